Source: an optimization exercise on an open RTL-to-GDS flow (aim: small area, a short achievable clock period and few clock cycles per item). Production flows keep margins and buffers that such runs may drop. RTL that was checked went through simulation tests only; none was proved equivalent to the original. Runs are listed by start time; runs that overlapped did not see each other's results, and the first one shown may already differ from the original design. Not every run is shown, and edits may drop behaviour that the tests do not exercise. The RTL of run 1 was laid out without a check of its function.

==> flow/design.v <==
`timescale 1ns / 1ps
module sbox(
    input  [7:0] data_i,
    output [7:0] data_o
    );
	wire[0:7] s, x;
	wire [21:1] y;
	wire [67:0] t;
	wire [17:0] z;
	assign x = data_i;
	assign y[14] = x[3]  ^ x[5];
	assign y[13] = x[0]  ^ x[6];
	assign y[9]  = x[0]  ^ x[3];
	assign y[8]  = x[0]  ^ x[5];
	assign t[0]  = x[1]  ^ x[2];
	assign y[1]  = t[0]  ^ x[7];
	assign y[4]  = y[1]  ^ x[3];
	assign y[12] = y[13] ^ y[14];
	assign y[2]  = y[1]  ^ x[0];
	assign y[5]  = y[1]  ^ x[6];
	assign y[3]  = y[5]  ^ y[8];
	assign t[1]  = x[4]  ^ y[12];
	assign y[15] = t[1]  ^ x[5];
	assign y[20] = t[1]  ^ x[1];
	assign y[6]  = y[15] ^ x[7];
	assign y[10] = y[15] ^ t[0];
	assign y[11] = y[20] ^ y[9];
	assign y[7]  = x[7]  ^ y[11];
	assign y[17] = y[10] ^ y[11];
	assign y[19] = y[10] ^ y[8];
	assign y[16] = t[0]  ^ y[11];
	assign y[21] = y[13] ^ y[16];
	assign y[18] = x[0]  ^ y[16];
	assign t[2]  = y[12] & y[15];
	assign t[3]  = y[3]  & y[6];
	assign t[4]  = t[3]  ^ t[2];
	assign t[5]  = y[4]  & x[7];
	assign t[6]  = t[5]  ^ t[2]; 
	assign t[7]  = y[13] & y[16];
	assign t[8]  = y[5]  & y[1];
	assign t[9]  = t[8]  ^ t[7];
	assign t[10] = y[2]  & y[7];
	assign t[11] = t[10] ^ t[7];
	assign t[12] = y[9]  & y[11];
	assign t[13] = y[14] & y[17];
	assign t[14] = t[13] ^ t[12];
	assign t[15] = y[8]  & y[10];
	assign t[16] = t[15] ^ t[12];
	assign t[17] = t[4]  ^ t[14];
	assign t[18] = t[6]  ^ t[16];
	assign t[19] = t[9]  ^ t[14];
	assign t[20] = t[11] ^ t[16];
	assign t[21] = t[17] ^ y[20];
	assign t[22] = t[18] ^ y[19];
	assign t[23] = t[19] ^ y[21];
	assign t[24] = t[20] ^ y[18];
	assign t[25] = t[21] ^ t[22];
	assign t[26] = t[21] & t[23];
	assign t[27] = t[24] ^ t[26];
	assign t[28] = t[25] & t[27]; 
	assign t[29] = t[28] ^ t[22];
	assign t[30] = t[23] ^ t[24];
	assign t[31] = t[22] ^ t[26];
	assign t[32] = t[31] & t[30];
	assign t[33] = t[32] ^ t[24];
	assign t[34] = t[23] ^ t[33];
	assign t[35] = t[27] ^ t[33];
	assign t[36] = t[24] & t[35]; 
	assign t[37] = t[36] ^ t[34];
	assign t[38] = t[27] ^ t[36];
	assign t[39] = t[29] & t[38];
	assign t[40] = t[25] ^ t[39];
	assign t[41] = t[40] ^ t[37];
	assign t[42] = t[29] ^ t[33];
	assign t[43] = t[29] ^ t[40];
	assign t[44] = t[33] ^ t[37];
	assign t[45] = t[42] ^ t[41];
	assign z[0]  = t[44] & y[15];
	assign z[1]  = t[37] & y[6];
	assign z[2]  = t[33] & x[7];
	assign z[3]  = t[43] & y[16];
	assign z[4]  = t[40] & y[1];
	assign z[5]  = t[29] & y[7];
	assign z[6]  = t[42] & y[11];
	assign z[7]  = t[45] & y[17];
	assign z[8]  = t[41] & y[10];
	assign z[9]  = t[44] & y[12];
	assign z[10] = t[37] & y[3];
	assign z[11] = t[33] & y[4];
	assign z[12] = t[43] & y[13];
	assign z[13] = t[40] & y[5];
	assign z[14] = t[29] & y[2];
	assign z[15] = t[42] & y[9];
	assign z[16] = t[45] & y[14];
	assign z[17] = t[41] & y[8];
	assign t[46] = z[15] ^ z[16];
	assign t[47] = z[10] ^ z[11];
	assign t[48] = z[5]  ^ z[13];
	assign t[49] = z[9]  ^ z[10];
	assign t[50] = z[2]  ^ z[12];
	assign t[51] = z[2]  ^ z[5];
	assign t[52] = z[7]  ^ z[8];
	assign t[53] = z[0]  ^ z[3];
	assign t[54] = z[6]  ^ z[7];
	assign t[55] = z[16] ^ z[17];
	assign t[56] = z[12] ^ t[48];
	assign t[57] = t[50] ^ t[53];
	assign t[58] = z[4]  ^ t[46];
	assign t[59] = z[3]  ^ t[54];
	assign t[60] = t[46] ^ t[57];
	assign t[61] = z[14] ^ t[57];
	assign t[62] = t[52] ^ t[58];
	assign t[63] = t[49] ^ t[58];
	assign t[64] = z[4]  ^ t[59];
	assign t[65] = t[61] ^ t[62];
	assign t[66] = z[1]  ^ t[63];
	assign s[0]  = t[59] ^ t[63];
	assign s[6]  = ~t[56] ^ t[62]; 
	assign s[7]  = ~t[48] ^ t[60]; 
	assign t[67] = t[64]  ^ t[65];
	assign s[3]  = t[53]  ^ t[66];
	assign s[4]  = t[51]  ^ t[66];
	assign s[5]  = t[47]  ^ t[65];
	assign s[1]  = ~t[64] ^ s[3]; 
	assign s[2]  = ~t[55] ^ t[67]; 
	assign data_o = s;
endmodule
module isbox(
    input  [7:0] data_i,
    output [7:0] data_o
    );
	wire[0:7] u, w;
	wire [63:0] m;
	wire [27:0] t;
	wire [19:0] r;
	wire [5:5]  y;
	wire [29:0] p;
	assign u = data_i;
	assign t[23] =   u[0]  ^ u[3];
	assign t[22] = ~(u[1]  ^ u[3]);
	assign t[2]  = ~(u[0]  ^ u[1]);
	assign t[1]  =   u[3]  ^ u[4];
	assign t[24] = ~(u[4]  ^ u[7]);
	assign r[5]  =   u[6]  ^ u[7];
	assign t[8]  = ~(u[1]  ^ t[23]);
	assign t[19] =   t[22] ^ r[5];
	assign t[9]  = ~(u[7]  ^ t[1]);
	assign t[10] =   t[2]  ^ t[24];
	assign t[13] =   t[2]  ^ r[5];
	assign t[3]  =   t[1]  ^ r[5];
	assign t[25] = ~(u[2]  ^ t[1]);
	assign r[13] =   u[1]  ^ u[6];
	assign t[17] = ~(u[2]  ^ t[19]);
	assign t[20] =   t[24] ^ r[13];
	assign t[4]  =   u[4]  ^ t[8];
	assign r[17] = ~(u[2]  ^ u[5]);
	assign r[18] = ~(u[5]  ^ u[6]);
	assign r[19] = ~(u[2]  ^ u[4]);
	assign y[5]  =  u[0]  ^ r[17];
	assign t[6]  =  t[22] ^ r[17];
	assign t[16] =  r[13] ^ r[19];
	assign t[27] =  t[1]  ^ r[18];
	assign t[15] =  t[10] ^ t[27];
	assign t[14] =  t[10] ^ r[18];
	assign t[26] =  t[3]  ^ t[16];
	assign m[1]  =  t[13] & t[6];
	assign m[2]  =  t[23] & t[8];
	assign m[3]  =  t[14] ^ m[1];
	assign m[4]  =  t[19] & y[5];
	assign m[5]  =  m[4]  ^ m[1];
	assign m[6]  =  t[3]  & t[16];
	assign m[7]  =  t[22] & t[9];
	assign m[8]  =  t[26] ^ m[6];
	assign m[9]  =  t[20] & t[17];
	assign m[10] =  m[9]  ^ m[6];
	assign m[11] =  t[1]  & t[15];
	assign m[12] =  t[4]  & t[27];
	assign m[13] =  m[12] ^ m[11];
	assign m[14] =  t[2]  & t[10];
	assign m[15] =  m[14] ^ m[11];
	assign m[16] =  m[3]  ^ m[2];
	assign m[17] =  m[5]  ^ t[24];
	assign m[18] =  m[8]  ^ m[7];
	assign m[19] =  m[10] ^ m[15];
	assign m[20] =  m[16] ^ m[13];
	assign m[21] =  m[17] ^ m[15];
	assign m[22] =  m[18] ^ m[13];
	assign m[23] =  m[19] ^ t[25];
	assign m[24] =  m[22] ^ m[23];
	assign m[25] =  m[22] & m[20];
	assign m[26] =  m[21] ^ m[25];
	assign m[27] =  m[20] ^ m[21];
	assign m[28] =  m[23] ^ m[25];
	assign m[29] =  m[28] & m[27];
	assign m[30] =  m[26] & m[24];
	assign m[31] =  m[20] & m[23];
	assign m[32] =  m[27] & m[31];
	assign m[33] =  m[27] ^ m[25];
	assign m[34] =  m[21] & m[22];
	assign m[35] =  m[24] & m[34];
	assign m[36] =  m[24] ^ m[25];
	assign m[37] =  m[21] ^ m[29];
	assign m[38] =  m[32] ^ m[33];
	assign m[39] =  m[23] ^ m[30];
	assign m[40] =  m[35] ^ m[36];
	assign m[41] =  m[38] ^ m[40];
	assign m[42] =  m[37] ^ m[39];
	assign m[43] =  m[37] ^ m[38];
	assign m[44] =  m[39] ^ m[40];
	assign m[45] =  m[42] ^ m[41];
	assign m[46] =  m[44] & t[6];
	assign m[47] =  m[40] & t[8];
	assign m[48] =  m[39] & y[5];
	assign m[49] =  m[43] & t[16];
	assign m[50] =  m[38] & t[9];
	assign m[51] =  m[37] & t[17];
	assign m[52] =  m[42] & t[15];
	assign m[53] =  m[45] & t[27];
	assign m[54] =  m[41] & t[10];
	assign m[55] =  m[44] & t[13];
	assign m[56] =  m[40] & t[23];
	assign m[57] =  m[39] & t[19];
	assign m[58] =  m[43] & t[3];
	assign m[59] =  m[38] & t[22];
	assign m[60] =  m[37] & t[20];
	assign m[61] =  m[42] & t[1];
	assign m[62] =  m[45] & t[4];
	assign m[63] =  m[41] & t[2];
	assign p[0]  =  m[52] ^ m[61];
	assign p[1]  =  m[58] ^ m[59];
	assign p[2]  =  m[54] ^ m[62];
	assign p[3]  =  m[47] ^ m[50];
	assign p[4]  =  m[48] ^ m[56];
	assign p[5]  =  m[46] ^ m[51];
	assign p[6]  =  m[49] ^ m[60];
	assign p[7]  =  p[0]  ^ p[1];
	assign p[8]  =  m[50] ^ m[53];
	assign p[9]  =  m[55] ^ m[63];
	assign p[10] =  m[57] ^ p[4];
	assign p[11] =  p[0]  ^ p[3];
	assign p[12] =  m[46] ^ m[48];
	assign p[13] =  m[49] ^ m[51];
	assign p[14] =  m[49] ^ m[62];
	assign p[15] =  m[54] ^ m[59];
	assign p[16] =  m[57] ^ m[61];
	assign p[17] =  m[58] ^ p[2];
	assign p[18] =  m[63] ^ p[5];
	assign p[19] =  p[2]  ^ p[3];
	assign p[20] =  p[4]  ^ p[6];
	assign p[22] =  p[2]  ^ p[7];
	assign p[23] =  p[7]  ^ p[8];
	assign p[24] =  p[5]  ^ p[7];
	assign p[25] =  p[6]  ^ p[10];
	assign p[26] =  p[9]  ^ p[11];
	assign p[27] =  p[10] ^ p[18];
	assign p[28] =  p[11] ^ p[25];
	assign p[29] =  p[15] ^ p[20];
	assign w[0]  =  p[13] ^ p[22];
	assign w[1]  =  p[26] ^ p[29];
	assign w[2]  =  p[17] ^ p[28];
	assign w[3]  =  p[12] ^ p[22];
	assign w[4]  =  p[23] ^ p[27];
	assign w[5]  =  p[19] ^ p[24];
	assign w[6]  =  p[14] ^ p[23];
	assign w[7]  =  p[9]  ^ p[16];
	assign data_o = w;
endmodule
`timescale 1ns / 1ps
module aes_gm2(
	input  [7:0] op_i,
	output [7:0] gm2_o
	);
 assign gm2_o = {op_i[6 : 0], 1'b0} ^ (8'h1b & {8{op_i[7]}});
endmodule  
 module aes_gm3(
	input  [7:0] op_i,
	output [7:0] gm3_o
	);
	wire [7:0] gm2;
	aes_gm2 m_gm2(.op_i(op_i), .gm2_o(gm2));
   assign gm3_o = gm2 ^ op_i;
 endmodule  
 module mixw(
	input  [31:0] w_i,
	output [31:0] mixw_o
	);
	wire [7:0] b0;
	wire [7:0] b1;
	wire [7:0] b2;
	wire [7:0] b3;
	wire [7:0] mb0;
	wire [7:0] mb1;
	wire [7:0] mb2;
	wire [7:0] mb3;
	wire [7:0] gm2_b0;
	wire [7:0] gm3_b1;
	wire [7:0] gm2_b1;
	wire [7:0] gm3_b2;
	wire [7:0] gm2_b2;
	wire [7:0] gm3_b3;
	wire [7:0] gm2_b3;
	wire [7:0] gm3_b0;
	assign b3 = w_i[31 : 24];
	assign b2 = w_i[23 : 16];
	assign b1 = w_i[15 : 8];
	assign b0 = w_i[07 : 0];
	aes_gm2 m0_gm2(.op_i(b0), .gm2_o(gm2_b0));
	aes_gm3 m0_gm3(.op_i(b1), .gm3_o(gm3_b1));
	aes_gm2 m1_gm2(.op_i(b1), .gm2_o(gm2_b1));
	aes_gm3 m1_gm3(.op_i(b2), .gm3_o(gm3_b2));
	aes_gm2 m2_gm2(.op_i(b2), .gm2_o(gm2_b2));
	aes_gm3 m2_gm3(.op_i(b3), .gm3_o(gm3_b3));
	aes_gm3 m3_gm3(.op_i(b0), .gm3_o(gm3_b0));
	aes_gm2 m3_gm2(.op_i(b3), .gm2_o(gm2_b3));
	assign mb0 = gm2_b0  ^ gm3_b1  ^ b2      ^ b3;
	assign mb1 = b0      ^ gm2_b1  ^ gm3_b2  ^ b3;
	assign mb2 = b0      ^ b1      ^ gm2_b2  ^ gm3_b3;
	assign mb3 = gm3_b0  ^ b1      ^ b2      ^ gm2_b3;
	assign mixw_o = {mb3, mb2, mb1, mb0};
 endmodule  
`timescale 1ns / 1ps
module gm2(
	input  [7:0] op_i,
	output [7:0] gm2_o
	);
	assign gm2_o = {op_i[6 : 0], 1'b0} ^ (8'h1b & {8{op_i[7]}});
endmodule
module gm4(
	input  [7:0] op_i,
	output [7:0] gm4_o
	);
	wire [7:0] gm2_p0;
	wire [7:0] gm2_p1;
	gm2 m_gm2_p0(.op_i(op_i),   .gm2_o(gm2_p0));
	gm2 m_gm2_p1(.op_i(gm2_p0), .gm2_o(gm2_p1));
	assign gm4_o = gm2_p1;
endmodule
module gm8(
	input  [7:0] op_i,
	output [7:0] gm8_o
	);
	wire [7:0] gm2;
	wire [7:0] gm4;
	gm4 m_gm4(.op_i(op_i), .gm4_o(gm4));
	gm2 m_gm2(.op_i(gm4),  .gm2_o(gm2));
	assign gm8_o = gm2;
endmodule
module gm09(
	input  [7:0] op_i,
	output [7:0] gm09_o
	);
	wire [7:0] gm8;
	gm8 m_gm8(.op_i(op_i), .gm8_o(gm8));
	assign gm09_o = gm8 ^ op_i;
endmodule 
module gm11(
	input  [7:0] op_i,
	output [7:0] gm11_o
	);
	wire [7:0] gm2;
	wire [7:0] gm8;
	gm8 m_gm8(.op_i(op_i), .gm8_o(gm8));
	gm2 m_gm2(.op_i(op_i), .gm2_o(gm2));
	assign gm11_o = gm8 ^ gm2 ^ op_i;
endmodule
module gm13(
	input  [7:0] op_i,
	output [7:0] gm13_o
	);
	wire [7:0] gm4;
	wire [7:0] gm8;
	gm8 m_gm8(.op_i(op_i), .gm8_o(gm8));
	gm4 m_gm4(.op_i(op_i), .gm4_o(gm4));
	assign gm13_o = gm8 ^ gm4 ^ op_i;
endmodule
module gm14(
	input  [7:0] op_i,
	output [7:0] gm14_o
	);
	wire [7:0] gm2;
	wire [7:0] gm4;
	wire [7:0] gm8;
	gm8 m_gm8(.op_i(op_i), .gm8_o(gm8));
	gm4 m_gm4(.op_i(op_i), .gm4_o(gm4));
	gm2 m_gm2(.op_i(op_i), .gm2_o(gm2));
	assign gm14_o = gm8 ^ gm4 ^ gm2;
endmodule  
module imixw(
	input  [31:0] w_i,
	output [31:0] mixw_o
	);
	wire [7:0] b0;
	wire [7:0] b1;
	wire [7:0] b2;
	wire [7:0] b3;
	wire [7:0] mb0;
	wire [7:0] mb1;
	wire [7:0] mb2;
	wire [7:0] mb3;
	wire [7:0] gm09_b0;
	wire [7:0] gm09_b1;
	wire [7:0] gm09_b2;
	wire [7:0] gm09_b3;
	wire [7:0] gm11_b0;
	wire [7:0] gm11_b1;
	wire [7:0] gm11_b2;
	wire [7:0] gm11_b3;
	wire [7:0] gm13_b0;
	wire [7:0] gm13_b1;
	wire [7:0] gm13_b2;
	wire [7:0] gm13_b3;
	wire [7:0] gm14_b0;
	wire [7:0] gm14_b1;
	wire [7:0] gm14_b2;
	wire [7:0] gm14_b3;
	gm09 m_gm09_b0(.op_i(b0), .gm09_o(gm09_b0));
	gm09 m_gm09_b1(.op_i(b1), .gm09_o(gm09_b1));
	gm09 m_gm09_b2(.op_i(b2), .gm09_o(gm09_b2));
	gm09 m_gm09_b3(.op_i(b3), .gm09_o(gm09_b3));
	gm11 m_gm11_b0(.op_i(b0), .gm11_o(gm11_b0));
	gm11 m_gm11_b1(.op_i(b1), .gm11_o(gm11_b1));
	gm11 m_gm11_b2(.op_i(b2), .gm11_o(gm11_b2));
	gm11 m_gm11_b3(.op_i(b3), .gm11_o(gm11_b3));
	gm13 m_gm13_b0(.op_i(b0), .gm13_o(gm13_b0));
	gm13 m_gm13_b1(.op_i(b1), .gm13_o(gm13_b1));
	gm13 m_gm13_b2(.op_i(b2), .gm13_o(gm13_b2));
	gm13 m_gm13_b3(.op_i(b3), .gm13_o(gm13_b3));
	gm14 m_gm14_b0(.op_i(b0), .gm14_o(gm14_b0));
	gm14 m_gm14_b1(.op_i(b1), .gm14_o(gm14_b1));
	gm14 m_gm14_b2(.op_i(b2), .gm14_o(gm14_b2));
	gm14 m_gm14_b3(.op_i(b3), .gm14_o(gm14_b3));
	assign b3 = w_i[31 : 24];
	assign b2 = w_i[23 : 16];
	assign b1 = w_i[15 : 08];
	assign b0 = w_i[07 : 00];
	assign mb0 = gm14_b0 ^ gm11_b1 ^ gm13_b2 ^ gm09_b3;
	assign mb1 = gm09_b0 ^ gm14_b1 ^ gm11_b2 ^ gm13_b3;
	assign mb2 = gm13_b0 ^ gm09_b1 ^ gm14_b2 ^ gm11_b3;
	assign mb3 = gm11_b0 ^ gm13_b1 ^ gm09_b2 ^ gm14_b3;
	assign mixw_o = {mb3, mb2, mb1, mb0};
endmodule
`timescale 1ns / 1ps
module aes_key_first_col(
	input  wire [31:0] key_w3_i,
	input  wire [7:0]  key_rcon_i,
	output wire [31:0] key_w3_next_o,
	output wire [7:0]  key_rcon_o
	);
	wire [31:0] key_rot;
	wire [31:0] key_sbox;
	wire [31:0] key_xor;
	wire [7:0]  rcon_next;
	wire [7:0]  debug_rcon_next;
	wire        rcon_overflow;
	assign key_rot[31:24] = key_w3_i[7:0];
	assign key_rot[23:16] = key_w3_i[31:24];
	assign key_rot[15:8]  = key_w3_i[23:16];
	assign key_rot[7:0]   = key_w3_i[15:8];
	genvar i;
	generate
		for(i=0; i<4; i=i+1) begin : loop_gen_key_sbox
			sbox m_key_sbox(
				.data_i(key_rot[(i*8)+7:(i*8)]),
				.data_o(key_sbox[(i*8)+7:(i*8)])
			);
		end
	endgenerate
	assign key_xor         = { key_sbox[31:8], key_sbox[7:0] ^ key_rcon_i };
	assign rcon_overflow   = key_rcon_i[7];
	assign rcon_next[7:0]  = { key_rcon_i[6:0], 1'b0} ;
	assign debug_rcon_next = ( {8{ rcon_overflow}} & 8'h1b ) 
			       			| ( {8{~rcon_overflow}} & rcon_next);
	assign key_w3_next_o   = key_xor;
	assign key_rcon_o[7:0] = debug_rcon_next[7:0];
endmodule  
module ks(
	input  wire [127:0] key_i,
	input  wire [7:0]   key_rcon_i,
	output wire [127:0] key_next_o,
	output wire [7:0]   key_rcon_o
	);
	wire [31:0] key_col[3:0];
	wire [31:0] key_col_w3;
	wire [31:0] key_col_next[3:0];
	wire [7:0]  key_rcon_next;
	genvar i;  
	generate
		for(i=0; i<4; i=i+1) begin : loop_gen_key_col
			assign key_col[i] = key_i[(i*32)+31:(i*32)];
			assign key_next_o[(i*32)+31:(i*32)] = key_col_next[i];
		end
	endgenerate
	aes_key_first_col aes_key_w3(
		.key_w3_i(key_col[3]),
		.key_rcon_i(key_rcon_i),
		.key_w3_next_o(key_col_w3),
		.key_rcon_o(key_rcon_next)
	);
	assign key_col_next[0] = key_col[0] ^ key_col_w3;
	assign key_col_next[1] = key_col_next[0] ^ key_col[1];
	assign key_col_next[2] = key_col_next[1] ^ key_col[2];
	assign key_col_next[3] = key_col_next[2] ^ key_col[3];
	assign key_rcon_o = key_rcon_next;
endmodule  
`timescale 1ns / 1ps
module aes_inv_key_first_col(
	input  wire [31:0] key_w3_i,
	input  wire [7:0]  key_rcon_i,
	output wire [31:0] key_w3_next_o,
	output wire [7:0]  key_rcon_o
	);
	wire [31:0] key_rot;
	wire [31:0] key_sbox;
	wire [31:0] key_xor;
	wire [7:0]  rcon_next;
	wire [7:0]  rcon_next_pq;
	wire        rcon_is27;
	assign key_rot[31:24] = key_w3_i[7:0];
	assign key_rot[23:16] = key_w3_i[31:24];
	assign key_rot[15:8]  = key_w3_i[23:16];
	assign key_rot[7:0]   = key_w3_i[15:8];
	genvar i;
	generate
		for(i=0; i<4; i=i+1) begin : loop_gen_key_sbox
			sbox m_key_sbox(
				.data_i(key_rot[(i*8)+7:(i*8)]),
				.data_o(key_sbox[(i*8)+7:(i*8)])
			);
		end
	endgenerate
	assign key_xor           = { key_sbox[31:8] ,  key_rcon_i ^ key_sbox[7:0] };
	assign rcon_is27         =  key_rcon_i[1] & key_rcon_i[0];  
	assign rcon_next_pq[7:0] = {  1'b0 , key_rcon_i[7:1]};  
	assign rcon_next         = ( {8{ rcon_is27}} & 8'h80 )  
				 | ( {8{~rcon_is27}} & rcon_next_pq);
	assign key_w3_next_o   = key_xor;
	assign key_rcon_o[7:0] = rcon_next[7:0];
endmodule  
module iks(
	input  wire [127:0] key_i,
	input  wire [7:0]   key_rcon_i,
	output wire [127:0] key_next_o,
	output wire [7:0]   key_rcon_o
	);
	wire [31:0] key_col[3:0];
	wire [31:0] key_col_xor[3:0];
	wire [31:0] key_col_w3;
	wire [31:0] key_col_next[3:0];
	wire [7:0]  key_rcon_next;
	genvar i;  
	generate
		for(i=0; i<4; i=i+1) begin : loop_gen_key_col
			assign key_col[i] = key_i[(i*32)+31:(i*32)];
			assign key_next_o[(i*32)+31:(i*32)] = key_col_xor[i];
		end
	endgenerate
	assign key_col_xor[3] = key_col[2] ^ key_col[3];
	assign key_col_xor[2] = key_col[1] ^ key_col[2];
	assign key_col_xor[1] = key_col[0] ^ key_col[1];
	aes_inv_key_first_col aes_inv_key_w3(
		.key_w3_i(      key_col_xor[3]),
		.key_rcon_i(    key_rcon_i),
		.key_w3_next_o( key_col_w3),
		.key_rcon_o(    key_rcon_next)
	);
	assign key_col_xor[0] = key_col[0] ^ key_col_w3; 
	assign key_rcon_o = key_rcon_next;
endmodule  
`timescale 1ns / 1ps
module aes(
	input clk,
	input nreset,
	input          data_v_i,  
	input [127:0]  data_i,    
	input [127:0]  key_i,     
	output         res_v_o,   
	output [127:0] res_o      
	);
	reg  [127:0] data_q;
	wire [127:0] data_next;
	reg  [3:0] fsm_q;
	wire [3:0] fsm_next;
	wire       fsm_en;
	wire       finished_v;
	wire       last_iter_v;
	wire       unused_fsm_sum_msb;
	wire [127:0] sub_bytes;
	wire [31:0]  sub_bytes_row[3:0];
	wire [127:0] shift_row;
	wire [31:0]  shift_row_row[3:0];
	wire [127:0] mix_columns;
	wire [127:0] round_key_next;
	wire [127:0] round_key;
	reg  [127:0] key_q;
	wire [127:0] key_next;
	wire [127:0] key_current;
	reg  [7:0]   key_rcon_q;
	wire [7:0]   key_rcon_next;
	wire [7:0]   key_rcon_current;
	assign fsm_en = |(fsm_q) | data_v_i;
	assign finished_v = fsm_q[3] & fsm_q[1] & fsm_q[0];
	assign {unused_fsm_sum_msb,fsm_next} = finished_v ? 5'b00000 : fsm_q + 4'b0001 ;
	assign last_iter_v = fsm_q[3] & fsm_q[1]; 
	always@(posedge clk) 
	begin : fsm_dff
		if (!nreset) 
			fsm_q <= 4'b0000;
		else
		if ( fsm_en ) 
			fsm_q <= fsm_next;
	end 
	always @(posedge clk)
		begin : data_dff
		 data_q <= data_next;
	end 
	genvar sb_i;
	generate 
		for (sb_i=0; sb_i<16; sb_i=sb_i+1) begin : loop_gen_sb_i				
			sbox m_sbox(
				.data_i( data_q[(sb_i*8)+7:(sb_i*8)]),
				.data_o( sub_bytes[(sb_i*8)+7:(sb_i*8)])
		        	);
		end
	endgenerate
	genvar sr_r;
	generate 
		for (sr_r=0; sr_r<4; sr_r=sr_r+1) begin : loop_gen_sr_r
			assign sub_bytes_row[sr_r] = { sub_bytes[3*32+8*sr_r+7:3*32+8*sr_r],
						       sub_bytes[2*32+8*sr_r+7:2*32+8*sr_r],
						       sub_bytes[32+8*sr_r+7:32+8*sr_r],
						       sub_bytes[8*sr_r+7:8*sr_r] };
			assign { shift_row[3*32+8*sr_r+7:3*32+8*sr_r],
						shift_row[2*32+8*sr_r+7:2*32+8*sr_r],
						shift_row[1*32+8*sr_r+7:1*32+8*sr_r],
						shift_row[0*32+8*sr_r+7:0*32+8*sr_r] } = shift_row_row[sr_r];
		end
	endgenerate
	assign shift_row_row[0]  =  sub_bytes_row[0];  
	assign shift_row_row[3]  =  { sub_bytes_row[3][23:16], sub_bytes_row[3][15:8],  sub_bytes_row[3][7:0] ,  sub_bytes_row[3][31:24] };  
	assign shift_row_row[2]  =  { sub_bytes_row[2][15:8],  sub_bytes_row[2][7:0],   sub_bytes_row[2][31:24], sub_bytes_row[2][23:16] };  
	assign shift_row_row[1]  =  { sub_bytes_row[1][7:0] ,  sub_bytes_row[1][31:24], sub_bytes_row[1][23:16], sub_bytes_row[1][15:8] };   
	genvar mc_c;  
	generate 
		for (mc_c=0; mc_c<4; mc_c=mc_c+1) begin : loop_gen_mc_c
			mixw m_mixw ( 
				.w_i(    shift_row[  mc_c*32+31:mc_c*32] ), 
				.mixw_o( mix_columns[mc_c*32+31:mc_c*32])
			);
		end
	endgenerate
	assign round_key_next = data_v_i ? data_i :( last_iter_v ?  shift_row : mix_columns );
	assign round_key = round_key_next ^ key_current;
	assign data_next = round_key;
	assign key_current      = data_v_i ? key_i        : key_q;
	assign key_rcon_current = data_v_i ? 8'b0000_0001 : key_rcon_q;
	ks m_ks(
		 .key_i     (key_current),
		 .key_rcon_i(key_rcon_current),
		 .key_next_o(key_next),
		 .key_rcon_o(key_rcon_next)
                 );
	 always @(posedge clk) begin
		 if ( fsm_en ) begin : key_dff
			key_q      <= key_next;
			key_rcon_q <= key_rcon_next;
		 end
	 end
	assign res_v_o = finished_v;  
	assign res_o   = data_q;
endmodule
module iaes(
	input clk,
	input nreset,
	input          data_v_i,  
	input  [127:0] data_i,	  
	input  [127:0] key_i,     
	output         res_v_o,   
	output [127:0] res_o      
	);
	reg  [127:0] data_q;
	wire [127:0] data_next;
	reg  [3:0] fsm_q;
	wire [3:0] fsm_next;
	wire       fsm_en;
	wire       finished_v;
	wire       last_iter_v;
	wire       unused_fsm_sum_msb;
	wire [127:0] inv_sbox_bytes;
	wire [31:0]  debug_inv_sbox[3:0];
	wire [31:0]  data_q_row[3:0];
	wire [127:0] inv_shift_row;
	wire [31:0]  inv_shift_row_row[3:0];
	wire [127:0] inv_mix_columns;
	wire [31:0]  debug_inv_mix_columns[3:0];
	wire [127:0] round_key_next;
	wire [127:0] round_key;
	reg  [127:0] key_q;
	wire [127:0] key_next;
	wire [127:0] key_current;
	reg  [7:0]   key_rcon_q;
	wire [7:0]   key_rcon_next;
	wire [7:0]   key_rcon_current;
	assign fsm_en = |(fsm_q) | data_v_i;
	assign finished_v = fsm_q[3] & fsm_q[1] & fsm_q[0];
	assign {unused_fsm_sum_msb,fsm_next} = finished_v ? 5'b00000 : fsm_q + 4'b0001 ;
	assign last_iter_v = fsm_q[3] & fsm_q[1]; 
	always@(posedge clk) 
	begin : fsm_dff
		if (!nreset) 
			fsm_q <= 4'b0000;
		else
		if ( fsm_en ) 
			fsm_q <= fsm_next;
	end 
	always @(posedge clk)
		begin : data_dff
		 data_q <= data_next;
	end 
	genvar sr_r;
	generate 
		for (sr_r=0; sr_r<4; sr_r=sr_r+1) begin : loop_gen_sr_r
			assign data_q_row[sr_r] = { data_q[3*32+8*sr_r+7:3*32+8*sr_r], 
						    data_q[2*32+8*sr_r+7:2*32+8*sr_r], 
						    data_q[32+8*sr_r+7:32+8*sr_r],     
						    data_q[8*sr_r+7:8*sr_r] };         
			assign debug_inv_sbox[sr_r] = { inv_sbox_bytes[3*32+8*sr_r+7:3*32+8*sr_r], 
							inv_sbox_bytes[2*32+8*sr_r+7:2*32+8*sr_r], 
							inv_sbox_bytes[32+8*sr_r+7:32+8*sr_r],     
							inv_sbox_bytes[8*sr_r+7:8*sr_r] };         
			assign debug_inv_mix_columns[sr_r] = { inv_mix_columns[3*32+8*sr_r+7:3*32+8*sr_r], 
							       inv_mix_columns[2*32+8*sr_r+7:2*32+8*sr_r], 
							       inv_mix_columns[32+8*sr_r+7:32+8*sr_r],     
							       inv_mix_columns[8*sr_r+7:8*sr_r] };         
			assign { inv_shift_row[3*32+8*sr_r+7:3*32+8*sr_r],
				 inv_shift_row[2*32+8*sr_r+7:2*32+8*sr_r],
				 inv_shift_row[1*32+8*sr_r+7:1*32+8*sr_r],
				 inv_shift_row[0*32+8*sr_r+7:0*32+8*sr_r] } = inv_shift_row_row[sr_r];
		end
	endgenerate
	assign inv_shift_row_row[0]  =  data_q_row[0];  
	assign inv_shift_row_row[1]  = { data_q_row[1][24:16],   data_q_row[1][15:8], data_q_row[1][7:0], data_q_row[1][31:24]  };  
	assign inv_shift_row_row[2]  =  { data_q_row[2][15:8],  data_q_row[2][7:0],   data_q_row[2][31:24], data_q_row[2][23:16] };  
	assign inv_shift_row_row[3]  =  { data_q_row[3][7:0], data_q_row[3][31:24],  data_q_row[3][23:16],   data_q_row[3][15:8] };  
	genvar sb_i;
	generate 
		for (sb_i=0; sb_i<16; sb_i=sb_i+1) begin : loop_gen_sb_i				
			isbox m_isbox(
				.data_i( inv_shift_row[(sb_i*8)+7:(sb_i*8)]),
				.data_o( inv_sbox_bytes[(sb_i*8)+7:(sb_i*8)])
			);
		end
	endgenerate
	genvar mc_c;  
	generate 
		for (mc_c=0; mc_c<4; mc_c=mc_c+1) begin : loop_gen_mc_c
			imixw m_imixw ( 
				.w_i(    round_key[      mc_c*32+31:mc_c*32] ), 
				.mixw_o( inv_mix_columns[mc_c*32+31:mc_c*32])
			);
	end
	endgenerate
	assign round_key_next = data_v_i ? data_i : inv_sbox_bytes ;
	assign round_key = round_key_next ^ key_current;
	assign data_next = ( last_iter_v | data_v_i ) ? round_key : inv_mix_columns;
	assign key_current      = data_v_i ? key_i        : key_q;
	assign key_rcon_current = data_v_i ? 8'b0011_0110 : key_rcon_q;  
	iks m_iks(
		 .key_i     (key_current),
		 .key_rcon_i(key_rcon_current),
		 .key_next_o(key_next),
		 .key_rcon_o(key_rcon_next)
    );
	 always @(posedge clk) begin
		 if ( fsm_en ) begin : key_dff
			key_q      <= key_next;
			key_rcon_q <= key_rcon_next;
		 end
	 end
	assign res_v_o = finished_v;  
	assign res_o   = data_q;
endmodule
`timescale 1ns / 1ps
module aes128_core(
	input          clk,
	input          rst_n,      
	input          start,      
	input          decrypt,    
	input  [127:0] key,        
	input  [127:0] data_in,    
	output         ready,      
	output         done,       
	output [127:0] data_out
	);
	reg  busy_q;
	reg  dec_q;
	wire accept;
	wire enc_v, dec_v;
	wire [127:0] enc_res, dec_res;
	assign ready  = ~busy_q;
	assign accept = start & ready;
	always @(posedge clk) begin
		if (!rst_n) begin
			busy_q <= 1'b0;
			dec_q  <= 1'b0;
		end else if (accept) begin
			busy_q <= 1'b1;
			dec_q  <= decrypt;
		end else if (done) begin
			busy_q <= 1'b0;
		end
	end
	aes m_enc(
		.clk     (clk),
		.nreset  (rst_n),
		.data_v_i(accept & ~decrypt),
		.data_i  (data_in),
		.key_i   (key),
		.res_v_o (enc_v),
		.res_o   (enc_res)
	);
	iaes m_dec(
		.clk     (clk),
		.nreset  (rst_n),
		.data_v_i(accept & decrypt),
		.data_i  (data_in),
		.key_i   (key),
		.res_v_o (dec_v),
		.res_o   (dec_res)
	);
	assign done     = enc_v | dec_v;
	assign data_out = dec_q ? dec_res : enc_res;
endmodule
==> flow/run.sh <==
#!/bin/bash
# synth_recipe.tcl (not shown) runs the flow's synth.tcl, then flattens the netlist and writes it again
# the make line also repeats each setting of config.mk as NAME=value (left out here)
make -C /OpenROAD-flow-scripts/flow DESIGN_CONFIG=/design/flow/config.mk WORK_HOME=/design/flow/orfs CLKGATE_MAP_FILE= SYNTH_SCRIPT=/design/flow/synth_recipe.tcl finish
==> flow/config.mk <==
export PLATFORM = sky130hd
export DESIGN_NAME = aes128_core
export DESIGN_NICKNAME = aes128_core
export VERILOG_FILES = /design/flow/design.v
export SDC_FILE = /design/flow/constraint.sdc
export NUM_CORES = 4
export LEC_CHECK = 0
export CAP_MARGIN = 20
export CORE_MARGIN = 2
export CORE_UTILIZATION = 40
export SLEW_MARGIN = 20
==> flow/constraint.sdc <==
create_clock -name core_clock -period 12.0 [get_ports {clk}]
set_input_delay 2.4000 -clock core_clock [delete_from_list [all_inputs] [get_ports {clk}]]
set_output_delay 2.4000 -clock core_clock [all_outputs]
set_load 0.01 [all_outputs]
==> results by group, run 1 <==
STA
  – Setup total negative slack: 0 ns
  – Max frequency: 95.8 MHz
  – Count of endpoints failing setup in the final report: 0
  – Tcrit/Tclk final: 87.0%
  – Final number of hold-violating endpoints: 0
  – Time the final worst path needs with I/O delays and setup: 10.44 ns
  – Max_slew headroom: 3.22%
  – Worst Max-Slew Pin Slew: 1.45 ns
  – Max Slew Vio Count: 0
  – Worst-case clock skew: 0.0591 ns
  – Setup repair after global routing missed its margin: false

Synthesis
  – Instance count of the mapped netlist: 15075
  – Count of flip-flops with a built-in enable after synthesis: 272
  – Fraction of the yosys area taken by sequential cells: 11.4%
  – Post-synthesis area per instance: 7.84 um2
  – Flop and latch count out of synthesis: 538
  – Library cells used by synthesis: 137
  – Async SR Flop Fraction: 0%
  – Most used DFF post-synth: sky130_fd_sc_hd__edfxtp_1
  – Yosys synthesis warning count: 5
  – Area of the mapped netlist: 118000 um2
  – Syn nets: 15467

Route
  – Residual antenna-violating net count after detailed routing: 0
  – Detailed router's first-iteration violation count: 18124
  – Per-cell routed wire length: 30.9 um
  – Total DRC errors in the routed layout: 0
  – Total via count after detailed routing: 121273
  – Number of detailed-routing iterations run before antenna repair: 8
  – Ratio of routed vias to standard cells: 6.36
  – Wire length reported by the detailed router: 588000 um

Critical path
  – Critical path data required time: 12.50 ns
  – Start-to-end type of the worst setup path: input pin to flip-flop
  – Reg2Reg Capture Point: m_enc.data_q[23]$_DFF_P_
  – Peak fanout along the critical path: 24
  – Data arrival, critical path: 10.93 ns
  – Endpoint type of the worst setup path: flip-flop
  – Delay of the slowest cell on the worst path: 0.65 ns
  – Master of the slowest instance on the critical path: sky130_fd_sc_hd__a2111oi_4
  – Cell repeated most along the worst path: sky130_fd_sc_hd__xnor2_1
  – Critical path launch point type: input pin
  – Reg-to-reg critical path startpoint: m_enc.data_q[87]$_DFF_P_
  – Worst reg2reg path depth: 24
  – Worst-case register-to-register setup slack: 2.04 ns
  – Cell-by-cell trace of the critical path: clkdlybuf4s50_1, or3b_4, buf_4, mux2i_1, xnor3_2, xnor2_1, xnor2_1, ha_1, xnor2_1, inv_1, ha_1, xor2_1, xnor2_1, xnor3_1, nand2_1, o22ai_1, a2111oi_4, xor2_2, xor2_2, xor2_2, xnor2_1, xnor2_2, xor2_1, xnor2_1

Place
  – Post-Place Cells: 18877
  – GPL Wtd Cong: 1.08
  – Buffers added on ports: 389
  – HPWL after detailed placement: 476000 um

Worst hold path
  – Start point of the worst min-delay path: m_enc.fsm_q[2]$_SDFFE_PN0P_
  – Worst min path class: flip-flop to flip-flop
  – Worst hold stages: 2
  – Hold Path Sink: m_enc.fsm_q[3]$_SDFFE_PN0P_

Final layout
  – Net count of the finished layout: 15429
  – Area used by multi-input combinational logic: 100000 um2
  – Commonest cells after routing, fill and taps aside: 2719 x sky130_fd_sc_hd__xnor2_1, 1239 x sky130_fd_sc_hd__xor2_1, 1190 x sky130_fd_sc_hd__nand2_1
  – Fraction of layout instances using a drive strength above 1: 7.48%
  – Cell Count, Final, Fillers Out: 19054
  – Synthesis-to-layout area growth: 9.63%
  – FILL cells: 29602
  – Most frequent standard cell in the layout excluding fill and tap cells: sky130_fd_sc_hd__xnor2_1
  – FF/Latch Area: 13500 um2

Job
  – Maxcap violations: 0

Clocking
  – Clock tree from TritonCTS: done
  – Htree depth: 3
  – Latest clock arrival within the worst-skew pair: 0.75 ns
  – # clock sinks: 538
  – Clock Path Buffers: 3
  – Number of buffers inserted by hold repair at cts: 0
  – Total clock buffers created by CTS: 76
  – Clock slew seen by the registers of the worst setup and hold paths: 0.07 ns
  – Gates resized, CTS repair: 0
  – Number of setup buffers added after CTS: 0
  – Clock root buffer: sky130_fd_sc_hd__clkbuf_16

GRT
  – Initial antenna violation count: 55
  – Number of global-route vias before repair: 107256
  – Wire length of the first global-routing pass: 818000 um
  – Pin count of the biggest net entering global routing: 130
  – Total grt overflow: 0
  – GR Util All Layers: 37.3%

Die
  – Number of rows in the core area: 199
  – Top Ports: 390
  – Die height: 548 um
  – Width of the die: 548 um
  – Effective utilization at floorplan: 40.2%
  – Die Footprint: 300000 um2
  – Std-Cell Core Area: 294000 um2

Status
  – Status: timing/DRC/antenna clean
-- logic make-up after synthesis --
kind of cell               count (synthesis)  synth area share [%]
xor gates and xnor gates                4548                  39.7
and+or+nand+nor                         4011                  15.9
muxes                                    539                  4.83
buffers and inverters                   1225                  4.19
DFF                                      538                  11.4
adders and majority gates                140                  1.47
AOI/OAI and AO/OA                       4074                  22.5
-- how the worst max path moves through the flow --
stage               startpoint                          end  slack (ns)  cells past startpoint
global route             start   m_enc.key_q[100]$_DFFE_PP_        1.27                     25
global placement         start   m_enc.key_q[124]$_DFFE_PP_        1.00                     24
finish                   start   m_enc.key_q[100]$_DFFE_PP_        1.56                     24
CTS                      start   m_enc.key_q[100]$_DFFE_PP_        1.75                     24
detailed placement       start   m_enc.key_q[100]$_DFFE_PP_        1.00                     24
floorplan                start  m_dec.fsm_q[2]$_SDFFE_PN0P_        1.22                     14
-- synth_stat cells (all sizes together) (261+ instances only) --
| cell type | number | area (um2) |
|---|---|---|
| buf | 343 | 1640 |
| xnor2 | 2812 | 25200 |
| clkbuf | 613 | 2300 |
| dfxtp | 266 | 5330 |
| nand3 | 373 | 1880 |
| a21oi | 981 | 4950 |
| nor2 | 1176 | 4440 |
| o21ai | 1118 | 5650 |
| xnor3 | 350 | 7890 |
| nor3 | 373 | 1920 |
| mux2i | 391 | 3990 |
| xor2 | 1291 | 11600 |
| nand2 | 1194 | 4490 |
| edfxtp | 272 | 8170 |
| inv | 261 | 980 |
-- final cells by class --
class / count / area share [%]
repair buffers: 840 / 5.65
inverters: 269 / 0.779
flip-flops and latches: 538 / 10.4
multi-input cells: 13312 / 77.3
diodes: 36 / 0.0695
clock buffers: 94 / 1.60
clock inverters: 46 / 0.381
well taps: 3919 / 3.78
-- flip-flops by register name, summed over array words and instances, names as in the netlist --
signal            cells
m_dec.data_q        128
m_dec.key_q         128
m_enc.fsm_q           4
busy_q                1
m_dec.fsm_q           4
m_enc.key_rcon_q      8
m_dec.key_rcon_q      8
dec_q                 1
m_enc.key_q         128
m_enc.data_q        128
-- per-stage QoR --
step	hold slack [ns]	area, um2	setup WS, ns	util [%]
2_1_floorplan	0.486	118000	1.22	-
3_3_place_gp	0.528	127000	1.00	43.1
3_5_place_dp	0.519	127000	1.00	43.1
4_1_cts	0.527	129000	1.75	44.0
5_1_grt	0.537	130000	1.27	44.0
6_report	0.528	130000	1.56	44.1
-- worst max-delay path: cells and delay by family --
kind | cells | cell delay, ns
xor+xnor | 14 | 4.35
fa+ha+maj | 2 | 0.81
buf+inv | 3 | 1.25
mux | 1 | 0.31
simple gates | 2 | 0.89
compound gates | 2 | 0.87
-- routing by layer --
layer | GRT usage [%] | wire, um | vias to the layer above
met5 | 0 | 152 | -
met4 | 26.5 | 49200 | 24
met3 | 7.79 | 65900 | 1208
met2 | 53.2 | 238000 | 7621
met1 | 49.8 | 234000 | 58331
li1 | - | - | 54089
Power of run 1 is not shown: default switching activity piles up to over one toggle a cycle in this logic, so the estimate is an artifact.
==> run 2: changes to the inputs <==
==> flow/design.v (replaced) <==
`timescale 1ns / 1ps
module sbox(
	input  [7:0] data_i,
	output [7:0] data_o
	);
	wire L0, L1, L2, L3, L4, L5, L6, L7, L8, L9, L10, L11, L12, L13, L14, L15, L16, L17, L18, L19, L20, L21, L22, L23, L24, L25, L26, L27, L28, L29, M1, M2, M3, M4, M5, M6, M7, M8, M9, M10, M11, M12, M13, M14, M15, M16, M17, M18, M19, M20, M21, M22, M23, M24, M25, M26, M27, M28, M29, M30, M31, M32, M33, M34, M35, M36, M37, M38, M39, M40, M41, M42, M43, M44, M45, M46, M47, M48, M49, M50, M51, M52, M53, M54, M55, M56, M57, M58, M59, M60, M61, M62, M63, T1, T2, T3, T4, T5, T6, T7, T8, T9, T10, T11, T12, T13, T14, T15, T16, T17, T18, T19, T20, T21, T22, T23, T24, T25, T26, T27;
	wire U0, U1, U2, U3, U4, U5, U6, U7;
	wire S0, S1, S2, S3, S4, S5, S6, S7;
	assign U0 = data_i[7];
	assign U1 = data_i[6];
	assign U2 = data_i[5];
	assign U3 = data_i[4];
	assign U4 = data_i[3];
	assign U5 = data_i[2];
	assign U6 = data_i[1];
	assign U7 = data_i[0];
	assign T1 = U0 ^ U3;
	assign T2 = U0 ^ U5;
	assign T3 = U0 ^ U6;
	assign T4 = U3 ^ U5;
	assign T5 = U4 ^ U6;
	assign T6 = T1 ^ T5;
	assign T7 = U1 ^ U2;
	assign T8 = U7 ^ T6;
	assign T9 = U7 ^ T7;
	assign T10 = T6 ^ T7;
	assign T11 = U1 ^ U5;
	assign T12 = U2 ^ U5;
	assign T13 = T3 ^ T4;
	assign T14 = T6 ^ T11;
	assign T15 = T5 ^ T11;
	assign T16 = T5 ^ T12;
	assign T17 = T9 ^ T16;
	assign T18 = U3 ^ U7;
	assign T19 = T7 ^ T18;
	assign T20 = T1 ^ T19;
	assign T21 = U6 ^ U7;
	assign T22 = T7 ^ T21;
	assign T23 = T2 ^ T22;
	assign T24 = T2 ^ T10;
	assign T25 = T20 ^ T17;
	assign T26 = T3 ^ T16;
	assign T27 = T1 ^ T12;
	assign M1 = T13 & T6;
	assign M2 = T23 & T8;
	assign M3 = T14 ^ M1;
	assign M4 = T19 & U7;
	assign M5 = M4 ^ M1;
	assign M6 = T3 & T16;
	assign M7 = T22 & T9;
	assign M8 = T26 ^ M6;
	assign M9 = T20 & T17;
	assign M10 = M9 ^ M6;
	assign M11 = T1 & T15;
	assign M12 = T4 & T27;
	assign M13 = M12 ^ M11;
	assign M14 = T2 & T10;
	assign M15 = M14 ^ M11;
	assign M16 = M3 ^ M2;
	assign M17 = M5 ^ T24;
	assign M18 = M8 ^ M7;
	assign M19 = M10 ^ M15;
	assign M20 = M16 ^ M13;
	assign M21 = M17 ^ M15;
	assign M22 = M18 ^ M13;
	assign M23 = M19 ^ T25;
	assign M24 = M22 ^ M23;
	assign M25 = M22 & M20;
	assign M26 = M21 ^ M25;
	assign M27 = M20 ^ M21;
	assign M28 = M23 ^ M25;
	assign M29 = M28 & M27;
	assign M30 = M26 & M24;
	assign M31 = M20 & M23;
	assign M32 = M27 & M31;
	assign M33 = M27 ^ M25;
	assign M34 = M21 & M22;
	assign M35 = M24 & M34;
	assign M36 = M24 ^ M25;
	assign M37 = M21 ^ M29;
	assign M38 = M32 ^ M33;
	assign M39 = M23 ^ M30;
	assign M40 = M35 ^ M36;
	assign M41 = M38 ^ M40;
	assign M42 = M37 ^ M39;
	assign M43 = M37 ^ M38;
	assign M44 = M39 ^ M40;
	assign M45 = M42 ^ M41;
	assign M46 = M44 & T6;
	assign M47 = M40 & T8;
	assign M48 = M39 & U7;
	assign M49 = M43 & T16;
	assign M50 = M38 & T9;
	assign M51 = M37 & T17;
	assign M52 = M42 & T15;
	assign M53 = M45 & T27;
	assign M54 = M41 & T10;
	assign M55 = M44 & T13;
	assign M56 = M40 & T23;
	assign M57 = M39 & T19;
	assign M58 = M43 & T3;
	assign M59 = M38 & T22;
	assign M60 = M37 & T20;
	assign M61 = M42 & T1;
	assign M62 = M45 & T4;
	assign M63 = M41 & T2;
	assign L0 = M61 ^ M62;
	assign L1 = M50 ^ M56;
	assign L2 = M46 ^ M48;
	assign L3 = M47 ^ M55;
	assign L4 = M54 ^ M58;
	assign L5 = M49 ^ M61;
	assign L6 = M62 ^ L5;
	assign L7 = M46 ^ L3;
	assign L8 = M51 ^ M59;
	assign L9 = M52 ^ M53;
	assign L10 = M53 ^ L4;
	assign L11 = M60 ^ L2;
	assign L12 = M48 ^ M51;
	assign L13 = M50 ^ L0;
	assign L14 = M52 ^ M61;
	assign L15 = M55 ^ L1;
	assign L16 = M56 ^ L0;
	assign L17 = M57 ^ L1;
	assign L18 = M58 ^ L8;
	assign L19 = M63 ^ L4;
	assign L20 = L0 ^ L1;
	assign L21 = L1 ^ L7;
	assign L22 = L3 ^ L12;
	assign L23 = L18 ^ L2;
	assign L24 = L15 ^ L9;
	assign L25 = L6 ^ L10;
	assign L26 = L7 ^ L9;
	assign L27 = L8 ^ L10;
	assign L28 = L11 ^ L14;
	assign L29 = L11 ^ L17;
	assign S0 = L6 ^ L24;
	assign S1 = ~(L16 ^ L26);
	assign S2 = ~(L19 ^ L28);
	assign S3 = L6 ^ L21;
	assign S4 = L20 ^ L22;
	assign S5 = L25 ^ L29;
	assign S6 = ~(L13 ^ L27);
	assign S7 = ~(L6 ^ L23);
	assign data_o = {S0, S1, S2, S3, S4, S5, S6, S7};
endmodule
`timescale 1ns / 1ps
module aes128_core(
	input          clk,
	input          rst_n,      
	input          start,      
	input          decrypt,    
	input  [127:0] key,        
	input  [127:0] data_in,    
	output         ready,      
	output         done,       
	output [127:0] data_out
	);
	function [7:0] xt;           
		input [7:0] b;
		xt = {b[6:0], 1'b0} ^ (b[7] ? 8'h1b : 8'h00);
	endfunction
	function [7:0] ainv;         
		input [7:0] b;
		integer i;
		for (i = 0; i < 8; i = i + 1)
			ainv[i] = b[(i+2)%8] ^ b[(i+5)%8] ^ b[(i+7)%8];
	endfunction
	function [31:0] mixcol;      
		input [31:0] w;
		reg [7:0] a0, a1, a2, a3, s;
		begin
			a0 = w[7:0]; a1 = w[15:8]; a2 = w[23:16]; a3 = w[31:24];
			s  = a0 ^ a1 ^ a2 ^ a3;
			mixcol = {a3 ^ s ^ xt(a3 ^ a0), a2 ^ s ^ xt(a2 ^ a3),
			          a1 ^ s ^ xt(a1 ^ a2), a0 ^ s ^ xt(a0 ^ a1)};
		end
	endfunction
	function [31:0] precol;      
		input [31:0] w;
		reg [7:0] a0, a1, a2, a3, u, v;
		begin
			a0 = w[7:0]; a1 = w[15:8]; a2 = w[23:16]; a3 = w[31:24];
			u  = xt(xt(a0 ^ a2));
			v  = xt(xt(a1 ^ a3));
			precol = {a3 ^ v, a2 ^ u, a1 ^ v, a0 ^ u};
		end
	endfunction
	reg  [127:0] sa, sb;         
	reg  [127:0] ka, kb;         
	reg  [31:0]  kfb;
	reg  [127:0] out_q;
	reg          busy_a, busy_b, dec_a, dec_b;
	reg  [3:0]   r_a, r_b;       
	reg          rdy_q, done_q;
	reg  [15:0]  dec_av, dec_bv, rdy_v;
	wire last_a = dec_a ? (r_a == 4'd1) : (r_a == 4'd10);
	wire last_b = dec_b ? (r_b == 4'd1) : (r_b == 4'd10);
	wire r_a1 = (r_a == 4'd1), r_a10 = (r_a == 4'd10);
	wire r_b1 = (r_b == 4'd1), r_b10 = (r_b == 4'd10);
	wire [15:0] last_bv;
	assign ready    = rdy_q;
	assign done     = done_q;
	assign data_out = out_q;
	wire accept = start & rdy_q;
	wire [127:0] sbox_o;
	genvar gi;
	generate
		for (gi = 0; gi < 16; gi = gi + 1) begin : g_sb
			sbox u_sb(.data_i(sa[8*gi +: 8]), .data_o(sbox_o[8*gi +: 8]));
		end
	endgenerate
	wire [31:0] w0 = ka[31:0], w1 = ka[63:32], w2 = ka[95:64], w3 = ka[127:96];
	wire [31:0] ks_sb;
	generate
		for (gi = 0; gi < 4; gi = gi + 1) begin : g_ksb
			sbox u_ksb(.data_i(w3[8*gi +: 8]), .data_o(ks_sb[8*gi +: 8]));
		end
	endgenerate
	wire [31:0] kf = {ks_sb[7:0], ks_sb[31:24], ks_sb[23:16], ks_sb[15:8]};
	wire [7:0]  rc = {r_a == 4'd8, r_a == 4'd7, r_a == 4'd6 | r_a == 4'd10,
	                  r_a == 4'd5 | r_a == 4'd9 | r_a == 4'd10, r_a == 4'd4 | r_a == 4'd9,
	                  r_a == 4'd3 | r_a == 4'd10, r_a == 4'd2 | r_a == 4'd9 | r_a == 4'd10,
	                  r_a == 4'd1 | r_a == 4'd9};
	wire [31:0] c0 = w0 ^ {24'h0, rc};
	wire [31:0] c1 = c0 ^ w1;
	wire [31:0] c2 = c1 ^ w2;
	wire [31:0] c3 = c2 ^ w3;
	wire [127:0] kc_d = {w3, w2 ^ w1, w1 ^ w0, c0};
	wire [127:0] kc_e = {c3, c2, c1, c0};
	wire [127:0] kc;
	wire [127:0] v, x, t, m, y, o, rk, st, sa_next, ka_next;
	genvar gr, gc;
	generate
		for (gi = 0; gi < 16; gi = gi + 1) begin : g_byte
			wire db = dec_bv[gi];
			assign last_bv[gi] = db ? r_b1 : r_b10;
			assign kc[8*gi +: 8] = dec_av[gi] ? kc_d[8*gi +: 8] : kc_e[8*gi +: 8];
			assign rk[8*gi +: 8] = kb[8*gi +: 8] ^ ((gi < 4 || !db) ? kfb[8*(gi%4) +: 8] : 8'h00);
			assign v[8*gi +: 8] = db ? (ainv(sb[8*gi +: 8]) ^ 8'h05) : sb[8*gi +: 8];
			assign x[8*gi +: 8] = v[8*gi +: 8] ^ rk[8*gi +: 8];
			assign y[8*gi +: 8] = db ? m[8*gi +: 8] : (m[8*gi +: 8] ^ rk[8*gi +: 8]);
			assign o[8*gi +: 8] = last_bv[gi] ? x[8*gi +: 8] : y[8*gi +: 8];
			assign st[8*gi +: 8] = rdy_v[gi] ? (data_in[8*gi +: 8] ^ key[8*gi +: 8]) : o[8*gi +: 8];
			if (gi >= 12) begin : g_kt
				assign ka_next[8*gi +: 8] = rdy_v[gi]
					? (decrypt ? key[8*gi +: 8] ^ key[8*gi-32 +: 8] : key[8*gi +: 8])
					: (db ? rk[8*gi +: 8] ^ rk[8*gi-32 +: 8] : rk[8*gi +: 8]);
			end else begin : g_kn
				assign ka_next[8*gi +: 8] = rdy_v[gi] ? key[8*gi +: 8] : rk[8*gi +: 8];
			end
		end
		for (gi = 0; gi < 4; gi = gi + 1) begin : g_mix
			wire [31:0] pc = precol(x[32*gi +: 32]);
			for (gr = 0; gr < 4; gr = gr + 1) begin : g_t
				assign t[32*gi+8*gr +: 8] = dec_bv[4*gi+gr] ? pc[8*gr +: 8] : v[32*gi+8*gr +: 8];
			end
			assign m[32*gi +: 32] = mixcol(t[32*gi +: 32]);
		end
		for (gc = 0; gc < 4; gc = gc + 1) begin : g_col
			for (gr = 0; gr < 4; gr = gr + 1) begin : g_row
				wire [7:0] be = st[8*(4*((gc+gr)%4)+gr) +: 8];       
				wire [7:0] bd = st[8*(4*((gc+4-gr)%4)+gr) +: 8];     
				wire ld_dec = rdy_v[4*gc+gr] ? decrypt : dec_bv[4*gc+gr];
				assign sa_next[8*(4*gc+gr) +: 8] = ld_dec ? (ainv(bd) ^ 8'h05) : be;
			end
		end
	endgenerate
	always @(posedge clk) begin
		sa    <= sa_next;
		sb    <= sbox_o;
		ka    <= ka_next;
		kb    <= kc;
		kfb   <= kf;
		out_q <= o;
		dec_b <= dec_a;
		r_b   <= r_a;
		dec_bv <= dec_av;
		dec_av <= rdy_v & {16{decrypt}} | ~rdy_v & dec_bv;
		if (rdy_q) begin
			dec_a <= decrypt;
			r_a   <= decrypt ? 4'd10 : 4'd1;
		end else begin
			dec_a <= dec_b;
			r_a   <= dec_b ? r_b - 4'd1 : r_b + 4'd1;
		end
	end
	always @(posedge clk) begin
		if (!rst_n) begin
			busy_a <= 1'b0;
			busy_b <= 1'b0;
			rdy_q  <= 1'b1;
			rdy_v  <= 16'hffff;
			done_q <= 1'b0;
		end else begin
			busy_a <= accept | (busy_b & ~last_b);
			busy_b <= busy_a;
			rdy_q  <= ~busy_a | last_a;
			rdy_v  <= ~{16{busy_a}} | dec_av & {16{r_a1}} | ~dec_av & {16{r_a10}};
			done_q <= busy_b & last_b;
		end
	end
endmodule
--- a/flow/config.mk
+++ b/flow/config.mk
@@ -5,6 +5,7 @@
 export SDC_FILE = /design/flow/constraint.sdc
 export NUM_CORES = 4
 export LEC_CHECK = 0
+export ABC_AREA = 1
 export CAP_MARGIN = 20
 export CORE_MARGIN = 2
 export CORE_UTILIZATION = 40
==> run 2 against run 1 <==
Against the previous run: still clean on timing, DRC and antenna; synthesized cell count decreased by 14%; flip-flop and latch count grew 196; sequential share of layout area rose by 7.0 points; first-iteration DRC count shrank 55%; core utilization is 1.5 points higher; clock skew down 0.011 ns; global-route usage shrank 3.7 points; clock-buffer cell count up 24; setup slack gained 4.9 ns; critical path type is now flip-flop to flip-flop; highest routed layer unchanged.
==> results by group, run 2 <==
Synthesis
  – Most used DFF post-synth: sky130_fd_sc_hd__dfxtp_1 (was sky130_fd_sc_hd__edfxtp_1)
  – Syn nets: 13202 (was 15467)
  – Instance count of the mapped netlist: 12898 (was 15075)
  – Top cell type's share of synthesized area: 28.7% (was 20.3%)
  – Fraction of the yosys area taken by sequential cells: 19.7% (was 11.4%)
  – Area of the mapped netlist: 74500 um2 (was 118000 um2)
  – Leading area contributor after synthesis: sky130_fd_sc_hd__nand2_1 (was sky130_fd_sc_hd__xnor2_1)
  – Library cells used by synthesis: 55 (was 137)
  – Async SR Flop Fraction: 0% (unchanged)
  – Count of flip-flops with a built-in enable after synthesis: 0 (was 272)
  – Top post-synthesis cells by count: 5691 x sky130_fd_sc_hd__nand2_1, 1615 x sky130_fd_sc_hd__nand3_1, 1252 x sky130_fd_sc_hd__inv_1 (was 2744 x sky130_fd_sc_hd__xnor2_1, 1252 x sky130_fd_sc_hd__xor2_1, 1192 x sky130_fd_sc_hd__nand2_1)
  – Synth top area cells: sky130_fd_sc_hd__nand2_1 29%, sky130_fd_sc_hd__dfxtp_1 20%, sky130_fd_sc_hd__xor2_1 13%, sky130_fd_sc_hd__nand3_1 11%, sky130_fd_sc_hd__xnor2_1 7.1% (was sky130_fd_sc_hd__xnor2_1 20%, sky130_fd_sc_hd__xor2_1 9.3%, sky130_fd_sc_hd__edfxtp_1 6.9%, sky130_fd_sc_hd__xnor3_1 6.6%, sky130_fd_sc_hd__dfxtp_1 4.5%)
  – Flop and latch count out of synthesis: 734 (was 538)
  – Post-synthesis area per instance: 5.78 um2 (was 7.84 um2)
  – Dominant cell by count in the synthesized netlist: sky130_fd_sc_hd__nand2_1 (was sky130_fd_sc_hd__xnor2_1)
  – Yosys synthesis warning count: 1 (was 5)

Die
  – Top Ports: 390 (unchanged)
  – Die height: 436 um (was 548 um)
  – Number of rows in the core area: 158 (was 199)
  – Std-Cell Core Area: 185000 um2 (was 294000 um2)
  – Effective utilization at floorplan: 40.2% (about the same)
  – Die Footprint: 190000 um2 (was 300000 um2)
  – Width of the die: 436 um (was 548 um)

STA
  – Worst Max-Slew Pin Slew: 1.20 ns (was 1.45 ns)
  – Worst-case clock skew: 0.0480 ns (was 0.0591 ns)
  – Max frequency: 181 MHz (was 95.8 MHz)
  – Tcrit/Tclk final: 46.1% (was 87.0%)
  – Time the final worst path needs with I/O delays and setup: 5.53 ns (was 10.44 ns)
  – Max Slew Vio Count: 0 (unchanged)
  – Max_slew headroom: 18.8% (was 3.22%)
  – Setup repair after global routing missed its margin: false (unchanged)
  – Setup total negative slack: 0 ns (unchanged)
  – Final number of hold-violating endpoints: 0 (unchanged)
  – Count of endpoints failing setup in the final report: 0 (unchanged)

Route
  – Residual antenna-violating net count after detailed routing: 0 (unchanged)
  – Ratio of routed vias to standard cells: 5.25 (was 6.36)
  – Detailed router's first-iteration violation count: 8094 (was 18124)
  – Per-cell routed wire length: 21.1 um (was 30.9 um)
  – Wire length reported by the detailed router: 333000 um (was 588000 um)
  – Total via count after detailed routing: 82906 (was 121273)
  – Total DRC errors in the routed layout: 0 (unchanged)
  – Number of detailed-routing iterations run before antenna repair: 8 (unchanged)

GRT
  – Number of global-route vias before repair: 76287 (was 107256)
  – GR Util All Layers: 33.6% (was 37.3%)
  – Pin count of the biggest net entering global routing: 46 (was 130)
  – Wire length of the first global-routing pass: 482000 um (was 818000 um)
  – Total grt overflow: 0 (unchanged)
  – Initial antenna violation count: 13 (was 55)

Final layout
  – Most frequent standard cell in the layout excluding fill and tap cells: sky130_fd_sc_hd__nand2_1 (was sky130_fd_sc_hd__xnor2_1)
  – Share of the core filled with cells: 45.6% (was 44.1%)
  – Synthesis-to-layout area growth: 13.3% (was 9.63%)
  – Commonest cells after routing, fill and taps aside: 5690 x sky130_fd_sc_hd__nand2_1, 1615 x sky130_fd_sc_hd__nand3_1, 1252 x sky130_fd_sc_hd__inv_1 (was 2719 x sky130_fd_sc_hd__xnor2_1, 1239 x sky130_fd_sc_hd__xor2_1, 1190 x sky130_fd_sc_hd__nand2_1)
  – Final instance area: 84500 um2 (was 130000 um2)
  – Fraction of layout instances using a drive strength above 1: 3.94% (was 7.48%)
  – Net count of the finished layout: 13514 (was 15429)

Clocking
  – # clock sinks: 734 (was 538)
  – Number of buffers inserted by hold repair at cts: 0 (unchanged)
  – Number of setup buffers added after CTS: 0 (unchanged)
  – Gates resized, CTS repair: 0 (unchanged)
  – Clock Path Buffers: 3 (unchanged)
  – Clock tree from TritonCTS: done (unchanged)
  – Clock slew seen by the registers of the worst setup and hold paths: 0.06 ns (was 0.07 ns)
  – Latest clock arrival within the worst-skew pair: 0.78 ns (was 0.75 ns)
  – Htree depth: 3 (unchanged)
  – Total clock buffers created by CTS: 94 (was 76)
  – Clock root buffer: sky130_fd_sc_hd__clkbuf_16 (unchanged)

Status
  – Status: timing/DRC/antenna clean (unchanged)

Worst hold path
  – Worst hold stages: 0 (was 2)
  – Worst min path class: flip-flop to flip-flop (unchanged)
  – Hold Path Sink: kb[25]$_DFF_P_ (was m_enc.fsm_q[3]$_SDFFE_PN0P_)
  – Start point of the worst min-delay path: ka[25]$_DFF_P_ (was m_enc.fsm_q[2]$_SDFFE_PN0P_)

Critical path
  – Critical path launch point type: flip-flop (was input pin)
  – Data arrival, critical path: 6.18 ns (was 10.93 ns)
  – Cell-by-cell trace of the critical path: buf_4, clkinv_1, nand3_1, nand2_1, inv_1, nand3_1, nand2_1, nand2_1, nand3_1, nand2_1, o21ai_0, nand2_1, nand2_1, xor2_1, nand2_1, nand3_1, nand2_1, o21ai_0, nand2_1, nand3_1, nand2_1, nand2_1, nand2_1 (was clkdlybuf4s50_1, or3b_4, buf_4, mux2i_1, xnor3_2, xnor2_1, xnor2_1, ha_1, xnor2_1, inv_1, ha_1, xor2_1, xnor2_1, xnor3_1, nand2_1, o22ai_1, a2111oi_4, xor2_2, xor2_2, xor2_2, xnor2_1, xnor2_2, xor2_1, xnor2_1)
  – Crit path from: dec_bv[10]$_DFF_P_ (was start)
  – Peak fanout along the critical path: 41 (was 24)
  – Endpoint type of the worst setup path: flip-flop (unchanged)
  – Reg2Reg Capture Point: sa[104]$_DFF_P_ (was m_enc.data_q[23]$_DFF_P_)
  – Master of the slowest instance on the critical path: sky130_fd_sc_hd__o21ai_0 (was sky130_fd_sc_hd__a2111oi_4)
  – Critical path data required time: 12.65 ns (was 12.50 ns)
  – Worst reg2reg path depth: 23 (was 24)
  – Reg-to-reg critical path startpoint: dec_bv[10]$_DFF_P_ (was m_enc.data_q[87]$_DFF_P_)
  – Cell repeated most along the worst path: sky130_fd_sc_hd__nand2_1 (was sky130_fd_sc_hd__xnor2_1)
  – Delay of the slowest cell on the worst path: 0.73 ns (was 0.65 ns)
  – Worst-case register-to-register setup slack: 6.47 ns (was 2.04 ns)
  – Start-to-end type of the worst setup path: flip-flop to flip-flop (was input pin to flip-flop)

Place
  – GPL Wtd Cong: 1.05 (was 1.08)
  – Buffers added on ports: 389 (unchanged)
  – HPWL after detailed placement: 281000 um (was 476000 um)
  – Placed inst area: 81000 um2 (was 127000 um2)

Job
  – Maxcap violations: 0 (unchanged)
run 2: cell count changes in the layout (fill, tap and decap cells not counted), moves of 340 or more:
cell and delta:
sky130_fd_sc_hd__nand3_1 +1246, sky130_fd_sc_hd__dfxtp_1 +469, sky130_fd_sc_hd__mux2i_1 -380, sky130_fd_sc_hd__buf_4 -383, sky130_fd_sc_hd__xnor2_1 -2113, sky130_fd_sc_hd__a21oi_1 -903
sky130_fd_sc_hd__nand2_1 +4500, sky130_fd_sc_hd__xnor3_1 -340, sky130_fd_sc_hd__nor2_1 -661, sky130_fd_sc_hd__inv_1 +995, sky130_fd_sc_hd__o21ai_0 -623
run 2: cell families (layout without fill, tap and decap cells):
group                      count (synthesis)  after routing  share of synthesized area, %
other                                      0              9                             0
adders and majority gates                 44             44                         0.739
DFF                                      734            734                          19.7
xor gates and xnor gates                1766           1766                          21.7
and+or+nand+nor                         8153           8153                          45.0
buffers and inverters                   1529           1919                          7.84
AOI/OAI and AO/OA                        672            672                          5.01
run 2: per-stage QoR:
| stage | setup WS (ns) | hold WS [ns] | std cells |
|---|---|---|---|
| global placement | 6.73 | 0.355 | 15594 |
| detailed placement | 6.71 | 0.357 | 15594 |
| CTS | 6.67 | 0.366 | 15768 |
| global route | 6.11 | 0.372 | 15768 |
| floorplan | 8.29 | 0.329 | 12898 |
| finish | 6.47 | 0.366 | 15777 |
run 2: critical path: cells and delay by family (launching register included):
family	cells	cell delay (ns)
flip-flops	1	0.31
XOR/XNOR	1	0.45
AO/OA/AOI/OAI	2	1.40
AND/OR/NAND/NOR	17	2.10
buffers and inverters	3	1.15
run 2: how the worst max path moves through the flow:
stage | end | cells after the start
4_1_cts | sa[104]$_DFF_P_ | 23
5_1_grt | sa[104]$_DFF_P_ | 24
3_3_place_gp | sa[26]$_DFF_P_ | 25
3_5_place_dp | sa[29]$_DFF_P_ | 25
6_report | sa[104]$_DFF_P_ | 23
2_1_floorplan | sa[29]$_DFF_P_ | 7
run 2: layout make-up:
class / count / area [um2]
clock buffers: 118 / 2570
clock inverters: 56 / 850
inverters: 1295 / 4860
well taps: 2480 / 3100
multi-input cells: 10635 / 54000
diodes: 9 / 22.5
flip-flops and latches: 734 / 14700
fillers: 19744 / 101000
repair buffers: 450 / 4350
run 2: metal layers:
layer  track usage (%)  vias to the layer above  part of all wire [%]
met5                 0                        -                0.0075
met3              5.03                      704                   7.1
met2              55.3                     3321                    45
met1              41.6                    38179                    41
met4              19.2                        4                   6.7
li1                  -                    40698                     -
Testbench counts for the RTL of run 2, summed over its fixed seeds: cycles 5,144, items 512.
Power of run 2 is left out for the same reason.
==> run 3: changes to the inputs <==
--- a/flow/config.mk
+++ b/flow/config.mk
@@ -8,5 +8,5 @@
 export ABC_AREA = 1
 export CAP_MARGIN = 20
 export CORE_MARGIN = 2
-export CORE_UTILIZATION = 40
+export CORE_UTILIZATION = 60
 export SLEW_MARGIN = 20
==> run 3 against run 2 <==
Against the previous run: critical path type unchanged; worst hold slack got worse by 0.024 ns; clock-buffer cell count shrank 7; final area fell by 1.9%; via count increased by 3.7%; synthesized cell count unchanged; routed wire length shrank 8.2%; critical path depth shrank 1; register-to-register slack worse by 0.11 ns; first-iteration DRC count increased by 27%; setup slack worse by 0.11 ns; clock skew decreased by 0.017 ns; flip-flop and latch count is the same; highest routed layer unchanged; still clean on timing, DRC and antenna.
==> results by group, run 3 <==
Clocking
  – Htree depth: 3 (unchanged)
  – Clock Path Buffers: 3 (unchanged)
  – # clock sinks: 734 (unchanged)
  – Clock tree from TritonCTS: done (unchanged)
  – Total clock buffers created by CTS: 84 (was 94)
  – Clock root buffer: sky130_fd_sc_hd__clkbuf_16 (unchanged)
  – Clock slew seen by the registers of the worst setup and hold paths: 0.07 ns (was 0.06 ns)
  – Latest clock arrival within the worst-skew pair: 0.73 ns (was 0.78 ns)
  – Gates resized, CTS repair: 0 (unchanged)
  – Number of buffers inserted by hold repair at cts: 0 (unchanged)
  – Number of setup buffers added after CTS: 0 (unchanged)

Synthesis
  – Async SR Flop Fraction: 0% (unchanged)
  – Area of the mapped netlist: 74500 um2 (unchanged)
  – Fraction of the yosys area taken by sequential cells: 19.7% (unchanged)
  – Most used DFF post-synth: sky130_fd_sc_hd__dfxtp_1 (unchanged)
  – Syn nets: 13202 (unchanged)
  – Flop and latch count out of synthesis: 734 (unchanged)
  – Instance count of the mapped netlist: 12898 (unchanged)
  – Count of flip-flops with a built-in enable after synthesis: 0 (unchanged)
  – Leading area contributor after synthesis: sky130_fd_sc_hd__nand2_1 (unchanged)
  – Top cell type's share of synthesized area: 28.7% (unchanged)
  – Yosys synthesis warning count: 1 (unchanged)
  – Dominant cell by count in the synthesized netlist: sky130_fd_sc_hd__nand2_1 (unchanged)
  – Library cells used by synthesis: 55 (unchanged)
  – Top post-synthesis cells by count: 5691 x sky130_fd_sc_hd__nand2_1, 1615 x sky130_fd_sc_hd__nand3_1, 1252 x sky130_fd_sc_hd__inv_1 (unchanged)
  – Post-synthesis area per instance: 5.78 um2 (unchanged)
  – Synth top area cells: sky130_fd_sc_hd__nand2_1 29%, sky130_fd_sc_hd__dfxtp_1 20%, sky130_fd_sc_hd__xor2_1 13%, sky130_fd_sc_hd__nand3_1 11%, sky130_fd_sc_hd__xnor2_1 7.1% (unchanged)

STA
  – Max frequency: 177 MHz (was 181 MHz)
  – Worst Max-Slew Pin Slew: 1.24 ns (was 1.20 ns)
  – Tcrit/Tclk final: 47.0% (was 46.1%)
  – Worst-case clock skew: 0.0310 ns (was 0.0480 ns)
  – Max Slew Vio Count: 0 (unchanged)
  – Worst-case hold slack: 0.341 ns (was 0.366 ns)
  – Setup repair after global routing missed its margin: false (unchanged)
  – Setup total negative slack: 0 ns (unchanged)
  – Time the final worst path needs with I/O delays and setup: 5.64 ns (was 5.53 ns)
  – Final number of hold-violating endpoints: 0 (unchanged)
  – Count of endpoints failing setup in the final report: 0 (unchanged)
  – Max_slew headroom: 16.7% (was 18.8%)

GRT
  – Initial antenna violation count: 11 (was 13)
  – Wire length of the first global-routing pass: 451000 um (was 482000 um)
  – Total grt overflow: 0 (unchanged)
  – Pin count of the biggest net entering global routing: 45 (was 46)
  – GR Util All Layers: 46.0% (was 33.6%)
  – Number of global-route vias before repair: 79181 (was 76287)

Die
  – Die Footprint: 127000 um2 (was 190000 um2)
  – Std-Cell Core Area: 123000 um2 (was 185000 um2)
  – Effective utilization at floorplan: 60.3% (was 40.2%)
  – Top Ports: 390 (unchanged)
  – Number of rows in the core area: 129 (was 158)
  – Width of the die: 356 um (was 436 um)
  – Die height: 356 um (was 436 um)

Critical path
  – Critical path launch point type: flip-flop (unchanged)
  – Critical path data required time: 12.65 ns (about the same)
  – Endpoint type of the worst setup path: flip-flop (unchanged)
  – Peak fanout along the critical path: 41 (unchanged)
  – Start-to-end type of the worst setup path: flip-flop to flip-flop (unchanged)
  – Data arrival, critical path: 6.29 ns (was 6.18 ns)

Route
  – Residual antenna-violating net count after detailed routing: 0 (unchanged)
  – Per-cell routed wire length: 20.5 um (was 21.1 um)
  – Number of detailed-routing iterations run before antenna repair: 10 (was 8)
  – Total via count after detailed routing: 85940 (was 82906)
  – Detailed router's first-iteration violation count: 10283 (was 8094)
  – Total DRC errors in the routed layout: 0 (unchanged)
  – Wire length reported by the detailed router: 305000 um (was 333000 um)
  – Ratio of routed vias to standard cells: 5.77 (was 5.25)

Final layout
  – FILL cells: 11273 (was 19744)
  – Most frequent standard cell in the layout excluding fill and tap cells: sky130_fd_sc_hd__nand2_1 (unchanged)
  – Net count of the finished layout: 13494 (was 13514)
  – Commonest cells after routing, fill and taps aside: 5690 x sky130_fd_sc_hd__nand2_1, 1615 x sky130_fd_sc_hd__nand3_1, 1252 x sky130_fd_sc_hd__inv_1 (unchanged)
  – Fraction of layout instances using a drive strength above 1: 3.72% (was 3.94%)
  – Synthesis-to-layout area growth: 11.2% (was 13.3%)
  – Share of the core filled with cells: 67.1% (was 45.6%)
  – Final instance area: 82800 um2 (was 84500 um2)

Place
  – Placed inst area: 79900 um2 (was 81000 um2)
  – Buffers added on ports: 389 (unchanged)
  – HPWL after detailed placement: 249000 um (was 281000 um)
  – GPL Wtd Cong: 1.10 (was 1.05)

Worst hold path
  – Worst min path class: flip-flop to flip-flop (unchanged)

Job
  – Maxcap violations: 0 (unchanged)

Status
  – Status: timing/DRC/antenna clean (unchanged)
## run 3: cell counts after synthesis
No cell type changed its count.
## run 3: path summary, 6_finish.rpt
kind / start / endpoint / slack [ns] / cells past startpoint
max: dec_bv[10]$_DFF_P_ / sa[56]$_DFF_P_ / 6.36 / 22
min: dec_av[2]$_DFF_P_ / dec_bv[2]$_DFF_P_ / 0.34 / 0
max reg2reg: dec_bv[10]$_DFF_P_ / sa[56]$_DFF_P_ / 6.36 / 22
min reg2reg: dec_av[2]$_DFF_P_ / dec_bv[2]$_DFF_P_ / 0.34 / 0
## run 3: routing by layer
layer  global-route usage [%]  vias up  wire, um
li1                         -    40612         -
met1                     53.7    38811    110000
met2                     71.6     5151    130000
met3                     13.1     1356     37600
met4                     35.0       10     27700
met5                        0        -        64
## run 3: cell type report
type	count	area (um2)	share of cell area [%]
well taps	1637	2050	2.47
inverters	1295	4860	5.87
clock inverters	45	592	0.714
repair buffers	440	4270	5.16
multi-input cells	10635	54000	65.2
clock buffers	111	2360	2.85
flip-flops and latches	734	14700	17.7
diodes	2	5.00	0.00604
## run 3: logic make-up after synthesis
| family | Yosys count | synth area share [%] |
|---|---|---|
| DFF | 734 | 19.7 |
| xor gates and xnor gates | 1766 | 21.7 |
| buffers and inverters | 1529 | 7.84 |
| AOI/OAI and AO/OA | 672 | 5.01 |
| and+or+nand+nor | 8153 | 45.0 |
| adders and majority gates | 44 | 0.739 |
## run 3: critical path, cell delays in order, from the launching register on
cell	delay, ns
sky130_fd_sc_hd__dfxtp_1	0.32
sky130_fd_sc_hd__buf_4	0.39
sky130_fd_sc_hd__clkinv_1	0.58
sky130_fd_sc_hd__nand3_1	0.22
sky130_fd_sc_hd__nand2_1	0.23
sky130_fd_sc_hd__inv_1	0.14
sky130_fd_sc_hd__nand3_1	0.08
sky130_fd_sc_hd__nand2_1	0.12
sky130_fd_sc_hd__nand2_1	0.10
sky130_fd_sc_hd__nand3_1	0.10
sky130_fd_sc_hd__nand2_1	0.10
sky130_fd_sc_hd__o21ai_0	0.64
sky130_fd_sc_hd__nand2_1	0.13
sky130_fd_sc_hd__nand2_1	0.19
sky130_fd_sc_hd__xor2_1	0.67
sky130_fd_sc_hd__nand2_1	0.13
sky130_fd_sc_hd__nand3_1	0.11
sky130_fd_sc_hd__o21ai_0	0.45
sky130_fd_sc_hd__a21boi_1	0.42
sky130_fd_sc_hd__nand3_1	0.14
sky130_fd_sc_hd__nand3_1	0.11
sky130_fd_sc_hd__nand3_1	0.07
sky130_fd_sc_hd__nand2_1	0.10
## run 3: stage by stage
stage	worst slack, ns	cells
detailed placement	6.82	14741
global route	6.10	14898
floorplan	8.29	12898
finish	6.36	14899
CTS	6.78	14897
global placement	6.87	14741
Power of run 3 is left out for the same reason.
==> run 4: changes to the inputs <==
--- a/flow/design.v
+++ b/flow/design.v
@@ -229,7 +229,7 @@
 	wire [127:0] kc_d = {w3, w2 ^ w1, w1 ^ w0, c0};
 	wire [127:0] kc_e = {c3, c2, c1, c0};
 	wire [127:0] kc;
-	wire [127:0] v, x, t, m, y, o, rk, st, sa_next, ka_next;
+	wire [127:0] v, x, t, m, y, rk, st, sa_next, ka_next;
 	genvar gr, gc;
 	generate
 		for (gi = 0; gi < 16; gi = gi + 1) begin : g_byte
@@ -239,9 +239,12 @@
 			assign rk[8*gi +: 8] = kb[8*gi +: 8] ^ ((gi < 4 || !db) ? kfb[8*(gi%4) +: 8] : 8'h00);
 			assign v[8*gi +: 8] = db ? (ainv(sb[8*gi +: 8]) ^ 8'h05) : sb[8*gi +: 8];
 			assign x[8*gi +: 8] = v[8*gi +: 8] ^ rk[8*gi +: 8];
-			assign y[8*gi +: 8] = db ? m[8*gi +: 8] : (m[8*gi +: 8] ^ rk[8*gi +: 8]);
-			assign o[8*gi +: 8] = last_bv[gi] ? x[8*gi +: 8] : y[8*gi +: 8];
-			assign st[8*gi +: 8] = rdy_v[gi] ? (data_in[8*gi +: 8] ^ key[8*gi +: 8]) : o[8*gi +: 8];
+			assign y[8*gi +: 8] = m[8*gi +: 8] ^ (db ? 8'h00 : rk[8*gi +: 8]);
+			wire sel_ld = rdy_v[gi];
+			wire sel_x  = ~rdy_v[gi] & last_bv[gi];
+			wire sel_y  = ~rdy_v[gi] & ~last_bv[gi];
+			assign st[8*gi +: 8] = {8{sel_ld}} & (data_in[8*gi +: 8] ^ key[8*gi +: 8])
+			                     | {8{sel_x}} & x[8*gi +: 8] | {8{sel_y}} & y[8*gi +: 8];
 			if (gi >= 12) begin : g_kt
 				assign ka_next[8*gi +: 8] = rdy_v[gi]
 					? (decrypt ? key[8*gi +: 8] ^ key[8*gi-32 +: 8] : key[8*gi +: 8])
@@ -272,7 +275,7 @@
 		ka    <= ka_next;
 		kb    <= kc;
 		kfb   <= kf;
-		out_q <= o;
+		out_q <= x;     
 		dec_b <= dec_a;
 		r_b   <= r_a;
 		dec_bv <= dec_av;
==> flow/flow/run.sh (new file) <==
#!/bin/bash
# Standard layout, with repair_timing asked to leave a setup margin (the
# SDC, clock period and every other setting are unchanged).
set -euo pipefail
export SETUP_SLACK_MARGIN=8
bash standard.sh > standard_make.log 2>&1
==> flow/standard.sh (new file) <==
#!/bin/bash
# synth_recipe.tcl (not shown) runs the flow's synth.tcl, then flattens the netlist and writes it again
# the make line also repeats each setting of config.mk as NAME=value (left out here)
make -C /OpenROAD-flow-scripts/flow DESIGN_CONFIG=/design/flow/config.mk WORK_HOME=/design/flow/orfs CLKGATE_MAP_FILE= SYNTH_SCRIPT=/design/flow/synth_recipe.tcl "${@:-finish}"
--- a/flow/config.mk
+++ b/flow/config.mk
@@ -8,5 +8,5 @@
 export ABC_AREA = 1
 export CAP_MARGIN = 20
 export CORE_MARGIN = 2
-export CORE_UTILIZATION = 60
+export CORE_UTILIZATION = 40
 export SLEW_MARGIN = 20
removed: flow/run.sh
==> run 4 against run 3 <==
Against the previous run: flip-flop and latch count unchanged; still clean on timing, DRC and antenna; routed wire length up 18%; first-iteration DRC count fell by 22%.
==> results by group, run 4 <==
Status
  – Status: timing/DRC/antenna clean (unchanged)

Synthesis
  – Yosys synthesis warning count: 1 (unchanged)
  – Library cells used by synthesis: 49 (was 55)
  – Flop and latch count out of synthesis: 734 (unchanged)
  – Instance count of the mapped netlist: 13018 (was 12898)
  – Dominant cell by count in the synthesized netlist: sky130_fd_sc_hd__nand2_1 (unchanged)
  – Most used DFF post-synth: sky130_fd_sc_hd__dfxtp_1 (unchanged)
  – Synth top area cells: sky130_fd_sc_hd__nand2_1 28%, sky130_fd_sc_hd__dfxtp_1 20%, sky130_fd_sc_hd__xor2_1 11%, sky130_fd_sc_hd__nand3_1 11%, sky130_fd_sc_hd__xnor2_1 7.5% (was sky130_fd_sc_hd__nand2_1 29%, sky130_fd_sc_hd__dfxtp_1 20%, sky130_fd_sc_hd__xor2_1 13%, sky130_fd_sc_hd__nand3_1 11%, sky130_fd_sc_hd__xnor2_1 7.1%)
  – Fraction of the yosys area taken by sequential cells: 19.7% (about the same)
  – Leading area contributor after synthesis: sky130_fd_sc_hd__nand2_1 (unchanged)
  – Top post-synthesis cells by count: 5642 x sky130_fd_sc_hd__nand2_1, 1588 x sky130_fd_sc_hd__nand3_1, 1481 x sky130_fd_sc_hd__inv_1 (was 5691 x sky130_fd_sc_hd__nand2_1, 1615 x sky130_fd_sc_hd__nand3_1, 1252 x sky130_fd_sc_hd__inv_1)
  – Count of flip-flops with a built-in enable after synthesis: 0 (unchanged)
  – Top cell type's share of synthesized area: 28.4% (was 28.7%)
  – Async SR Flop Fraction: 0% (unchanged)
  – Area of the mapped netlist: 74600 um2 (was 74500 um2)
  – Post-synthesis area per instance: 5.73 um2 (was 5.78 um2)
  – Syn nets: 13322 (was 13202)

Die
  – Width of the die: 436 um (was 356 um)
  – Die height: 436 um (was 356 um)
  – Effective utilization at floorplan: 40.2% (was 60.3%)
  – Die Footprint: 190000 um2 (was 127000 um2)
  – Number of rows in the core area: 158 (was 129)
  – Std-Cell Core Area: 185000 um2 (was 123000 um2)
  – Top Ports: 390 (unchanged)

Final layout
  – Net count of the finished layout: 14002 (was 13494)
  – Share of the core filled with cells: 51.4% (was 67.1%)
  – Most frequent standard cell in the layout excluding fill and tap cells: sky130_fd_sc_hd__nand2_1 (unchanged)
  – Synthesis-to-layout area growth: 27.6% (was 11.2%)
  – Fraction of layout instances using a drive strength above 1: 15.9% (was 3.72%)
  – Commonest cells after routing, fill and taps aside: 5089 x sky130_fd_sc_hd__nand2_1, 1505 x sky130_fd_sc_hd__nand3_1, 1393 x sky130_fd_sc_hd__inv_1 (was 5690 x sky130_fd_sc_hd__nand2_1, 1615 x sky130_fd_sc_hd__nand3_1, 1252 x sky130_fd_sc_hd__inv_1)

Critical path
  – Reg-to-reg critical path startpoint: r_b[1]$_DFF_P_ (was dec_bv[10]$_DFF_P_)
  – Worst reg2reg path depth: 13 (was 22)
  – Worst-case register-to-register setup slack: 8.07 ns (was 6.36 ns)
  – Peak fanout along the critical path: 4 (was 41)
  – Critical path launch point type: input pin (was flip-flop)
  – Data arrival, critical path: 4.74 ns (was 6.29 ns)
  – Critical path data required time: 12.66 ns (was 12.65 ns)
  – Reg2Reg Capture Point: sa[14]$_DFF_P_ (was sa[56]$_DFF_P_)
  – Start-to-end type of the worst setup path: input pin to flip-flop (was flip-flop to flip-flop)
  – Endpoint type of the worst setup path: flip-flop (unchanged)
  – Crit path to: sa[58]$_DFF_P_ (was sa[56]$_DFF_P_)
  – Crit path from: key[92] (was dec_bv[10]$_DFF_P_)

Route
  – Total DRC errors in the routed layout: 0 (unchanged)
  – Number of detailed-routing iterations run before antenna repair: 9 (was 10)
  – Per-cell routed wire length: 22.1 um (was 20.5 um)
  – Ratio of routed vias to standard cells: 5.29 (was 5.77)
  – Residual antenna-violating net count after detailed routing: 0 (unchanged)
  – Total via count after detailed routing: 86007 (was 85940)
  – Wire length reported by the detailed router: 360000 um (was 305000 um)
  – Detailed router's first-iteration violation count: 8006 (was 10283)

GRT
  – Total grt overflow: 0 (unchanged)
  – Initial antenna violation count: 14 (was 11)
  – GR Util All Layers: 35.5% (was 46.0%)
  – Number of global-route vias before repair: 78138 (was 79181)
  – Pin count of the biggest net entering global routing: 44 (was 45)
  – Wire length of the first global-routing pass: 505000 um (was 451000 um)

Clocking
  – Total clock buffers created by CTS: 93 (was 84)
  – Htree depth: 3 (unchanged)
  – Clock tree from TritonCTS: done (unchanged)
  – Number of buffers inserted by hold repair at cts: 0 (unchanged)
  – # clock sinks: 734 (unchanged)
  – Latest clock arrival within the worst-skew pair: 0.77 ns (was 0.73 ns)
  – Clock root buffer: sky130_fd_sc_hd__clkbuf_16 (unchanged)
  – Clock Path Buffers: 3 (unchanged)
  – Clock slew seen by the registers of the worst setup and hold paths: 0.06 ns (was 0.07 ns)

STA
  – Worst-case hold slack: 0.358 ns (was 0.341 ns)
  – Final number of hold-violating endpoints: 0 (unchanged)
  – Tcrit/Tclk final: 34.0% (was 47.0%)
  – Final setup margin: 7.92 ns (was 6.36 ns)
  – Max_slew headroom: 22.5% (was 16.7%)
  – Worst-case clock skew: 0.0425 ns (was 0.0310 ns)
  – Max Slew Vio Count: 0 (unchanged)
  – Count of endpoints failing setup in the final report: 0 (unchanged)
  – Max frequency: 245 MHz (was 177 MHz)
  – Setup total negative slack: 0 ns (unchanged)
  – Worst Max-Slew Pin Slew: 1.16 ns (was 1.24 ns)
  – Time the final worst path needs with I/O delays and setup: 4.08 ns (was 5.64 ns)
  – Setup repair after global routing missed its margin: true (was false)

Place
  – GPL Wtd Cong: 1.04 (was 1.10)
  – HPWL after detailed placement: 294000 um (was 249000 um)
  – Post-place setup slack: 6.66 ns (was 6.82 ns)
  – Buffers added on ports: 389 (unchanged)

Worst hold path
  – Worst min path class: flip-flop to flip-flop (unchanged)

Job
  – Maxcap violations: 0 (unchanged)
-- run 4: changes by cell type after synthesis, moves of 30 or more --
cell / change
sky130_fd_sc_hd__or2_2: -65
sky130_fd_sc_hd__nand2_1: -49
sky130_fd_sc_hd__xor2_1: -106
sky130_fd_sc_hd__inv_1: +229
sky130_fd_sc_hd__xnor2_1: +34
sky130_fd_sc_hd__clkbuf_1: -30
sky130_fd_sc_hd__o22ai_1: +109
sky130_fd_sc_hd__nor2_1: +44
-- run 4: cells by family (layout without fill, tap and decap cells) --
logic type / Yosys count / count (layout) / share of synthesized area, %
other: 0 / 7 / 0
xor gates and xnor gates: 1686 / 1686 / 20.7
adders and majority gates: 44 / 44 / 0.738
and+or+nand+nor: 8068 / 8068 / 44.3
DFF: 734 / 734 / 19.7
buffers and inverters: 1715 / 2471 / 8.79
AOI/OAI and AO/OA: 771 / 771 / 5.84
-- run 4: timing repair --
| action | 4_1_cts | 5_1_grt |
|---|---|---|
| gates resized for setup | 887 | 1216 |
| setup endpoints to repair | 396 | 288 |
| pin swaps | 70 | 265 |
| cloned | 8 | 13 |
| buffers inserted | 82 | 238 |
-- run 4: worst max-delay path, cell delays in order --
cell and delay (ns):
sky130_fd_sc_hd__clkdlybuf4s50_1 0.74, sky130_fd_sc_hd__xnor2_1 0.26, sky130_fd_sc_hd__o22ai_1 0.56, sky130_fd_sc_hd__inv_1 0.26, sky130_fd_sc_hd__nand2_4 0.14, sky130_fd_sc_hd__nand2_1 0.07, sky130_fd_sc_hd__nand3_1 0.07, sky130_fd_sc_hd__nand3_1 0.11
sky130_fd_sc_hd__nand2_1 0.12
-- run 4: per-stage QoR --
step           cell area (um2)  cells
2_1_floorplan            74600  13018
3_3_place_gp             81200  15742
3_5_place_dp             81200  15742
4_1_cts                  88000  16003
5_1_grt                  95200  16255
6_report                 95200  16261
-- run 4: worst min-delay path by stage --
| stage | cells after the start | end | from |
|---|---|---|---|
| global placement | 0 | dec_bv[2]$_DFF_P_ | dec_av[2]$_DFF_P_ |
| detailed placement | 0 | dec_bv[7]$_DFF_P_ | dec_av[7]$_DFF_P_ |
| CTS | 0 | dec_bv[7]$_DFF_P_ | dec_av[7]$_DFF_P_ |
| finish | 0 | dec_bv[7]$_DFF_P_ | dec_av[7]$_DFF_P_ |
| global route | 0 | dec_bv[7]$_DFF_P_ | dec_av[7]$_DFF_P_ |
| floorplan | 0 | dec_bv[10]$_DFF_P_ | dec_av[10]$_DFF_P_ |
-- run 4: routing by layer --
metal | GRT usage, % | vias up | part of all wire, %
li1 | - | 41652 | -
met1 | 43.7 | 40191 | 40
met2 | 58.6 | 3330 | 45
met3 | 4.88 | 832 | 6.9
met4 | 22.1 | 2 | 7.5
met5 | 0 | - | 0.0031
-- run 4: cell type report --
| class | count | area [um2] |
|---|---|---|
| sequential | 734 | 15200 |
| fill | 19213 | 90200 |
| clock buffer | 116 | 2510 |
| multi-input combinational | 10569 | 60400 |
| antenna | 7 | 17.5 |
| tap | 2480 | 3100 |
| timing repair inverter | 4 | 27.5 |
| clock inverter | 55 | 749 |
| timing repair buffer | 786 | 7500 |
| inverter | 1510 | 5760 |
Testbench counts for the RTL of run 4, summed over its fixed seeds: cycles 5,144, items 512.
Power of run 4 is left out for the same reason.
==> run 5: changes to the inputs <==
==> flow/flow/run.sh (replaced) <==
#!/bin/bash
# Standard layout, with repair_timing asked to leave a setup margin and the
# port buffers made with buf_2 cells (the SDC, clock period and every other
# setting are unchanged). make's output goes to standard_make.log; ORFS keeps
# each step's log under orfs/logs.
set -euo pipefail
export SETUP_SLACK_MARGIN=8
export BUFFER_PORTS_ARGS="-buffer_cell sky130_fd_sc_hd__buf_2"
bash standard.sh > standard_make.log 2>&1
==> run 5 against run 4 <==
Against the previous run: final area decreased by 4.4%; critical path type is now flip-flop to flip-flop; critical path depth rose by 11; via count down 2.6%; worst hold slack improved by 0.0021 ns; final cell count is 0.63% lower.
==> results by group, run 5 <==
Place
  – GPL Wtd Cong: 1.07 (was 1.04)
  – HPWL after detailed placement: 268000 um (was 294000 um)
  – Buffers added on ports: 389 (unchanged)

STA
  – Tcrit/Tclk final: 32.7% (was 34.0%)
  – Setup total negative slack: 0 ns (unchanged)
  – Worst-case clock skew: 0.0476 ns (was 0.0425 ns)
  – Max_slew headroom: 23.1% (was 22.5%)
  – Count of endpoints failing setup in the final report: 0 (unchanged)
  – Setup repair after global routing missed its margin: true (unchanged)
  – Worst-case hold slack: 0.361 ns (was 0.358 ns)
  – Max Slew Vio Count: 0 (unchanged)
  – Final number of hold-violating endpoints: 0 (unchanged)
  – Time the final worst path needs with I/O delays and setup: 3.92 ns (was 4.08 ns)
  – Worst Max-Slew Pin Slew: 1.15 ns (was 1.16 ns)
  – Max frequency: 255 MHz (was 245 MHz)

Route
  – Ratio of routed vias to standard cells: 5.18 (was 5.29)
  – Residual antenna-violating net count after detailed routing: 0 (unchanged)
  – Total DRC errors in the routed layout: 0 (unchanged)
  – Number of detailed-routing iterations run before antenna repair: 12 (was 9)
  – Detailed router's first-iteration violation count: 7697 (was 8006)
  – Per-cell routed wire length: 20.4 um (was 22.1 um)
  – Total via count after detailed routing: 83761 (was 86007)
  – Wire length reported by the detailed router: 329000 um (was 360000 um)

Synthesis
  – Most used DFF post-synth: sky130_fd_sc_hd__dfxtp_1 (unchanged)
  – Dominant cell by count in the synthesized netlist: sky130_fd_sc_hd__nand2_1 (unchanged)
  – Area of the mapped netlist: 74600 um2 (unchanged)
  – Post-synthesis area per instance: 5.73 um2 (unchanged)
  – Top cell type's share of synthesized area: 28.4% (unchanged)
  – Leading area contributor after synthesis: sky130_fd_sc_hd__nand2_1 (unchanged)
  – Yosys synthesis warning count: 1 (unchanged)
  – Instance count of the mapped netlist: 13018 (unchanged)
  – Flop and latch count out of synthesis: 734 (unchanged)
  – Library cells used by synthesis: 49 (unchanged)
  – Syn nets: 13322 (unchanged)
  – Async SR Flop Fraction: 0% (unchanged)
  – Top post-synthesis cells by count: 5642 x sky130_fd_sc_hd__nand2_1, 1588 x sky130_fd_sc_hd__nand3_1, 1481 x sky130_fd_sc_hd__inv_1 (unchanged)
  – Count of flip-flops with a built-in enable after synthesis: 0 (unchanged)
  – Synth top area cells: sky130_fd_sc_hd__nand2_1 28%, sky130_fd_sc_hd__dfxtp_1 20%, sky130_fd_sc_hd__xor2_1 11%, sky130_fd_sc_hd__nand3_1 11%, sky130_fd_sc_hd__xnor2_1 7.5% (unchanged)
  – Fraction of the yosys area taken by sequential cells: 19.7% (unchanged)

Die
  – Number of rows in the core area: 158 (unchanged)
  – Die height: 436 um (unchanged)
  – Die Footprint: 190000 um2 (unchanged)
  – Top Ports: 390 (unchanged)
  – Std-Cell Core Area: 185000 um2 (unchanged)
  – Width of the die: 436 um (unchanged)
  – Effective utilization at floorplan: 40.2% (unchanged)

Clocking
  – Clock root buffer: sky130_fd_sc_hd__clkbuf_16 (unchanged)
  – Htree depth: 3 (unchanged)
  – Clock Path Buffers: 3 (unchanged)
  – Clock tree from TritonCTS: done (unchanged)
  – Total clock buffers created by CTS: 93 (unchanged)
  – Number of buffers inserted by hold repair at cts: 0 (unchanged)
  – # clock sinks: 734 (unchanged)
  – Clock slew seen by the registers of the worst setup and hold paths: 0.06 ns (about the same)
  – Latest clock arrival within the worst-skew pair: 0.77 ns (about the same)

Final layout
  – Most frequent standard cell in the layout excluding fill and tap cells: sky130_fd_sc_hd__nand2_1 (unchanged)
  – Net count of the finished layout: 13898 (was 14002)
  – Synthesis-to-layout area growth: 22.1% (was 27.6%)
  – Fraction of layout instances using a drive strength above 1: 16.1% (was 15.9%)
  – Commonest cells after routing, fill and taps aside: 5181 x sky130_fd_sc_hd__nand2_1, 1542 x sky130_fd_sc_hd__nand3_1, 1418 x sky130_fd_sc_hd__inv_1 (was 5089 x sky130_fd_sc_hd__nand2_1, 1505 x sky130_fd_sc_hd__nand3_1, 1393 x sky130_fd_sc_hd__inv_1)

GRT
  – GR Util All Layers: 32.5% (was 35.5%)
  – Total grt overflow: 0 (unchanged)
  – Number of global-route vias before repair: 74504 (was 78138)
  – Wire length of the first global-routing pass: 466000 um (was 505000 um)
  – Initial antenna violation count: 9 (was 14)
  – Pin count of the biggest net entering global routing: 47 (was 44)

Critical path
  – Reg-to-reg critical path startpoint: ka[115]$_DFF_P_ (was r_b[1]$_DFF_P_)
  – Data arrival, critical path: 4.55 ns (was 4.74 ns)
  – Crit path from: ka[115]$_DFF_P_ (was key[92])
  – Peak fanout along the critical path: 4 (unchanged)
  – Delay of the slowest cell on the worst path: 0.43 ns (was 0.74 ns)
  – Master of the slowest instance on the critical path: sky130_fd_sc_hd__dfxtp_2 (was sky130_fd_sc_hd__clkdlybuf4s50_1)
  – Start-to-end type of the worst setup path: flip-flop to flip-flop (was input pin to flip-flop)
  – Critical path launch point type: flip-flop (was input pin)
  – Endpoint type of the worst setup path: flip-flop (unchanged)
  – Cell repeated most along the worst path: sky130_fd_sc_hd__nand2_1
  – Critical path data required time: 12.63 ns (was 12.66 ns)
  – Cell-by-cell trace of the critical path: xnor2_4, inv_1, or2_2, nand2_2, xor2_2, ha_1, xnor2_1, xor2_1, xor2_2, inv_1, o21ai_2, xnor2_2, inv_1, nor2_2, xor2_1, nand2_1, nand2_1, nand2_1, nand2_1, xor2_4 (was clkdlybuf4s50_1, xnor2_1, o22ai_1, inv_1, nand2_4, nand2_1, nand3_1, nand3_1, nand2_1)

Worst hold path
  – Start point of the worst min-delay path: dec_av[5]$_DFF_P_ (was dec_av[7]$_DFF_P_)
  – Worst min path class: flip-flop to flip-flop (unchanged)

Job
  – Maxcap violations: 0 (unchanged)

Status
  – Status: timing/DRC/antenna clean (unchanged)
-- run 5: worst max-delay path: cells and delay by family, from the launching register on --
| kind | cells | cell delay (ns) |
|---|---|---|
| xor+xnor | 8 | 1.68 |
| buf+inv | 3 | 0.29 |
| fa+ha+maj | 1 | 0.27 |
| compound gates | 1 | 0.19 |
| simple gates | 7 | 0.96 |
| flops | 1 | 0.43 |
-- run 5: cells by family (layout without fill, tap and decap cells) --
kind of cell / Yosys count / in the layout / share of synthesized area, %
xor+xnor: 1686 / 1686 / 20.7
flops: 734 / 734 / 19.7
fa+ha+maj: 44 / 44 / 0.738
compound gates: 771 / 771 / 5.84
other cells: 0 / 12 / 0
buf+inv: 1715 / 2364 / 8.79
simple gates: 8068 / 8068 / 44.3
-- run 5: per-layer routing --
| layer | vias up | share of wire (%) | track usage [%] |
|---|---|---|---|
| met5 | - | 0 | 0 |
| met4 | 0 | 8.7 | 23.9 |
| met3 | 787 | 7.3 | 4.07 |
| met2 | 3355 | 45 | 52.6 |
| met1 | 38160 | 39 | 39.7 |
| li1 | 41459 | - | - |
-- run 5: final cells by class --
cell class / count / area [um2]
fill: 19701 / 94400
multi-input combinational: 10569 / 59100
sequential: 734 / 15100
inverter: 1510 / 5750
timing repair buffer: 681 / 4680
tap: 2480 / 3100
clock buffer: 110 / 2460
clock inverter: 58 / 807
timing repair inverter: 5 / 35.0
antenna: 12 / 30.0
-- run 5: metrics by stage --
| stage | utilization, % | cell area [um2] | worst slack, ns | std cells |
|---|---|---|---|---|
| after global placement | 42.7 | 79200 | 7.11 | 15740 |
| final | 49.1 | 91100 | 8.08 | 16159 |
| after global routing | 49.1 | 91100 | 7.85 | 16153 |
| after CTS | 45.9 | 85100 | 7.94 | 15957 |
| after floorplan | - | 74600 | 8.29 | 13018 |
| after detailed placement | 42.7 | 79200 | 7.14 | 15740 |
-- run 5: timing repair --
action | in CTS | in global routing
pin swaps | 34 | 224
buffers inserted | 44 | 180
endpoints found under the setup margin | 254 | 288
cloned | 5 | 10
resized for setup | 569 | 1037
-- run 5: path summary, 6_finish.rpt --
kind / endpoint / slack [ns] / cells past startpoint
max: kfb[8]$_DFF_P_ / 8.08 / 20
min: dec_bv[5]$_DFF_P_ / 0.36 / 0
max reg2reg: kfb[8]$_DFF_P_ / 8.08 / 20
min reg2reg: dec_bv[5]$_DFF_P_ / 0.36 / 0
Power of run 5 is left out for the same reason.
==> run 6: changes to the inputs <==
--- a/flow/flow/run.sh
+++ b/flow/flow/run.sh
@@ -4,6 +4,6 @@
 # setting are unchanged). make's output goes to standard_make.log; ORFS keeps
 # each step's log under orfs/logs.
 set -euo pipefail
-export SETUP_SLACK_MARGIN=8
+export SETUP_SLACK_MARGIN=7.85
 export BUFFER_PORTS_ARGS="-buffer_cell sky130_fd_sc_hd__buf_2"
 bash standard.sh > standard_make.log 2>&1
--- a/flow/config.mk
+++ b/flow/config.mk
@@ -9,4 +9,5 @@
 export CAP_MARGIN = 20
 export CORE_MARGIN = 2
 export CORE_UTILIZATION = 40
+export CTS_BUF_LIST = sky130_fd_sc_hd__clkbuf_8
 export SLEW_MARGIN = 20
==> run 6 against run 5 <==
Against the previous run: worst hold slack improved by 0.0011 ns; clock-buffer cell count is 60 higher; critical path depth grew 1; first-iteration DRC count increased by 1.1%; routed wire length down 0.88%; flip-flop and latch count is the same; final cell count is essentially flat; non-clock buffer count is 106 lower; die area stayed put; critical path type unchanged.
==> results by group, run 6 <==
Status
  – Status: timing/DRC/antenna clean (unchanged)

STA
  – Setup total negative slack: 0 ns (unchanged)
  – Tcrit/Tclk final: 34.4% (was 32.7%)
  – Max_slew headroom: 14.0% (was 23.1%)
  – Max Slew Vio Count: 0 (unchanged)
  – Time the final worst path needs with I/O delays and setup: 4.12 ns (was 3.92 ns)
  – Worst-case clock skew: 0.0851 ns (was 0.0476 ns)
  – Setup repair after global routing missed its margin: true (unchanged)
  – Max frequency: 242 MHz (was 255 MHz)
  – Count of endpoints failing setup in the final report: 0 (unchanged)
  – Worst Max-Slew Pin Slew: 1.29 ns (was 1.15 ns)
  – Final number of hold-violating endpoints: 0 (unchanged)

Critical path
  – Critical path launch point type: flip-flop (unchanged)
  – Cell repeated most along the worst path: sky130_fd_sc_hd__nand2_1 (unchanged)
  – Worst reg2reg path depth: 21 (was 20)
  – Stages on the worst setup path: 21 (was 20)
  – Endpoint type of the worst setup path: flip-flop (unchanged)
  – Critical path data required time: 12.74 ns (was 12.63 ns)
  – Peak fanout along the critical path: 4 (unchanged)
  – Dominant delay contributor by cell family on the critical path: XOR/XNOR gates (unchanged)
  – Master of the slowest instance on the critical path: sky130_fd_sc_hd__dfxtp_2 (unchanged)
  – Start-to-end type of the worst setup path: flip-flop to flip-flop (unchanged)
  – Delay of the slowest cell on the worst path: 0.36 ns (was 0.43 ns)
  – Data arrival, critical path: 4.86 ns (was 4.55 ns)
  – Cell-by-cell trace of the critical path: xnor2_2, inv_1, or2_2, nand2_2, xor2_2, ha_1, xnor2_1, xor2_1, xor2_2, buf_4, nand2_1, nand2_1, nand2_1, nor2_2, xnor2_2, inv_1, nand2_1, nand2_1, xor2_1, nand2_1, nand2_1 (was xnor2_4, inv_1, or2_2, nand2_2, xor2_2, ha_1, xnor2_1, xor2_1, xor2_2, inv_1, o21ai_2, xnor2_2, inv_1, nor2_2, xor2_1, nand2_1, nand2_1, nand2_1, nand2_1, xor2_4)
  – Number of buffers and inverters on the critical path: 3 (unchanged)

GRT
  – GR Util All Layers: 32.5% (about the same)
  – Pin count of the biggest net entering global routing: 47 (unchanged)
  – Total grt overflow: 0 (unchanged)
  – Number of global-route vias before repair: 74250 (was 74504)
  – Initial antenna violation count: 10 (was 9)
  – Wire length of the first global-routing pass: 465000 um (was 466000 um)

Die
  – Width of the die: 436 um (unchanged)
  – Effective utilization at floorplan: 40.2% (unchanged)
  – Die Footprint: 190000 um2 (unchanged)
  – Top Ports: 390 (unchanged)
  – Std-Cell Core Area: 185000 um2 (unchanged)
  – Die height: 436 um (unchanged)
  – Number of rows in the core area: 158 (unchanged)

Final layout
  – Synthesis-to-layout area growth: 18.2% (was 22.1%)
  – Fraction of layout instances using a drive strength above 1: 13.6% (was 16.1%)
  – Area used by multi-input combinational logic: 57300 um2 (was 59100 um2)
  – Net count of the finished layout: 13841 (was 13898)
  – FILL cells: 20057 (was 19701)
  – FF/Latch Area: 15000 um2 (was 15100 um2)
  – Commonest cells after routing, fill and taps aside: 5322 x sky130_fd_sc_hd__nand2_1, 1557 x sky130_fd_sc_hd__nand3_1, 1472 x sky130_fd_sc_hd__inv_1 (was 5181 x sky130_fd_sc_hd__nand2_1, 1542 x sky130_fd_sc_hd__nand3_1, 1418 x sky130_fd_sc_hd__inv_1)
  – Most frequent standard cell in the layout excluding fill and tap cells: sky130_fd_sc_hd__nand2_1 (unchanged)

Route
  – Per-cell routed wire length: 20.2 um (was 20.4 um)
  – Residual antenna-violating net count after detailed routing: 0 (unchanged)
  – Total DRC errors in the routed layout: 0 (unchanged)
  – Ratio of routed vias to standard cells: 5.17 (was 5.18)
  – Detailed router's first-iteration violation count: 7781 (was 7697)
  – Total via count after detailed routing: 83432 (was 83761)
  – Wire length reported by the detailed router: 326000 um (was 329000 um)
  – Number of detailed-routing iterations run before antenna repair: 7 (was 12)

Synthesis
  – Flop and latch count out of synthesis: 734 (unchanged)
  – Fraction of the yosys area taken by sequential cells: 19.7% (unchanged)
  – Leading area contributor after synthesis: sky130_fd_sc_hd__nand2_1 (unchanged)
  – Count of flip-flops with a built-in enable after synthesis: 0 (unchanged)
  – Syn nets: 13322 (unchanged)
  – Top cell type's share of synthesized area: 28.4% (unchanged)
  – Area of the mapped netlist: 74600 um2 (unchanged)
  – Yosys synthesis warning count: 1 (unchanged)
  – Most used DFF post-synth: sky130_fd_sc_hd__dfxtp_1 (unchanged)
  – Dominant cell by count in the synthesized netlist: sky130_fd_sc_hd__nand2_1 (unchanged)
  – Synth top area cells: sky130_fd_sc_hd__nand2_1 28%, sky130_fd_sc_hd__dfxtp_1 20%, sky130_fd_sc_hd__xor2_1 11%, sky130_fd_sc_hd__nand3_1 11%, sky130_fd_sc_hd__xnor2_1 7.5% (unchanged)
  – Post-synthesis area per instance: 5.73 um2 (unchanged)
  – Async SR Flop Fraction: 0% (unchanged)
  – Instance count of the mapped netlist: 13018 (unchanged)
  – Top post-synthesis cells by count: 5642 x sky130_fd_sc_hd__nand2_1, 1588 x sky130_fd_sc_hd__nand3_1, 1481 x sky130_fd_sc_hd__inv_1 (unchanged)
  – Library cells used by synthesis: 49 (unchanged)

Clocking
  – Latest clock arrival within the worst-skew pair: 0.99 ns (was 0.77 ns)
  – Clock Path Buffers: 3 (unchanged)
  – Total clock buffers created by CTS: 143 (was 93)
  – Clock slew seen by the registers of the worst setup and hold paths: 0.06 ns (about the same)
  – Clock root buffer: sky130_fd_sc_hd__clkbuf_8 (was sky130_fd_sc_hd__clkbuf_16)
  – Clock tree from TritonCTS: done (unchanged)
  – # clock sinks: 734 (unchanged)
  – Number of buffers inserted by hold repair at cts: 0 (unchanged)
  – Htree depth: 4 (was 3)

Job
  – Maxcap violations: 0 (unchanged)

Worst hold path
  – Worst hold stages: 0 (unchanged)
  – Worst min path class: flip-flop to flip-flop (unchanged)

Place
  – Buffers added on ports: 389 (unchanged)
  – GPL Wtd Cong: 1.07 (unchanged)
  – HPWL after detailed placement: 268000 um (unchanged)
## run 6: cells by family after synthesis
group | after synthesis | share of synthesized area (%)
xor gates and xnor gates | 1686 | 20.7
AOI/OAI and AO/OA | 771 | 5.84
buffers and inverters | 1715 | 8.79
DFF | 734 | 19.7
and+or+nand+nor | 8068 | 44.3
adders and majority gates | 44 | 0.738
## run 6: what timing repair did
| action | in CTS | in global routing |
|---|---|---|
| setup endpoints to repair | 204 | 288 |
| pin swaps | 13 | 104 |
| resized for setup | 350 | 792 |
| gates cloned | 4 | 6 |
| setup buffers | 21 | 101 |
## run 6: per-stage QoR
stage               cell area (um2)  hold WS (ns)  util, %  cells  setup slack [ns]
finish                        88200         0.362     47.6  16143              7.88
global route                  88200         0.374     47.6  16135              7.79
CTS                           84100         0.367     45.3  16021              7.81
detailed placement            79200         0.356     42.7  15740              7.14
global placement              79200         0.356     42.7  15740              7.11
floorplan                     74600         0.329        -  13018              8.29
## run 6: worst reg2reg max path: stages (launching register included)
cell                      delay (ns)
sky130_fd_sc_hd__dfxtp_2        0.36
sky130_fd_sc_hd__xnor2_2        0.24
sky130_fd_sc_hd__inv_1          0.10
sky130_fd_sc_hd__or2_2          0.29
sky130_fd_sc_hd__nand2_2        0.13
sky130_fd_sc_hd__xor2_2         0.19
sky130_fd_sc_hd__ha_1           0.26
sky130_fd_sc_hd__xnor2_1        0.19
sky130_fd_sc_hd__xor2_1         0.24
sky130_fd_sc_hd__xor2_2         0.26
sky130_fd_sc_hd__buf_4          0.17
sky130_fd_sc_hd__nand2_1        0.08
sky130_fd_sc_hd__nand2_1        0.07
sky130_fd_sc_hd__nand2_1        0.10
sky130_fd_sc_hd__nor2_2         0.26
sky130_fd_sc_hd__xnor2_2        0.17
sky130_fd_sc_hd__inv_1          0.08
sky130_fd_sc_hd__nand2_1        0.08
sky130_fd_sc_hd__nand2_1        0.12
sky130_fd_sc_hd__xor2_1         0.19
sky130_fd_sc_hd__nand2_1        0.06
sky130_fd_sc_hd__nand2_1        0.26
## run 6: area by class of cell
type / count / area share (%)
tap: 2480 / 3.52
timing repair buffer: 575 / 4.23
antenna: 15 / 0.0425
clock buffer: 170 / 2.65
multi-input combinational: 10569 / 65.0
inverter: 1510 / 6.50
clock inverter: 86 / 1.05
sequential: 734 / 17.0
timing repair inverter: 4 / 0.0312
## run 6: metal layers
layer	share of wire (%)	track usage, %	vias to the layer above
met5	0	0	-
met4	8.7	23.5	0
met3	7.5	4.46	850
met2	44	52.5	3310
met1	40	39.7	37865
li1	-	-	41407
## run 6: path summary, 6_finish.rpt
| path | slack (ns) | to | start |
|---|---|---|---|
| hold / removal | 0.36 | dec_bv[5]$_DFF_P_ | dec_av[5]$_DFF_P_ |
| setup / recovery | 7.88 | kfb[13]$_DFF_P_ | ka[115]$_DFF_P_ |
| setup reg to reg | 7.88 | kfb[13]$_DFF_P_ | ka[115]$_DFF_P_ |
| hold reg to reg | 0.36 | dec_bv[5]$_DFF_P_ | dec_av[5]$_DFF_P_ |
Power of run 6 is left out for the same reason.
==> run 7: changes to the inputs <==
--- a/flow/config.mk
+++ b/flow/config.mk
@@ -9,5 +9,4 @@
 export CAP_MARGIN = 20
 export CORE_MARGIN = 2
 export CORE_UTILIZATION = 40
-export CTS_BUF_LIST = sky130_fd_sc_hd__clkbuf_8
 export SLEW_MARGIN = 20
==> run 7 against run 6 <==
Against the previous run: clock skew down 0.035 ns; highest routed layer unchanged; register-to-register slack about the same; synthesized area unchanged; core utilization down 0.12 points; first-iteration DRC count up 2.9%; final area down 0.26%; via count down 0.55%; worst hold slack about the same; final cell count down 0.61%; largest cell class unchanged; maximum frequency up 0.15%.
==> results by group, run 7 <==
Clocking
  – Clock Path Buffers: 3 (unchanged)
  – Clock slew seen by the registers of the worst setup and hold paths: 0.06 ns (about the same)
  – Clock tree from TritonCTS: done (unchanged)
  – Htree depth: 3 (was 4)
  – Clock root buffer: sky130_fd_sc_hd__clkbuf_16 (was sky130_fd_sc_hd__clkbuf_8)
  – Total clock buffers created by CTS: 93 (was 143)
  – # clock sinks: 734 (unchanged)
  – Number of buffers inserted by hold repair at cts: 0 (unchanged)
  – Latest clock arrival within the worst-skew pair: 0.78 ns (was 0.99 ns)

Synthesis
  – Area of the mapped netlist: 74600 um2 (unchanged)
  – Synth Area in Compound Gates: 5.84% (unchanged)
  – Flop and latch count out of synthesis: 734 (unchanged)
  – Post-synthesis area per instance: 5.73 um2 (unchanged)
  – Yosys synthesis warning count: 1 (unchanged)
  – Library cells used by synthesis: 49 (unchanged)
  – Synth Area in Adders: 0.738% (unchanged)
  – Share of synthesized cell area in and, or, nand and nor gates: 44.3% (unchanged)
  – Combinational family with the most area after synthesis: simple AND/OR/NAND/NOR gates (unchanged)
  – Share of the synthesized netlist area taken by xor and xnor gates: 20.7% (unchanged)
  – Instance count of the mapped netlist: 13018 (unchanged)
  – Most used DFF post-synth: sky130_fd_sc_hd__dfxtp_1 (unchanged)
  – Synth top area cells: sky130_fd_sc_hd__nand2_1 28%, sky130_fd_sc_hd__dfxtp_1 20%, sky130_fd_sc_hd__xor2_1 11%, sky130_fd_sc_hd__nand3_1 11%, sky130_fd_sc_hd__xnor2_1 7.5% (unchanged)
  – Dominant cell by count in the synthesized netlist: sky130_fd_sc_hd__nand2_1 (unchanged)
  – Count of flip-flops with a built-in enable after synthesis: 0 (unchanged)
  – Async SR Flop Fraction: 0% (unchanged)
  – Share of cell area taken by muxes after synthesis: 0% (unchanged)
  – Top cell type's share of synthesized area: 28.4% (unchanged)
  – Top post-synthesis cells by count: 5642 x sky130_fd_sc_hd__nand2_1, 1588 x sky130_fd_sc_hd__nand3_1, 1481 x sky130_fd_sc_hd__inv_1 (unchanged)
  – Syn nets: 13322 (unchanged)
  – Leading area contributor after synthesis: sky130_fd_sc_hd__nand2_1 (unchanged)
  – Fraction of the yosys area taken by sequential cells: 19.7% (unchanged)

Critical path
  – Crit path from: ka[115]$_DFF_P_ (unchanged)
  – Reg-to-reg critical path startpoint: ka[115]$_DFF_P_ (unchanged)
  – Peak fanout along the critical path: 4 (unchanged)
  – Endpoint type of the worst setup path: flip-flop (unchanged)
  – Critical path launch point type: flip-flop (unchanged)
  – Data arrival, critical path: 4.65 ns (was 4.86 ns)
  – Worst reg2reg path depth: 21 (unchanged)
  – Start-to-end type of the worst setup path: flip-flop to flip-flop (unchanged)
  – Critical path data required time: 12.53 ns (was 12.74 ns)

STA
  – Tcrit/Tclk final: 34.3% (was 34.4%)
  – Time the final worst path needs with I/O delays and setup: 4.12 ns (about the same)
  – Worst-case clock skew: 0.0501 ns (was 0.0851 ns)
  – Max Slew Vio Count: 0 (unchanged)
  – Count of endpoints failing setup in the final report: 0 (unchanged)
  – Setup total negative slack: 0 ns (unchanged)
  – Max_slew headroom: 20.0% (was 14.0%)
  – Worst Max-Slew Pin Slew: 1.19 ns (was 1.29 ns)
  – Final number of hold-violating endpoints: 0 (unchanged)
  – Setup repair after global routing missed its margin: true (unchanged)
  – Max frequency: 243 MHz (was 242 MHz)

Die
  – Width of the die: 436 um (unchanged)
  – Effective utilization at floorplan: 40.2% (unchanged)
  – Std-Cell Core Area: 185000 um2 (unchanged)
  – Die Footprint: 190000 um2 (unchanged)
  – Die height: 436 um (unchanged)
  – Number of rows in the core area: 158 (unchanged)
  – Top Ports: 390 (unchanged)

GRT
  – Number of global-route vias before repair: 74023 (was 74250)
  – Pin count of the biggest net entering global routing: 47 (unchanged)
  – Wire length of the first global-routing pass: 463000 um (was 465000 um)
  – Initial antenna violation count: 8 (was 10)
  – GR Util All Layers: 32.4% (was 32.5%)
  – Total grt overflow: 0 (unchanged)

Route
  – Wire length reported by the detailed router: 325000 um (was 326000 um)
  – Number of detailed-routing iterations run before antenna repair: 8 (was 7)
  – Per-cell routed wire length: 20.2 um (about the same)
  – Detailed router's first-iteration violation count: 8003 (was 7781)
  – Residual antenna-violating net count after detailed routing: 0 (unchanged)
  – Total via count after detailed routing: 82973 (was 83432)
  – Ratio of routed vias to standard cells: 5.17 (about the same)
  – Total DRC errors in the routed layout: 0 (unchanged)

Place
  – Buffers added on ports: 389 (unchanged)
  – Placed inst area: 79200 um2 (unchanged)
  – GPL Wtd Cong: 1.07 (unchanged)
  – Post-Place Cells: 15740 (unchanged)
  – HPWL after detailed placement: 268000 um (unchanged)

Final layout
  – Net count of the finished layout: 13777 (was 13841)
  – Area used by multi-input combinational logic: 57200 um2 (was 57300 um2)
  – Final instance area: 88000 um2 (was 88200 um2)
  – FILL cells: 19960 (was 20057)
  – Cell Count, Final, Fillers Out: 16044 (was 16143)
  – Commonest cells after routing, fill and taps aside: 5336 x sky130_fd_sc_hd__nand2_1, 1557 x sky130_fd_sc_hd__nand3_1, 1445 x sky130_fd_sc_hd__inv_1 (was 5322 x sky130_fd_sc_hd__nand2_1, 1557 x sky130_fd_sc_hd__nand3_1, 1472 x sky130_fd_sc_hd__inv_1)
  – Fraction of layout instances using a drive strength above 1: 12.9% (was 13.6%)
  – Synthesis-to-layout area growth: 17.9% (was 18.2%)
  – Most frequent standard cell in the layout excluding fill and tap cells: sky130_fd_sc_hd__nand2_1 (unchanged)
  – FF/Latch Area: 15000 um2 (about the same)

Worst hold path
  – Start point of the worst min-delay path: dec_av[5]$_DFF_P_ (unchanged)
  – Worst min path class: flip-flop to flip-flop (unchanged)
  – Worst hold stages: 0 (unchanged)

Status
  – Status: timing/DRC/antenna clean (unchanged)

Job
  – Maxcap violations: 0 (unchanged)
## run 7: cell counts after synthesis
Identical to the previous run, type by type.
## run 7: logic make-up after synthesis
group	count (synthesis)
simple gates	8068
buf+inv	1715
xor+xnor	1686
compound gates	771
flops	734
fa+ha+maj	44
## run 7: final cells by class
type                            instances  area share (%)
Multi-Input combinational cell      10569            65.0
Sequential cell                       734            17.1
Inverter                             1510            6.51
Timing Repair Buffer                  561            4.11
Tap cell                             2480            3.53
Clock buffer                          110            2.80
Clock inverter                         58           0.917
Antenna cell                           18          0.0512
Timing Repair inverter                  4          0.0313
## run 7: layer usage
metal  GRT usage, %  vias to the layer above  part of all wire, %
met5              0                        -                    0
met4           23.9                        0                  8.4
met3           4.15                      773                  7.5
met2           52.2                     3254                   45
met1           39.5                    37665                   39
li1               -                    41281                    -
## run 7: what timing repair did
| item | in CTS | in global routing |
|---|---|---|
| setup endpoints to repair | 204 | 288 |
| pin swaps | 13 | 92 |
| gates resized for setup | 327 | 788 |
| setup buffers | 22 | 86 |
| gates cloned | 4 | 6 |
## run 7: worst paths after layout
path | slack (ns) | to
setup / recovery | 7.88 | kfb[13]$_DFF_P_
hold / removal | 0.36 | dec_bv[5]$_DFF_P_
setup reg to reg | 7.88 | kfb[13]$_DFF_P_
hold reg to reg | 0.36 | dec_bv[5]$_DFF_P_
## run 7: worst max-delay path, cell delays in order, from the launching register on
cell                      delay, ns
sky130_fd_sc_hd__dfxtp_2       0.36
sky130_fd_sc_hd__xnor2_2       0.25
sky130_fd_sc_hd__inv_1         0.09
sky130_fd_sc_hd__or2_2         0.29
sky130_fd_sc_hd__nand2_2       0.13
sky130_fd_sc_hd__xor2_2        0.19
sky130_fd_sc_hd__ha_1          0.26
sky130_fd_sc_hd__xnor2_1       0.19
sky130_fd_sc_hd__xor2_1        0.24
sky130_fd_sc_hd__xor2_2        0.25
sky130_fd_sc_hd__buf_4         0.17
sky130_fd_sc_hd__nand2_1       0.08
sky130_fd_sc_hd__nand2_1       0.07
sky130_fd_sc_hd__nand2_1       0.10
sky130_fd_sc_hd__nor2_2        0.25
sky130_fd_sc_hd__xnor2_2       0.17
sky130_fd_sc_hd__inv_1         0.08
sky130_fd_sc_hd__nand2_1       0.08
sky130_fd_sc_hd__nand2_1       0.13
sky130_fd_sc_hd__xor2_1        0.19
sky130_fd_sc_hd__nand2_1       0.06
sky130_fd_sc_hd__nand2_1       0.26
## run 7: through the flow
step                      worst slack (ns)  hold slack [ns]  util, %
after global routing                  7.77            0.374     47.4
after floorplan                       8.29            0.329        -
final                                 7.88            0.362     47.5
after global placement                7.11            0.356     42.7
after CTS                             7.81            0.367     45.3
after detailed placement              7.14            0.356     42.7
Power of run 7 is left out for the same reason.
==> run 8: changes to the inputs <==
--- a/flow/design.v
+++ b/flow/design.v
@@ -193,7 +193,10 @@
 	reg          busy_a, busy_b, dec_a, dec_b;
 	reg  [3:0]   r_a, r_b;       
 	reg          rdy_q, done_q;
-	reg  [15:0]  dec_av, dec_bv, rdy_v;
+	reg  [3:0]   dec_ac, dec_bc, rdy_c;
+	wire [15:0]  dec_av = {{4{dec_ac[3]}}, {4{dec_ac[2]}}, {4{dec_ac[1]}}, {4{dec_ac[0]}}};
+	wire [15:0]  dec_bv = {{4{dec_bc[3]}}, {4{dec_bc[2]}}, {4{dec_bc[1]}}, {4{dec_bc[0]}}};
+	wire [15:0]  rdy_v  = {{4{rdy_c[3]}}, {4{rdy_c[2]}}, {4{rdy_c[1]}}, {4{rdy_c[0]}}};
 	wire last_a = dec_a ? (r_a == 4'd1) : (r_a == 4'd10);
 	wire last_b = dec_b ? (r_b == 4'd1) : (r_b == 4'd10);
 	wire r_a1 = (r_a == 4'd1), r_a10 = (r_a == 4'd10);
@@ -278,8 +281,8 @@
 		out_q <= x;     
 		dec_b <= dec_a;
 		r_b   <= r_a;
-		dec_bv <= dec_av;
-		dec_av <= rdy_v & {16{decrypt}} | ~rdy_v & dec_bv;
+		dec_bc <= dec_ac;
+		dec_ac <= rdy_c & {4{decrypt}} | ~rdy_c & dec_bc;
 		if (rdy_q) begin
 			dec_a <= decrypt;
 			r_a   <= decrypt ? 4'd10 : 4'd1;
@@ -293,13 +296,13 @@
 			busy_a <= 1'b0;
 			busy_b <= 1'b0;
 			rdy_q  <= 1'b1;
-			rdy_v  <= 16'hffff;
+			rdy_c  <= 4'hf;
 			done_q <= 1'b0;
 		end else begin
 			busy_a <= accept | (busy_b & ~last_b);
 			busy_b <= busy_a;
 			rdy_q  <= ~busy_a | last_a;
-			rdy_v  <= ~{16{busy_a}} | dec_av & {16{r_a1}} | ~dec_av & {16{r_a10}};
+			rdy_c  <= ~{4{busy_a}} | dec_ac & {4{r_a1}} | ~dec_ac & {4{r_a10}};
 			done_q <= busy_b & last_b;
 		end
 	end
==> run 8 against run 7 <==
Against the previous run: routed wire length increased by 2.7%; synthesized area is 4.9% lower; first-iteration DRC count grew 5.9%; final area decreased by 2.0%; setup slack improved by 0.0094 ns; non-clock buffer count is 71 higher; maximum frequency increased by 0.23%; sequential share of layout area is 0.49 points lower; critical path type is now input pin to flip-flop.
==> results by group, run 8 <==
Status
  – Status: timing/DRC/antenna clean (unchanged)

Critical path
  – Critical path launch point type: input pin (was flip-flop)
  – Data arrival, critical path: 4.67 ns (was 4.65 ns)
  – Dominant delay contributor by cell family on the critical path: XOR/XNOR gates (unchanged)
  – Start-to-end type of the worst setup path: input pin to flip-flop (was flip-flop to flip-flop)
  – Cell repeated most along the worst path: sky130_fd_sc_hd__nand3_1 (was sky130_fd_sc_hd__nand2_1)
  – Cell-by-cell trace of the critical path: buf_2, xnor2_1, o22ai_1, inv_1, nand2_4, nand2_1, nand3_1, nand3_1, o21ai_0 (was xnor2_2, inv_1, or2_2, nand2_2, xor2_2, ha_1, xnor2_1, xor2_1, xor2_2, buf_4, nand2_1, nand2_1, nand2_1, nor2_2, xnor2_2, inv_1, nand2_1, nand2_1, xor2_1, nand2_1, nand2_1)
  – Master of the slowest instance on the critical path: sky130_fd_sc_hd__xnor2_1 (was sky130_fd_sc_hd__dfxtp_2)
  – Delay of the slowest cell on the worst path: 0.94 ns (was 0.36 ns)
  – Endpoint type of the worst setup path: flip-flop (unchanged)
  – Critical path data required time: 12.56 ns (was 12.53 ns)
  – Number of buffers and inverters on the critical path: 2 (was 3)
  – Peak fanout along the critical path: 5 (was 4)

STA
  – Tcrit/Tclk final: 34.2% (was 34.3%)
  – Time the final worst path needs with I/O delays and setup: 4.11 ns (was 4.12 ns)
  – Max_slew headroom: 19.2% (was 20.0%)
  – Final setup margin: 7.89 ns (was 7.88 ns)
  – Max Slew Vio Count: 0 (unchanged)
  – Worst Max-Slew Pin Slew: 1.20 ns (was 1.19 ns)
  – Max frequency: 243 MHz (about the same)
  – Setup repair after global routing missed its margin: true (unchanged)
  – Worst-case clock skew: 0.0482 ns (was 0.0501 ns)
  – Setup total negative slack: 0 ns (unchanged)
  – Final number of hold-violating endpoints: 0 (unchanged)
  – Count of endpoints failing setup in the final report: 0 (unchanged)

Clocking
  – Latest clock arrival within the worst-skew pair: 0.75 ns (was 0.78 ns)
  – Total clock buffers created by CTS: 91 (was 93)
  – Clock tree from TritonCTS: done (unchanged)
  – Htree depth: 3 (unchanged)
  – Clock root buffer: sky130_fd_sc_hd__clkbuf_16 (unchanged)
  – Number of buffers inserted by hold repair at cts: 0 (unchanged)
  – Clock Path Buffers: 3 (unchanged)
  – Clock slew seen by the registers of the worst setup and hold paths: 0.06 ns (about the same)
  – # clock sinks: 698 (was 734)

GRT
  – Met1 capacity usage during global routing: 45.7% (was 39.5%)
  – GR Util All Layers: 34.9% (was 32.4%)
  – Most utilized layer in the global route result: met2 (unchanged)
  – Wire length of the first global-routing pass: 469000 um (was 463000 um)
  – Pin count of the biggest net entering global routing: 70 (was 47)
  – Total grt overflow: 0 (unchanged)
  – Met2 Track Usage GR: 53.9% (was 52.2%)
  – GRT met3 Usage: 5.44% (was 4.15%)
  – Number of global-route vias before repair: 71837 (was 74023)
  – Initial antenna violation count: 26 (was 8)

Final layout
  – Synthesis-to-layout area growth: 21.6% (was 17.9%)
  – Commonest cells after routing, fill and taps aside: 4530 x sky130_fd_sc_hd__nand2_1, 1290 x sky130_fd_sc_hd__inv_1, 1273 x sky130_fd_sc_hd__nand3_1 (was 5336 x sky130_fd_sc_hd__nand2_1, 1557 x sky130_fd_sc_hd__nand3_1, 1445 x sky130_fd_sc_hd__inv_1)
  – Fraction of layout instances using a drive strength above 1: 15.8% (was 12.9%)
  – Cell Count, Final, Fillers Out: 14963 (was 16044)
  – FF/Latch Area: 14300 um2 (was 15000 um2)
  – FILL cells: 18454 (was 19960)
  – Final instance area: 86300 um2 (was 88000 um2)
  – Most frequent standard cell in the layout excluding fill and tap cells: sky130_fd_sc_hd__nand2_1 (unchanged)
  – Net count of the finished layout: 12843 (was 13777)
  – Area used by multi-input combinational logic: 55900 um2 (was 57200 um2)

Place
  – GPL Wtd Cong: 1.07 (about the same)
  – HPWL after detailed placement: 267000 um (was 268000 um)
  – Post-place setup slack: 6.46 ns (was 7.14 ns)
  – Post-Place Cells: 14584 (was 15740)
  – Buffers added on ports: 389 (unchanged)
  – Placed inst area: 75300 um2 (was 79200 um2)

Die
  – Std-Cell Core Area: 176000 um2 (was 185000 um2)
  – Die height: 425 um (was 436 um)
  – Top Ports: 390 (unchanged)
  – Effective utilization at floorplan: 40.3% (was 40.2%)
  – Die Footprint: 181000 um2 (was 190000 um2)
  – Number of rows in the core area: 154 (was 158)
  – Width of the die: 425 um (was 436 um)

Route
  – Total DRC errors in the routed layout: 0 (unchanged)
  – Wire length reported by the detailed router: 334000 um (was 325000 um)
  – Ratio of routed vias to standard cells: 5.35 (was 5.17)
  – Detailed router's first-iteration violation count: 8473 (was 8003)
  – Number of detailed-routing iterations run before antenna repair: 7 (was 8)
  – Residual antenna-violating net count after detailed routing: 0 (unchanged)
  – Total via count after detailed routing: 80065 (was 82973)
  – Per-cell routed wire length: 22.3 um (was 20.2 um)

Synthesis
  – Top post-synthesis cells by count: 4932 x sky130_fd_sc_hd__nand2_1, 1328 x sky130_fd_sc_hd__inv_1, 1317 x sky130_fd_sc_hd__nand3_1 (was 5642 x sky130_fd_sc_hd__nand2_1, 1588 x sky130_fd_sc_hd__nand3_1, 1481 x sky130_fd_sc_hd__inv_1)
  – Area of the mapped netlist: 71000 um2 (was 74600 um2)
  – Count of flip-flops with a built-in enable after synthesis: 0 (unchanged)
  – Flop and latch count out of synthesis: 698 (was 734)
  – Syn nets: 12348 (was 13322)
  – Dominant cell by count in the synthesized netlist: sky130_fd_sc_hd__nand2_1 (unchanged)
  – Library cells used by synthesis: 53 (was 49)
  – Leading area contributor after synthesis: sky130_fd_sc_hd__nand2_1 (unchanged)
  – Fraction of the yosys area taken by sequential cells: 19.7% (about the same)
  – Top cell type's share of synthesized area: 26.1% (was 28.4%)
  – Async SR Flop Fraction: 0% (unchanged)
  – Post-synthesis area per instance: 5.89 um2 (was 5.73 um2)
  – Instance count of the mapped netlist: 12044 (was 13018)
  – Yosys synthesis warning count: 1 (unchanged)
  – Synth top area cells: sky130_fd_sc_hd__nand2_1 26%, sky130_fd_sc_hd__dfxtp_1 20%, sky130_fd_sc_hd__xor2_1 14%, sky130_fd_sc_hd__nand3_1 9.3%, sky130_fd_sc_hd__xnor2_1 7.9% (was sky130_fd_sc_hd__nand2_1 28%, sky130_fd_sc_hd__dfxtp_1 20%, sky130_fd_sc_hd__xor2_1 11%, sky130_fd_sc_hd__nand3_1 11%, sky130_fd_sc_hd__xnor2_1 7.5%)
  – Most used DFF post-synth: sky130_fd_sc_hd__dfxtp_1 (unchanged)

Job
  – Maxcap violations: 0 (unchanged)

Worst hold path
  – Worst min path class: flip-flop to flip-flop (unchanged)
## run 8: cell count changes after synthesis, moves of 10 or more
cell,change
sky130_fd_sc_hd__a21oi_1,+16
sky130_fd_sc_hd__buf_2,-14
sky130_fd_sc_hd__clkbuf_1,+36
sky130_fd_sc_hd__dfxtp_1,-36
sky130_fd_sc_hd__inv_1,-153
sky130_fd_sc_hd__nand2_1,-710
sky130_fd_sc_hd__nand3_1,-271
sky130_fd_sc_hd__nand4_1,+10
sky130_fd_sc_hd__nor2_1,-17
sky130_fd_sc_hd__xor2_1,+160
## run 8: repair_timing
| action | in CTS | in global routing |
|---|---|---|
| setup endpoints to repair | 193 | 288 |
| gates cloned | 14 | 9 |
| setup buffers | 25 | 154 |
| resized for setup | 353 | 980 |
| pin swaps | 9 | 185 |
## run 8: metrics by stage
step	hold slack, ns	util, %
after global placement	0.362	42.7
after detailed placement	0.363	42.7
after floorplan	0.329	-
after CTS	0.374	45.8
after global routing	0.390	49.0
final	0.372	49.0
## run 8: final timing paths
kind	cells past startpoint	to	startpoint	slack, ns
worst max-delay path	9	sa[92]$_DFF_P_	key[123]	7.89
worst min-delay path	0	dec_b$_DFF_P_	dec_a$_DFF_P_	0.37
worst max register to register	30	sa[77]$_DFF_P_	dec_bc[1]$_DFF_P_	7.91
worst min register to register	0	dec_b$_DFF_P_	dec_a$_DFF_P_	0.37
## run 8: layout make-up
| type | instances | share of cell area (%) |
|---|---|---|
| multi-input combinational | 9759 | 64.8 |
| sequential | 698 | 16.6 |
| inverter | 1353 | 5.97 |
| timing repair buffer | 632 | 5.26 |
| tap | 2340 | 3.39 |
| clock buffer | 114 | 2.90 |
| clock inverter | 52 | 1.01 |
| timing repair inverter | 4 | 0.0435 |
| antenna | 11 | 0.0319 |
## run 8: cells by family (layout without fill, tap and decap cells)
| group | after synthesis | in the layout | share of synthesized area [%] |
|---|---|---|---|
| buf+inv | 1587 | 2155 | 8.58 |
| compound gates | 802 | 802 | 6.40 |
| other cells | 0 | 11 | 0 |
| fa+ha+maj | 44 | 44 | 0.776 |
| simple gates | 7062 | 7062 | 40.8 |
| flops | 698 | 698 | 19.7 |
| xor+xnor | 1851 | 1851 | 23.8 |
## run 8: metal layers
| metal | share of wire [%] | vias to the layer above |
|---|---|---|
| li1 | - | 38301 |
| met1 | 41 | 37229 |
| met5 | 0.031 | - |
| met4 | 7.1 | 16 |
| met2 | 43 | 3794 |
| met3 | 8.9 | 725 |
Testbench counts for the RTL of run 8, summed over its fixed seeds: cycles 5,144, items 512.
Power of run 8 is left out for the same reason.
==> run 9: changes to the inputs <==
--- a/flow/design.v
+++ b/flow/design.v
@@ -193,10 +193,9 @@
 	reg          busy_a, busy_b, dec_a, dec_b;
 	reg  [3:0]   r_a, r_b;       
 	reg          rdy_q, done_q;
-	reg  [3:0]   dec_ac, dec_bc, rdy_c;
-	wire [15:0]  dec_av = {{4{dec_ac[3]}}, {4{dec_ac[2]}}, {4{dec_ac[1]}}, {4{dec_ac[0]}}};
-	wire [15:0]  dec_bv = {{4{dec_bc[3]}}, {4{dec_bc[2]}}, {4{dec_bc[1]}}, {4{dec_bc[0]}}};
-	wire [15:0]  rdy_v  = {{4{rdy_c[3]}}, {4{rdy_c[2]}}, {4{rdy_c[1]}}, {4{rdy_c[0]}}};
+	wire [15:0]  dec_av = {16{dec_a}};
+	wire [15:0]  dec_bv = {16{dec_b}};
+	wire [15:0]  rdy_v  = {16{rdy_q}};
 	wire last_a = dec_a ? (r_a == 4'd1) : (r_a == 4'd10);
 	wire last_b = dec_b ? (r_b == 4'd1) : (r_b == 4'd10);
 	wire r_a1 = (r_a == 4'd1), r_a10 = (r_a == 4'd10);
@@ -281,8 +280,6 @@
 		out_q <= x;     
 		dec_b <= dec_a;
 		r_b   <= r_a;
-		dec_bc <= dec_ac;
-		dec_ac <= rdy_c & {4{decrypt}} | ~rdy_c & dec_bc;
 		if (rdy_q) begin
 			dec_a <= decrypt;
 			r_a   <= decrypt ? 4'd10 : 4'd1;
@@ -296,13 +293,11 @@
 			busy_a <= 1'b0;
 			busy_b <= 1'b0;
 			rdy_q  <= 1'b1;
-			rdy_c  <= 4'hf;
 			done_q <= 1'b0;
 		end else begin
 			busy_a <= accept | (busy_b & ~last_b);
 			busy_b <= busy_a;
 			rdy_q  <= ~busy_a | last_a;
-			rdy_c  <= ~{4{busy_a}} | dec_ac & {4{r_a1}} | ~dec_ac & {4{r_a10}};
 			done_q <= busy_b & last_b;
 		end
 	end
==> run 9 against run 8 <==
Against the previous run: routed wire length rose by 2.3%; still clean on timing, DRC and antenna; core utilization fell by 0.80 points; via count rose by 8.6%; first-iteration DRC count increased by 1.8%; critical path depth grew 19; sequential share of layout area decreased by 1.0 points; flip-flop and latch count down 12; final area increased by 3.8%; highest routed layer unchanged; worst hold slack got worse by 0.011 ns; final cell count grew 11%; synthesized area grew 5.6%; register-to-register slack better by 0.05 ns; largest cell class unchanged.
==> results by group, run 9 <==
Synthesis
  – Instance count of the mapped netlist: 13617 (was 12044)
  – Syn nets: 13921 (was 12348)
  – Area of the mapped netlist: 74900 um2 (was 71000 um2)
  – Top post-synthesis cells by count: 6319 x sky130_fd_sc_hd__nand2_1, 1876 x sky130_fd_sc_hd__nand3_1, 1516 x sky130_fd_sc_hd__inv_1 (was 4932 x sky130_fd_sc_hd__nand2_1, 1328 x sky130_fd_sc_hd__inv_1, 1317 x sky130_fd_sc_hd__nand3_1)
  – Fraction of the yosys area taken by sequential cells: 18.3% (was 19.7%)
  – Top cell type's share of synthesized area: 31.7% (was 26.1%)
  – Flop and latch count out of synthesis: 686 (was 698)
  – Library cells used by synthesis: 53 (unchanged)
  – Yosys synthesis warning count: 1 (unchanged)
  – Dominant cell by count in the synthesized netlist: sky130_fd_sc_hd__nand2_1 (unchanged)
  – Leading area contributor after synthesis: sky130_fd_sc_hd__nand2_1 (unchanged)
  – Async SR Flop Fraction: 0% (unchanged)
  – Synth top area cells: sky130_fd_sc_hd__nand2_1 32%, sky130_fd_sc_hd__dfxtp_1 18%, sky130_fd_sc_hd__nand3_1 13%, sky130_fd_sc_hd__xor2_1 9.6%, sky130_fd_sc_hd__inv_1 7.6% (was sky130_fd_sc_hd__nand2_1 26%, sky130_fd_sc_hd__dfxtp_1 20%, sky130_fd_sc_hd__xor2_1 14%, sky130_fd_sc_hd__nand3_1 9.3%, sky130_fd_sc_hd__xnor2_1 7.9%)
  – Post-synthesis area per instance: 5.50 um2 (was 5.89 um2)
  – Most used DFF post-synth: sky130_fd_sc_hd__dfxtp_1 (unchanged)
  – Count of flip-flops with a built-in enable after synthesis: 0 (unchanged)

Place
  – Buffers added on ports: 389 (unchanged)
  – GPL Wtd Cong: 1.06 (was 1.07)
  – HPWL after detailed placement: 271000 um (was 267000 um)

Critical path
  – Peak fanout along the critical path: 8 (was 5)
  – Worst-case register-to-register setup slack: 7.96 ns (was 7.91 ns)
  – Start-to-end type of the worst setup path: flip-flop to flip-flop (was input pin to flip-flop)
  – Reg-to-reg critical path startpoint: dec_b$_DFF_P_ (was dec_bc[1]$_DFF_P_)
  – Cell repeated most along the worst path: sky130_fd_sc_hd__nand2_1 (was sky130_fd_sc_hd__nand3_1)
  – Worst reg2reg path depth: 28 (was 30)
  – Endpoint type of the worst setup path: flip-flop (unchanged)
  – Number of buffers and inverters on the critical path: 6 (was 2)
  – Stages on the worst setup path: 28 (was 9)
  – Critical path data required time: 12.65 ns (was 12.56 ns)
  – Delay of the slowest cell on the worst path: 0.37 ns (was 0.94 ns)
  – Dominant delay contributor by cell family on the critical path: simple AND/OR/NAND/NOR gates (was XOR/XNOR gates)
  – Crit path from: dec_b$_DFF_P_ (was key[123])
  – Master of the slowest instance on the critical path: sky130_fd_sc_hd__dfxtp_4 (was sky130_fd_sc_hd__xnor2_1)
  – Critical path launch point type: flip-flop (was input pin)
  – Data arrival, critical path: 4.69 ns (was 4.67 ns)

STA
  – Final number of hold-violating endpoints: 0 (unchanged)
  – Setup repair after global routing missed its margin: true (unchanged)
  – Setup total negative slack: 0 ns (unchanged)
  – Tcrit/Tclk final: 33.7% (was 34.2%)
  – Count of endpoints failing setup in the final report: 0 (unchanged)
  – Time the final worst path needs with I/O delays and setup: 4.04 ns (was 4.11 ns)
  – Max frequency: 247 MHz (was 243 MHz)
  – Max Slew Vio Count: 0 (unchanged)
  – Worst-case clock skew: 0.0823 ns (was 0.0482 ns)
  – Max_slew headroom: 22.6% (was 19.2%)
  – Worst Max-Slew Pin Slew: 1.15 ns (was 1.20 ns)

Die
  – Effective utilization at floorplan: 40.3% (about the same)
  – Top Ports: 390 (unchanged)
  – Width of the die: 437 um (was 425 um)
  – Std-Cell Core Area: 186000 um2 (was 176000 um2)
  – Die Footprint: 191000 um2 (was 181000 um2)
  – Number of rows in the core area: 158 (was 154)
  – Die height: 437 um (was 425 um)

Route
  – Per-cell routed wire length: 20.5 um (was 22.3 um)
  – Wire length reported by the detailed router: 341000 um (was 334000 um)
  – Total via count after detailed routing: 86957 (was 80065)
  – Detailed router's first-iteration violation count: 8628 (was 8473)
  – Residual antenna-violating net count after detailed routing: 0 (unchanged)
  – Ratio of routed vias to standard cells: 5.22 (was 5.35)
  – Number of detailed-routing iterations run before antenna repair: 8 (was 7)
  – Total DRC errors in the routed layout: 0 (unchanged)

Worst hold path
  – Worst min path class: flip-flop to flip-flop (unchanged)
  – Worst hold stages: 0 (unchanged)
  – Start point of the worst min-delay path: ka[23]$_DFF_P_ (was dec_a$_DFF_P_)

Status
  – Status: timing/DRC/antenna clean (unchanged)

Clocking
  – # clock sinks: 686 (was 698)
  – Total clock buffers created by CTS: 89 (was 91)
  – Htree depth: 3 (unchanged)
  – Number of buffers inserted by hold repair at cts: 0 (unchanged)
  – Clock slew seen by the registers of the worst setup and hold paths: 0.06 ns (about the same)
  – Clock tree from TritonCTS: done (unchanged)
  – Clock root buffer: sky130_fd_sc_hd__clkbuf_16 (unchanged)
  – Clock Path Buffers: 3 (unchanged)
  – Latest clock arrival within the worst-skew pair: 0.78 ns (was 0.75 ns)

Final layout
  – Synthesis-to-layout area growth: 19.5% (was 21.6%)
  – Commonest cells after routing, fill and taps aside: 6015 x sky130_fd_sc_hd__nand2_1, 1825 x sky130_fd_sc_hd__nand3_1, 1478 x sky130_fd_sc_hd__inv_1 (was 4530 x sky130_fd_sc_hd__nand2_1, 1290 x sky130_fd_sc_hd__inv_1, 1273 x sky130_fd_sc_hd__nand3_1)
  – Fraction of layout instances using a drive strength above 1: 12.9% (was 15.8%)
  – Net count of the finished layout: 14398 (was 12843)
  – Most frequent standard cell in the layout excluding fill and tap cells: sky130_fd_sc_hd__nand2_1 (unchanged)

GRT
  – Wire length of the first global-routing pass: 482000 um (was 469000 um)
  – Number of global-route vias before repair: 75351 (was 71837)
  – GR Util All Layers: 33.5% (was 34.9%)
  – Total grt overflow: 0 (unchanged)
  – Initial antenna violation count: 25 (was 26)
  – Pin count of the biggest net entering global routing: 121 (was 70)

Job
  – Maxcap violations: 0 (unchanged)
run 9: changes by cell type after synthesis, moves of 15 or more:
cell                       previous run  this run
sky130_fd_sc_hd__a21oi_1             71        47
sky130_fd_sc_hd__buf_2               58        41
sky130_fd_sc_hd__inv_1             1328      1516
sky130_fd_sc_hd__nand2_1           4932      6319
sky130_fd_sc_hd__nand2_2             36        77
sky130_fd_sc_hd__nand3_1           1317      1876
sky130_fd_sc_hd__nor3_1              34         1
sky130_fd_sc_hd__o211ai_1            16         1
sky130_fd_sc_hd__o21ai_0            405       323
sky130_fd_sc_hd__o21bai_1            65         6
sky130_fd_sc_hd__o22ai_1            157       124
sky130_fd_sc_hd__or2_2               65        93
sky130_fd_sc_hd__xnor2_1            640       620
sky130_fd_sc_hd__xor2_1            1137       820
run 9: kinds of logic after synthesis:
kind of cell | share of synthesized area, %
AND/OR/NAND/NOR | 49.8
flip-flops | 18.3
XOR/XNOR | 17.8
buffers and inverters | 9.11
AO/OA/AOI/OAI | 4.18
adder cells (fa/ha/maj) | 0.735
run 9: path summary, 6_finish.rpt:
| path | end |
|---|---|
| setup / recovery | sa[104]$_DFF_P_ |
| hold / removal | kb[23]$_DFF_P_ |
| setup reg to reg | sa[104]$_DFF_P_ |
| hold reg to reg | kb[23]$_DFF_P_ |
run 9: layout make-up:
cell class	instances	area, um2
diodes	12	30.0
inverters	1549	5860
well taps	2480	3100
flip-flops and latches	686	13900
repair buffers	604	4520
fillers	19922	96300
clock buffers	110	2450
repair inverters	4	76.3
clock inverters	55	673
multi-input cells	11160	58900
run 9: through the flow:
stage	hold WS [ns]	setup WS (ns)	utilization, %	cell area (um2)	std cells
floorplan	0.350	8.40	-	74900	13617
global placement	0.354	6.12	42.8	79500	16320
detailed placement	0.356	6.15	42.8	79500	16320
CTS	0.361	7.79	45.6	84700	16526
global route	0.369	7.77	48.2	89500	16653
finish	0.361	7.96	48.2	89500	16660
run 9: timing repair:
action                     4_1_cts  5_1_grt
gates cloned                    14       13
resized for setup              233      844
pin swaps                       10      114
hold endpoints to repair         0        0
setup endpoints to repair      151      286
setup buffers                   27      109
run 9: metal layers:
metal | vias to the layer above | wire length, um | part of all wire (%) | global-route usage [%]
met5 | - | 38 | 0.011 | 0
met4 | 6 | 31100 | 9.1 | 25.2
met1 | 39411 | 139000 | 41 | 43.1
li1 | 43108 | - | - | -
met2 | 3655 | 143000 | 42 | 50.8
met3 | 777 | 28700 | 8.4 | 4.56
run 9: worst reg2reg max path, delay by kind of cell, from the launching register on:
family                    cells  cell delay [ns]
xor gates and xnor gates      2             0.47
AOI/OAI and AO/OA             2             0.26
buffers and inverters         6             0.91
and+or+nand+nor              18             1.93
DFF                           1             0.37
Testbench counts for the RTL of run 9, summed over its fixed seeds: cycles 5,144, items 512.
Power of run 9 is left out for the same reason.

-- separate check: timing with driven ports --
How much do the figures lean on ideal ports? The routed layouts below were timed once more, with nothing changed but the port constraints.
Step 1, drivers: a clkbuf_16 drives clk and a buf_2 each remaining input, both assumed.
Step 2 moves the port delays by t, midway between the first and last clock arrival at a register: inputs arrive t later, outputs are due t later. That takes back most of the time a late clock gives input paths.
a / b / c = no drivers / after step 1 / after step 2; a / b = the first two.
| run | shift t [ns] | slack for setup (ns) | clock arrival spread, ns | slew at the worst register clock pin (ns) | pins driven straight from the clock port |
|---|---|---|---|---|---|
| run 1 | 0.822 | 1.563 / 1.549 / 0.727 | 0.064 / 0.064 | 0.07 / 0.07 | 1 |
| run 2 | 0.839 | 6.465 / 6.465 / 6.465 | 0.048 / 0.049 | 0.07 / 0.07 | 1 |
| run 3 | 0.795 | 6.358 / 6.358 / 6.358 | 0.032 / 0.032 | 0.07 / 0.07 | 1 |
| run 4 | 0.837 | 7.922 / 7.981 / 7.144 | 0.044 / 0.044 | 0.07 / 0.07 | 1 |
| run 5 | 0.831 | 8.079 / 8.066 / 7.436 | 0.048 / 0.049 | 0.07 / 0.07 | 1 |
| run 6 | 1.030 | 7.875 / 7.854 / 7.411 | 0.087 / 0.087 | 0.09 / 0.09 | 1 |
| run 7 | 0.834 | 7.881 / 7.881 / 7.421 | 0.050 / 0.050 | 0.07 / 0.07 | 1 |
| run 8 | 0.819 | 7.891 / 7.895 / 7.076 | 0.056 / 0.055 | 0.08 / 0.08 | 1 |
| run 9 | 0.836 | 7.959 / 7.952 / 7.307 | 0.083 / 0.082 | 0.07 / 0.07 | 1 |
After both steps setup and hold are still met in every run listed. For run 1, which loses most, drivers alone change the setup slack by -0.014 ns; drivers and shift together by -0.836 ns.
